Background: an optimization exercise with open tools, aiming at small area. Do not read the settings as production practice. At most, simulation tests tie the RTL to the original design; equivalence was not proved. Order is by start time. A run may have started before the one above it ended, and the first run may already hold edits. Some runs may be left out. An edit can pass the tests and still lose a function that they never use. Function not checked in runs 3 to 8: the RTL went through the layout flow alone.

==> design.v <==
module dynamic_display_top(
	input wire sys_clk,
	input wire sys_rst_n,
	input wire stop,
	output wire stcp,
	output wire shcp,
	output reg  ds,
	output wire oe
);
assign oe = ~sys_rst_n;
reg       stop_deb, stop_dly, running, cnt_flag;
reg [3:0] deb_cnt;
reg [3:0] cnt_ms;
always @(posedge sys_clk or negedge sys_rst_n)
	if (!sys_rst_n) begin
		stop_deb <= 1'b1;
		stop_dly <= 1'b1;
		deb_cnt  <= 4'd0;
	end else begin
		if (stop != stop_deb) begin
			deb_cnt <= deb_cnt + 1'b1;
			if (deb_cnt == 4'd15)
				stop_deb <= stop;
		end else
			deb_cnt <= 4'd0;
		stop_dly <= stop_deb;
	end
always @(posedge sys_clk or negedge sys_rst_n)
	if (!sys_rst_n)
		running <= 1'b1;
	else if (stop_dly && !stop_deb)
		running <= ~running;
always @(posedge sys_clk or negedge sys_rst_n)
	if (!sys_rst_n)
		cnt_ms <= 4'd0;
	else if (running)
		cnt_ms <= cnt_ms + 1'b1;
always @(posedge sys_clk or negedge sys_rst_n)
	if (!sys_rst_n)
		cnt_flag <= 1'b0;
	else
		cnt_flag <= (cnt_ms == 4'd14);
reg [3:0] d0, d1, d2, d3, d4, d5;
wire c0 = cnt_flag;
wire c1 = c0 & (d0 == 4'd9);
wire c2 = c1 & (d1 == 4'd9);
wire c3 = c2 & (d2 == 4'd9);
wire c4 = c3 & (d3 == 4'd9);
wire c5 = c4 & (d4 == 4'd9);
always @(posedge sys_clk or negedge sys_rst_n)
	if (!sys_rst_n) begin
		d0 <= 4'd0; d1 <= 4'd0; d2 <= 4'd0;
		d3 <= 4'd0; d4 <= 4'd0; d5 <= 4'd0;
	end else begin
		if (c0) d0 <= (d0 == 4'd9) ? 4'd0 : d0 + 1'b1;
		if (c1) d1 <= (d1 == 4'd9) ? 4'd0 : d1 + 1'b1;
		if (c2) d2 <= (d2 == 4'd9) ? 4'd0 : d2 + 1'b1;
		if (c3) d3 <= (d3 == 4'd9) ? 4'd0 : d3 + 1'b1;
		if (c4) d4 <= (d4 == 4'd9) ? 4'd0 : d4 + 1'b1;
		if (c5) d5 <= (d5 == 4'd9) ? 4'd0 : d5 + 1'b1;
	end
reg [5:0] ph;
reg [2:0] idx;
reg [3:0] bitn;
reg [3:0] cvt;
wire step4 = (ph[1:0] == 2'd3);
wire step64 = (ph == 6'd63);
always @(posedge sys_clk or negedge sys_rst_n)
	if (!sys_rst_n) begin
		ph   <= 6'd63;
		idx  <= 3'd6;
		bitn <= 4'd0;
		cvt  <= 4'd10;
	end else begin
		ph <= ph + 1'b1;
		if (step64)
			idx <= (idx == 3'd5) ? 3'd0 : idx + 1'b1;
		if (step4) begin
			bitn <= (bitn == 4'd13) ? 4'd0 : bitn + 1'b1;
			cvt  <= (cvt == 4'd10) ? 4'd0 : cvt + 1'b1;
		end
	end
wire started = (idx != 3'd6);
wire snap   = (cvt == 4'd0) && (ph[1:0] == 2'd0);
wire near   = (ph[5:2] <= 4'd4);      
wire [2:0] nidx = idx + 3'd1 + {2'd0, ph[5]};
reg  [2:0] sidx;
always @*
	case (nidx)
		3'd7: sidx = 3'd1;
		3'd6: sidx = 3'd0;
		default: sidx = nidx;
	endcase
reg [3:0] sdig;
always @*
	case (sidx)
		3'd0: sdig = d0;
		3'd1: sdig = d1;
		3'd2: sdig = d2;
		3'd3: sdig = (d3 != 4'd0 || d4 != 4'd0 || d5 != 4'd0) ? d3 : 4'd11;
		3'd4: sdig = (d4 != 4'd0 || d5 != 4'd0) ? d4 : 4'd11;
		default: sdig = (d5 != 4'd0) ? d5 : 4'd11;
	endcase
reg [3:0] qa, qb, disp;
always @(posedge sys_clk or negedge sys_rst_n)
	if (!sys_rst_n) begin
		qa <= 4'd0;
		qb <= 4'd0;
		disp <= 4'd0;
	end else begin
		if (snap && !near)
			qa <= sdig;
		if (snap && near)
			qb <= sdig;
		else if (step64)
			qb <= qa;
		if (step64)
			disp <= qb;
	end
reg [7:0] seg;
always @*
	case (disp)
		4'd0 : seg = {1'b1,7'b100_0000};
		4'd1 : seg = {1'b1,7'b111_1001};
		4'd2 : seg = {1'b1,7'b010_0100};
		4'd3 : seg = {1'b1,7'b011_0000};
		4'd4 : seg = {1'b1,7'b001_1001};
		4'd5 : seg = {1'b1,7'b001_0010};
		4'd6 : seg = {1'b1,7'b000_0010};
		4'd7 : seg = {1'b1,7'b111_1000};
		4'd8 : seg = {1'b1,7'b000_0000};
		4'd9 : seg = {1'b1,7'b001_0000};
		default: seg = 8'b1111_1111;
	endcase
wire dot = (idx != 3'd2);
wire [13:0] frame = {seg[0],seg[1],seg[2],seg[3],seg[4],seg[5],seg[6],dot,
                     idx == 3'd5, idx == 3'd4, idx == 3'd3,
                     idx == 3'd2, idx == 3'd1, idx == 3'd0};
always @(posedge sys_clk or negedge sys_rst_n)
	if (!sys_rst_n)
		ds <= 1'b0;
	else if (step4)
		ds <= frame[bitn];
assign shcp = started & ph[1];
assign stcp = started & step4 & (bitn == 4'd0);
endmodule
==> run.sh <==
#!/bin/bash
# synth_recipe.tcl (not shown) runs the flow's synth.tcl, then flattens the netlist and writes it again
# the make line also repeats each setting of config.mk as NAME=value (left out here)
make -C /OpenROAD-flow-scripts/flow DESIGN_CONFIG=/design/flow/config.mk WORK_HOME=/design/flow/orfs CLKGATE_MAP_FILE= SYNTH_SCRIPT=/design/flow/synth_recipe.tcl finish
==> config.mk <==
export PLATFORM = sky130hd
export DESIGN_NAME = dynamic_display_top
export DESIGN_NICKNAME = dynamic_display_top
export VERILOG_FILES = /design/flow/design.v
export SDC_FILE = /design/flow/constraint.sdc
export NUM_CORES = 4
export LEC_CHECK = 0
export CAP_MARGIN = 20
export CORE_MARGIN = 2
export CORE_UTILIZATION = 40
export SLEW_MARGIN = 20
==> constraint.sdc <==
create_clock -name core_clock -period 10.0 [get_ports {sys_clk}]
set_input_delay 2.0000 -clock core_clock [delete_from_list [all_inputs] [get_ports {sys_clk}]]
set_output_delay 2.0000 -clock core_clock [all_outputs]
set_load 0.01 [all_outputs]
==> flow_summary.rst, run 1 <==
.. list-table::
   :header-rows: 1

   * - Metric
     - Value
   * - Result of the run
     - no timing/DRC/antenna violations
   * - Count of instances resized after the clock tree is built
     - 0
   * - Count of endpoints failing setup in the final report
     - 0
   * - Simple-gate share of the synthesized area
     - 0.181
   * - Synthesized Nets
     - 386
   * - # DRC
     - 0
   * - First-pass GRT wire length
     - 11,600 microns
   * - Count of flip-flops with a built-in enable after synthesis
     - 0
   * - CP required
     - 8.00 ns
   * - Worst path max stage delay
     - 0.64 ns
   * - Wire length per cell
     - 13.5 microns
   * - DRT iter0 DRCs
     - 102
   * - Synthesized area per cell
     - 9.91 sq um
   * - Sequential element share of the synthesized area
     - 0.454
   * - Largest net degree at the start of global routing
     - 68
   * - Post-CTS Setup Repair Bufs
     - 0
   * - Width of the chip
     - 99.9 microns
   * - Count of unique library cells instantiated by Yosys
     - 57
   * - Area enclosed by the die boundary
     - 0.00997 sq mm
   * - Max reg flops
     - 6
   * - Effective utilization at floorplan
     - 0.417
   * - Slowest CP cell
     - sky130_fd_sc_hd__buf_4
   * - Maximum capacitance violations
     - 0
   * - CTS max path bufs
     - 2
   * - Commonest non-fill, non-tap cell in the layout
     - sky130_fd_sc_hd__dfrtp_1
   * - Later-pin clock latency in the skew report
     - 0.34 ns
   * - Buffer cell driving the clock tree root
     - sky130_fd_sc_hd__clkbuf_8
   * - Final HPWL from detailed placement
     - 4530 microns
   * - Number of I/O port buffers
     - 6
   * - Dominant combinational cell family by area after synthesis
     - simple AND/OR/NAND/NOR gates
   * - Number of H-tree levels
     - 3
   * - DIE HEIGHT
     - 99.9 microns
   * - I/O pin total
     - 7
   * - Count of buffer and inverter cells on the critical path
     - 4
   * - Max Clk Rate
     - 0.189 GHz
   * - Remaining number of nets flagged by the antenna check after routing
     - 0
   * - Clock edge transition at the registers on the reported setup and hold paths
     - 0.07 ns
   * - Minimum clock period
     - 5.30 ns
   * - Total CTS buffers
     - 9
   * - Area of the multi-input gates
     - 0.00185 sq mm
   * - Cts-stage hold buffer count
     - 0
   * - Yosys synthesis warning count
     - 1
   * - Via count of the first global-routing pass
     - 2,506
   * - Via count
     - 2,580
   * - Unrepaired setup endpoints after global routing
     - no
   * - Post-DR vias/cell
     - 5.30
   * - Area added between synthesis and finish
     - 8.68%
   * - Highest fanout seen on the critical path
     - 67
   * - Flip-flop cell with the highest count after synthesis
     - sky130_fd_sc_hd__dfrtp_1
   * - Xor/xnor cell area share of the yosys netlist
     - 0.0711
   * - DRT Pass-1 Iters
     - 4
   * - Count of endpoints failing hold in the final timing report
     - 0
   * - Initial antenna violation count
     - 0
   * - Complex-gate fraction of the synthesized area
     - 0.142
   * - Count of fill cells added during filler insertion
     - 832
   * - CTS tree
     - done
   * - Remaining global-route overflow
     - 0
   * - Fin Setup TNS
     - 0 ns
   * - Synthesized cell area
     - 0.00368 sq mm
   * - Count of pins over their slew limit
     - 0
   * - Endpoint kind of the worst setup timing path
     - primary output
   * - Cells along the critical path
     - buf_2 > buf_4 > inv_1 > clkdlybuf4s50_1
   * - CP Data Arrival Time
     - 3.30 ns
   * - Final weighted congestion of routability-driven global placement
     - 0.790
   * - Post-layout nets
     - 389
   * - CTS sink cnt
     - 66
   * - Yosys reg bits
     - 66
   * - Ant. Diodes
     - 0
   * - Gate count of the mapped netlist
     - 371
   * - Leading cell types in the layout, fill and taps excluded
     - 53 x sky130_fd_sc_hd__dfrtp_1, 28 x sky130_fd_sc_hd__nand2_1, 25 x sky130_fd_sc_hd__nor2_1, 25 x sky130_fd_sc_hd__o21ai_0, 22 x sky130_fd_sc_hd__inv_1
   * - Relative slew slack
     - 0.458
   * - Share of synthesized flip-flops with an asynchronous set or reset
     - 1.00
   * - Register cell area after layout
     - 0.00167 sq mm
   * - Post-route clock skew
     - 0.00973 ns
   * - Register ranked first by flip-flop count
     - ph
   * - Std-Cell Rows
     - 34
   * - Hold/Removal Path Class
     - reg2reg
   * - GRT Util Overall
     - 0.146
   * - Final worst-path cycle share
     - 0.530
   * - Detailed-route wire length
     - 6560 microns
   * - Worst setup SP type
     - input pin
   * - Portion of netlist area occupied by mux cells
     - 0.0619
   * - Slew at the pin closest to its max-slew limit
     - 0.812 ns
   * - Adder-cell share of the synthesized area
     - 0.0463
   * - Core Region
     - 0.00881 sq mm
   * - Fraction of final layout cells sized beyond drive strength 1
     - 0.124
   * - Critical path type
     - in2out
   * - Cell family with the largest share of critical-path delay
     - buffers and inverters
==> metal layers <==
metal  part of all wire  up-vias  global-route usage  wire [microns]
li1                   -     1322                   -               -
met1               0.51     1232               0.198            3320
met2               0.46       22               0.219            3040
met3              0.021        4              0.0418             135
met4             0.0096        0              0.0622              63
met5                  0        -                   0               0
==> worst paths after layout <==
path	from	to	slack, ns	cells past startpoint
hold reg to reg	stop_deb	stop_dly	0.39	0
setup / recovery	sys_rst_n	oe	4.70	4
min in group asynchronous	sys_rst_n	cnt_ms[0]	1.84	2
setup reg to reg	idx[0]	qb[0]	7.06	9
hold / removal	stop_deb	stop_dly	0.39	0
max in group asynchronous	sys_rst_n	d5[2]	7.63	2
==> cell type report <==
type,count,share of cell area
multi-input combinational,268,0.463
clock buffer,13,0.0398
timing repair buffer,7,0.0157
inverter,22,0.0207
sequential,66,0.417
clock inverter,3,0.0100
tap,108,0.0338
==> through the flow <==
step                      setup slack [ns]  hold WS, ns   util  instance area [sq um]  cells
after floorplan                       5.93        0.370      -                   3680    371
after global placement                4.64        0.376  0.431                   3800    471
after detailed placement              4.63        0.380  0.431                   3800    471
after CTS                             4.63        0.391  0.454                   4000    487
after global routing                  4.53        0.402  0.454                   4000    487
final                                 4.70        0.388  0.454                   4000    487
==> synth_stat cells (3+ instances only) <==
library cell | number | area (sq um)
sky130_fd_sc_hd__nor2b_1 | 10 | 62.6
sky130_fd_sc_hd__nor4_1 | 5 | 31.3
sky130_fd_sc_hd__clkbuf_1 | 7 | 26.3
sky130_fd_sc_hd__nor3b_1 | 6 | 45.0
sky130_fd_sc_hd__inv_1 | 22 | 82.6
sky130_fd_sc_hd__nor2_1 | 25 | 93.8
sky130_fd_sc_hd__buf_2 | 5 | 25.0
sky130_fd_sc_hd__mux2i_1 | 10 | 100
sky130_fd_sc_hd__nand3_1 | 19 | 95.1
sky130_fd_sc_hd__xor2_1 | 7 | 61.3
sky130_fd_sc_hd__a31oi_1 | 3 | 18.8
sky130_fd_sc_hd__xnor2_1 | 21 | 184
sky130_fd_sc_hd__nand3b_1 | 4 | 30.0
sky130_fd_sc_hd__a21o_1 | 4 | 30.0
sky130_fd_sc_hd__and3_1 | 5 | 31.3
sky130_fd_sc_hd__o21ai_0 | 25 | 125
sky130_fd_sc_hd__o31ai_1 | 3 | 22.5
sky130_fd_sc_hd__o22ai_1 | 3 | 18.8
sky130_fd_sc_hd__a211oi_1 | 3 | 22.5
sky130_fd_sc_hd__mux2_2 | 10 | 113
sky130_fd_sc_hd__nand2_1 | 28 | 105
sky130_fd_sc_hd__dfstp_2 | 13 | 342
sky130_fd_sc_hd__nor3_1 | 3 | 15.0
sky130_fd_sc_hd__ha_1 | 12 | 150
sky130_fd_sc_hd__a21oi_1 | 14 | 70.1
sky130_fd_sc_hd__nand2b_1 | 9 | 56.3
sky130_fd_sc_hd__dfrtp_1 | 53 | 1330
==> worst register-to-register path: cells and delay by family, from the launching register on <==
kind                     cells  cell delay, ns
adder cells (fa/ha/maj)      2            0.39
buffers and inverters        2            0.22
AND/OR/NAND/NOR              1            0.16
XOR/XNOR                     1            0.48
flip-flops                   1            0.43
AO/OA/AOI/OAI                3            1.10
==> kinds of logic (layout without fill, tap and decap cells) <==
| group | after synthesis | in the layout |
|---|---|---|
| DFF | 66 | 66 |
| AOI/OAI and AO/OA | 79 | 79 |
| and+or+nand+nor | 125 | 125 |
| xor gates and xnor gates | 29 | 29 |
| adders and majority gates | 14 | 14 |
| buffers and inverters | 37 | 45 |
| muxes | 21 | 21 |
Power of run 1 is not shown: the default activity estimate is doubtful for this run.
==> run 2, diff against run 1 <==
--- a/config.mk
+++ b/config.mk
@@ -8,4 +8,7 @@
 export CAP_MARGIN = 20
 export CORE_MARGIN = 2
 export CORE_UTILIZATION = 40
+export CTS_BUF_LIST = sky130_fd_sc_hd__clkbuf_4
+export CTS_CLUSTER_DIAMETER = 500
+export CTS_CLUSTER_SIZE = 100
 export SLEW_MARGIN = 20
==> flow_summary.rst, run 2 <==
.. list-table::
   :header-rows: 1

   * - Metric
     - Value
   * - Critical path type
     - in2out
   * - CTS tree
     - done
   * - Flop2flop setup slack
     - 7.06 ns (about the same)
   * - Yosys synthesis warning count
     - 1 (unchanged)
   * - DRT Pass-1 Iters
     - 6 (+2)
   * - Post-layout nets
     - 389 (unchanged)
   * - Final worst-path cycle share
     - 0.530 (about the same)
   * - Synthesized area per cell
     - 9.91 sq um (unchanged)
   * - Critical register-to-register path endpoint
     - qb[0]
   * - Cell types with the largest area share after synthesis
     - sky130_fd_sc_hd__dfrtp_1 36%, sky130_fd_sc_hd__dfstp_2 9.3%, sky130_fd_sc_hd__xnor2_1 5.0%, sky130_fd_sc_hd__ha_1 4.1%, sky130_fd_sc_hd__o21ai_0 3.4%
   * - Number of I/O port buffers
     - 6 (unchanged)
   * - Fraction of final layout cells sized beyond drive strength 1
     - 0.124 (unchanged)
   * - DRT iter0 DRCs
     - 77 (-25%)
   * - Register ranked first by flip-flop count
     - ph
   * - Worst hold endpoint
     - stop_dly
   * - Initial antenna violation count
     - 0 (unchanged)
   * - Remaining global-route overflow
     - 0 (unchanged)
   * - Minimum clock period
     - 5.30 ns (+0.00461 ns)
   * - Buffer cell driving the clock tree root
     - sky130_fd_sc_hd__clkbuf_4
   * - CTS sink cnt
     - 66 (unchanged)
   * - Detailed-route wire length
     - 6610 microns (+0.84%)
   * - Flip-flop cell with the highest count after synthesis
     - sky130_fd_sc_hd__dfrtp_1
   * - Yosys reg bits
     - 66 (unchanged)
   * - Post-route clock skew
     - 0.0140 ns (+0.00429 ns)
   * - Count of endpoints failing setup in the final report
     - 0 (unchanged)
   * - Count of flip-flops with a built-in enable after synthesis
     - 0 (unchanged)
   * - Total placed cells including tap cells
     - 471 (unchanged)
   * - Number of H-tree levels
     - 3 (unchanged)
   * - Slowest CP cell
     - sky130_fd_sc_hd__buf_4
   * - Count of unique library cells instantiated by Yosys
     - 57 (unchanged)
   * - Ant. Diodes
     - 0 (unchanged)
   * - Most common cell in the netlist
     - sky130_fd_sc_hd__dfrtp_1
   * - First-pass GRT wire length
     - 11,700 microns (+0.30%)
   * - Wire length per cell
     - 13.6 microns (+0.84%)
   * - GRT Util Overall
     - 0.147 (+0.000742)
   * - Count of endpoints failing hold in the final timing report
     - 0 (unchanged)
   * - Top cell type's share of synthesized area
     - 0.361 (unchanged)
   * - Max reg flops
     - 6 (unchanged)
   * - Relative slew slack
     - 0.452 (-0.00643)
   * - Start point of the worst min-delay path
     - stop_deb
   * - Unrepaired setup endpoints after global routing
     - no
   * - Maximum capacitance violations
     - 0 (unchanged)
   * - Slew at the pin closest to its max-slew limit
     - 0.822 ns (+0.00965 ns)
   * - Width of the chip
     - 99.9 microns (unchanged)
   * - List of most frequent post-synthesis cells
     - 53 x sky130_fd_sc_hd__dfrtp_1, 28 x sky130_fd_sc_hd__nand2_1, 25 x sky130_fd_sc_hd__nor2_1, 25 x sky130_fd_sc_hd__o21ai_0, 22 x sky130_fd_sc_hd__inv_1
   * - Library cell occupying the most area in the post-synthesis netlist
     - sky130_fd_sc_hd__dfrtp_1
   * - Std-Cell Rows
     - 34 (unchanged)
   * - Later-pin clock latency in the skew report
     - 0.41 ns (+0.07 ns)
   * - DIE HEIGHT
     - 99.9 microns (unchanged)
   * - Instance count along the most critical hold path
     - 0 (unchanged)
   * - Worst reg2reg path startpoint
     - idx[0]
   * - Gate count of the mapped netlist
     - 371 (unchanged)
   * - Hold/Removal Path Class
     - reg2reg
   * - Share of synthesized flip-flops with an asynchronous set or reset
     - 1.00 (unchanged)
   * - Via count of the first global-routing pass
     - 2,493 (-0.52%)
   * - Via count
     - 2,593 (+0.50%)
   * - Largest net degree at the start of global routing
     - 68 (unchanged)
   * - Fin Setup TNS
     - 0 ns (unchanged)
   * - CP required
     - 8.00 ns (about the same)
   * - Remaining number of nets flagged by the antenna check after routing
     - 0 (unchanged)
   * - Result of the run
     - no timing/DRC/antenna violations
   * - Synthesized cell area
     - 0.00368 sq mm (unchanged)
   * - Number of standard cells in the layout, taps in and fillers out
     - 487 (unchanged)
   * - Final-layout worst hold slack
     - 0.393 ns (+0.00549 ns)
   * - Max Clk Rate
     - 0.189 GHz (about the same)
   * - Effective utilization at floorplan
     - 0.417 (unchanged)
   * - Commonest non-fill, non-tap cell in the layout
     - sky130_fd_sc_hd__dfrtp_1
   * - Worst r2r path cells
     - 9 (unchanged)
   * - Core Region
     - 0.00881 sq mm (unchanged)
   * - Highest fanout seen on the critical path
     - 67 (unchanged)
   * - # DRC
     - 0 (unchanged)
   * - I/O pin total
     - 7 (unchanged)
   * - Cts-stage hold buffer count
     - 0 (unchanged)
   * - Leading cell types in the layout, fill and taps excluded
     - 53 x sky130_fd_sc_hd__dfrtp_1, 28 x sky130_fd_sc_hd__nand2_1, 25 x sky130_fd_sc_hd__nor2_1, 25 x sky130_fd_sc_hd__o21ai_0, 22 x sky130_fd_sc_hd__inv_1
   * - Final weighted congestion of routability-driven global placement
     - 0.790 (unchanged)
   * - CTS max path bufs
     - 2 (unchanged)
   * - Endpoint kind of the worst setup timing path
     - primary output
   * - CP Data Arrival Time
     - 3.30 ns (about the same)
   * - Post-CTS Setup Repair Bufs
     - 0 (unchanged)
   * - Sequential element share of the synthesized area
     - 0.454 (unchanged)
   * - Cells along the critical path
     - buf_2 > buf_4 > inv_1 > clkdlybuf4s50_1
   * - Count of instances resized after the clock tree is built
     - 0 (unchanged)
   * - Clock edge transition at the registers on the reported setup and hold paths
     - 0.11 ns (+0.04 ns)
   * - Worst path max stage delay
     - 0.64 ns (about the same)
   * - Synthesized Nets
     - 386 (unchanged)
   * - Worst setup SP type
     - input pin
   * - Total CTS buffers
     - 9 (unchanged)
   * - Post-DR vias/cell
     - 5.32 (+0.50%)
   * - Area enclosed by the die boundary
     - 0.00997 sq mm (unchanged)
   * - Core Util, Final
     - 0.446 (-0.00782)
   * - Final HPWL from detailed placement
     - 4530 microns (unchanged)
   * - Count of pins over their slew limit
     - 0 (unchanged)
   * - Area added between synthesis and finish
     - 6.81%
==> run 2: cell counts after synthesis <==
No cell type changed its count.
==> run 2: worst max-delay path by stage <==
stage,startpoint,endpoint,slack [ns]
floorplan,sys_rst_n,oe,5.93
global placement,sys_rst_n,oe,4.64
detailed placement,sys_rst_n,oe,4.63
CTS,sys_rst_n,oe,4.63
global route,sys_rst_n,oe,4.52
finish,sys_rst_n,oe,4.70
==> run 2: kinds of logic (layout without fill, tap and decap cells) <==
family	after synthesis	in the layout	synth area share
adder cells (fa/ha/maj)	14	14	0.0463
AND/OR/NAND/NOR	125	125	0.181
buffers and inverters	37	45	0.0436
multiplexers	21	21	0.0619
AO/OA/AOI/OAI	79	79	0.142
flip-flops	66	66	0.454
XOR/XNOR	29	29	0.0711
==> run 2: critical path, delay by kind of cell <==
kind,cells,cell delay [ns]
buffers and inverters,4,1.29
==> run 2: cell type report <==
class | count | area [sq um]
Timing Repair Buffer | 7 | 62.6
Multi-Input combinational cell | 268 | 1850
Clock inverter | 5 | 47.5
Tap cell | 108 | 135
Fill cell | 844 | 4880
Inverter | 22 | 82.6
Clock buffer | 11 | 82.6
Sequential cell | 66 | 1670
==> run 2: stage by stage <==
| stage | setup WS [ns] | cell area, sq um |
|---|---|---|
| detailed placement | 4.63 | 3800 |
| global placement | 4.64 | 3800 |
| floorplan | 5.93 | 3680 |
| global route | 4.52 | 3930 |
| CTS | 4.63 | 3930 |
| finish | 4.70 | 3930 |
==> run 2: routing by layer <==
layer  global-route usage  up-vias  wire [microns]
met2                0.224       30            3020
met5                    0        -               0
met1                0.197     1238            3290
met3               0.0481        4             229
met4               0.0516        0              71
li1                     -     1321               -
Power of run 2 is not shown: the default activity estimate is doubtful for this run.
==> run 3, diff against run 2 <==
==> design.v (replaced) <==
module dynamic_display_top(
	input wire sys_clk,
	input wire sys_rst_n,
	input wire stop,
	output wire stcp,
	output wire shcp,
	output reg  ds,
	output wire oe
);
assign oe = ~sys_rst_n;
reg       stop_deb, run_n;
reg [3:0] deb_cnt;
reg [3:0] pre;
wire deb_hit = (stop != stop_deb) && (deb_cnt == 4'd15);
always @(posedge sys_clk or negedge sys_rst_n)
	if (!sys_rst_n) begin
		stop_deb <= 1'b1;
		deb_cnt  <= 4'd0;
	end else begin
		if (stop != stop_deb)
			deb_cnt <= deb_cnt + 1'b1;
		else
			deb_cnt <= 4'd0;
		if (deb_hit)
			stop_deb <= stop;
	end
always @(posedge sys_clk or negedge sys_rst_n)
	if (!sys_rst_n)
		run_n <= 1'b1;
	else if (deb_hit && stop_deb)
		run_n <= ~run_n;
always @(posedge sys_clk or negedge sys_rst_n)
	if (!sys_rst_n)
		pre <= 4'd1;
	else if (run_n)
		pre <= pre + 1'b1;
wire cnt_flag = (pre == 4'd14);
reg [3:0] d0, d1, d2, d3, d4, d5;
wire c0 = cnt_flag;
wire c1 = c0 & (d0 == 4'd9);
wire c2 = c1 & (d1 == 4'd9);
wire c3 = c2 & (d2 == 4'd9);
wire c4 = c3 & (d3 == 4'd9);
wire c5 = c4 & (d4 == 4'd9);
always @(posedge sys_clk or negedge sys_rst_n)
	if (!sys_rst_n) begin
		d0 <= 4'd0; d1 <= 4'd0; d2 <= 4'd0;
		d3 <= 4'd0; d4 <= 4'd0; d5 <= 4'd0;
	end else begin
		if (c0) d0 <= (d0 == 4'd9) ? 4'd0 : d0 + 1'b1;
		if (c1) d1 <= (d1 == 4'd9) ? 4'd0 : d1 + 1'b1;
		if (c2) d2 <= (d2 == 4'd9) ? 4'd0 : d2 + 1'b1;
		if (c3) d3 <= (d3 == 4'd9) ? 4'd0 : d3 + 1'b1;
		if (c4) d4 <= (d4 == 4'd9) ? 4'd0 : d4 + 1'b1;
		if (c5) d5 <= (d5 == 4'd9) ? 4'd0 : d5 + 1'b1;
	end
reg [5:0] ph;
reg [2:0] idx;
reg [2:0] c7;
reg [3:0] cvt;
wire step4 = (ph[1:0] == 2'd3);
wire step64 = (ph == 6'd63);
always @(posedge sys_clk or negedge sys_rst_n)
	if (!sys_rst_n) begin
		ph   <= 6'd63;
		idx  <= 3'd6;
		c7   <= 3'd0;
		cvt  <= 4'd10;
	end else begin
		ph <= ph + 1'b1;
		if (step64)
			idx <= (idx == 3'd5) ? 3'd0 : idx + 1'b1;
		if (ph[2:0] == 3'd3)
			c7 <= (c7 == 3'd6) ? 3'd0 : c7 + 1'b1;
		if (step4)
			cvt <= (cvt == 4'd10) ? 4'd0 : cvt + 1'b1;
	end
wire started = (idx != 3'd6);
wire snap   = (cvt == 4'd10) && (ph[1:0] == 2'd2);
wire near   = (ph[5:4] == 2'd0);      
wire [2:0] nidx = idx + 3'd1 + {2'd0, ph[5]};
reg  [2:0] sidx;
always @*
	case (nidx)
		3'd7: sidx = 3'd1;
		3'd6: sidx = 3'd0;
		default: sidx = nidx;
	endcase
reg [3:0] sdig;
always @*
	case (sidx)
		3'd0: sdig = d0;
		3'd1: sdig = d1;
		3'd2: sdig = d2;
		3'd3: sdig = (d3 != 4'd0 || d4 != 4'd0 || d5 != 4'd0) ? d3 : 4'd11;
		3'd4: sdig = (d4 != 4'd0 || d5 != 4'd0) ? d4 : 4'd11;
		default: sdig = (d5 != 4'd0) ? d5 : 4'd11;
	endcase
reg [3:0] qa, qb, disp;
always @(posedge sys_clk)
	if (snap && !near)
		qa <= sdig;
always @(posedge sys_clk or negedge sys_rst_n)
	if (!sys_rst_n)
		qb <= 4'd0;
	else if (snap && near)
		qb <= sdig;
	else if (step64 && started)
		qb <= qa;
always @(posedge sys_clk or negedge sys_rst_n)
	if (!sys_rst_n)
		disp <= 4'd0;
	else if (step64)
		disp <= qb;
reg [7:0] seg;
always @*
	case (disp)
		4'd0 : seg = {1'b1,7'b100_0000};
		4'd1 : seg = {1'b1,7'b111_1001};
		4'd2 : seg = {1'b1,7'b010_0100};
		4'd3 : seg = {1'b1,7'b011_0000};
		4'd4 : seg = {1'b1,7'b001_1001};
		4'd5 : seg = {1'b1,7'b001_0010};
		4'd6 : seg = {1'b1,7'b000_0010};
		4'd7 : seg = {1'b1,7'b111_1000};
		4'd8 : seg = {1'b1,7'b000_0000};
		4'd9 : seg = {1'b1,7'b001_0000};
		default: seg = 8'b1111_1111;
	endcase
wire [2:0] bsel = {c7[1:0], ~ph[2]};
reg ds_n;
always @*
	if (c7 < 3'd3)
		ds_n = (idx == bsel);
	else if (c7 == 3'd3 && ph[2])
		ds_n = (idx != 3'd2);
	else
		case ({c7, ~ph[2]})
			4'd7:  ds_n = seg[6];
			4'd8:  ds_n = seg[5];
			4'd9:  ds_n = seg[4];
			4'd10: ds_n = seg[3];
			4'd11: ds_n = seg[2];
			4'd12: ds_n = seg[1];
			default: ds_n = seg[0];
		endcase
always @(posedge sys_clk or negedge sys_rst_n)
	if (!sys_rst_n)
		ds <= 1'b0;
	else if (step4)
		ds <= ds_n;
assign shcp = started & ph[1];
assign stcp = started & step4 & (c7 == 3'd0) & ph[2];
endmodule
--- a/config.mk
+++ b/config.mk
@@ -8,7 +8,4 @@
 export CAP_MARGIN = 20
 export CORE_MARGIN = 2
 export CORE_UTILIZATION = 40
-export CTS_BUF_LIST = sky130_fd_sc_hd__clkbuf_4
-export CTS_CLUSTER_DIAMETER = 500
-export CTS_CLUSTER_SIZE = 100
 export SLEW_MARGIN = 20
==> flow_summary.rst, run 3 <==
.. list-table::
   :header-rows: 1

   * - Metric
     - Value
   * - Result of the run
     - no timing/DRC/antenna violations
   * - # DRC
     - 0 (unchanged)
   * - Most common cell in the netlist
     - sky130_fd_sc_hd__dfrtp_1
   * - Area after DPL
     - 0.00384 sq mm (+1.3%)
   * - Worst setup SP type
     - input pin
   * - Amount of wire on met3 after detailed routing
     - 150 microns (-34%)
   * - GRT Util Overall
     - 0.151 (+0.00383)
   * - Worst reg2reg path startpoint
     - ph[5]
   * - Ant. Diodes
     - 0 (unchanged)
   * - Max reg flops
     - 6 (unchanged)
   * - Largest net degree at the start of global routing
     - 61 (-10%)
   * - Library cell occupying the most area in the post-synthesis netlist
     - sky130_fd_sc_hd__dfrtp_1
   * - Count of unique library cells instantiated by Yosys
     - 65 (+14%)
   * - Unrepaired setup endpoints after global routing
     - no
   * - CTS tree
     - done
   * - Count of pins over their slew limit
     - 0 (unchanged)
   * - Count of instances resized after the clock tree is built
     - 0 (unchanged)
   * - Number of H-tree levels
     - 3 (unchanged)
   * - CP Data Arrival Time
     - 3.28 ns (-0.02 ns)
   * - Share of synthesized flip-flops with an asynchronous set or reset
     - 0.937 (-0.0635)
   * - CTS sink cnt
     - 63 (-4.5%)
   * - Final HPWL from detailed placement
     - 4590 microns (+1.3%)
   * - Top cell type's share of synthesized area
     - 0.309 (-0.0522)
   * - Remaining number of nets flagged by the antenna check after routing
     - 0 (unchanged)
   * - First-pass GRT wire length
     - 12,100 microns (+3.9%)
   * - CTS max path bufs
     - 2 (unchanged)
   * - I/O pin total
     - 7 (unchanged)
   * - Remaining global-route overflow
     - 0 (unchanged)
   * - Leading cell types in the layout, fill and taps excluded
     - 46 x sky130_fd_sc_hd__dfrtp_1, 33 x sky130_fd_sc_hd__nand2_1, 31 x sky130_fd_sc_hd__inv_1, 26 x sky130_fd_sc_hd__nor2_1, 24 x sky130_fd_sc_hd__o21ai_0
   * - Cell types with the largest area share after synthesis
     - sky130_fd_sc_hd__dfrtp_1 31%, sky130_fd_sc_hd__dfstp_2 9.2%, sky130_fd_sc_hd__ha_1 5.0%, sky130_fd_sc_hd__xnor2_1 4.7%, sky130_fd_sc_hd__nand2_1 3.3%
   * - Post-layout nets
     - 401 (+3.1%)
   * - Count of flip-flops with a built-in enable after synthesis
     - 4 (+4)
   * - Fin Setup TNS
     - 0 ns (unchanged)
   * - Via count of the first global-routing pass
     - 2,592 (+4.0%)
   * - Number of standard cells in the layout, taps in and fillers out
     - 499 (+2.5%)
   * - Total CTS buffers
     - 9 (unchanged)
   * - Gate count of the mapped netlist
     - 382 (+3.0%)
   * - Register ranked first by flip-flop count
     - ph
   * - Final weighted congestion of routability-driven global placement
     - 0.787 (-0.46%)
   * - Worst Slack Setup Final
     - 4.72 ns (+0.0227 ns)
   * - Cts-stage hold buffer count
     - 0 (unchanged)
   * - Initial antenna violation count
     - 0 (unchanged)
   * - DRT iter0 DRCs
     - 91 (+18%)
   * - Area of the multi-input gates
     - 0.00191 sq mm (+3.6%)
   * - Yosys reg bits
     - 63 (-4.5%)
   * - Via count
     - 2,630 (+1.4%)
   * - Synthesized cell area
     - 0.00373 sq mm (+1.5%)
   * - Post-CTS Setup Repair Bufs
     - 0 (unchanged)
   * - CP required
     - 8.00 ns (about the same)
   * - Width of the chip
     - 101 microns (+0.70%)
   * - Final worst-path cycle share
     - 0.528 (-0.00227)
   * - Top layer used by detailed routing
     - met4
   * - Synthesized area per cell
     - 9.76 sq um (-1.5%)
   * - Core Region
     - 0.00915 sq mm (+3.9%)
   * - List of most frequent post-synthesis cells
     - 46 x sky130_fd_sc_hd__dfrtp_1, 33 x sky130_fd_sc_hd__nand2_1, 31 x sky130_fd_sc_hd__inv_1, 26 x sky130_fd_sc_hd__nor2_1, 24 x sky130_fd_sc_hd__o21ai_0
   * - Total placed cells including tap cells
     - 483 (+2.5%)
   * - Std-Cell Rows
     - 35 (+2.9%)
   * - Flip-flop cell with the highest count after synthesis
     - sky130_fd_sc_hd__dfrtp_1
   * - Detailed-route wire length
     - 6650 microns (+0.54%)
   * - DIE HEIGHT
     - 101 microns (+0.70%)
   * - Hold/Removal Path Class
     - reg2reg
   * - Synthesized Nets
     - 400 (+3.6%)
   * - Wire length per cell
     - 13.3 microns (-1.9%)
   * - Fraction of final layout cells sized beyond drive strength 1
     - 0.116 (-0.00803)
   * - Met2 wire len
     - 3050 microns (+1.2%)
   * - Relative slew slack
     - 0.490 (+0.0376)
   * - DRT Pass-1 Iters
     - 4 (-2)
   * - Highest fanout seen on the critical path
     - 60 (-10%)
   * - Post-route clock skew
     - 0.0169 ns (+0.00286 ns)
   * - Count of endpoints failing setup in the final report
     - 0 (unchanged)
   * - Count of fill cells added during filler insertion
     - 872 (+3.3%)
   * - Number of I/O port buffers
     - 6 (unchanged)
   * - Start point of the worst min-delay path
     - deb_cnt[0]
   * - Slew at the pin closest to its max-slew limit
     - 0.766 ns (-0.0564 ns)
   * - Minimum clock period
     - 5.28 ns (-0.0227 ns)
   * - Max Clk Rate
     - 0.189 GHz (+0.43%)
   * - Commonest non-fill, non-tap cell in the layout
     - sky130_fd_sc_hd__dfrtp_1
   * - Yosys synthesis warning count
     - 1 (unchanged)
   * - Later-pin clock latency in the skew report
     - 0.35 ns (-0.06 ns)
   * - Effective utilization at floorplan
     - 0.408 (-0.00993)
   * - Setup WS pre-CTS
     - 4.65 ns (+0.0249 ns)
   * - Register cell area after layout
     - 0.00161 sq mm (-3.3%)
   * - Area added between synthesis and finish
     - 8.35%
   * - Area enclosed by the die boundary
     - 0.0101 sq mm (+1.4%)
   * - Met1 wire length
     - 3340 microns (+1.5%)
   * - Endpoint kind of the worst setup timing path
     - primary output
   * - Post-DR vias/cell
     - 5.27 (-1.0%)
   * - Clock edge transition at the registers on the reported setup and hold paths
     - 0.09 ns (-0.02 ns)
   * - Critical path type
     - in2out
   * - Maximum capacitance violations
     - 0 (unchanged)
   * - Worst setup startpoint
     - sys_rst_n
   * - Count of endpoints failing hold in the final timing report
     - 0 (unchanged)
   * - Cell area after layout
     - 0.00404 sq mm (+2.9%)
   * - Sequential element share of the synthesized area
     - 0.432 (-0.0213)
   * - Buffer cell driving the clock tree root
     - sky130_fd_sc_hd__clkbuf_8
==> run 3: cell types whose count changed after synthesis, sizes merged, moves of 4 or more <==
cell | before | now
nand2 | 28 | 33
edfxtp | 0 | 4
dfrtp | 53 | 46
clkbuf | 7 | 11
nand2b | 9 | 5
inv | 22 | 31
a22oi | 0 | 4
nor3 | 3 | 7
mux2 | 11 | 2
==> run 3: worst max-delay path: stages <==
cell	delay [ns]
sky130_fd_sc_hd__buf_2	0.07
sky130_fd_sc_hd__buf_4	0.57
sky130_fd_sc_hd__inv_1	0.08
sky130_fd_sc_hd__clkdlybuf4s50_1	0.50
==> run 3: cells by family (layout without fill, tap and decap cells) <==
group                    after synthesis  after routing  synth area share
multiplexers                          13             13            0.0389
flip-flops                            63             63             0.432
adder cells (fa/ha/maj)               15             15            0.0503
AO/OA/AOI/OAI                         83             83             0.144
buffers and inverters                 48             54            0.0543
XOR/XNOR                              28             28            0.0765
AND/OR/NAND/NOR                      132            132             0.204
==> run 3: stage by stage <==
| step | hold WS (ns) | util |
|---|---|---|
| floorplan | 0.433 | - |
| global placement | 0.456 | 0.420 |
| detailed placement | 0.451 | 0.420 |
| CTS | 0.473 | 0.442 |
| global route | 0.500 | 0.442 |
| finish | 0.474 | 0.442 |
==> run 3: area by class of cell <==
| class | instances | share of cell area |
|---|---|---|
| Multi-Input combinational cell | 271 | 0.474 |
| Sequential cell | 63 | 0.399 |
| Tap cell | 111 | 0.0344 |
| Clock buffer | 10 | 0.0316 |
| Inverter | 31 | 0.0288 |
| Clock inverter | 6 | 0.0170 |
| Timing Repair Buffer | 7 | 0.0155 |
==> run 3: final timing paths <==
check	end	slack, ns	depth (start not counted)
max in group asynchronous	c7[0]	7.69	2
min in group asynchronous	d5[2]	1.81	2
min reg2reg	deb_cnt[0]	0.47	1
max reg2reg	qa[0]	7.56	9
min	deb_cnt[0]	0.47	1
max	oe	4.72	4
==> run 3: layer usage <==
layer	vias up	track usage
met5	-	0
met4	0	0.0474
met3	9	0.0416
met2	19	0.242
met1	1257	0.198
li1	1345	-
Power of run 3 is not shown: the default activity estimate is doubtful for this run.
==> run 4, diff against run 3 <==
==> flow/run.sh (new file) <==
#!/bin/bash
# Layout flow: the standard flow (standard.sh), with two changes:
#  - synthesis maps with an area-oriented ABC script (flow/abc.script)
#    instead of ORFS's delay-oriented one; everything else in synthesis,
#    including the registers it makes, is unchanged;
#  - clock tree synthesis without dummy loads and with small buffers.
# Each step's full output goes to its own log file in this folder.
set -euo pipefail
here=$(pwd)
rm -rf scripts_abc
cp -r "$FLOW_HOME/scripts" scripts_abc
cp flow/abc.script scripts_abc/abc_speed.script
cp flow/abc.script scripts_abc/abc_area.script
SCRIPTS_DIR="$here/scripts_abc" bash standard.sh synth > synth.log 2>&1
CTS="-sink_clustering_enable -repair_clock_nets -dont_use_dummy_load"
if [[ -f flow/cts_args ]]; then CTS=$(cat flow/cts_args); fi
bash standard.sh "CTS_ARGS=$CTS" finish > layout.log 2>&1
==> flow/abc.script (new file) <==
strash
dc2
dch -f
amap
topo
==> standard.sh (new file) <==
#!/bin/bash
# synth_recipe.tcl (not shown) runs the flow's synth.tcl, then flattens the netlist and writes it again
# the make line also repeats each setting of config.mk as NAME=value (left out here)
make -C /OpenROAD-flow-scripts/flow DESIGN_CONFIG=/design/flow/config.mk WORK_HOME=/design/flow/orfs CLKGATE_MAP_FILE= SYNTH_SCRIPT=/design/flow/synth_recipe.tcl "${@:-finish}"
removed: run.sh
==> flow_summary.rst, run 4 <==
.. list-table::
   :header-rows: 1

   * - Metric
     - Value
   * - Leading cell types in the layout, fill and taps excluded
     - 67 x sky130_fd_sc_hd__clkinv_1, 62 x sky130_fd_sc_hd__nor2_1, 46 x sky130_fd_sc_hd__dfrtp_1, 31 x sky130_fd_sc_hd__nand2_1, 22 x sky130_fd_sc_hd__a21oi_1
   * - Total CTS buffers
     - 9 (unchanged)
   * - CP Data Arrival Time
     - 3.32 ns (+0.04 ns)
   * - Remaining global-route overflow
     - 0 (unchanged)
   * - Count of fill cells added during filler insertion
     - 768 (-12%)
   * - Sequential element share of the synthesized area
     - 0.493 (+0.0609)
   * - I/O pin total
     - 7 (unchanged)
   * - DRT iter0 DRCs
     - 119 (+31%)
   * - Worst setup SP type
     - input pin
   * - Cell types with the largest area share after synthesis
     - sky130_fd_sc_hd__dfrtp_1 35%, sky130_fd_sc_hd__dfstp_2 10%, sky130_fd_sc_hd__clkinv_1 7.7%, sky130_fd_sc_hd__nor2_1 7.1%, sky130_fd_sc_hd__ha_1 5.7%
   * - Count of pins over their slew limit
     - 0 (unchanged)
   * - Post-route clock skew
     - 0.0211 ns (+0.00419 ns)
   * - Highest fanout seen on the critical path
     - 60 (unchanged)
   * - Via count of the first global-routing pass
     - 2,484 (-4.2%)
   * - Fraction of final layout cells sized beyond drive strength 1
     - 0.0612 (-0.0548)
   * - Yosys reg bits
     - 63 (unchanged)
   * - Number of H-tree levels
     - 3 (unchanged)
   * - Count of endpoints failing hold in the final timing report
     - 0 (unchanged)
   * - Final worst-path cycle share
     - 0.532 (+0.00387)
   * - Total placed cells including tap cells
     - 485 (+0.41%)
   * - Synthesized cell area
     - 0.00327 sq mm (-12%)
   * - Wire length per cell
     - 12.4 microns (-6.9%)
   * - Hold/Removal Path Class
     - reg2reg
   * - Unrepaired setup endpoints after global routing
     - no
   * - Synthesized Nets
     - 394 (-1.5%)
   * - Clock edge transition at the registers on the reported setup and hold paths
     - 0.06 ns (-0.03 ns)
   * - CTS max path bufs
     - 2 (unchanged)
   * - Yosys synthesis warning count
     - 1 (unchanged)
   * - CTS sink cnt
     - 63 (unchanged)
   * - Number of I/O port buffers
     - 6 (unchanged)
   * - Core Util, Final
     - 0.459 (+0.0174)
   * - Final HPWL from detailed placement
     - 4530 microns (-1.4%)
   * - Register ranked first by flip-flop count
     - ph
   * - Max reg flops
     - 6 (unchanged)
   * - Post-DR vias/cell
     - 5.28 (+0.24%)
   * - Ant. Diodes
     - 0 (unchanged)
   * - GRT Util Overall
     - 0.156 (+0.00529)
   * - Share of synthesized flip-flops with an asynchronous set or reset
     - 0.937 (unchanged)
   * - Count of endpoints failing setup in the final report
     - 0 (unchanged)
   * - Commonest non-fill, non-tap cell in the layout
     - sky130_fd_sc_hd__clkinv_1
   * - Max Clk Rate
     - 0.188 GHz (-0.73%)
   * - Result of the run
     - no timing/DRC/antenna violations
   * - Largest net degree at the start of global routing
     - 61 (unchanged)
   * - Final-layout worst hold slack
     - 0.457 ns (-0.0171 ns)
   * - First-pass GRT wire length
     - 10,900 microns (-10%)
   * - # DRC
     - 0 (unchanged)
   * - Width of the chip
     - 94.4 microns (-6.1%)
   * - Via count
     - 2,610 (-0.76%)
   * - Area enclosed by the die boundary
     - 0.00891 sq mm (-12%)
   * - DIE HEIGHT
     - 94.4 microns (-6.1%)
   * - DRT Pass-1 Iters
     - 4 (unchanged)
   * - Cts-stage hold buffer count
     - 0 (unchanged)
   * - Flip-flop cell with the highest count after synthesis
     - sky130_fd_sc_hd__dfrtp_1
   * - Std-Cell Rows
     - 32 (-8.6%)
   * - Later-pin clock latency in the skew report
     - 0.34 ns (about the same)
   * - Minimum clock period
     - 5.32 ns (+0.0387 ns)
   * - Core Region
     - 0.00781 sq mm (-15%)
   * - Synthesized area per cell
     - 8.70 sq um (-11%)
   * - Fin Setup TNS
     - 0 ns (unchanged)
   * - CTS tree
     - done
   * - Most common cell in the netlist
     - sky130_fd_sc_hd__clkinv_1
   * - Area added between synthesis and finish
     - 9.61%
   * - Endpoint kind of the worst setup timing path
     - primary output
   * - Gate count of the mapped netlist
     - 376 (-1.6%)
   * - Library cell occupying the most area in the post-synthesis netlist
     - sky130_fd_sc_hd__dfrtp_1
   * - CP required
     - 8.00 ns (about the same)
   * - Count of instances resized after the clock tree is built
     - 0 (unchanged)
   * - Count of unique library cells instantiated by Yosys
     - 31 (-52%)
   * - Number of standard cells in the layout, taps in and fillers out
     - 494 (-1.0%)
   * - List of most frequent post-synthesis cells
     - 67 x sky130_fd_sc_hd__clkinv_1, 62 x sky130_fd_sc_hd__nor2_1, 46 x sky130_fd_sc_hd__dfrtp_1, 31 x sky130_fd_sc_hd__nand2_1, 22 x sky130_fd_sc_hd__a21oi_1
   * - Post-CTS Setup Repair Bufs
     - 0 (unchanged)
   * - Top cell type's share of synthesized area
     - 0.352 (+0.0435)
   * - Buffer cell driving the clock tree root
     - sky130_fd_sc_hd__clkbuf_8
   * - Slew at the pin closest to its max-slew limit
     - 0.762 ns (-0.00343 ns)
   * - Maximum capacitance violations
     - 0 (unchanged)
   * - Count of flip-flops with a built-in enable after synthesis
     - 4 (unchanged)
   * - Detailed-route wire length
     - 6130 microns (-7.8%)
   * - Initial antenna violation count
     - 0 (unchanged)
   * - Effective utilization at floorplan
     - 0.419 (+0.0112)
   * - Final weighted congestion of routability-driven global placement
     - 0.855 (+8.6%)
   * - Post-layout nets
     - 412 (+2.7%)
   * - Relative slew slack
     - 0.488 (-0.00162)
   * - Critical path type
     - in2out
   * - Remaining number of nets flagged by the antenna check after routing
     - 0 (unchanged)
[run 4: changes by cell type in the layout (fill, tap and decap cells not counted), moves of 9 or more]
cell / delta
sky130_fd_sc_hd__o21ai_0: -9
sky130_fd_sc_hd__nor2_1: +36
sky130_fd_sc_hd__xnor2_1: -20
sky130_fd_sc_hd__inv_1: -31
sky130_fd_sc_hd__mux2i_1: -10
sky130_fd_sc_hd__clkinv_1: +67
sky130_fd_sc_hd__nor3_1: +14
[run 4: worst max-delay path: stages]
cell and delay (ns):
sky130_fd_sc_hd__buf_2 0.08, sky130_fd_sc_hd__buf_4 0.58, sky130_fd_sc_hd__clkinv_1 0.14, sky130_fd_sc_hd__clkdlybuf4s50_1 0.50
[run 4: area by class of cell]
class | instances | area, sq um | share of cell area
flip-flops and latches | 63 | 1610 | 0.450
multi-input cells | 246 | 1410 | 0.392
inverters | 67 | 251 | 0.0702
well taps | 102 | 128 | 0.0356
clock buffers | 9 | 124 | 0.0346
repair buffers | 7 | 62.6 | 0.0175
[run 4: through the flow]
stage	setup WS, ns	cell area (sq um)
3_5_place_dp	4.61	3460
2_1_floorplan	5.92	3270
3_3_place_gp	4.63	3460
5_1_grt	4.41	3580
6_report	4.68	3580
4_1_cts	4.61	3580
[run 4: logic make-up (layout without fill, tap and decap cells)]
kind of cell	Yosys count	after routing	share of synthesized area
AO/OA/AOI/OAI	89	89	0.183
buffers and inverters	67	83	0.0769
flip-flops	63	63	0.493
adder cells (fa/ha/maj)	15	15	0.0574
AND/OR/NAND/NOR	142	142	0.189
[run 4: final timing paths]
path,startpoint,to,slack [ns],cells past startpoint
worst min register to register,deb_cnt[0],deb_cnt[0],0.46,1
worst max register to register,ph[1],qb[3],6.55,10
min in group asynchronous,sys_rst_n,cvt[2],1.81,2
max in group asynchronous,sys_rst_n,d4[1],7.69,2
worst min-delay path,deb_cnt[0],deb_cnt[0],0.46,1
worst max-delay path,sys_rst_n,oe,4.68,4
[run 4: per-layer routing]
layer	GRT usage	vias up	share of wire
met5	0	-	0
li1	-	1346	-
met1	0.198	1210	0.50
met4	0.0737	0	0.020
met2	0.247	42	0.45
met3	0.0439	12	0.034
Power of run 4 is not shown: the default activity estimate is doubtful for this run.
==> run 5, diff against run 4 <==
==> flow/run.sh (replaced) <==
#!/bin/bash
# Layout flow: the standard flow (standard.sh), with two changes:
#  - synthesis maps with an area-oriented ABC script (flow/abc.script)
#    instead of ORFS's delay-oriented one, and without mapping adders to
#    half/full-adder cells first; everything else in synthesis,
#    including the registers it makes, is unchanged;
#  - clock tree synthesis without dummy loads and with small buffers.
# Each step's full output goes to its own log file in this folder.
set -euo pipefail
here=$(pwd)
rm -rf scripts_abc
cp -r "$FLOW_HOME/scripts" scripts_abc
cp flow/abc.script scripts_abc/abc_speed.script
cp flow/abc.script scripts_abc/abc_area.script
SCRIPTS_DIR="$here/scripts_abc" bash standard.sh ADDER_MAP_FILE= synth > synth.log 2>&1
CTS="-sink_clustering_enable -repair_clock_nets -dont_use_dummy_load"
if [[ -f flow/cts_args ]]; then CTS=$(cat flow/cts_args); fi
bash standard.sh "CTS_ARGS=$CTS" finish > layout.log 2>&1
==> flow/abc.script (replaced) <==
strash
&get -n
&deepsyn -T 60
&put
dch -f
amap
topo
==> flow/cts_args (new file) <==
-repair_clock_nets -dont_use_dummy_load -buf_list sky130_fd_sc_hd__clkbuf_8 -root_buf sky130_fd_sc_hd__clkbuf_8
==> flow_summary.rst, run 5 <==
.. list-table::
   :header-rows: 1

   * - Metric
     - Value
   * - Result of the run
     - no timing/DRC/antenna violations
   * - Sequential element share of the synthesized area
     - 0.553 (+0.0592)
   * - Worst reg2reg path startpoint
     - pre[0]
   * - Unrepaired setup endpoints after global routing
     - no
   * - Final HPWL from detailed placement
     - 4070 microns (-10%)
   * - Final worst-path cycle share
     - 0.532 (about the same)
   * - Hold/Removal Path Class
     - reg2reg
   * - Total CTS buffers
     - 9 (unchanged)
   * - Worst setup SP type
     - input pin
   * - Register ranked first by flip-flop count
     - ph
   * - Area added between synthesis and finish
     - 10.6%
   * - Count of endpoints failing setup in the final report
     - 0 (unchanged)
   * - Count of pins over their slew limit
     - 0 (unchanged)
   * - CP required
     - 8.00 ns (about the same)
   * - Count of flip-flops with a built-in enable after synthesis
     - 4 (unchanged)
   * - Count of unique library cells instantiated by Yosys
     - 38 (+23%)
   * - Maximum capacitance violations
     - 0 (unchanged)
   * - Fin Setup TNS
     - 0 ns (unchanged)
   * - Max Clk Rate
     - 0.188 GHz (about the same)
   * - Ant. Diodes
     - 0 (unchanged)
   * - Number of I/O port buffers
     - 6 (unchanged)
   * - DRT iter0 DRCs
     - 87 (-27%)
   * - Relative slew slack
     - 0.505 (+0.0171)
   * - CTS max path bufs
     - 2 (unchanged)
   * - CTS tree
     - done
   * - Synthesized Nets
     - 328 (-17%)
   * - GRT Util Overall
     - 0.160 (+0.00427)
   * - Via count
     - 2,286 (-12%)
   * - Library cell occupying the most area in the post-synthesis netlist
     - sky130_fd_sc_hd__dfrtp_1
   * - Initial antenna violation count
     - 0 (unchanged)
   * - Post-route clock skew
     - 0.0209 ns (-0.000200 ns)
   * - Final weighted congestion of routability-driven global placement
     - 0.836 (-2.2%)
   * - Remaining number of nets flagged by the antenna check after routing
     - 0 (unchanged)
   * - Width of the chip
     - 89.4 microns (-5.3%)
   * - Synthesized area per cell
     - 8.98 sq um (+3.3%)
   * - CP Data Arrival Time
     - 3.32 ns (about the same)
   * - First-pass GRT wire length
     - 9550 microns (-12%)
   * - Count of endpoints failing hold in the final timing report
     - 0 (unchanged)
   * - Flop2flop setup slack
     - 6.04 ns (-0.51 ns)
   * - Highest fanout seen on the critical path
     - 60 (unchanged)
   * - List of most frequent post-synthesis cells
     - 65 x sky130_fd_sc_hd__nor2_1, 50 x sky130_fd_sc_hd__clkinv_1, 46 x sky130_fd_sc_hd__dfrtp_1, 22 x sky130_fd_sc_hd__nand2_1, 20 x sky130_fd_sc_hd__a21oi_1
   * - Post-layout nets
     - 346 (-16%)
   * - Post-DR vias/cell
     - 5.20 (-1.7%)
   * - DRT Pass-1 Iters
     - 4 (unchanged)
   * - Worst hold endpoint
     - qb[1]
   * - Start point of the worst min-delay path
     - qa[1]
   * - Number of H-tree levels
     - 3 (unchanged)
   * - Instance count along the most critical hold path
     - 2 (+1)
   * - Core Region
     - 0.00718 sq mm (-8.1%)
   * - Endpoint kind of the worst setup timing path
     - primary output
   * - Critical register-to-register path endpoint
     - d5[1]
   * - Cell types with the largest area share after synthesis
     - sky130_fd_sc_hd__dfrtp_1 39%, sky130_fd_sc_hd__dfstp_2 12%, sky130_fd_sc_hd__nor2_1 8.4%, sky130_fd_sc_hd__clkinv_1 6.4%, sky130_fd_sc_hd__edfxtp_1 4.1%
   * - DIE HEIGHT
     - 89.4 microns (-5.3%)
   * - Largest net degree at the start of global routing
     - 61 (unchanged)
   * - Commonest non-fill, non-tap cell in the layout
     - sky130_fd_sc_hd__nor2_1
   * - Yosys synthesis warning count
     - 1 (unchanged)
   * - Max reg flops
     - 6 (unchanged)
   * - Area enclosed by the die boundary
     - 0.00800 sq mm (-10%)
   * - Std-Cell Rows
     - 31 (-3.1%)
   * - Share of synthesized flip-flops with an asynchronous set or reset
     - 0.937 (unchanged)
   * - Cts-stage hold buffer count
     - 0 (unchanged)
   * - # DRC
     - 0 (unchanged)
   * - Detailed-route wire length
     - 5630 microns (-8.1%)
   * - Gate count of the mapped netlist
     - 325 (-14%)
   * - Yosys reg bits
     - 63 (unchanged)
   * - Critical path type
     - in2out
   * - Buffer cell driving the clock tree root
     - sky130_fd_sc_hd__clkbuf_8
   * - Top cell type's share of synthesized area
     - 0.394 (+0.0423)
   * - Slew at the pin closest to its max-slew limit
     - 0.743 ns (-0.0197 ns)
   * - Synthesized cell area
     - 0.00292 sq mm (-11%)
   * - Post-CTS Setup Repair Bufs
     - 0 (unchanged)
   * - Effective utilization at floorplan
     - 0.407 (-0.0119)
   * - Wire length per cell
     - 12.8 microns (+3.2%)
   * - Count of instances resized after the clock tree is built
     - 0 (unchanged)
   * - Via count of the first global-routing pass
     - 2,097 (-16%)
   * - CTS sink cnt
     - 63 (unchanged)
   * - I/O pin total
     - 7 (unchanged)
   * - Clock edge transition at the registers on the reported setup and hold paths
     - 0.06 ns (about the same)
   * - Later-pin clock latency in the skew report
     - 0.34 ns (about the same)
   * - Leading cell types in the layout, fill and taps excluded
     - 65 x sky130_fd_sc_hd__nor2_1, 50 x sky130_fd_sc_hd__clkinv_1, 46 x sky130_fd_sc_hd__dfrtp_1, 22 x sky130_fd_sc_hd__nand2_1, 20 x sky130_fd_sc_hd__a21oi_1
   * - Worst r2r path cells
     - 20 (+10)
   * - Remaining global-route overflow
     - 0 (unchanged)
   * - Flip-flop cell with the highest count after synthesis
     - sky130_fd_sc_hd__dfrtp_1
   * - Fraction of final layout cells sized beyond drive strength 1
     - 0.0704 (+0.00916)
   * - Core Util, Final
     - 0.450 (-0.00893)
   * - Most common cell in the netlist
     - sky130_fd_sc_hd__nor2_1
   * - Minimum clock period
     - 5.32 ns (+0.00455 ns)
## run 5: cell types whose count changed in the layout (fill, tap and decap cells not counted), moves of 4 or more
cell,delta
sky130_fd_sc_hd__clkinv_1,-17
sky130_fd_sc_hd__or2_0,+4
sky130_fd_sc_hd__ha_1,-15
sky130_fd_sc_hd__nand3_1,-7
sky130_fd_sc_hd__nand2_1,-9
sky130_fd_sc_hd__o22ai_1,-4
## run 5: critical path, cell delays in order
cell,delay [ns]
sky130_fd_sc_hd__buf_2,0.08
sky130_fd_sc_hd__buf_4,0.58
sky130_fd_sc_hd__clkinv_1,0.14
sky130_fd_sc_hd__clkdlybuf4s50_1,0.51
## run 5: kinds of logic after synthesis
| kind of cell | after synthesis | share of synthesized area |
|---|---|---|
| compound gates | 84 | 0.191 |
| buf+inv | 50 | 0.0643 |
| flops | 63 | 0.553 |
| simple gates | 128 | 0.192 |
## run 5: per-stage QoR
step	hold WS [ns]	area (sq um)	instances	worst slack, ns
after global placement	0.452	3110	431	4.62
final	0.458	3230	440	4.68
after detailed placement	0.460	3110	431	4.62
after floorplan	0.433	2920	325	5.92
after CTS	0.462	3230	440	4.62
after global routing	0.485	3230	440	4.48
## run 5: metal layers
metal | vias to the layer above | wire (microns) | global-route usage
li1 | 1177 | - | -
met1 | 1074 | 2770 | 0.204
met2 | 27 | 2610 | 0.250
met3 | 8 | 184 | 0.0554
met4 | 0 | 64 | 0.0651
met5 | - | 0 | 0
## run 5: layout make-up
class	instances	area (sq um)
sequential	63	1610
clock buffer	9	124
timing repair buffer	7	62.6
fill	711	3950
inverter	50	188
tap	99	124
multi-input combinational	212	1120
## run 5: worst max-delay path by stage
stage,from,to,depth (start not counted)
5_1_grt,sys_rst_n,oe,4
6_report,sys_rst_n,oe,4
2_1_floorplan,sys_rst_n,oe,1
4_1_cts,sys_rst_n,oe,4
3_5_place_dp,sys_rst_n,oe,4
3_3_place_gp,sys_rst_n,oe,4
Power of run 5 is not shown: the default activity estimate is doubtful for this run.
==> run 6, diff against run 5 <==
==> flow/cts_args (replaced) <==
-sink_clustering_enable -repair_clock_nets -dont_use_dummy_load -sink_clustering_size 100 -sink_clustering_max_diameter 1000 -buf_list sky130_fd_sc_hd__clkbuf_4
==> flow_summary.rst, run 6 <==
.. list-table::
   :header-rows: 1

   * - Metric
     - Value
   * - Post-CTS Setup Repair Bufs
     - 0 (unchanged)
   * - Critical path type
     - in2out
   * - Detailed-route wire length
     - 5540 microns (-1.7%)
   * - Synthesized Nets
     - 328 (unchanged)
   * - Wire length per cell
     - 12.6 microns (-1.7%)
   * - CTS sink cnt
     - 63 (unchanged)
   * - Number of standard cells in the layout, taps in and fillers out
     - 440 (unchanged)
   * - Library cell occupying the most area in the post-synthesis netlist
     - sky130_fd_sc_hd__dfrtp_1
   * - Count of flip-flops with a built-in enable after synthesis
     - 4 (unchanged)
   * - Amount of wire on met3 after detailed routing
     - 170 microns (-7.6%)
   * - GRT Util Overall
     - 0.158 (-0.00213)
   * - Via count of the first global-routing pass
     - 2,085 (-0.57%)
   * - Yosys synthesis warning count
     - 1 (unchanged)
   * - Count of instances resized after the clock tree is built
     - 0 (unchanged)
   * - Slew at the pin closest to its max-slew limit
     - 0.739 ns (-0.00349 ns)
   * - Later-pin clock latency in the skew report
     - 0.41 ns (+0.07 ns)
   * - Unrepaired setup endpoints after global routing
     - no
   * - Highest fanout seen on the critical path
     - 60 (unchanged)
   * - Count of endpoints failing setup in the final report
     - 0 (unchanged)
   * - Count of fill cells added during filler insertion
     - 716 (+0.70%)
   * - Largest net degree at the start of global routing
     - 61 (unchanged)
   * - Top cell type's share of synthesized area
     - 0.394 (unchanged)
   * - Met1 wire length
     - 2720 microns (-2.1%)
   * - Critical register-to-register path endpoint
     - d5[1]
   * - CP required
     - 8.00 ns (about the same)
   * - Core Region
     - 0.00718 sq mm (unchanged)
   * - Most common cell in the netlist
     - sky130_fd_sc_hd__nor2_1
   * - Fraction of final layout cells sized beyond drive strength 1
     - 0.0704 (unchanged)
   * - Final weighted congestion of routability-driven global placement
     - 0.836 (unchanged)
   * - Post-layout nets
     - 346 (unchanged)
   * - Ant. Diodes
     - 0 (unchanged)
   * - DRT iter0 DRCs
     - 80 (-8.0%)
   * - Top layer used by detailed routing
     - met4
   * - Worst hold endpoint
     - qb[1]
   * - Via count
     - 2,277 (-0.39%)
   * - Register ranked first by flip-flop count
     - ph
   * - Max reg flops
     - 6 (unchanged)
   * - Minimum clock period
     - 5.32 ns (-0.00663 ns)
   * - Final HPWL from detailed placement
     - 4070 microns (unchanged)
   * - Count of pins over their slew limit
     - 0 (unchanged)
   * - Synthesized cell area
     - 0.00292 sq mm (unchanged)
   * - Remaining global-route overflow
     - 0 (unchanged)
   * - Synthesized area per cell
     - 8.98 sq um (unchanged)
   * - Area added between synthesis and finish
     - 8.70%
   * - I/O pin total
     - 7 (unchanged)
   * - Yosys reg bits
     - 63 (unchanged)
   * - Post-DR vias/cell
     - 5.18 (-0.39%)
   * - Flop2flop setup slack
     - 6.06 ns (+0.02 ns)
   * - CP Data Arrival Time
     - 3.32 ns (about the same)
   * - List of most frequent post-synthesis cells
     - 65 x sky130_fd_sc_hd__nor2_1, 50 x sky130_fd_sc_hd__clkinv_1, 46 x sky130_fd_sc_hd__dfrtp_1, 22 x sky130_fd_sc_hd__nand2_1, 20 x sky130_fd_sc_hd__a21oi_1
   * - Effective utilization at floorplan
     - 0.407 (unchanged)
   * - Result of the run
     - no timing/DRC/antenna violations
   * - Relative slew slack
     - 0.507 (+0.00233)
   * - DRT Pass-1 Iters
     - 5 (+1)
   * - CTS max path bufs
     - 2 (unchanged)
   * - Final worst-path cycle share
     - 0.532 (-0.000663)
   * - Remaining number of nets flagged by the antenna check after routing
     - 0 (unchanged)
   * - Initial antenna violation count
     - 0 (unchanged)
   * - Area of the multi-input gates
     - 0.00112 sq mm (unchanged)
   * - Instance count along the most critical hold path
     - 2 (unchanged)
   * - DIE HEIGHT
     - 89.4 microns (unchanged)
   * - Count of unique library cells instantiated by Yosys
     - 38 (unchanged)
   * - Max Clk Rate
     - 0.188 GHz (+0.13%)
   * - Share of synthesized flip-flops with an asynchronous set or reset
     - 0.937 (unchanged)
   * - Register cell area after layout
     - 0.00161 sq mm (unchanged)
   * - Number of H-tree levels
     - 3 (unchanged)
   * - CTS tree
     - done
   * - Clock edge transition at the registers on the reported setup and hold paths
     - 0.09 ns (+0.03 ns)
   * - Leading cell types in the layout, fill and taps excluded
     - 65 x sky130_fd_sc_hd__nor2_1, 50 x sky130_fd_sc_hd__clkinv_1, 46 x sky130_fd_sc_hd__dfrtp_1, 22 x sky130_fd_sc_hd__nand2_1, 20 x sky130_fd_sc_hd__a21oi_1
   * - Hold/Removal Path Class
     - reg2reg
   * - First-pass GRT wire length
     - 9470 microns (-0.80%)
   * - Gate count of the mapped netlist
     - 325 (unchanged)
   * - # DRC
     - 0 (unchanged)
   * - Worst reg2reg path startpoint
     - pre[2]
   * - Endpoint kind of the worst setup timing path
     - primary output
   * - Final-layout worst hold slack
     - 0.457 ns (-0.000917 ns)
   * - Count of endpoints failing hold in the final timing report
     - 0 (unchanged)
   * - Std-Cell Rows
     - 31 (unchanged)
   * - Total CTS buffers
     - 9 (unchanged)
   * - Start point of the worst min-delay path
     - qa[1]
   * - Width of the chip
     - 89.4 microns (unchanged)
   * - Post-route clock skew
     - 0.0379 ns (+0.0170 ns)
   * - Fin Setup TNS
     - 0 ns (unchanged)
   * - Cts-stage hold buffer count
     - 0 (unchanged)
   * - Commonest non-fill, non-tap cell in the layout
     - sky130_fd_sc_hd__nor2_1
   * - Maximum capacitance violations
     - 0 (unchanged)
   * - Total placed cells including tap cells
     - 431 (unchanged)
   * - Sequential element share of the synthesized area
     - 0.553 (unchanged)
   * - Core Util, Final
     - 0.442 (-0.00785)
   * - Buffer cell driving the clock tree root
     - sky130_fd_sc_hd__clkbuf_4
   * - Worst setup SP type
     - input pin
   * - Number of I/O port buffers
     - 6 (unchanged)
   * - Worst r2r path cells
     - 20 (unchanged)
   * - Cell types with the largest area share after synthesis
     - sky130_fd_sc_hd__dfrtp_1 39%, sky130_fd_sc_hd__dfstp_2 12%, sky130_fd_sc_hd__nor2_1 8.4%, sky130_fd_sc_hd__clkinv_1 6.4%, sky130_fd_sc_hd__edfxtp_1 4.1%
   * - Met2 wire len
     - 2580 microns (-1.2%)
   * - Area enclosed by the die boundary
     - 0.00800 sq mm (unchanged)
   * - Flip-flop cell with the highest count after synthesis
     - sky130_fd_sc_hd__dfrtp_1
-- run 6: metrics by stage --
step           cell area [sq um]  worst slack (ns)
2_1_floorplan               2920              5.92
3_3_place_gp                3110              4.62
3_5_place_dp                3110              4.62
4_1_cts                     3170              4.62
5_1_grt                     3170              4.49
6_report                    3170              4.68
-- run 6: final cells by class --
| class | count | area share |
|---|---|---|
| sequential | 63 | 0.508 |
| multi-input combinational | 212 | 0.353 |
| inverter | 50 | 0.0591 |
| tap | 99 | 0.0390 |
| clock buffer | 9 | 0.0213 |
| timing repair buffer | 7 | 0.0197 |
-- run 6: worst max-delay path: stages --
cell                              delay [ns]
sky130_fd_sc_hd__buf_2                  0.08
sky130_fd_sc_hd__buf_4                  0.57
sky130_fd_sc_hd__clkinv_1               0.14
sky130_fd_sc_hd__clkdlybuf4s50_1        0.50
-- run 6: cell families (layout without fill, tap and decap cells) --
family / Yosys count / count (layout) / share of synthesized area
simple gates: 128 / 128 / 0.192
flops: 63 / 63 / 0.553
buf+inv: 50 / 66 / 0.0643
compound gates: 84 / 84 / 0.191
-- run 6: how the worst max path moves through the flow --
stage | start | end | cells past startpoint
6_report | sys_rst_n | oe | 4
3_3_place_gp | sys_rst_n | oe | 4
5_1_grt | sys_rst_n | oe | 4
4_1_cts | sys_rst_n | oe | 4
2_1_floorplan | sys_rst_n | oe | 1
3_5_place_dp | sys_rst_n | oe | 4
-- run 6: per-layer routing --
layer,GRT usage,vias to the layer above
li1,-,1179
met1,0.201,1071
met2,0.250,20
met3,0.0554,7
met4,0.0570,0
met5,0,-
Power of run 6 is not shown: the default activity estimate is doubtful for this run.
==> run 7, diff against run 6 <==
==> flow/cts_args (replaced) <==
-sink_clustering_enable -repair_clock_nets -dont_use_dummy_load -sink_clustering_size 30 -sink_clustering_max_diameter 60 -buf_list sky130_fd_sc_hd__clkbuf_4 -root_buf sky130_fd_sc_hd__clkbuf_8
==> flow_summary.rst, run 7 <==
.. list-table::
   :header-rows: 1

   * - Metric
     - Value
   * - Result of the run
     - no timing/DRC/antenna violations
   * - Synthesized cell area
     - 0.00293 sq mm (+0.43%)
   * - Via count of the first global-routing pass
     - 2,108 (+1.1%)
   * - Clock edge transition at the registers on the reported setup and hold paths
     - 0.06 ns (-0.03 ns)
   * - Relative slew slack
     - 0.422 (-0.0853)
   * - Worst reg2reg path startpoint
     - pre[2]
   * - Count of unique library cells instantiated by Yosys
     - 36 (-5.3%)
   * - Count of fill cells added during filler insertion
     - 722 (+0.84%)
   * - Hold/Removal Path Class
     - reg2reg
   * - Std-Cell Rows
     - 31 (unchanged)
   * - CTS max path bufs
     - 2 (unchanged)
   * - Start point of the worst min-delay path
     - ph[0]
   * - Post-CTS Setup Repair Bufs
     - 0 (unchanged)
   * - Library cell occupying the most area in the post-synthesis netlist
     - sky130_fd_sc_hd__dfrtp_1
   * - Detailed-route wire length
     - 5600 microns (+1.1%)
   * - Count of flip-flops with a built-in enable after synthesis
     - 4 (unchanged)
   * - DRT Pass-1 Iters
     - 4 (-1)
   * - Leading cell types in the layout, fill and taps excluded
     - 74 x sky130_fd_sc_hd__nor2_1, 55 x sky130_fd_sc_hd__clkinv_1, 46 x sky130_fd_sc_hd__dfrtp_1, 28 x sky130_fd_sc_hd__nand2_1, 25 x sky130_fd_sc_hd__a21oi_1
   * - Fraction of final layout cells sized beyond drive strength 1
     - 0.0680 (-0.00239)
   * - Buffer cell driving the clock tree root
     - sky130_fd_sc_hd__clkbuf_8
   * - Synthesized area per cell
     - 8.70 sq um (-3.1%)
   * - Cells along the critical path
     - buf_2 > buf_4 > clkinv_1 > clkdlybuf4s50_1
   * - CTS sink cnt
     - 63 (unchanged)
   * - Final worst-path cycle share
     - 0.532 (+0.000601)
   * - Effective utilization at floorplan
     - 0.409 (+0.00174)
   * - GRT Util Overall
     - 0.158 (-0.000275)
   * - Via count
     - 2,312 (+1.5%)
   * - Wire length per cell
     - 12.4 microns (-1.6%)
   * - Max Clk Rate
     - 0.188 GHz (-0.11%)
   * - Sequential element share of the synthesized area
     - 0.550 (-0.00236)
   * - Flip-flop cell with the highest count after synthesis
     - sky130_fd_sc_hd__dfrtp_1
   * - Remaining global-route overflow
     - 0 (unchanged)
   * - Core Region
     - 0.00718 sq mm (unchanged)
   * - Most common cell in the netlist
     - sky130_fd_sc_hd__nor2_1
   * - Post-route clock skew
     - 0.0213 ns (-0.0166 ns)
   * - Endpoint kind of the worst setup timing path
     - primary output
   * - DIE HEIGHT
     - 89.6 microns (+0.21%)
   * - I/O pin total
     - 7 (unchanged)
   * - Later-pin clock latency in the skew report
     - 0.34 ns (-0.07 ns)
   * - List of most frequent post-synthesis cells
     - 74 x sky130_fd_sc_hd__nor2_1, 55 x sky130_fd_sc_hd__clkinv_1, 46 x sky130_fd_sc_hd__dfrtp_1, 28 x sky130_fd_sc_hd__nand2_1, 25 x sky130_fd_sc_hd__a21oi_1
   * - Yosys reg bits
     - 63 (unchanged)
   * - Cell types with the largest area share after synthesis
     - sky130_fd_sc_hd__dfrtp_1 39%, sky130_fd_sc_hd__dfstp_2 12%, sky130_fd_sc_hd__nor2_1 9.5%, sky130_fd_sc_hd__clkinv_1 7.0%, sky130_fd_sc_hd__a21oi_1 4.3%
   * - Top cell type's share of synthesized area
     - 0.393 (-0.00168)
   * - Area of the multi-input gates
     - 0.00111 sq mm (-0.56%)
   * - Area added between synthesis and finish
     - 10.6%
   * - Register cell area after layout
     - 0.00161 sq mm (unchanged)
   * - Width of the chip
     - 89.6 microns (+0.21%)
   * - Final HPWL from detailed placement
     - 4140 microns (+1.8%)
   * - Number of I/O port buffers
     - 6 (unchanged)
   * - Gate count of the mapped netlist
     - 337 (+3.7%)
   * - Count of endpoints failing hold in the final timing report
     - 0 (unchanged)
   * - Remaining number of nets flagged by the antenna check after routing
     - 0 (unchanged)
   * - Minimum clock period
     - 5.32 ns (+0.00601 ns)
   * - Worst setup startpoint
     - sys_rst_n
   * - CTS tree
     - done
   * - # DRC
     - 0 (unchanged)
   * - Slowest CP cell
     - sky130_fd_sc_hd__buf_4
   * - Ant. Diodes
     - 0 (unchanged)
   * - Register ranked first by flip-flop count
     - ph
   * - First-pass GRT wire length
     - 9440 microns (-0.36%)
   * - Synthesized Nets
     - 340 (+3.7%)
   * - Area enclosed by the die boundary
     - 0.00803 sq mm (+0.41%)
   * - Worst path max stage delay
     - 0.59 ns (+0.02 ns)
   * - Post-layout nets
     - 358 (+3.5%)
   * - Number of H-tree levels
     - 3 (unchanged)
   * - Highest fanout seen on the critical path
     - 60 (unchanged)
   * - Count of endpoints failing setup in the final report
     - 0 (unchanged)
   * - DRT iter0 DRCs
     - 78 (-2.5%)
   * - Fin Setup TNS
     - 0 ns (unchanged)
   * - Worst setup SP type
     - input pin
   * - Share of synthesized flip-flops with an asynchronous set or reset
     - 0.937 (unchanged)
   * - Total CTS buffers
     - 9 (unchanged)
   * - Yosys synthesis warning count
     - 1 (unchanged)
   * - Maximum capacitance violations
     - 0 (unchanged)
   * - Count of instances resized after the clock tree is built
     - 0 (unchanged)
   * - Cts-stage hold buffer count
     - 0 (unchanged)
   * - Max reg flops
     - 6 (unchanged)
   * - CP Data Arrival Time
     - 3.32 ns (about the same)
   * - Critical path type
     - in2out
   * - Largest net degree at the start of global routing
     - 61 (unchanged)
   * - Unrepaired setup endpoints after global routing
     - no
   * - Final weighted congestion of routability-driven global placement
     - 0.827 (-1.1%)
   * - Commonest non-fill, non-tap cell in the layout
     - sky130_fd_sc_hd__nor2_1
   * - Slew at the pin closest to its max-slew limit
     - 0.845 ns (+0.106 ns)
   * - Initial antenna violation count
     - 0 (unchanged)
   * - Count of pins over their slew limit
     - 0 (unchanged)
   * - Post-DR vias/cell
     - 5.12 (-1.2%)
   * - CP required
     - 8.00 ns (about the same)
-- run 7: worst max-delay path, delay by kind of cell --
kind	cells	cell delay (ns)
buf+inv	4	1.31
-- run 7: metrics by stage --
step,area [sq um],instances,setup WS (ns),hold slack [ns],utilization
after global placement,3120,443,4.61,0.432,0.435
after floorplan,2930,337,5.92,0.425,-
after CTS,3240,452,4.61,0.455,0.452
after detailed placement,3120,443,4.61,0.440,0.435
after global routing,3240,452,4.51,0.473,0.452
final,3240,452,4.68,0.451,0.452
-- run 7: routing by layer --
metal  global-route usage  part of all wire  vias to the layer above
met4               0.0841             0.022                        0
met1                0.198              0.48                     1088
met3               0.0475             0.028                       12
li1                     -                 -                     1186
met5                    0                 0                        -
met2                0.245              0.47                       26
-- run 7: path summary, 6_finish.rpt --
path,to,slack (ns),depth (start not counted)
worst max-delay path,oe,4.68,4
worst min-delay path,ph[0],0.45,1
worst max register to register,d5[3],5.71,23
worst min register to register,ph[0],0.45,1
max in group asynchronous,cvt[0],7.68,2
min in group asynchronous,ds,1.83,2
-- run 7: kinds of logic after synthesis --
kind of cell	after synthesis	synth area share
AO/OA/AOI/OAI	83	0.186
flip-flops	63	0.550
buffers and inverters	55	0.0704
AND/OR/NAND/NOR	136	0.193
-- run 7: cell type report --
cell class	count	area share
inverters	55	0.0637
flip-flops and latches	63	0.497
well taps	99	0.0382
multi-input cells	219	0.343
clock buffers	9	0.0382
repair buffers	7	0.0193
Power of run 7 is not shown: the default activity estimate is doubtful for this run.
==> run 8, diff against run 7 <==
==> flow/cts_args (replaced) <==
-sink_clustering_enable -repair_clock_nets -dont_use_dummy_load -sink_clustering_size 100 -sink_clustering_max_diameter 1000 -buf_list sky130_fd_sc_hd__clkbuf_4 sky130_fd_sc_hd__clkbuf_8
==> flow_summary.rst, run 8 <==
.. list-table::
   :header-rows: 1

   * - Metric
     - Value
   * - Result of the run
     - did not finish
   * - Stage at which the flow ended
     - clock tree synthesis (4_1_cts)
   * - Tool error
     - [ERROR STA-0564] clock_tree_synthesis positional arguments not supported.
   * - Width of the chip
     - 89.6 microns (unchanged)
   * - Flip-flop cell with the highest count after synthesis
     - sky130_fd_sc_hd__dfrtp_1
   * - Sequential element share of the synthesized area
     - 0.550 (unchanged)
   * - Effective utilization at floorplan
     - 0.409 (unchanged)
   * - Share of synthesized flip-flops with an asynchronous set or reset
     - 0.937 (unchanged)
   * - Yosys synthesis warning count
     - 1 (unchanged)
   * - Count of unique library cells instantiated by Yosys
     - 36 (unchanged)
   * - Synthesized cell area
     - 0.00293 sq mm (unchanged)
   * - Gate count of the mapped netlist
     - 337 (unchanged)
   * - List of most frequent post-synthesis cells
     - 74 x sky130_fd_sc_hd__nor2_1, 55 x sky130_fd_sc_hd__clkinv_1, 46 x sky130_fd_sc_hd__dfrtp_1, 28 x sky130_fd_sc_hd__nand2_1, 25 x sky130_fd_sc_hd__a21oi_1
   * - Synthesized area per cell
     - 8.70 sq um (unchanged)
   * - Cell types with the largest area share after synthesis
     - sky130_fd_sc_hd__dfrtp_1 39%, sky130_fd_sc_hd__dfstp_2 12%, sky130_fd_sc_hd__nor2_1 9.5%, sky130_fd_sc_hd__clkinv_1 7.0%, sky130_fd_sc_hd__a21oi_1 4.3%
   * - Yosys reg bits
     - 63 (unchanged)
   * - Count of flip-flops with a built-in enable after synthesis
     - 4 (unchanged)
   * - Number of I/O port buffers
     - 6 (unchanged)
   * - Library cell occupying the most area in the post-synthesis netlist
     - sky130_fd_sc_hd__dfrtp_1
   * - Final HPWL from detailed placement
     - 4140 microns (unchanged)
   * - Top cell type's share of synthesized area
     - 0.393 (unchanged)
   * - Final weighted congestion of routability-driven global placement
     - 0.827 (unchanged)
   * - Synthesized Nets
     - 340 (unchanged)
   * - I/O pin total
     - 7 (unchanged)
   * - DIE HEIGHT
     - 89.6 microns (unchanged)
   * - Most common cell in the netlist
     - sky130_fd_sc_hd__nor2_1
   * - Std-Cell Rows
     - 31 (unchanged)
run 8: cell counts after synthesis:
No cell type changed its count.
run 8: kinds of logic after synthesis:
| kind of cell | share of synthesized area |
|---|---|
| AO/OA/AOI/OAI | 0.186 |
| flip-flops | 0.550 |
| buffers and inverters | 0.0704 |
| AND/OR/NAND/NOR | 0.193 |
run 8: how the worst max path moves through the flow:
stage              start  to
3_5_place_dp   sys_rst_n  oe
3_3_place_gp   sys_rst_n  oe
2_1_floorplan  sys_rst_n  oe
run 8: through the flow:
step	worst slack (ns)	hold WS, ns	area [sq um]	utilization	std cells
global placement	4.61	0.432	3120	0.435	443
floorplan	5.92	0.425	2930	-	337
detailed placement	4.61	0.440	3120	0.435	443
==> run 9, diff against run 8 <==
--- a/design.v
+++ b/design.v
@@ -37,22 +37,28 @@
 wire cnt_flag = (pre == 4'd14);
 reg [3:0] d0, d1, d2, d3, d4, d5;
 wire c0 = cnt_flag;
-wire c1 = c0 & (d0 == 4'd9);
-wire c2 = c1 & (d1 == 4'd9);
-wire c3 = c2 & (d2 == 4'd9);
-wire c4 = c3 & (d3 == 4'd9);
-wire c5 = c4 & (d4 == 4'd9);
+wire c1 = c0 & d0[0] & d0[3];
+wire c2 = c1 & d1[0] & d1[3];
+wire c3 = c2 & d2[0] & d2[3];
+wire c4 = c3 & d3[0] & d3[3];
+wire c5 = c4 & d4[0] & d4[3];
+function [3:0] binc(input [3:0] q, input c);
+	binc = {q[3] ^ (c & q[0] & (q[3] | (q[1] & q[2]))),
+	        q[2] ^ (c & q[0] & q[1]),
+	        q[1] ^ (c & q[0] & ~q[3]),
+	        q[0] ^ c};
+endfunction
 always @(posedge sys_clk or negedge sys_rst_n)
 	if (!sys_rst_n) begin
 		d0 <= 4'd0; d1 <= 4'd0; d2 <= 4'd0;
 		d3 <= 4'd0; d4 <= 4'd0; d5 <= 4'd0;
 	end else begin
-		if (c0) d0 <= (d0 == 4'd9) ? 4'd0 : d0 + 1'b1;
-		if (c1) d1 <= (d1 == 4'd9) ? 4'd0 : d1 + 1'b1;
-		if (c2) d2 <= (d2 == 4'd9) ? 4'd0 : d2 + 1'b1;
-		if (c3) d3 <= (d3 == 4'd9) ? 4'd0 : d3 + 1'b1;
-		if (c4) d4 <= (d4 == 4'd9) ? 4'd0 : d4 + 1'b1;
-		if (c5) d5 <= (d5 == 4'd9) ? 4'd0 : d5 + 1'b1;
+		d0 <= binc(d0, c0);
+		d1 <= binc(d1, c1);
+		d2 <= binc(d2, c2);
+		d3 <= binc(d3, c3);
+		d4 <= binc(d4, c4);
+		d5 <= binc(d5, c5);
 	end
 reg [5:0] ph;
 reg [2:0] idx;
==> flow/cts_args (replaced) <==
-sink_clustering_enable -repair_clock_nets -dont_use_dummy_load -buf_list sky130_fd_sc_hd__clkbuf_4 -root_buf sky130_fd_sc_hd__clkbuf_8
==> flow_summary.rst, run 9 <==
.. list-table::
   :header-rows: 1

   * - Metric
     - Value
   * - CTS tree
     - done
   * - Total CTS buffers
     - 9
   * - Synthesized area per cell
     - 8.65 sq um (-0.57%)
   * - CP Data Arrival Time
     - 3.33 ns
   * - Area enclosed by the die boundary
     - 0.00790 sq mm
   * - Synthesized cell area
     - 0.00288 sq mm (-1.7%)
   * - List of most frequent post-synthesis cells
     - 89 x sky130_fd_sc_hd__nor2_1, 46 x sky130_fd_sc_hd__clkinv_1, 46 x sky130_fd_sc_hd__dfrtp_1, 25 x sky130_fd_sc_hd__a21oi_1, 22 x sky130_fd_sc_hd__nor3_1
   * - Area of the multi-input gates
     - 0.00109 sq mm
   * - First-pass GRT wire length
     - 9720 microns
   * - Largest net degree at the start of global routing
     - 61
   * - Cts-stage hold buffer count
     - 0
   * - Core Region
     - 0.00687 sq mm
   * - Fin Setup TNS
     - 0 ns
   * - Final worst-path cycle share
     - 0.533
   * - Count of buffer and inverter cells on the critical path
     - 4
   * - Hold/Removal Path Class
     - reg2reg
   * - Worst path max stage delay
     - 0.56 ns
   * - Register ranked first by flip-flop count
     - ph
   * - Clock edge transition at the registers on the reported setup and hold paths
     - 0.06 ns
   * - Critical path type
     - in2out
   * - Width of the chip
     - 88.9 microns (-0.84%)
   * - Relative slew slack
     - 0.497
   * - Flop2flop setup slack
     - 7.15 ns
   * - Final weighted congestion of routability-driven global placement
     - 0.780 (-5.6%)
   * - Final HPWL from detailed placement
     - 3930 microns (-5.0%)
   * - Detailed-route wire length
     - 5490 microns
   * - Yosys reg bits
     - 63 (unchanged)
   * - Worst hold endpoint
     - ph[0]
   * - Slowest CP cell
     - sky130_fd_sc_hd__buf_4
   * - GRT Util Overall
     - 0.164
   * - Count of endpoints failing setup in the final report
     - 0
   * - Worst setup SP type
     - input pin
   * - Worst reg2reg path startpoint
     - pre[1]
   * - Commonest non-fill, non-tap cell in the layout
     - sky130_fd_sc_hd__nor2_1
   * - Flip-flop cell with the highest count after synthesis
     - sky130_fd_sc_hd__dfrtp_1
   * - Leading cell types in the layout, fill and taps excluded
     - 89 x sky130_fd_sc_hd__nor2_1, 46 x sky130_fd_sc_hd__clkinv_1, 46 x sky130_fd_sc_hd__dfrtp_1, 25 x sky130_fd_sc_hd__a21oi_1, 22 x sky130_fd_sc_hd__nor3_1
   * - Cell family with the largest share of critical-path delay
     - buffers and inverters
   * - Post-layout nets
     - 354
   * - Sequential element share of the synthesized area
     - 0.560 (+0.00980)
   * - Top cell type's share of synthesized area
     - 0.400 (+0.00699)
   * - Remaining number of nets flagged by the antenna check after routing
     - 0
   * - Initial antenna violation count
     - 0
   * - Instance count along the most critical hold path
     - 1
   * - Minimum clock period
     - 5.33 ns
   * - Endpoint kind of the worst setup timing path
     - primary output
   * - Std-Cell Rows
     - 30 (-3.2%)
   * - Cell types with the largest area share after synthesis
     - sky130_fd_sc_hd__dfrtp_1 40%, sky130_fd_sc_hd__dfstp_2 12%, sky130_fd_sc_hd__nor2_1 12%, sky130_fd_sc_hd__clkinv_1 6.0%, sky130_fd_sc_hd__a21oi_1 4.3%
   * - DRT Pass-1 Iters
     - 4
   * - Start point of the worst min-delay path
     - ph[0]
   * - Count of instances resized after the clock tree is built
     - 0
   * - Buffer cell driving the clock tree root
     - sky130_fd_sc_hd__clkbuf_8
   * - Post-DR vias/cell
     - 4.95
   * - Register cell area after layout
     - 0.00161 sq mm
   * - Synthesized Nets
     - 336 (-1.2%)
   * - Via count
     - 2,203
   * - Highest fanout seen on the critical path
     - 60
   * - Number of H-tree levels
     - 3
   * - Fraction of final layout cells sized beyond drive strength 1
     - 0.0688
   * - CTS max path bufs
     - 2
   * - Maximum capacitance violations
     - 0
   * - Remaining global-route overflow
     - 0
   * - Number of I/O port buffers
     - 6 (unchanged)
   * - Count of fill cells added during filler insertion
     - 663
   * - Wire length per cell
     - 12.3 microns
   * - Result of the run
     - no timing/DRC/antenna violations
   * - Effective utilization at floorplan
     - 0.419 (+0.0108)
   * - Max Clk Rate
     - 0.188 GHz
   * - Yosys synthesis warning count
     - 1 (unchanged)
   * - Area added between synthesis and finish
     - 10.6%
   * - Count of unique library cells instantiated by Yosys
     - 30 (-17%)
   * - Share of synthesized flip-flops with an asynchronous set or reset
     - 0.937 (unchanged)
   * - Slew at the pin closest to its max-slew limit
     - 0.754 ns
   * - CP required
     - 8.00 ns
   * - I/O pin total
     - 7 (unchanged)
   * - Post-CTS Setup Repair Bufs
     - 0
   * - DRT iter0 DRCs
     - 171
   * - Post-route clock skew
     - 0.0177 ns
   * - Most common cell in the netlist
     - sky130_fd_sc_hd__nor2_1
   * - Library cell occupying the most area in the post-synthesis netlist
     - sky130_fd_sc_hd__dfrtp_1
   * - # DRC
     - 0
   * - Count of flip-flops with a built-in enable after synthesis
     - 4 (unchanged)
   * - Later-pin clock latency in the skew report
     - 0.35 ns
   * - Count of endpoints failing hold in the final timing report
     - 0
   * - DIE HEIGHT
     - 88.9 microns (-0.84%)
   * - Max reg flops
     - 6
   * - Gate count of the mapped netlist
     - 333 (-1.2%)
   * - Critical register-to-register path endpoint
     - d5[1]
   * - Ant. Diodes
     - 0
   * - CTS sink cnt
     - 63
   * - Via count of the first global-routing pass
     - 2,130
   * - Worst r2r path cells
     - 13
   * - Count of pins over their slew limit
     - 0
   * - Unrepaired setup endpoints after global routing
     - no
   * - Cells along the critical path
     - buf_2 > buf_4 > clkinv_1 > clkdlybuf4s50_1
==> run 9: worst max path at each step <==
stage,from,end,slack [ns],cells after the start
6_report,sys_rst_n,oe,4.67,4
4_1_cts,sys_rst_n,oe,4.60,4
5_1_grt,sys_rst_n,oe,4.47,4
3_3_place_gp,sys_rst_n,oe,4.60,4
2_1_floorplan,sys_rst_n,oe,5.92,1
3_5_place_dp,sys_rst_n,oe,4.60,4
==> run 9: cells by family after synthesis <==
logic type             Yosys count  share of synthesized area
AOI/OAI and AO/OA               71                      0.159
and+or+nand+nor                153                      0.222
buffers and inverters           46                     0.0599
DFF                             63                      0.560
==> run 9: layout make-up <==
type                       count  area share
inverter                      46      0.0542
multi-input combinational    224       0.344
timing repair buffer           7      0.0196
clock buffer                   9      0.0389
sequential                    63       0.506
tap                           96      0.0377
==> run 9: layer usage <==
| layer | routed length [microns] | track usage | part of all wire |
|---|---|---|---|
| met2 | 2410 | 0.244 | 0.44 |
| met3 | 195 | 0.0588 | 0.036 |
| met1 | 2800 | 0.222 | 0.51 |
| met5 | 0 | 0 | 0 |
| met4 | 82 | 0.0537 | 0.015 |
==> run 9: through the flow <==
step | area (sq um) | utilization | hold slack, ns | instances | setup WS, ns
after floorplan | 2880 | - | 0.433 | 333 | 5.92
after global placement | 3060 | 0.446 | 0.445 | 436 | 4.60
after detailed placement | 3060 | 0.446 | 0.453 | 436 | 4.60
after CTS | 3190 | 0.464 | 0.466 | 445 | 4.60
after global routing | 3190 | 0.464 | 0.481 | 445 | 4.47
final | 3190 | 0.464 | 0.463 | 445 | 4.67
Power of run 9 is not shown: the default activity estimate is doubtful for this run.
==> run 10, diff against run 9 <==
==> flow/cts_args (replaced) <==
-sink_clustering_enable -repair_clock_nets -dont_use_dummy_load -buf_list sky130_fd_sc_hd__clkbuf_4
==> flow_summary.rst, run 10 <==
.. list-table::
   :header-rows: 1

   * - Metric
     - Value
   * - Result of the run
     - no timing/DRC/antenna violations
   * - Endpoint kind of the worst setup timing path
     - primary output
   * - Minimum clock period
     - 5.33 ns (-0.000800 ns)
   * - DRT iter0 DRCs
     - 163 (-4.7%)
   * - Detailed-route wire length
     - 5420 microns (-1.3%)
   * - Clock edge transition at the registers on the reported setup and hold paths
     - 0.08 ns (+0.02 ns)
   * - CP Data Arrival Time
     - 3.33 ns (about the same)
   * - Leading cell types in the layout, fill and taps excluded
     - 89 x sky130_fd_sc_hd__nor2_1, 46 x sky130_fd_sc_hd__clkinv_1, 46 x sky130_fd_sc_hd__dfrtp_1, 25 x sky130_fd_sc_hd__a21oi_1, 22 x sky130_fd_sc_hd__nor3_1
   * - Count of endpoints failing hold in the final timing report
     - 0 (unchanged)
   * - Worst setup SP type
     - input pin
   * - Commonest non-fill, non-tap cell in the layout
     - sky130_fd_sc_hd__nor2_1
   * - Yosys reg bits
     - 63 (unchanged)
   * - Cell types with the largest area share after synthesis
     - sky130_fd_sc_hd__dfrtp_1 40%, sky130_fd_sc_hd__dfstp_2 12%, sky130_fd_sc_hd__nor2_1 12%, sky130_fd_sc_hd__clkinv_1 6.0%, sky130_fd_sc_hd__a21oi_1 4.3%
   * - Unrepaired setup endpoints after global routing
     - no
   * - Std-Cell Rows
     - 30 (unchanged)
   * - Highest fanout seen on the critical path
     - 60 (unchanged)
   * - Total placed cells including tap cells
     - 436 (unchanged)
   * - Later-pin clock latency in the skew report
     - 0.40 ns (+0.05 ns)
   * - Final weighted congestion of routability-driven global placement
     - 0.780 (unchanged)
   * - Synthesized area per cell
     - 8.65 sq um (unchanged)
   * - Final HPWL from detailed placement
     - 3930 microns (unchanged)
   * - Max Clk Rate
     - 0.188 GHz (about the same)
   * - Total CTS buffers
     - 9 (unchanged)
   * - Fraction of final layout cells sized beyond drive strength 1
     - 0.0688 (unchanged)
   * - I/O pin total
     - 7 (unchanged)
   * - Ant. Diodes
     - 0 (unchanged)
   * - Effective utilization at floorplan
     - 0.419 (unchanged)
   * - Library cell occupying the most area in the post-synthesis netlist
     - sky130_fd_sc_hd__dfrtp_1
   * - Flip-flop cell with the highest count after synthesis
     - sky130_fd_sc_hd__dfrtp_1
   * - Remaining number of nets flagged by the antenna check after routing
     - 0 (unchanged)
   * - Gate count of the mapped netlist
     - 333 (unchanged)
   * - Maximum capacitance violations
     - 0 (unchanged)
   * - Number of H-tree levels
     - 3 (unchanged)
   * - CTS max path bufs
     - 2 (unchanged)
   * - Hold/Removal Path Class
     - reg2reg
   * - Via count of the first global-routing pass
     - 2,145 (+0.70%)
   * - Number of I/O port buffers
     - 6 (unchanged)
   * - Buffer cell driving the clock tree root
     - sky130_fd_sc_hd__clkbuf_4
   * - Initial antenna violation count
     - 0 (unchanged)
   * - CP required
     - 8.00 ns (about the same)
   * - First-pass GRT wire length
     - 9650 microns (-0.71%)
   * - Post-DR vias/cell
     - 5.00 (+1.0%)
   * - List of most frequent post-synthesis cells
     - 89 x sky130_fd_sc_hd__nor2_1, 46 x sky130_fd_sc_hd__clkinv_1, 46 x sky130_fd_sc_hd__dfrtp_1, 25 x sky130_fd_sc_hd__a21oi_1, 22 x sky130_fd_sc_hd__nor3_1
   * - Count of unique library cells instantiated by Yosys
     - 30 (unchanged)
   * - Slew at the pin closest to its max-slew limit
     - 0.752 ns (-0.00177 ns)
   * - Share of synthesized flip-flops with an asynchronous set or reset
     - 0.937 (unchanged)
   * - Final worst-path cycle share
     - 0.533 (about the same)
   * - Core Region
     - 0.00687 sq mm (unchanged)
   * - Max reg flops
     - 6 (unchanged)
   * - DIE HEIGHT
     - 88.9 microns (unchanged)
   * - Post-layout nets
     - 354 (unchanged)
   * - Register ranked first by flip-flop count
     - ph
   * - Synthesized cell area
     - 0.00288 sq mm (unchanged)
   * - Cts-stage hold buffer count
     - 0 (unchanged)
   * - Count of flip-flops with a built-in enable after synthesis
     - 4 (unchanged)
   * - Fin Setup TNS
     - 0 ns (unchanged)
   * - Count of instances resized after the clock tree is built
     - 0 (unchanged)
   * - DRT Pass-1 Iters
     - 4 (unchanged)
   * - Count of pins over their slew limit
     - 0 (unchanged)
   * - Critical path type
     - in2out
   * - Remaining global-route overflow
     - 0 (unchanged)
   * - Wire length per cell
     - 12.2 microns (-1.3%)
   * - Largest net degree at the start of global routing
     - 61 (unchanged)
   * - CTS sink cnt
     - 63 (unchanged)
   * - Relative slew slack
     - 0.498 (+0.00118)
   * - GRT Util Overall
     - 0.160 (-0.00313)
   * - Post-CTS Setup Repair Bufs
     - 0 (unchanged)
   * - Most common cell in the netlist
     - sky130_fd_sc_hd__nor2_1
   * - Area enclosed by the die boundary
     - 0.00790 sq mm (unchanged)
   * - CTS tree
     - done
   * - Count of endpoints failing setup in the final report
     - 0 (unchanged)
   * - Via count
     - 2,225 (+1.0%)
   * - Post-route clock skew
     - 0.0299 ns (+0.0123 ns)
   * - Yosys synthesis warning count
     - 1 (unchanged)
   * - Number of standard cells in the layout, taps in and fillers out
     - 445 (unchanged)
   * - Width of the chip
     - 88.9 microns (unchanged)
   * - Synthesized Nets
     - 336 (unchanged)
   * - Top cell type's share of synthesized area
     - 0.400 (unchanged)
   * - Sequential element share of the synthesized area
     - 0.560 (unchanged)
   * - Area added between synthesis and finish
     - 8.69%
   * - # DRC
     - 0 (unchanged)
run 10: final cells by class:
class	count	area (sq um)
fill	667	3740
clock buffer	9	67.6
inverter	46	173
multi-input combinational	224	1090
sequential	63	1610
timing repair buffer	7	62.6
tap	96	120
run 10: worst max-delay path, stage by stage:
cell and delay (ns):
sky130_fd_sc_hd__buf_2 0.08, sky130_fd_sc_hd__buf_4 0.56, sky130_fd_sc_hd__clkinv_1 0.14, sky130_fd_sc_hd__clkdlybuf4s50_1 0.50
run 10: metal layers:
layer  up-vias  routed length, microns  GRT usage
li1       1181                       -          -
met5         -                       0          0
met4         0                      60     0.0744
met1       999                    2760      0.223
met3         7                     188     0.0364
met2        38                    2410      0.238
run 10: final timing paths:
| path | startpoint | to | slack [ns] | cells past startpoint |
|---|---|---|---|---|
| worst max-delay path | sys_rst_n | oe | 4.67 | 4 |
| worst min-delay path | ph[0] | ph[0] | 0.47 | 1 |
| worst max register to register | pre[1] | d5[1] | 7.13 | 13 |
| worst min register to register | ph[0] | ph[0] | 0.47 | 1 |
| max in group asynchronous | sys_rst_n | qb[0] | 7.72 | 2 |
| min in group asynchronous | sys_rst_n | qb[3] | 1.74 | 2 |
run 10: through the flow:
stage | hold WS [ns] | setup WS [ns] | util | cell area, sq um
CTS | 0.471 | 4.60 | 0.456 | 3130
detailed placement | 0.453 | 4.60 | 0.446 | 3060
finish | 0.469 | 4.67 | 0.456 | 3130
global placement | 0.445 | 4.60 | 0.446 | 3060
floorplan | 0.433 | 5.92 | - | 2880
global route | 0.488 | 4.47 | 0.456 | 3130
run 10: cell families after synthesis:
logic type,synth area share
buf+inv,0.0599
compound gates,0.159
simple gates,0.222
flops,0.560
Power of run 10 is not shown: the default activity estimate is doubtful for this run.
==> run 11, diff against run 10 <==
--- a/flow/run.sh
+++ b/flow/run.sh
@@ -15,4 +15,4 @@
 SCRIPTS_DIR="$here/scripts_abc" bash standard.sh ADDER_MAP_FILE= synth > synth.log 2>&1
 CTS="-sink_clustering_enable -repair_clock_nets -dont_use_dummy_load"
 if [[ -f flow/cts_args ]]; then CTS=$(cat flow/cts_args); fi
-bash standard.sh "CTS_ARGS=$CTS" finish > layout.log 2>&1
+bash standard.sh "CTS_ARGS=$CTS" "BUFFER_PORTS_ARGS=-buffer_cell sky130_fd_sc_hd__buf_1" finish > layout.log 2>&1
==> flow_summary.rst, run 11 <==
.. list-table::
   :header-rows: 1

   * - Metric
     - Value
   * - Cts-stage hold buffer count
     - 0 (unchanged)
   * - Total CTS buffers
     - 9 (unchanged)
   * - Via count
     - 2,214 (-0.49%)
   * - Post-layout nets
     - 354 (unchanged)
   * - Count of unique library cells instantiated by Yosys
     - 30 (unchanged)
   * - Library cell occupying the most area in the post-synthesis netlist
     - sky130_fd_sc_hd__dfrtp_1
   * - Count of instances resized after the clock tree is built
     - 0 (unchanged)
   * - CP Data Arrival Time
     - 2.98 ns (-0.35 ns)
   * - Fin Setup TNS
     - 0 ns (unchanged)
   * - Area enclosed by the die boundary
     - 0.00790 sq mm (unchanged)
   * - Hold/Removal Path Class
     - reg2reg
   * - CTS max path bufs
     - 2 (unchanged)
   * - Number of H-tree levels
     - 3 (unchanged)
   * - Buffer cell driving the clock tree root
     - sky130_fd_sc_hd__clkbuf_4
   * - Width of the chip
     - 88.9 microns (unchanged)
   * - Post-CTS Setup Repair Bufs
     - 0 (unchanged)
   * - Count of endpoints failing hold in the final timing report
     - 0 (unchanged)
   * - Synthesized Nets
     - 336 (unchanged)
   * - Minimum clock period
     - 4.98 ns (-0.351 ns)
   * - Detailed-route wire length
     - 5420 microns (unchanged)
   * - DRT iter0 DRCs
     - 104 (-36%)
   * - Later-pin clock latency in the skew report
     - 0.40 ns (about the same)
   * - CTS sink cnt
     - 63 (unchanged)
   * - Ant. Diodes
     - 0 (unchanged)
   * - Final worst-path cycle share
     - 0.498 (-0.0351)
   * - DRT Pass-1 Iters
     - 4 (unchanged)
   * - Slew at the pin closest to its max-slew limit
     - 0.743 ns (-0.00952 ns)
   * - Gate count of the mapped netlist
     - 333 (unchanged)
   * - Leading cell types in the layout, fill and taps excluded
     - 89 x sky130_fd_sc_hd__nor2_1, 46 x sky130_fd_sc_hd__clkinv_1, 46 x sky130_fd_sc_hd__dfrtp_1, 25 x sky130_fd_sc_hd__a21oi_1, 22 x sky130_fd_sc_hd__nor3_1
   * - Final weighted congestion of routability-driven global placement
     - 0.803 (+3.0%)
   * - Register ranked first by flip-flop count
     - ph
   * - Unrepaired setup endpoints after global routing
     - no
   * - Maximum capacitance violations
     - 0 (unchanged)
   * - Core Region
     - 0.00687 sq mm (unchanged)
   * - # DRC
     - 0 (unchanged)
   * - I/O pin total
     - 7 (unchanged)
   * - Flip-flop cell with the highest count after synthesis
     - sky130_fd_sc_hd__dfrtp_1
   * - Max Clk Rate
     - 0.201 GHz (+7.1%)
   * - CP required
     - 8.00 ns (about the same)
   * - Remaining global-route overflow
     - 0 (unchanged)
   * - CTS tree
     - done
   * - Count of flip-flops with a built-in enable after synthesis
     - 4 (unchanged)
   * - Count of pins over their slew limit
     - 0 (unchanged)
   * - GRT Util Overall
     - 0.161 (+0.000632)
   * - Sequential element share of the synthesized area
     - 0.560 (unchanged)
   * - Effective utilization at floorplan
     - 0.419 (unchanged)
   * - Via count of the first global-routing pass
     - 2,122 (-1.1%)
   * - Share of synthesized flip-flops with an asynchronous set or reset
     - 0.937 (unchanged)
   * - Number of I/O port buffers
     - 6 (unchanged)
   * - Max reg flops
     - 6 (unchanged)
   * - Top cell type's share of synthesized area
     - 0.400 (unchanged)
   * - Area added between synthesis and finish
     - 7.60%
   * - Most common cell in the netlist
     - sky130_fd_sc_hd__nor2_1
   * - Relative slew slack
     - 0.505 (+0.00634)
   * - Yosys reg bits
     - 63 (unchanged)
   * - Fraction of final layout cells sized beyond drive strength 1
     - 0.0688 (unchanged)
   * - Final HPWL from detailed placement
     - 3970 microns (+0.98%)
   * - Post-route clock skew
     - 0.0382 ns (+0.00827 ns)
   * - Worst setup SP type
     - input pin
   * - Post-DR vias/cell
     - 4.98 (-0.49%)
   * - Yosys synthesis warning count
     - 1 (unchanged)
   * - Cell types with the largest area share after synthesis
     - sky130_fd_sc_hd__dfrtp_1 40%, sky130_fd_sc_hd__dfstp_2 12%, sky130_fd_sc_hd__nor2_1 12%, sky130_fd_sc_hd__clkinv_1 6.0%, sky130_fd_sc_hd__a21oi_1 4.3%
   * - Wire length per cell
     - 12.2 microns (unchanged)
   * - DIE HEIGHT
     - 88.9 microns (unchanged)
   * - Remaining number of nets flagged by the antenna check after routing
     - 0 (unchanged)
   * - Endpoint kind of the worst setup timing path
     - primary output
   * - Final-layout worst hold slack
     - 0.463 ns (-0.00626 ns)
   * - Critical path type
     - in2out
   * - Synthesized cell area
     - 0.00288 sq mm (unchanged)
   * - Largest net degree at the start of global routing
     - 61 (unchanged)
   * - Highest fanout seen on the critical path
     - 60 (unchanged)
   * - Commonest non-fill, non-tap cell in the layout
     - sky130_fd_sc_hd__nor2_1
   * - List of most frequent post-synthesis cells
     - 89 x sky130_fd_sc_hd__nor2_1, 46 x sky130_fd_sc_hd__clkinv_1, 46 x sky130_fd_sc_hd__dfrtp_1, 25 x sky130_fd_sc_hd__a21oi_1, 22 x sky130_fd_sc_hd__nor3_1
   * - First-pass GRT wire length
     - 9670 microns (+0.21%)
   * - Result of the run
     - no timing/DRC/antenna violations
   * - Initial antenna violation count
     - 0 (unchanged)
   * - Std-Cell Rows
     - 30 (unchanged)
   * - Count of endpoints failing setup in the final report
     - 0 (unchanged)
   * - Synthesized area per cell
     - 8.65 sq um (unchanged)
   * - Clock edge transition at the registers on the reported setup and hold paths
     - 0.07 ns (about the same)
==> run 11: final timing paths <==
check	start	endpoint	slack, ns	depth (start not counted)
worst max-delay path	sys_rst_n	oe	5.02	4
worst min-delay path	ph[0]	ph[0]	0.46	1
worst max register to register	pre[1]	d5[1]	7.13	13
worst min register to register	ph[0]	ph[0]	0.46	1
max in group asynchronous	sys_rst_n	d1[0]	7.73	2
min in group asynchronous	sys_rst_n	c7[0]	1.74	2
==> run 11: worst max-delay path: stages <==
cell and delay, ns:
sky130_fd_sc_hd__clkbuf_2 0.08, sky130_fd_sc_hd__buf_4 0.59, sky130_fd_sc_hd__clkinv_1 0.14, sky130_fd_sc_hd__buf_1 0.16
==> run 11: per-stage QoR <==
stage / cells / utilization / worst slack (ns) / instance area, sq um
3_3_place_gp: 436 / 0.441 / 4.95 / 3030
6_report: 445 / 0.451 / 5.02 / 3100
5_1_grt: 445 / 0.451 / 4.84 / 3100
3_5_place_dp: 436 / 0.441 / 4.95 / 3030
4_1_cts: 445 / 0.451 / 4.95 / 3100
2_1_floorplan: 333 / - / 5.92 / 2880
==> run 11: area by class of cell <==
| class | count | area, sq um |
|---|---|---|
| timing repair buffer | 7 | 31.3 |
| tap | 96 | 120 |
| clock buffer | 9 | 67.6 |
| fill | 723 | 3770 |
| multi-input combinational | 224 | 1090 |
| inverter | 46 | 173 |
| sequential | 63 | 1610 |
==> run 11: logic make-up after synthesis <==
family,after synthesis,share of synthesized area
and+or+nand+nor,153,0.222
AOI/OAI and AO/OA,71,0.159
DFF,63,0.560
buffers and inverters,46,0.0599
==> run 11: routing by layer <==
metal  vias up  track usage  wire [microns]
met5         -            0               0
met4         0       0.0702             104
met3        10       0.0392             123
met2        19        0.242            2460
met1      1012        0.222            2730
li1       1173            -               -
Power of run 11 is not shown: the default activity estimate is doubtful for this run.
==> run 12, diff against run 11 <==
--- a/design.v
+++ b/design.v
@@ -75,14 +75,14 @@
 	end else begin
 		ph <= ph + 1'b1;
 		if (step64)
-			idx <= (idx == 3'd5) ? 3'd0 : idx + 1'b1;
+			idx <= (idx[2] & idx[0]) ? 3'd0 : idx + 1'b1;    
 		if (ph[2:0] == 3'd3)
-			c7 <= (c7 == 3'd6) ? 3'd0 : c7 + 1'b1;
+			c7 <= (c7[2] & c7[1]) ? 3'd0 : c7 + 1'b1;
 		if (step4)
-			cvt <= (cvt == 4'd10) ? 4'd0 : cvt + 1'b1;
+			cvt <= (cvt[3] & cvt[1]) ? 4'd0 : cvt + 1'b1;
 	end
 wire started = (idx != 3'd6);
-wire snap   = (cvt == 4'd10) && (ph[1:0] == 2'd2);
+wire snap   = cvt[3] & cvt[1] & ph[1] & ~ph[0];
 wire near   = (ph[5:4] == 2'd0);      
 wire [2:0] nidx = idx + 3'd1 + {2'd0, ph[5]};
 reg  [2:0] sidx;
@@ -98,9 +98,9 @@
 		3'd0: sdig = d0;
 		3'd1: sdig = d1;
 		3'd2: sdig = d2;
-		3'd3: sdig = (d3 != 4'd0 || d4 != 4'd0 || d5 != 4'd0) ? d3 : 4'd11;
-		3'd4: sdig = (d4 != 4'd0 || d5 != 4'd0) ? d4 : 4'd11;
-		default: sdig = (d5 != 4'd0) ? d5 : 4'd11;
+		3'd3: sdig = (d3 != 4'd0 || d4 != 4'd0 || d5 != 4'd0) ? d3 : 4'd10;
+		3'd4: sdig = (d4 != 4'd0 || d5 != 4'd0) ? d4 : 4'd10;
+		default: sdig = (d5 != 4'd0) ? d5 : 4'd10;
 	endcase
 reg [3:0] qa, qb, disp;
 always @(posedge sys_clk)
==> flow_summary.rst, run 12 <==
.. list-table::
   :header-rows: 1

   * - Metric
     - Value
   * - Most common cell in the netlist
     - sky130_fd_sc_hd__nor2_1
   * - Count of fill cells added during filler insertion
     - 674 (-6.8%)
   * - Relative slew slack
     - 0.503 (-0.00140)
   * - First-pass GRT wire length
     - 9570 microns (-1.1%)
   * - Count of unique library cells instantiated by Yosys
     - 32 (+6.7%)
   * - DIE HEIGHT
     - 88.6 microns (-0.25%)
   * - Core Region
     - 0.00687 sq mm (unchanged)
   * - Initial antenna violation count
     - 0 (unchanged)
   * - Count of flip-flops with a built-in enable after synthesis
     - 4 (unchanged)
   * - Count of pins over their slew limit
     - 0 (unchanged)
   * - Area enclosed by the die boundary
     - 0.00786 sq mm (-0.49%)
   * - Top cell type's share of synthesized area
     - 0.402 (+0.00209)
   * - Unrepaired setup endpoints after global routing
     - no
   * - Effective utilization at floorplan
     - 0.417 (-0.00219)
   * - Result of the run
     - no timing/DRC/antenna violations
   * - Worst path max stage delay
     - 0.56 ns (-0.03 ns)
   * - Final weighted congestion of routability-driven global placement
     - 0.824 (+2.6%)
   * - List of most frequent post-synthesis cells
     - 93 x sky130_fd_sc_hd__nor2_1, 46 x sky130_fd_sc_hd__dfrtp_1, 41 x sky130_fd_sc_hd__clkinv_1, 27 x sky130_fd_sc_hd__a21oi_1, 17 x sky130_fd_sc_hd__nor3_1
   * - Crit path to
     - oe
   * - DRT Pass-1 Iters
     - 4 (unchanged)
   * - DRT iter0 DRCs
     - 94 (-9.6%)
   * - Hold/Removal Path Class
     - reg2reg
   * - Start point of the worst min-delay path
     - pre[3]
   * - Flop2flop setup slack
     - 6.95 ns (-0.18 ns)
   * - Via count of the first global-routing pass
     - 2,149 (+1.3%)
   * - Count of instances resized after the clock tree is built
     - 0 (unchanged)
   * - Worst Slack Setup Final
     - 5.03 ns (+0.00455 ns)
   * - Post-DR vias/cell
     - 5.09 (+2.4%)
   * - Largest net degree at the start of global routing
     - 61 (unchanged)
   * - Width of the chip
     - 88.6 microns (-0.25%)
   * - Later-pin clock latency in the skew report
     - 0.40 ns (about the same)
   * - Slowest CP cell
     - sky130_fd_sc_hd__buf_4
   * - Cell types with the largest area share after synthesis
     - sky130_fd_sc_hd__dfrtp_1 40%, sky130_fd_sc_hd__nor2_1 12%, sky130_fd_sc_hd__dfstp_2 12%, sky130_fd_sc_hd__clkinv_1 5.4%, sky130_fd_sc_hd__a21oi_1 4.7%
   * - Setup WS pre-CTS
     - 4.96 ns (+0.0148 ns)
   * - Gate count of the mapped netlist
     - 325 (-2.4%)
   * - Share of synthesized flip-flops with an asynchronous set or reset
     - 0.937 (unchanged)
   * - Highest fanout seen on the critical path
     - 60 (unchanged)
   * - Slew at the pin closest to its max-slew limit
     - 0.745 ns (+0.00210 ns)
   * - CP required
     - 8.00 ns (about the same)
   * - Cts-stage hold buffer count
     - 0 (unchanged)
   * - Wire length per cell
     - 12.1 microns (-0.31%)
   * - Flip-flop cell with the highest count after synthesis
     - sky130_fd_sc_hd__dfrtp_1
   * - Critical register-to-register path endpoint
     - qb[1]
   * - Remaining global-route overflow
     - 0 (unchanged)
   * - Worst r2r path cells
     - 11 (-2)
   * - Ant. Diodes
     - 0 (unchanged)
   * - Final HPWL from detailed placement
     - 3880 microns (-2.4%)
   * - Sequential element share of the synthesized area
     - 0.563 (+0.00293)
   * - CP Data Arrival Time
     - 2.97 ns (about the same)
   * - Worst reg2reg path startpoint
     - ph[0]
   * - Library cell occupying the most area in the post-synthesis netlist
     - sky130_fd_sc_hd__dfrtp_1
   * - GRT Util Overall
     - 0.162 (+0.000626)
   * - Commonest non-fill, non-tap cell in the layout
     - sky130_fd_sc_hd__nor2_1
   * - CTS max path bufs
     - 2 (unchanged)
   * - Minimum clock period
     - 4.97 ns (-0.00455 ns)
   * - Count of endpoints failing setup in the final report
     - 0 (unchanged)
   * - Fin Setup TNS
     - 0 ns (unchanged)
   * - Remaining number of nets flagged by the antenna check after routing
     - 0 (unchanged)
   * - Detailed-route wire length
     - 5300 microns (-2.1%)
   * - CTS sink cnt
     - 63 (unchanged)
   * - Final worst-path cycle share
     - 0.497 (about the same)
   * - Count of endpoints failing hold in the final timing report
     - 0 (unchanged)
   * - Worst setup startpoint
     - sys_rst_n
   * - Cells along the critical path
     - clkbuf_2 > buf_4 > clkinv_1 > buf_1
   * - Fraction of final layout cells sized beyond drive strength 1
     - 0.0704 (+0.00161)
   * - Leading cell types in the layout, fill and taps excluded
     - 93 x sky130_fd_sc_hd__nor2_1, 46 x sky130_fd_sc_hd__dfrtp_1, 41 x sky130_fd_sc_hd__clkinv_1, 27 x sky130_fd_sc_hd__a21oi_1, 17 x sky130_fd_sc_hd__nor3_1
   * - Worst setup SP type
     - input pin
   * - Post-route clock skew
     - 0.0209 ns (-0.0173 ns)
   * - Maximum capacitance violations
     - 0 (unchanged)
   * - Synthesized area per cell
     - 8.82 sq um (+1.9%)
   * - Synthesized Nets
     - 328 (-2.4%)
   * - Register ranked first by flip-flop count
     - ph
   * - Std-Cell Rows
     - 30 (unchanged)
   * - Critical path type
     - in2out
   * - Total CTS buffers
     - 9 (unchanged)
   * - Post-layout nets
     - 346 (-2.3%)
   * - Number of H-tree levels
     - 3 (unchanged)
   * - Yosys reg bits
     - 63 (unchanged)
   * - Max Clk Rate
     - 0.201 GHz (about the same)
   * - Endpoint kind of the worst setup timing path
     - primary output
   * - Yosys synthesis warning count
     - 1 (unchanged)
   * - Max reg flops
     - 6 (unchanged)
   * - Synthesized cell area
     - 0.00287 sq mm (-0.52%)
   * - Area added between synthesis and finish
     - 7.64% (about the same)
   * - Number of I/O port buffers
     - 6 (unchanged)
   * - Buffer cell driving the clock tree root
     - sky130_fd_sc_hd__clkbuf_4
   * - I/O pin total
     - 7 (unchanged)
   * - CTS tree
     - done
   * - Post-CTS Setup Repair Bufs
     - 0 (unchanged)
   * - Clock edge transition at the registers on the reported setup and hold paths
     - 0.10 ns (+0.03 ns)
   * - Via count
     - 2,226 (+0.54%)
   * - # DRC
     - 0 (unchanged)
==> run 12: layout make-up <==
class	count	area (sq um)	share of cell area
timing repair buffer	7	31.3	0.0101
clock buffer	9	67.6	0.0219
sequential	63	1610	0.523
inverter	41	154	0.0499
tap	96	120	0.0389
multi-input combinational	221	1100	0.356
==> run 12: how the worst min path moves through the flow <==
stage,slack (ns),endpoint,depth (start not counted)
floorplan,0.43,deb_cnt[0],1
global placement,0.45,ph[0],1
detailed placement,0.46,pre[3],1
CTS,0.47,pre[3],1
global route,0.50,pre[3],1
finish,0.47,pre[3],1
==> run 12: through the flow <==
step / area, sq um / cells / util / hold WS, ns
floorplan: 2870 / 325 / - / 0.435
global placement: 3020 / 428 / 0.439 / 0.453
detailed placement: 3020 / 428 / 0.439 / 0.460
CTS: 3080 / 437 / 0.449 / 0.475
global route: 3080 / 437 / 0.449 / 0.502
finish: 3080 / 437 / 0.449 / 0.472
==> run 12: per-layer routing <==
metal / track usage / up-vias / part of all wire
met5: 0 / - / 0
li1: - / 1158 / -
met3: 0.0448 / 10 / 0.038
met1: 0.217 / 1028 / 0.50
met4: 0.0840 / 0 / 0.023
met2: 0.239 / 30 / 0.44
==> run 12: cells by family after synthesis <==
logic type | after synthesis | share of synthesized area
simple gates | 148 | 0.216
compound gates | 73 | 0.167
flops | 63 | 0.563
buf+inv | 41 | 0.0537
==> run 12: critical path, delay by kind of cell <==
family                 cells  cell delay, ns
buffers and inverters      4            0.92
Power of run 12 is not shown: the default activity estimate is doubtful for this run.
==> run 13, diff against run 12 <==
--- a/design.v
+++ b/design.v
@@ -8,33 +8,35 @@
 	output wire oe
 );
 assign oe = ~sys_rst_n;
-reg       stop_deb, run_n;
+reg       stop_deb_n, stopped_n;
 reg [3:0] deb_cnt;
-reg [3:0] pre;
-wire deb_hit = (stop != stop_deb) && (deb_cnt == 4'd15);
+reg [3:0] pre_m1;                     
+wire      stop_deb = ~stop_deb_n;
+wire      run_n = ~stopped_n;
+wire deb_hit = (stop != stop_deb) && (deb_cnt == 4'b1000);    
 always @(posedge sys_clk or negedge sys_rst_n)
 	if (!sys_rst_n) begin
-		stop_deb <= 1'b1;
+		stop_deb_n <= 1'b0;
 		deb_cnt  <= 4'd0;
 	end else begin
 		if (stop != stop_deb)
-			deb_cnt <= deb_cnt + 1'b1;
+			deb_cnt <= {deb_cnt[2:0], deb_cnt[3] ^ deb_cnt[2] ^ (deb_cnt[2:0] == 3'd0)};
 		else
 			deb_cnt <= 4'd0;
 		if (deb_hit)
-			stop_deb <= stop;
+			stop_deb_n <= ~stop;
 	end
 always @(posedge sys_clk or negedge sys_rst_n)
 	if (!sys_rst_n)
-		run_n <= 1'b1;
+		stopped_n <= 1'b0;
 	else if (deb_hit && stop_deb)
-		run_n <= ~run_n;
+		stopped_n <= ~stopped_n;
 always @(posedge sys_clk or negedge sys_rst_n)
 	if (!sys_rst_n)
-		pre <= 4'd1;
+		pre_m1 <= 4'd0;
 	else if (run_n)
-		pre <= pre + 1'b1;
-wire cnt_flag = (pre == 4'd14);
+		pre_m1 <= pre_m1 + 1'b1;
+wire cnt_flag = (pre_m1 == 4'd13);
 reg [3:0] d0, d1, d2, d3, d4, d5;
 wire c0 = cnt_flag;
 wire c1 = c0 & d0[0] & d0[3];
@@ -60,26 +62,29 @@
 		d4 <= binc(d4, c4);
 		d5 <= binc(d5, c5);
 	end
-reg [5:0] ph;
-reg [2:0] idx;
+reg [5:0] ph_n;                       
+wire [5:0] ph = ~ph_n;
+reg [2:0] idx_x;                      
+wire [2:0] idx = idx_x ^ 3'b110;
 reg [2:0] c7;
-reg [3:0] cvt;
+reg [3:0] cvt_x;                      
+wire [3:0] cvt = cvt_x ^ 4'b1010;
 wire step4 = (ph[1:0] == 2'd3);
 wire step64 = (ph == 6'd63);
 always @(posedge sys_clk or negedge sys_rst_n)
 	if (!sys_rst_n) begin
-		ph   <= 6'd63;
-		idx  <= 3'd6;
+		ph_n <= 6'd0;
+		idx_x <= 3'd0;
 		c7   <= 3'd0;
-		cvt  <= 4'd10;
+		cvt_x <= 4'd0;
 	end else begin
-		ph <= ph + 1'b1;
+		ph_n <= ph_n - 1'b1;
 		if (step64)
-			idx <= (idx[2] & idx[0]) ? 3'd0 : idx + 1'b1;    
+			idx_x <= ((idx[2] & idx[0]) ? 3'd0 : idx + 1'b1) ^ 3'b110;    
 		if (ph[2:0] == 3'd3)
 			c7 <= (c7[2] & c7[1]) ? 3'd0 : c7 + 1'b1;
 		if (step4)
-			cvt <= (cvt[3] & cvt[1]) ? 4'd0 : cvt + 1'b1;
+			cvt_x <= ((cvt[3] & cvt[1]) ? 4'd0 : cvt + 1'b1) ^ 4'b1010;
 	end
 wire started = (idx != 3'd6);
 wire snap   = cvt[3] & cvt[1] & ph[1] & ~ph[0];
--- a/flow/run.sh
+++ b/flow/run.sh
@@ -1,10 +1,12 @@
 #!/bin/bash
-# Layout flow: the standard flow (standard.sh), with two changes:
+# Layout flow: the standard flow (standard.sh), with three changes:
 #  - synthesis maps with an area-oriented ABC script (flow/abc.script)
 #    instead of ORFS's delay-oriented one, and without mapping adders to
 #    half/full-adder cells first; everything else in synthesis,
 #    including the registers it makes, is unchanged;
-#  - clock tree synthesis without dummy loads and with small buffers.
+#  - clock tree synthesis without dummy loads and with small buffers
+#    (flow/cts_args);
+#  - ports are buffered with the smallest buffer (buf_1).
 # Each step's full output goes to its own log file in this folder.
 set -euo pipefail
 here=$(pwd)
==> flow_summary.rst, run 13 <==
.. list-table::
   :header-rows: 1

   * - Metric
     - Value
   * - Via count
     - 2,236 (+0.45%)
   * - Flop2flop setup slack
     - 7.08 ns (+0.13 ns)
   * - Area of the multi-input gates
     - 0.00110 sq mm (+0.23%)
   * - First-pass GRT wire length
     - 9250 microns (-3.3%)
   * - Count of instances resized after the clock tree is built
     - 0 (unchanged)
   * - DRT iter0 DRCs
     - 184 (+96%)
   * - Yosys synthesis warning count
     - 1 (unchanged)
   * - Adder-cell share of the synthesized area
     - 0 (unchanged)
   * - # DRC
     - 0 (unchanged)
   * - Max Clk Rate
     - 0.200 GHz (-0.50%)
   * - Number of I/O port buffers
     - 6 (unchanged)
   * - Count of endpoints failing hold in the final timing report
     - 0 (unchanged)
   * - Worst path max stage delay
     - 0.59 ns (+0.03 ns)
   * - Synthesized Nets
     - 332 (+1.2%)
   * - Critical path type
     - in2out
   * - Synthesized cell area
     - 0.00286 sq mm (about the same)
   * - Leading cell types in the layout, fill and taps excluded
     - 72 x sky130_fd_sc_hd__nor2_1, 59 x sky130_fd_sc_hd__dfrtp_1, 44 x sky130_fd_sc_hd__clkinv_1, 29 x sky130_fd_sc_hd__nand2_1, 24 x sky130_fd_sc_hd__a21oi_1
   * - Initial antenna violation count
     - 0 (unchanged)
   * - Dominant combinational cell family by area after synthesis
     - simple AND/OR/NAND/NOR gates
   * - Start point of the worst min-delay path
     - pre_m1[3]
   * - CP Data Arrival Time
     - 3.00 ns (+0.03 ns)
   * - Later-pin clock latency in the skew report
     - 0.40 ns (about the same)
   * - Final HPWL from detailed placement
     - 3910 microns (+0.75%)
   * - Total CTS buffers
     - 9 (unchanged)
   * - Count of pins over their slew limit
     - 0 (unchanged)
   * - Remaining number of nets flagged by the antenna check after routing
     - 0 (unchanged)
   * - Cell types with the largest area share after synthesis
     - sky130_fd_sc_hd__dfrtp_1 52%, sky130_fd_sc_hd__nor2_1 9.4%, sky130_fd_sc_hd__clkinv_1 5.8%, sky130_fd_sc_hd__a21oi_1 4.2%, sky130_fd_sc_hd__edfxtp_1 4.2%
   * - Instance count along the most critical hold path
     - 1 (unchanged)
   * - DIE HEIGHT
     - 88.6 microns (about the same)
   * - Cts-stage hold buffer count
     - 0 (unchanged)
   * - Max reg flops
     - 6 (unchanged)
   * - GRT Util Overall
     - 0.155 (-0.00693)
   * - Endpoint kind of the worst setup timing path
     - primary output
   * - Post-CTS Setup Repair Bufs
     - 0 (unchanged)
   * - Count of endpoints failing setup in the final report
     - 0 (unchanged)
   * - Hold/Removal Path Class
     - reg2reg
   * - Final weighted congestion of routability-driven global placement
     - 0.864 (+4.8%)
   * - Gate count of the mapped netlist
     - 329 (+1.2%)
   * - Count of buffer and inverter cells on the critical path
     - 4 (unchanged)
   * - Count of unique library cells instantiated by Yosys
     - 29 (-9.4%)
   * - Count of flip-flops with a built-in enable after synthesis
     - 4 (unchanged)
   * - DRT Pass-1 Iters
     - 5 (+1)
   * - Complex-gate fraction of the synthesized area
     - 0.176 (+0.00845)
   * - Portion of netlist area occupied by mux cells
     - 0 (unchanged)
   * - Yosys reg bits
     - 63 (unchanged)
   * - Critical register-to-register path endpoint
     - d5[2]
   * - Maximum capacitance violations
     - 0 (unchanged)
   * - Remaining global-route overflow
     - 0 (unchanged)
   * - Result of the run
     - no timing/DRC/antenna violations
   * - Worst reg2reg path startpoint
     - pre_m1[2]
   * - Top cell type's share of synthesized area
     - 0.516 (+0.114)
   * - Clock edge transition at the registers on the reported setup and hold paths
     - 0.09 ns (about the same)
   * - Cells along the critical path
     - clkbuf_2 > buf_4 > clkinv_1 > buf_1
   * - Relative slew slack
     - 0.490 (-0.0138)
   * - Largest net degree at the start of global routing
     - 61 (unchanged)
   * - Synthesized area per cell
     - 8.70 sq um (-1.3%)
   * - Cell family with the largest share of critical-path delay
     - buffers and inverters
   * - Minimum clock period
     - 5.00 ns (+0.0250 ns)
   * - Worst setup startpoint
     - sys_rst_n
   * - Buffer cell driving the clock tree root
     - sky130_fd_sc_hd__clkbuf_4
   * - Detailed-route wire length
     - 5320 microns (+0.30%)
   * - Post-DR vias/cell
     - 5.07 (-0.46%)
   * - Register cell area after layout
     - 0.00160 sq mm (-1.0%)
   * - Most common cell in the netlist
     - sky130_fd_sc_hd__nor2_1
   * - Count of fill cells added during filler insertion
     - 690 (+2.4%)
   * - Area enclosed by the die boundary
     - 0.00785 sq mm (about the same)
   * - CP required
     - 8.00 ns (about the same)
   * - Worst setup SP type
     - input pin
   * - Area added between synthesis and finish
     - 7.65% (about the same)
   * - Post-route clock skew
     - 0.0191 ns (-0.00180 ns)
   * - Commonest non-fill, non-tap cell in the layout
     - sky130_fd_sc_hd__nor2_1
   * - Wire length per cell
     - 12.1 microns (-0.61%)
   * - Worst hold endpoint
     - pre_m1[3]
   * - Final worst-path cycle share
     - 0.500 (+0.00250)
   * - CTS sink cnt
     - 63 (unchanged)
   * - I/O pin total
     - 7 (unchanged)
   * - Library cell occupying the most area in the post-synthesis netlist
     - sky130_fd_sc_hd__dfrtp_1
   * - CTS max path bufs
     - 2 (unchanged)
   * - Std-Cell Rows
     - 30 (unchanged)
   * - Fin Setup TNS
     - 0 ns (unchanged)
   * - Ant. Diodes
     - 0 (unchanged)
   * - Slowest CP cell
     - sky130_fd_sc_hd__buf_4
   * - Unrepaired setup endpoints after global routing
     - no
   * - CTS tree
     - done
   * - Flip-flop cell with the highest count after synthesis
     - sky130_fd_sc_hd__dfrtp_1
   * - Post-layout nets
     - 350 (+1.2%)
   * - Effective utilization at floorplan
     - 0.417 (about the same)
   * - Simple-gate share of the synthesized area
     - 0.209 (-0.00724)
   * - Sequential element share of the synthesized area
     - 0.558 (-0.00519)
   * - List of most frequent post-synthesis cells
     - 72 x sky130_fd_sc_hd__nor2_1, 59 x sky130_fd_sc_hd__dfrtp_1, 44 x sky130_fd_sc_hd__clkinv_1, 29 x sky130_fd_sc_hd__nand2_1, 24 x sky130_fd_sc_hd__a21oi_1
   * - Via count of the first global-routing pass
     - 2,038 (-5.2%)
   * - Register ranked first by flip-flop count
     - ph_n
   * - Width of the chip
     - 88.6 microns (about the same)
   * - Xor/xnor cell area share of the yosys netlist
     - 0 (unchanged)
   * - Fraction of final layout cells sized beyond drive strength 1
     - 0.0319 (-0.0385)
   * - Worst r2r path cells
     - 14 (+3)
   * - Highest fanout seen on the critical path
     - 60 (unchanged)
   * - Slew at the pin closest to its max-slew limit
     - 0.766 ns (+0.0207 ns)
   * - Number of H-tree levels
     - 3 (unchanged)
   * - Share of synthesized flip-flops with an asynchronous set or reset
     - 0.937 (unchanged)
   * - Core Region
     - 0.00687 sq mm (unchanged)
==> run 13: area by class of cell <==
type | instances | share of cell area
Clock buffer | 9 | 0.0219
Inverter | 44 | 0.0536
Multi-Input combinational cell | 222 | 0.357
Sequential cell | 63 | 0.518
Tap cell | 96 | 0.0390
Timing Repair Buffer | 7 | 0.0102
==> run 13: kinds of logic after synthesis <==
| group | after synthesis |
|---|---|
| AND/OR/NAND/NOR | 142 |
| AO/OA/AOI/OAI | 80 |
| flip-flops | 63 |
| buffers and inverters | 44 |
==> run 13: through the flow <==
step,area (sq um),util,instances,hold WS [ns],setup slack [ns]
global route,3080,0.449,441,0.490,4.85
finish,3080,0.449,441,0.477,5.00
CTS,3080,0.449,441,0.481,4.94
detailed placement,3010,0.439,432,0.466,4.94
global placement,3010,0.439,432,0.459,4.95
floorplan,2860,-,329,0.440,5.92
==> run 13: worst max path at each step <==
stage	to	slack [ns]	depth (start not counted)
floorplan	oe	5.92	1
global placement	oe	4.95	4
detailed placement	oe	4.94	4
CTS	oe	4.94	4
global route	oe	4.85	4
finish	oe	5.00	4
==> run 13: worst register-to-register path: stages (launching register included) <==
cell	delay, ns
sky130_fd_sc_hd__dfrtp_1	0.34
sky130_fd_sc_hd__clkinv_1	0.09
sky130_fd_sc_hd__nor3_1	0.30
sky130_fd_sc_hd__nand2_1	0.15
sky130_fd_sc_hd__nor2_1	0.24
sky130_fd_sc_hd__nand2_1	0.14
sky130_fd_sc_hd__nor2_1	0.28
sky130_fd_sc_hd__nand3_1	0.19
sky130_fd_sc_hd__clkinv_1	0.12
sky130_fd_sc_hd__and3_1	0.24
sky130_fd_sc_hd__and3_1	0.25
sky130_fd_sc_hd__nand2_1	0.10
sky130_fd_sc_hd__nor2_1	0.18
sky130_fd_sc_hd__nand2_1	0.09
sky130_fd_sc_hd__o21a_1	0.11
==> run 13: metal layers <==
layer | part of all wire | track usage | vias to the layer above
met3 | 0.042 | 0.0606 | 6
li1 | - | - | 1166
met5 | 0 | 0 | -
met1 | 0.48 | 0.203 | 1028
met2 | 0.46 | 0.234 | 36
met4 | 0.014 | 0.0537 | 0
Power of run 13 is not shown: the default activity estimate is doubtful for this run.
==> run 14, diff against run 13 <==
--- a/design.v
+++ b/design.v
@@ -90,23 +90,11 @@
 wire snap   = cvt[3] & cvt[1] & ph[1] & ~ph[0];
 wire near   = (ph[5:4] == 2'd0);      
 wire [2:0] nidx = idx + 3'd1 + {2'd0, ph[5]};
-reg  [2:0] sidx;
-always @*
-	case (nidx)
-		3'd7: sidx = 3'd1;
-		3'd6: sidx = 3'd0;
-		default: sidx = nidx;
-	endcase
-reg [3:0] sdig;
-always @*
-	case (sidx)
-		3'd0: sdig = d0;
-		3'd1: sdig = d1;
-		3'd2: sdig = d2;
-		3'd3: sdig = (d3 != 4'd0 || d4 != 4'd0 || d5 != 4'd0) ? d3 : 4'd10;
-		3'd4: sdig = (d4 != 4'd0 || d5 != 4'd0) ? d4 : 4'd10;
-		default: sdig = (d5 != 4'd0) ? d5 : 4'd10;
-	endcase
+wire [3:0] b3 = (d3 != 4'd0 || d4 != 4'd0 || d5 != 4'd0) ? d3 : 4'd10;
+wire [3:0] b4 = (d4 != 4'd0 || d5 != 4'd0) ? d4 : 4'd10;
+wire [3:0] b5 = (d5 != 4'd0) ? d5 : 4'd10;
+wire [31:0] dv = {d1, d0, b5, b4, b3, d2, d1, d0};
+wire [3:0] sdig = dv[nidx*4 +: 4];
 reg [3:0] qa, qb, disp;
 always @(posedge sys_clk)
 	if (snap && !near)
@@ -123,38 +111,20 @@
 		disp <= 4'd0;
 	else if (step64)
 		disp <= qb;
-reg [7:0] seg;
-always @*
-	case (disp)
-		4'd0 : seg = {1'b1,7'b100_0000};
-		4'd1 : seg = {1'b1,7'b111_1001};
-		4'd2 : seg = {1'b1,7'b010_0100};
-		4'd3 : seg = {1'b1,7'b011_0000};
-		4'd4 : seg = {1'b1,7'b001_1001};
-		4'd5 : seg = {1'b1,7'b001_0010};
-		4'd6 : seg = {1'b1,7'b000_0010};
-		4'd7 : seg = {1'b1,7'b111_1000};
-		4'd8 : seg = {1'b1,7'b000_0000};
-		4'd9 : seg = {1'b1,7'b001_0000};
-		default: seg = 8'b1111_1111;
-	endcase
-wire [2:0] bsel = {c7[1:0], ~ph[2]};
-reg ds_n;
-always @*
-	if (c7 < 3'd3)
-		ds_n = (idx == bsel);
-	else if (c7 == 3'd3 && ph[2])
-		ds_n = (idx != 3'd2);
-	else
-		case ({c7, ~ph[2]})
-			4'd7:  ds_n = seg[6];
-			4'd8:  ds_n = seg[5];
-			4'd9:  ds_n = seg[4];
-			4'd10: ds_n = seg[3];
-			4'd11: ds_n = seg[2];
-			4'd12: ds_n = seg[1];
-			default: ds_n = seg[0];
-		endcase
+wire [6:0] seg;
+assign seg[0] = (~disp[3] & ~disp[2] & ~disp[1] & disp[0]) | (disp[3] & disp[1]) | (disp[2] & ~disp[1] & ~disp[0]);
+assign seg[1] = (disp[3] & disp[1]) | (disp[2] & ~disp[1] & disp[0]) | (disp[2] & disp[1] & ~disp[0]);
+assign seg[2] = (~disp[2] & disp[1] & ~disp[0]);
+assign seg[3] = (~disp[3] & ~disp[2] & ~disp[1] & disp[0]) | (disp[3] & disp[1]) | (disp[2] & ~disp[1] & ~disp[0]) | (disp[2] & disp[1] & disp[0]);
+assign seg[4] = (disp[3] & disp[1]) | (disp[2] & ~disp[1]) | (disp[0]);
+assign seg[5] = (~disp[3] & ~disp[2] & disp[0]) | (~disp[2] & disp[1]) | (disp[1] & disp[0]);
+assign seg[6] = (~disp[3] & ~disp[2] & ~disp[1]) | (disp[3] & disp[1]) | (disp[2] & disp[1] & disp[0]);
+wire [15:0] frame = {seg[0], seg[0],
+                     seg[0], seg[1], seg[2], seg[3], seg[4], seg[5], seg[6],
+                     idx != 3'd2,
+                     idx == 3'd5, idx == 3'd4, idx == 3'd3,
+                     idx == 3'd2, idx == 3'd1, idx == 3'd0};
+wire ds_n = frame[{c7, ~ph[2]}];
 always @(posedge sys_clk or negedge sys_rst_n)
 	if (!sys_rst_n)
 		ds <= 1'b0;
==> flow_summary.rst, run 14 <==
.. list-table::
   :header-rows: 1

   * - Metric
     - Value
   * - Detailed-route wire length
     - 5300 microns (-0.41%)
   * - Portion of netlist area occupied by mux cells
     - 0 (unchanged)
   * - Relative slew slack
     - 0.496 (+0.00676)
   * - Dominant combinational cell family by area after synthesis
     - simple AND/OR/NAND/NOR gates
   * - Library cell occupying the most area in the post-synthesis netlist
     - sky130_fd_sc_hd__dfrtp_1
   * - Most common cell in the netlist
     - sky130_fd_sc_hd__nor2_1
   * - Via count
     - 2,187 (-2.2%)
   * - Final HPWL from detailed placement
     - 3890 microns (-0.41%)
   * - Max Clk Rate
     - 0.202 GHz (+0.85%)
   * - Total CTS buffers
     - 9 (unchanged)
   * - CTS max path bufs
     - 2 (unchanged)
   * - CP required
     - 8.00 ns (about the same)
   * - Hold/Removal Path Class
     - reg2reg
   * - Buffer cell driving the clock tree root
     - sky130_fd_sc_hd__clkbuf_4
   * - Fraction of final layout cells sized beyond drive strength 1
     - 0.0331 (+0.00125)
   * - Minimum clock period
     - 4.95 ns (-0.0422 ns)
   * - CP Data Arrival Time
     - 2.95 ns (-0.05 ns)
   * - Result of the run
     - no timing/DRC/antenna violations
   * - Cts-stage hold buffer count
     - 0 (unchanged)
   * - Yosys synthesis warning count
     - 1 (unchanged)
   * - Gate count of the mapped netlist
     - 316 (-4.0%)
   * - Slew at the pin closest to its max-slew limit
     - 0.756 ns (-0.0101 ns)
   * - Complex-gate fraction of the synthesized area
     - 0.180 (+0.00399)
   * - List of most frequent post-synthesis cells
     - 67 x sky130_fd_sc_hd__nor2_1, 59 x sky130_fd_sc_hd__dfrtp_1, 41 x sky130_fd_sc_hd__clkinv_1, 26 x sky130_fd_sc_hd__nand2_1, 22 x sky130_fd_sc_hd__a21oi_1
   * - Top cell type's share of synthesized area
     - 0.521 (+0.00524)
   * - Maximum capacitance violations
     - 0 (unchanged)
   * - Critical path type
     - in2out
   * - GRT Util Overall
     - 0.158 (+0.00353)
   * - Final weighted congestion of routability-driven global placement
     - 0.786 (-9.0%)
   * - DRT Pass-1 Iters
     - 4 (-1)
   * - Max reg flops
     - 6 (unchanged)
   * - Final worst-path cycle share
     - 0.495 (-0.00422)
   * - Fin Setup TNS
     - 0 ns (unchanged)
   * - Synthesized area per cell
     - 8.97 sq um (+3.1%)
   * - First-pass GRT wire length
     - 9220 microns (-0.37%)
   * - Area added between synthesis and finish
     - 7.73% (about the same)
   * - CTS tree
     - done
   * - Effective utilization at floorplan
     - 0.415 (-0.00192)
   * - Yosys reg bits
     - 63 (unchanged)
   * - Share of synthesized flip-flops with an asynchronous set or reset
     - 0.937 (unchanged)
   * - Core Util, Final
     - 0.447 (-0.00175)
   * - Width of the chip
     - 88.2 microns (-0.49%)
   * - Flop2flop setup slack
     - 7.09 ns (about the same)
   * - Initial antenna violation count
     - 0 (unchanged)
   * - Std-Cell Rows
     - 30 (unchanged)
   * - Via count of the first global-routing pass
     - 2,032 (-0.29%)
   * - Ant. Diodes
     - 0 (unchanged)
   * - Synthesized Nets
     - 319 (-3.9%)
   * - DRT iter0 DRCs
     - 104 (-43%)
   * - Count of pins over their slew limit
     - 0 (unchanged)
   * - Xor/xnor cell area share of the yosys netlist
     - 0.00309 (+0.00309)
   * - Core Region
     - 0.00683 sq mm (-0.55%)
   * - Highest fanout seen on the critical path
     - 60 (unchanged)
   * - Number of standard cells in the layout, taps in and fillers out
     - 428 (-2.9%)
   * - Post-route clock skew
     - 0.0185 ns (-0.000655 ns)
   * - Count of endpoints failing hold in the final timing report
     - 0 (unchanged)
   * - Count of endpoints failing setup in the final report
     - 0 (unchanged)
   * - Count of unique library cells instantiated by Yosys
     - 35 (+21%)
   * - Post-DR vias/cell
     - 5.11 (+0.78%)
   * - DIE HEIGHT
     - 88.2 microns (-0.49%)
   * - Count of flip-flops with a built-in enable after synthesis
     - 4 (unchanged)
   * - Post-CTS Setup Repair Bufs
     - 0 (unchanged)
   * - Leading cell types in the layout, fill and taps excluded
     - 67 x sky130_fd_sc_hd__nor2_1, 59 x sky130_fd_sc_hd__dfrtp_1, 41 x sky130_fd_sc_hd__clkinv_1, 26 x sky130_fd_sc_hd__nand2_1, 22 x sky130_fd_sc_hd__a21oi_1
   * - Remaining global-route overflow
     - 0 (unchanged)
   * - Post-layout nets
     - 337 (-3.7%)
   * - Wire length per cell
     - 12.4 microns (+2.6%)
   * - Area enclosed by the die boundary
     - 0.00777 sq mm (-0.97%)
   * - Clock edge transition at the registers on the reported setup and hold paths
     - 0.10 ns (about the same)
   * - Remaining number of nets flagged by the antenna check after routing
     - 0 (unchanged)
   * - CTS sink cnt
     - 63 (unchanged)
   * - Commonest non-fill, non-tap cell in the layout
     - sky130_fd_sc_hd__nor2_1
   * - Synthesized cell area
     - 0.00283 sq mm (-1.0%)
   * - Count of fill cells added during filler insertion
     - 701 (+1.6%)
   * - Number of I/O port buffers
     - 6 (unchanged)
   * - Endpoint kind of the worst setup timing path
     - primary output
   * - Later-pin clock latency in the skew report
     - 0.40 ns (about the same)
   * - Count of instances resized after the clock tree is built
     - 0 (unchanged)
   * - I/O pin total
     - 7 (unchanged)
   * - Worst setup SP type
     - input pin
   * - Adder-cell share of the synthesized area
     - 0 (unchanged)
   * - Total placed cells including tap cells
     - 419 (-3.0%)
   * - Sequential element share of the synthesized area
     - 0.563 (+0.00566)
   * - Cell types with the largest area share after synthesis
     - sky130_fd_sc_hd__dfrtp_1 52%, sky130_fd_sc_hd__nor2_1 8.9%, sky130_fd_sc_hd__clkinv_1 5.4%, sky130_fd_sc_hd__edfxtp_1 4.2%, sky130_fd_sc_hd__a21oi_1 3.9%
   * - # DRC
     - 0 (unchanged)
   * - Unrepaired setup endpoints after global routing
     - no
   * - Simple-gate share of the synthesized area
     - 0.200 (-0.00936)
   * - Flip-flop cell with the highest count after synthesis
     - sky130_fd_sc_hd__dfrtp_1
   * - Largest net degree at the start of global routing
     - 61 (unchanged)
   * - Number of H-tree levels
     - 3 (unchanged)
   * - Register ranked first by flip-flop count
     - ph_n
run 14: cell count changes in the layout (fill, tap and decap cells not counted), sizes merged, moves of 2 or more:
cell,before,now
nor2,72,67
nor3,17,12
clkinv,44,41
nand2,29,26
a2111oi,3,1
a21o,3,1
a21oi,24,22
a22oi,5,3
a32o,0,2
o32ai,0,2
run 14: worst paths after layout:
path                            from  endpoint  cells past startpoint
max in group asynchronous  sys_rst_n     d3[3]                      2
max                        sys_rst_n        oe                      4
min in group asynchronous  sys_rst_n        ds                      2
min                            qa[2]     qb[2]                      2
max reg2reg                pre_m1[2]     d5[3]                     12
min reg2reg                    qa[2]     qb[2]                      2
run 14: layer usage:
layer | GRT usage | vias up | part of all wire
li1 | - | 1130 | -
met1 | 0.199 | 1022 | 0.49
met2 | 0.254 | 29 | 0.46
met3 | 0.0622 | 6 | 0.036
met4 | 0.0468 | 0 | 0.014
met5 | 0 | - | 0
run 14: kinds of logic after synthesis:
logic type	after synthesis
xor gates and xnor gates	1
DFF	63
and+or+nand+nor	132
AOI/OAI and AO/OA	79
buffers and inverters	41
run 14: layout make-up:
class	instances	area (sq um)	area share
timing repair buffer	7	31.3	0.0102
sequential	63	1600	0.523
clock buffer	9	67.6	0.0221
multi-input combinational	212	1080	0.355
tap	96	120	0.0393
inverter	41	154	0.0504
run 14: stage by stage:
| stage | worst slack, ns | hold slack (ns) | area [sq um] |
|---|---|---|---|
| floorplan | 5.92 | 0.440 | 2830 |
| global placement | 4.95 | 0.462 | 2990 |
| detailed placement | 4.97 | 0.469 | 2990 |
| CTS | 4.97 | 0.479 | 3050 |
| global route | 4.80 | 0.520 | 3050 |
| finish | 5.05 | 0.476 | 3050 |
run 14: worst max-delay path, stage by stage:
cell and delay, ns:
sky130_fd_sc_hd__clkbuf_2 0.07, sky130_fd_sc_hd__buf_4 0.56, sky130_fd_sc_hd__clkinv_1 0.14, sky130_fd_sc_hd__buf_1 0.15
Power of run 14 is not shown: the default activity estimate is doubtful for this run.
==> run 15, diff against run 14 <==
--- a/design.v
+++ b/design.v
@@ -4,7 +4,7 @@
 	input wire stop,
 	output wire stcp,
 	output wire shcp,
-	output reg  ds,
+	output wire ds,
 	output wire oe
 );
 assign oe = ~sys_rst_n;
@@ -66,30 +66,33 @@
 wire [5:0] ph = ~ph_n;
 reg [2:0] idx_x;                      
 wire [2:0] idx = idx_x ^ 3'b110;
-reg [2:0] c7;
+reg [2:0] c7_x;                       
+wire [2:0] c7 = c7_x ^ 3'b110;
 reg [3:0] cvt_x;                      
 wire [3:0] cvt = cvt_x ^ 4'b1010;
 wire step4 = (ph[1:0] == 2'd3);
-wire step64 = (ph == 6'd63);
+wire turn = (ph == 6'd3);             
 always @(posedge sys_clk or negedge sys_rst_n)
 	if (!sys_rst_n) begin
 		ph_n <= 6'd0;
 		idx_x <= 3'd0;
-		c7   <= 3'd0;
+		c7_x <= 3'd0;
 		cvt_x <= 4'd0;
 	end else begin
 		ph_n <= ph_n - 1'b1;
-		if (step64)
+		if (turn)
 			idx_x <= ((idx[2] & idx[0]) ? 3'd0 : idx + 1'b1) ^ 3'b110;    
-		if (ph[2:0] == 3'd3)
-			c7 <= (c7[2] & c7[1]) ? 3'd0 : c7 + 1'b1;
+		if (ph[2:0] == 3'd7)
+			c7_x <= ((c7[2] & c7[1]) ? 3'd0 : c7 + 1'b1) ^ 3'b110;
 		if (step4)
 			cvt_x <= ((cvt[3] & cvt[1]) ? 4'd0 : cvt + 1'b1) ^ 4'b1010;
 	end
-wire started = (idx != 3'd6);
+wire first = (idx == 3'd6);           
+wire started = ~(first & (ph == 6'd63));    
 wire snap   = cvt[3] & cvt[1] & ph[1] & ~ph[0];
-wire near   = (ph[5:4] == 2'd0);      
-wire [2:0] nidx = idx + 3'd1 + {2'd0, ph[5]};
+wire q0     = (ph[5:2] == 4'd0);
+wire near   = (ph[5:4] == 2'd0) & ~q0;
+wire [2:0] nidx = idx + 3'd1 + {2'd0, ph[5] | q0};
 wire [3:0] b3 = (d3 != 4'd0 || d4 != 4'd0 || d5 != 4'd0) ? d3 : 4'd10;
 wire [3:0] b4 = (d4 != 4'd0 || d5 != 4'd0) ? d4 : 4'd10;
 wire [3:0] b5 = (d5 != 4'd0) ? d5 : 4'd10;
@@ -97,19 +100,19 @@
 wire [3:0] sdig = dv[nidx*4 +: 4];
 reg [3:0] qa, qb, disp;
 always @(posedge sys_clk)
-	if (snap && !near)
+	if (snap)
 		qa <= sdig;
 always @(posedge sys_clk or negedge sys_rst_n)
 	if (!sys_rst_n)
 		qb <= 4'd0;
 	else if (snap && near)
 		qb <= sdig;
-	else if (step64 && started)
+	else if (turn && !first)
 		qb <= qa;
 always @(posedge sys_clk or negedge sys_rst_n)
 	if (!sys_rst_n)
 		disp <= 4'd0;
-	else if (step64)
+	else if (turn)
 		disp <= qb;
 wire [6:0] seg;
 assign seg[0] = (~disp[3] & ~disp[2] & ~disp[1] & disp[0]) | (disp[3] & disp[1]) | (disp[2] & ~disp[1] & ~disp[0]);
@@ -124,12 +127,7 @@
                      idx != 3'd2,
                      idx == 3'd5, idx == 3'd4, idx == 3'd3,
                      idx == 3'd2, idx == 3'd1, idx == 3'd0};
-wire ds_n = frame[{c7, ~ph[2]}];
-always @(posedge sys_clk or negedge sys_rst_n)
-	if (!sys_rst_n)
-		ds <= 1'b0;
-	else if (step4)
-		ds <= ds_n;
+assign ds = frame[{c7, ph[2]}];
 assign shcp = started & ph[1];
-assign stcp = started & step4 & (c7 == 3'd0) & ph[2];
+assign stcp = started & step4 & (c7 == 3'd6) & ph[2];
 endmodule
==> flow_summary.rst, run 15 <==
.. list-table::
   :header-rows: 1

   * - Metric
     - Value
   * - CTS max path bufs
     - 2 (unchanged)
   * - Synthesized Nets
     - 321 (+0.63%)
   * - Slowest CP cell
     - sky130_fd_sc_hd__buf_4
   * - Width of the chip
     - 88.0 microns (-0.21%)
   * - I/O pin total
     - 7 (unchanged)
   * - Minimum clock period
     - 4.96 ns (+0.00709 ns)
   * - Start point of the worst min-delay path
     - qa[0]
   * - Highest fanout seen on the critical path
     - 59 (-1.7%)
   * - Library cell occupying the most area in the post-synthesis netlist
     - sky130_fd_sc_hd__dfrtp_1
   * - Count of buffer and inverter cells on the critical path
     - 4 (unchanged)
   * - Register ranked first by flip-flop count
     - ph_n
   * - Instance count along the most critical hold path
     - 2 (unchanged)
   * - Fraction of final layout cells sized beyond drive strength 1
     - 0.0359 (+0.00280)
   * - DRT Pass-1 Iters
     - 4 (unchanged)
   * - Total placed cells including tap cells
     - 421 (+0.48%)
   * - Remaining number of nets flagged by the antenna check after routing
     - 0 (unchanged)
   * - Number of standard cells in the layout, taps in and fillers out
     - 430 (+0.47%)
   * - Cells along the critical path
     - clkbuf_2 > buf_4 > clkinv_1 > buf_1
   * - Share of synthesized flip-flops with an asynchronous set or reset
     - 0.935 (-0.00102)
   * - Clock edge transition at the registers on the reported setup and hold paths
     - 0.08 ns (-0.02 ns)
   * - Area enclosed by the die boundary
     - 0.00774 sq mm (-0.42%)
   * - Cell family with the largest share of critical-path delay
     - buffers and inverters
   * - Cell types with the largest area share after synthesis
     - sky130_fd_sc_hd__dfrtp_1 51%, sky130_fd_sc_hd__nor2_1 9.6%, sky130_fd_sc_hd__clkinv_1 5.7%, sky130_fd_sc_hd__edfxtp_1 4.3%, sky130_fd_sc_hd__a21oi_1 3.7%
   * - Count of pins over their slew limit
     - 0 (unchanged)
   * - GRT Util Overall
     - 0.154 (-0.00430)
   * - Sequential element share of the synthesized area
     - 0.557 (-0.00637)
   * - Post-CTS Setup Repair Bufs
     - 0 (unchanged)
   * - Synthesized area per cell
     - 8.87 sq um (-1.1%)
   * - Flop2flop setup slack
     - 7.02 ns (-0.07 ns)
   * - DRT iter0 DRCs
     - 151 (+45%)
   * - Critical path type
     - in2out
   * - Remaining global-route overflow
     - 0 (unchanged)
   * - Top cell type's share of synthesized area
     - 0.514 (-0.00656)
   * - Effective utilization at floorplan
     - 0.415 (+0.000450)
   * - Wire length per cell
     - 11.7 microns (-5.1%)
   * - Area after DPL
     - 0.00297 sq mm (-0.42%)
   * - Slew at the pin closest to its max-slew limit
     - 0.726 ns (-0.0292 ns)
   * - Area added between synthesis and finish
     - 7.98%
   * - Post-route clock skew
     - 0.0249 ns (+0.00640 ns)
   * - CP required
     - 8.00 ns (about the same)
   * - Max reg flops
     - 6 (unchanged)
   * - Post-layout nets
     - 339 (+0.59%)
   * - Count of endpoints failing hold in the final timing report
     - 0 (unchanged)
   * - Total CTS buffers
     - 9 (unchanged)
   * - Worst reg2reg path startpoint
     - pre_m1[2]
   * - Final HPWL from detailed placement
     - 3740 microns (-3.9%)
   * - Final weighted congestion of routability-driven global placement
     - 0.806 (+2.5%)
   * - Result of the run
     - no timing/DRC/antenna violations
   * - Number of I/O port buffers
     - 6 (unchanged)
   * - Initial antenna violation count
     - 0 (unchanged)
   * - List of most frequent post-synthesis cells
     - 72 x sky130_fd_sc_hd__nor2_1, 58 x sky130_fd_sc_hd__dfrtp_1, 43 x sky130_fd_sc_hd__clkinv_1, 22 x sky130_fd_sc_hd__nand2_1, 21 x sky130_fd_sc_hd__a21oi_1
   * - Fin Setup TNS
     - 0 ns (unchanged)
   * - Via count
     - 2,159 (-1.3%)
   * - Largest net degree at the start of global routing
     - 60 (-1.6%)
   * - # DRC
     - 0 (unchanged)
   * - Detailed-route wire length
     - 5050 microns (-4.7%)
   * - Gate count of the mapped netlist
     - 318 (+0.63%)
   * - Synthesized cell area
     - 0.00282 sq mm (-0.44%)
   * - CP Data Arrival Time
     - 2.96 ns (about the same)
   * - Max Clk Rate
     - 0.202 GHz (-0.14%)
   * - Final worst-path cycle share
     - 0.496 (+0.000709)
   * - Maximum capacitance violations
     - 0 (unchanged)
   * - Worst path max stage delay
     - 0.57 ns (about the same)
   * - Cell area after layout
     - 0.00305 sq mm (-0.21%)
   * - Hold/Removal Path Class
     - reg2reg
   * - CTS sink cnt
     - 62 (-1.6%)
   * - Via count of the first global-routing pass
     - 2,074 (+2.1%)
   * - Count of flip-flops with a built-in enable after synthesis
     - 4 (unchanged)
   * - First-pass GRT wire length
     - 9220 microns (unchanged)
   * - Post-DR vias/cell
     - 5.02 (-1.7%)
   * - Cts-stage hold buffer count
     - 0 (unchanged)
   * - Yosys reg bits
     - 62 (-1.6%)
   * - Worst r2r path cells
     - 13 (+1)
   * - Ant. Diodes
     - 0 (unchanged)
   * - Buffer cell driving the clock tree root
     - sky130_fd_sc_hd__clkbuf_4
   * - Count of instances resized after the clock tree is built
     - 0 (unchanged)
   * - Count of unique library cells instantiated by Yosys
     - 30 (-14%)
   * - Std-Cell Rows
     - 30 (unchanged)
   * - Commonest non-fill, non-tap cell in the layout
     - sky130_fd_sc_hd__nor2_1
   * - Unrepaired setup endpoints after global routing
     - no
   * - Yosys synthesis warning count
     - 1 (unchanged)
   * - Core Util, Final
     - 0.448 (+0.00155)
   * - Number of H-tree levels
     - 3 (unchanged)
   * - Leading cell types in the layout, fill and taps excluded
     - 72 x sky130_fd_sc_hd__nor2_1, 58 x sky130_fd_sc_hd__dfrtp_1, 43 x sky130_fd_sc_hd__clkinv_1, 22 x sky130_fd_sc_hd__nand2_1, 21 x sky130_fd_sc_hd__a21oi_1
   * - Endpoint kind of the worst setup timing path
     - primary output
   * - Count of endpoints failing setup in the final report
     - 0 (unchanged)
   * - CTS tree
     - done
   * - Later-pin clock latency in the skew report
     - 0.38 ns (-0.02 ns)
   * - Worst setup SP type
     - input pin
   * - Most common cell in the netlist
     - sky130_fd_sc_hd__nor2_1
   * - Critical register-to-register path endpoint
     - d5[2]
   * - Worst hold endpoint
     - qb[0]
   * - Flip-flop cell with the highest count after synthesis
     - sky130_fd_sc_hd__dfrtp_1
   * - DIE HEIGHT
     - 88.0 microns (-0.21%)
   * - Core Region
     - 0.00679 sq mm (-0.55%)
   * - Relative slew slack
     - 0.516 (+0.0194)
[run 15: cell count changes after synthesis, moves of 3 or more]
cell | before | now
sky130_fd_sc_hd__nand2_1 | 26 | 22
sky130_fd_sc_hd__nand3_1 | 12 | 7
sky130_fd_sc_hd__nor2_1 | 67 | 72
sky130_fd_sc_hd__o21a_1 | 9 | 12
[run 15: tightest hold or removal path, delay by kind of cell, from the launching register on]
kind,cells,cell delay [ns]
DFF,1,0.32
AOI/OAI and AO/OA,2,0.13
[run 15: per-layer routing]
layer  routed length (microns)  part of all wire  GRT usage  vias to the layer above
li1                          -                 -          -                     1139
met1                      2540              0.50      0.202                     1002
met2                      2360              0.47      0.234                       16
met3                       110             0.022     0.0566                        2
met4                        38            0.0075     0.0573                        0
met5                         0                 0          0                        -
[run 15: layout make-up]
type                            instances  area [sq um]
Sequential cell                        62          1570
Multi-Input combinational cell        213          1090
Clock buffer                            9          67.6
Timing Repair Buffer                    7          31.3
Fill cell                             665          3750
Tap cell                               96           120
Inverter                               43           161
[run 15: worst max path at each step]
| stage | cells past startpoint | start | slack, ns | endpoint |
|---|---|---|---|---|
| after floorplan | 1 | sys_rst_n | 5.92 | oe |
| after global placement | 4 | sys_rst_n | 4.98 | oe |
| after detailed placement | 4 | sys_rst_n | 4.97 | oe |
| after CTS | 4 | sys_rst_n | 4.97 | oe |
| after global routing | 4 | sys_rst_n | 4.83 | oe |
| final | 4 | sys_rst_n | 5.04 | oe |
[run 15: metrics by stage]
stage | hold slack, ns | setup WS (ns)
finish | 0.465 | 5.04
global route | 0.492 | 4.83
CTS | 0.464 | 4.97
detailed placement | 0.460 | 4.97
global placement | 0.453 | 4.98
floorplan | 0.440 | 5.92
[run 15: cells by family after synthesis]
kind of cell | after synthesis | synth area share
AND/OR/NAND/NOR | 131 | 0.199
AO/OA/AOI/OAI | 82 | 0.187
flip-flops | 62 | 0.557
buffers and inverters | 43 | 0.0572
Power of run 15 is not shown: the default activity estimate is doubtful for this run.
==> run 16, diff against run 15 <==
--- a/config.mk
+++ b/config.mk
@@ -5,7 +5,7 @@
 export SDC_FILE = /design/flow/constraint.sdc
 export NUM_CORES = 4
 export LEC_CHECK = 0
-export CAP_MARGIN = 20
+export CAP_MARGIN = 0
 export CORE_MARGIN = 2
 export CORE_UTILIZATION = 40
-export SLEW_MARGIN = 20
+export SLEW_MARGIN = 0
==> flow_summary.rst, run 16 <==
.. list-table::
   :header-rows: 1

   * - Metric
     - Value
   * - Result of the run
     - no timing/DRC/antenna violations
   * - Worst setup SP type
     - input pin
   * - Final weighted congestion of routability-driven global placement
     - 0.806 (unchanged)
   * - Cts-stage hold buffer count
     - 0 (unchanged)
   * - GRT Util Overall
     - 0.154 (unchanged)
   * - Critical path type
     - in2out
   * - Count of endpoints failing hold in the final timing report
     - 0 (unchanged)
   * - Commonest non-fill, non-tap cell in the layout
     - sky130_fd_sc_hd__nor2_1
   * - Core Region
     - 0.00679 sq mm (unchanged)
   * - Fraction of final layout cells sized beyond drive strength 1
     - 0.0329 (-0.00299)
   * - Yosys reg bits
     - 62 (unchanged)
   * - Count of instances resized after the clock tree is built
     - 0 (unchanged)
   * - DIE HEIGHT
     - 88.0 microns (unchanged)
   * - Area added between synthesis and finish
     - 7.76%
   * - Slew at the pin closest to its max-slew limit
     - 0.970 ns (+0.243 ns)
   * - Slowest CP cell
     - sky130_fd_sc_hd__buf_4
   * - I/O pin total
     - 7 (unchanged)
   * - List of most frequent post-synthesis cells
     - 72 x sky130_fd_sc_hd__nor2_1, 58 x sky130_fd_sc_hd__dfrtp_1, 43 x sky130_fd_sc_hd__clkinv_1, 22 x sky130_fd_sc_hd__nand2_1, 21 x sky130_fd_sc_hd__a21oi_1
   * - Effective utilization at floorplan
     - 0.415 (unchanged)
   * - Count of endpoints failing setup in the final report
     - 0 (unchanged)
   * - Sequential element share of the synthesized area
     - 0.557 (unchanged)
   * - Initial antenna violation count
     - 0 (unchanged)
   * - Highest fanout seen on the critical path
     - 59 (unchanged)
   * - Synthesized cell area
     - 0.00282 sq mm (unchanged)
   * - Yosys synthesis warning count
     - 1 (unchanged)
   * - Final worst-path cycle share
     - 0.496 (about the same)
   * - Clock edge transition at the registers on the reported setup and hold paths
     - 0.08 ns (about the same)
   * - Cells along the critical path
     - clkbuf_2 > buf_4 > clkinv_1 > buf_1
   * - Count of pins over their slew limit
     - 0 (unchanged)
   * - Gate count of the mapped netlist
     - 318 (unchanged)
   * - DRT iter0 DRCs
     - 148 (-2.0%)
   * - Share of synthesized flip-flops with an asynchronous set or reset
     - 0.935 (unchanged)
   * - Hold/Removal Path Class
     - reg2reg
   * - Remaining number of nets flagged by the antenna check after routing
     - 0 (unchanged)
   * - Register ranked first by flip-flop count
     - ph_n
   * - Wire length per cell
     - 11.7 microns (-0.46%)
   * - Via count of the first global-routing pass
     - 2,074 (unchanged)
   * - Largest net degree at the start of global routing
     - 60 (unchanged)
   * - Buffer cell driving the clock tree root
     - sky130_fd_sc_hd__clkbuf_4
   * - Relative slew slack
     - 0.348 (-0.168)
   * - Count of fill cells added during filler insertion
     - 666 (+0.15%)
   * - First-pass GRT wire length
     - 9220 microns (unchanged)
   * - Core Util, Final
     - 0.448 (-0.000921)
   * - Max reg flops
     - 6 (unchanged)
   * - Most common cell in the netlist
     - sky130_fd_sc_hd__nor2_1
   * - Leading cell types in the layout, fill and taps excluded
     - 72 x sky130_fd_sc_hd__nor2_1, 58 x sky130_fd_sc_hd__dfrtp_1, 43 x sky130_fd_sc_hd__clkinv_1, 22 x sky130_fd_sc_hd__nand2_1, 21 x sky130_fd_sc_hd__a21oi_1
   * - Number of H-tree levels
     - 3 (unchanged)
   * - Total CTS buffers
     - 9 (unchanged)
   * - Endpoint kind of the worst setup timing path
     - primary output
   * - Library cell occupying the most area in the post-synthesis netlist
     - sky130_fd_sc_hd__dfrtp_1
   * - Ant. Diodes
     - 0 (unchanged)
   * - Unrepaired setup endpoints after global routing
     - no
   * - CTS sink cnt
     - 62 (unchanged)
   * - Area of the multi-input gates
     - 0.00109 sq mm (-0.57%)
   * - Post-CTS Setup Repair Bufs
     - 0 (unchanged)
   * - Count of unique library cells instantiated by Yosys
     - 30 (unchanged)
   * - Post-layout nets
     - 339 (unchanged)
   * - CP Data Arrival Time
     - 2.96 ns (about the same)
   * - Flip-flop cell with the highest count after synthesis
     - sky130_fd_sc_hd__dfrtp_1
   * - Via count
     - 2,142 (-0.79%)
   * - Synthesized Nets
     - 321 (unchanged)
   * - Flop2flop setup slack
     - 7.02 ns (about the same)
   * - Synthesized area per cell
     - 8.87 sq um (unchanged)
   * - Post-DR vias/cell
     - 4.98 (-0.79%)
   * - CP required
     - 8.00 ns (about the same)
   * - # DRC
     - 0 (unchanged)
   * - CTS max path bufs
     - 2 (unchanged)
   * - Count of flip-flops with a built-in enable after synthesis
     - 4 (unchanged)
   * - Later-pin clock latency in the skew report
     - 0.38 ns (about the same)
   * - Area enclosed by the die boundary
     - 0.00774 sq mm (unchanged)
   * - Remaining global-route overflow
     - 0 (unchanged)
   * - CTS tree
     - done
   * - Minimum clock period
     - 4.96 ns (-0.000460 ns)
   * - Top cell type's share of synthesized area
     - 0.514 (unchanged)
   * - Std-Cell Rows
     - 30 (unchanged)
   * - Width of the chip
     - 88.0 microns (unchanged)
   * - Post-route clock skew
     - 0.0246 ns (-0.000232 ns)
   * - Number of I/O port buffers
     - 6 (unchanged)
   * - Final HPWL from detailed placement
     - 3740 microns (unchanged)
   * - Fin Setup TNS
     - 0 ns (unchanged)
   * - Cell types with the largest area share after synthesis
     - sky130_fd_sc_hd__dfrtp_1 51%, sky130_fd_sc_hd__nor2_1 9.6%, sky130_fd_sc_hd__clkinv_1 5.7%, sky130_fd_sc_hd__edfxtp_1 4.3%, sky130_fd_sc_hd__a21oi_1 3.7%
   * - Register cell area after layout
     - 0.00157 sq mm (unchanged)
   * - Max Clk Rate
     - 0.202 GHz (about the same)
   * - DRT Pass-1 Iters
     - 4 (unchanged)
   * - Detailed-route wire length
     - 5030 microns (-0.46%)
   * - Maximum capacitance violations
     - 0 (unchanged)
   * - Worst path max stage delay
     - 0.57 ns (about the same)
[run 16: routing by layer]
layer / vias to the layer above / global-route usage / share of wire
met2: 14 / 0.234 / 0.47
met4: 0 / 0.0573 / 0.0076
met3: 2 / 0.0566 / 0.023
met1: 986 / 0.202 / 0.50
met5: - / 0 / 0
li1: 1140 / - / -
[run 16: worst paths after layout]
kind	from	endpoint	cells past startpoint
min in group asynchronous	sys_rst_n	cvt_x[3]	2
worst min-delay path	qa[0]	qb[0]	2
worst min register to register	qa[0]	qb[0]	2
worst max register to register	pre_m1[2]	d5[2]	13
worst max-delay path	sys_rst_n	oe	4
max in group asynchronous	sys_rst_n	d5[2]	2
[run 16: cells by family after synthesis]
family                 Yosys count  synth area share
buffers and inverters           43            0.0572
and+or+nand+nor                131             0.199
DFF                             62             0.557
AOI/OAI and AO/OA               82             0.187
[run 16: per-stage QoR]
step	hold WS (ns)	setup WS [ns]	instances	instance area [sq um]
after CTS	0.464	4.97	430	3040
after detailed placement	0.460	4.97	421	2970
after floorplan	0.440	5.92	318	2820
after global placement	0.453	4.98	421	2970
final	0.465	5.04	430	3040
after global routing	0.492	4.83	430	3040
[run 16: area by class of cell]
type,instances,share of cell area
tap,96,0.0395
inverter,43,0.0531
multi-input combinational,213,0.358
clock buffer,9,0.0222
sequential,62,0.517
timing repair buffer,7,0.0103
[run 16: worst max-delay path, delay by kind of cell]
family | cells | cell delay (ns)
buf+inv | 4 | 0.95
Power of run 16 is not shown: the default activity estimate is doubtful for this run.

## static timing again, ports no longer ideal
The results above use ideal ports. As a check the final layouts listed here were re-extracted and re-timed, cells and wires unchanged. Step 1 assumes that a clkbuf_16 drives the clock port and a buf_2 every other input. Step 2 times the ports against the registers' clock, not the clock port: input delays grow and output delays shrink by t, the midpoint of the rising clock arrivals with the driver on. a / b / c = no drivers / after step 1 / after step 2; a / b = the first two.
run	t (ns)	slack for setup (ns)	hold slack, ns	worst setup path after step 2
run 1	0.365	4.703 / 4.681 / 4.681	0.388 / 0.388 / 0.388	input to output
run 2	0.432	4.698 / 4.677 / 4.677	0.393 / 0.393 / 0.393	input to output
run 3	0.370	4.721 / 4.699 / 4.699	0.474 / 0.474 / 0.474	input to output
run 4	0.357	4.682 / 4.662 / 4.662	0.457 / 0.457 / 0.457	input to output
run 5	0.363	4.678 / 4.658 / 4.658	0.458 / 0.458 / 0.458	input to output
run 6	0.422	4.684 / 4.664 / 4.664	0.457 / 0.457 / 0.457	input to output
run 7	0.357	4.678 / 4.657 / 4.657	0.451 / 0.451 / 0.451	input to output
run 9	0.365	4.672 / 4.651 / 4.651	0.463 / 0.463 / 0.463	input to output
run 10	0.412	4.673 / 4.651 / 4.651	0.469 / 0.469 / 0.469	input to output
run 11	0.412	5.024 / 5.000 / 5.000	0.463 / 0.463 / 0.463	input to output
run 12	0.419	5.028 / 5.003 / 5.003	0.472 / 0.472 / 0.472	input to output
run 13	0.415	5.003 / 4.980 / 4.980	0.477 / 0.477 / 0.477	input to output
run 14	0.419	5.045 / 5.020 / 5.020	0.476 / 0.476 / 0.476	input to output
run 15	0.398	5.038 / 5.016 / 5.016	0.465 / 0.465 / 0.465	input to output
run 16	0.398	5.039 / 5.017 / 5.017	0.465 / 0.465 / 0.465	input to output
After both steps every run listed still meets setup and hold.
